What follows belongs to an exercise in optimizing a design on an open flow for small area; a production flow would make more cautious choices. Where RTL was checked, it was by simulation tests only, not by an equivalence proof against the original. Order is by start time. A run may have started before the one above it ended, and the first run may already hold edits. Some runs may be left out. An edit can pass the tests and still lose a function that they never use. Only the layout flow was run in runs 5 and 6; the RTL was not checked for function there. The flow treats the clock pin as an ideal source. Dropping or thinning the clock tree relies on that and would not hold on a real chip.

## flow/design.v

```verilog
`default_nettype none
module MagComp
  #(parameter WIDTH = 30)
  (output logic AltB, AeqB, AgtB,
   input logic [WIDTH-1:0] A,
   input logic [WIDTH-1:0] B);
  assign AltB= (A<B);
  assign AgtB= (A>B);
  assign AeqB= (A==B);
endmodule : MagComp
module Adder
  #(parameter WIDTH = 30)
  (output logic [WIDTH:0] S,
   input logic add,
   input logic [WIDTH-1:0] A,
   input logic [WIDTH-1:0] B);
  assign S = add ? A+B : A-B;
endmodule : Adder
module Multiplier
  #(parameter WIDTH = 30)
  (output logic [(WIDTH*2)-1:0] S,
   input logic [WIDTH-1:0] A,
   input logic [WIDTH-1:0] B);
  assign S = A*B;
endmodule : Multiplier
module Mux2to1
  #(parameter WIDTH = 30)
  (output logic [WIDTH-1:0]Y,
   input logic S,
   input logic [WIDTH-1:0]I0,
   input logic [WIDTH-1:0]I1);
  assign Y=S?I1:I0;
endmodule : Mux2to1
module Register
  #(parameter WIDTH = 3)
  (input logic [WIDTH-1:0] D,
   input logic en, clear,
   input logic clock,
   output logic [WIDTH-1:0] Q);
  always_ff @(posedge clock)
    if (clear)
      Q <= 0;
    else if (en)
      Q <= D;
    else
      Q <= Q;
endmodule: Register
module Counter
  #(parameter WIDTH = 4)
  (input logic clock,
   input logic clear,
   input logic en,
   output logic [WIDTH-1:0] Q);
  always_ff @(posedge clock) begin
    if (clear) begin
      Q <= 0;
    end
    else if (en) begin
      Q <= Q + 1'b1;
    end
    else begin
      Q <= Q;
    end
  end
endmodule: Counter
module Synchronizer
  (input logic async,
   input logic clock,
   output logic sync);
  logic tmp1, tmp2;
  assign tmp2 = tmp1;
  always_ff @(posedge clock)
    tmp1 <= async;
  always_ff @(posedge clock)
    sync <= tmp2;
endmodule : Synchronizer
module ShiftRegister_8_128 
  (input logic [7:0] data_in,
   input logic en,
   input logic clock, rst,
   output logic [127:0] Q);
  always_ff @(posedge clock) begin
    if (rst) begin
      Q <= 128'b0;
    end
    else if (en) begin
      Q <= {Q[119:0],data_in};
    end
    else begin
      Q <= Q;
    end
  end
endmodule : ShiftRegister_8_128
module ShiftRegister_6_96
  (input logic [5:0] data_in,
   input logic en,
   input logic clock, rst,
   output logic [95:0] Q);
  always_ff @(posedge clock) begin
    if (rst) begin
      Q <= 96'b0;
    end
    else if (en) begin
      Q <= {Q[89:0],data_in};
    end
    else begin
      Q <= Q;
    end
  end
endmodule : ShiftRegister_6_96
module ShiftRegister_48_96
  (input logic [47:0] data_in,
   input logic en,
   input logic clock, rst,
   output logic [95:0] Q);
  always_ff @(posedge clock) begin
    if (rst) begin
      Q <= 96'b0;
    end
    else if (en) begin
      Q <= {Q[47:0],data_in};
    end
    else begin
      Q <= Q;
    end
  end
endmodule : ShiftRegister_48_96
module edge_detector (
    input logic signal,
    input logic clk,
    output logic pulse
);
    logic tmp1;
    always_ff @(posedge clk) begin
        tmp1<=signal;
    end
    assign pulse = (~tmp1)& signal;
endmodule: edge_detector
module ShiftRegister_12_96
  (input logic [11:0] data_in,
   input logic en,
   input logic clock, rst,
   output logic [95:0] Q);
  always_ff @(posedge clock) begin
    if (rst) begin
      Q <= 96'b0;
    end
    else if (en) begin
      Q <= {Q[83:0],data_in};
    end
    else begin
      Q <= Q;
    end
  end
endmodule : ShiftRegister_12_96
module ShiftRegister_20_160
  (input logic [19:0] data_in,
   input logic en,
   input logic clock, rst,
   output logic [159:0] Q);
  always_ff @(posedge clock) begin
    if (rst) begin
      Q <= 160'b0;
    end
    else if (en) begin
      Q <= {Q[149:0],data_in};
    end
    else begin
      Q <= Q;
    end
  end
endmodule : ShiftRegister_20_160
module ShiftRegister_96_96
  (input logic [95:0] data_in,
   input logic en,
   input logic clock, rst,
   output logic [95:0] Q);
  always_ff @(posedge clock) begin
    if (rst) begin
      Q <= 96'b0;
    end
    else if (en) begin
      Q <= data_in;
    end
    else begin
      Q <= Q;
    end
  end
endmodule : ShiftRegister_96_96
module ShiftRegister_160_160
  (input logic [159:0] data_in,
   input logic en,
   input logic clock, rst,
   output logic [159:0] Q);
  always_ff @(posedge clock) begin
    if (rst) begin
      Q <= 160'b0;
    end
    else if (en) begin
      Q <= data_in;
    end
    else begin
      Q <= Q;
    end
  end
endmodule : ShiftRegister_160_160
module ShiftRegister_80_160
  (input logic [79:0] data_in,
   input logic en,
   input logic clock, rst,
   output logic [159:0] Q);
  always_ff @(posedge clock) begin
    if (rst) begin
      Q <= 160'b0;
    end
    else if (en) begin
      Q <= {Q[79:0],data_in};
    end
    else begin
      Q <= Q;
    end
  end
endmodule : ShiftRegister_80_160
module ShiftRegister_40_160
  (input logic [39:0] data_in,
   input logic en,
   input logic clock, rst,
   output logic [159:0] Q);
  always_ff @(posedge clock) begin
    if (rst) begin
      Q <= 160'b0;
    end
    else if (en) begin
      Q <= {Q[119:0],data_in};
    end
    else begin
      Q <= Q;
    end
  end
endmodule : ShiftRegister_40_160
`default_nettype none
module Add_Path(input logic [63:0] mat_A, mat_B,
                input logic clk, rst, add_en,
                input logic sign,
                output logic [159:0] mat_out,
                output logic finish);
    logic shift_en;
    logic [19:0] shift_in;
    logic [4:0] add1_out, add2_out;
    logic [3:0] add1_in1, add1_in2, add2_in1, add2_in2;
    Adder #(4) add1 (.S(add1_out), .add(~sign), .A(add1_in1), .B(add1_in2));
    Adder #(4) add2 (.S(add2_out), .add(~sign), .A(add2_in1), .B(add2_in2));
    assign shift_in[19:10] = {5'b0, add1_out};
    assign shift_in[9:0] = {5'b0, add2_out};
    ShiftRegister_20_160 shift1 (.data_in(shift_in), .en(shift_en), .clock(clk), .rst(rst), .Q(mat_out));
    add_fsm fsm (.mat_A(mat_A), .mat_B(mat_B), .clk(clk), .rst(rst), .add_en(add_en),
                 .add1_in1(add1_in1), .add1_in2(add1_in2), .add2_in1(add2_in1), .add2_in2(add2_in2),
                 .shift_en(shift_en), .finish(finish));
endmodule : Add_Path
module add_fsm (input logic [63:0] mat_A, mat_B,
                input logic clk, rst, add_en,
                output logic [3:0] add1_in1, add1_in2, add2_in1, add2_in2,
                output logic shift_en, finish);
    logic [3:0] mat_A_1, mat_A_2, mat_A_3, mat_A_4;
    logic [3:0] mat_A_5, mat_A_6, mat_A_7, mat_A_8;
    logic [3:0] mat_A_9, mat_A_10, mat_A_11, mat_A_12;
    logic [3:0] mat_A_13, mat_A_14, mat_A_15, mat_A_16;
    logic [3:0] mat_B_1, mat_B_2, mat_B_3, mat_B_4;
    logic [3:0] mat_B_5, mat_B_6, mat_B_7, mat_B_8;
    logic [3:0] mat_B_9, mat_B_10, mat_B_11, mat_B_12;
    logic [3:0] mat_B_13, mat_B_14, mat_B_15, mat_B_16;
    assign mat_A_1 = mat_A[63:60];
    assign mat_A_2 = mat_A[59:56];
    assign mat_A_3 = mat_A[55:52];
    assign mat_A_4 = mat_A[51:48];
    assign mat_A_5 = mat_A[47:44];
    assign mat_A_6 = mat_A[43:40];
    assign mat_A_7 = mat_A[39:36];
    assign mat_A_8 = mat_A[35:32];
    assign mat_A_9 = mat_A[31:28];
    assign mat_A_10 = mat_A[27:24];
    assign mat_A_11 = mat_A[23:20];
    assign mat_A_12 = mat_A[19:16];
    assign mat_A_13 = mat_A[15:12];
    assign mat_A_14 = mat_A[11:8];
    assign mat_A_15 = mat_A[7:4];
    assign mat_A_16 = mat_A[3:0];
    assign mat_B_1 = mat_B[63:60];
    assign mat_B_2 = mat_B[59:56];
    assign mat_B_3 = mat_B[55:52];
    assign mat_B_4 = mat_B[51:48];
    assign mat_B_5 = mat_B[47:44];
    assign mat_B_6 = mat_B[43:40];
    assign mat_B_7 = mat_B[39:36];
    assign mat_B_8 = mat_B[35:32];
    assign mat_B_9 = mat_B[31:28];
    assign mat_B_10 = mat_B[27:24];
    assign mat_B_11 = mat_B[23:20];
    assign mat_B_12 = mat_B[19:16];
    assign mat_B_13 = mat_B[15:12];
    assign mat_B_14 = mat_B[11:8];
    assign mat_B_15 = mat_B[7:4];
    assign mat_B_16 = mat_B[3:0];
    enum logic [3:0] {S,A1,A2,A3,A4,A5,A6,A7,A8,E} cur_state, n_state;
    always_comb begin
        case(cur_state)
            S: begin
                add1_in1 = 4'b0;
                add1_in2 = 4'b0;
                add2_in1 = 4'b0;
                add2_in2 = 4'b0;
                shift_en = 1'b0;
                finish = 1'b0;
                if(add_en) begin
                    n_state = A1;
                end
                else begin
                    n_state = S;
                end
            end
            A1: begin
                add1_in1 = mat_A_1;
                add1_in2 = mat_B_1;
                add2_in1 = mat_A_2;
                add2_in2 = mat_B_2;
                shift_en = 1'b1;
                finish = 1'b0;
                n_state = A2;
            end
            A2: begin
                add1_in1 = mat_A_3;
                add1_in2 = mat_B_3;
                add2_in1 = mat_A_4;
                add2_in2 = mat_B_4;
                shift_en = 1'b1;
                finish = 1'b0;
                n_state = A3;
            end
            A3: begin
                add1_in1 = mat_A_5;
                add1_in2 = mat_B_5;
                add2_in1 = mat_A_6;
                add2_in2 = mat_B_6;
                shift_en = 1'b1;
                finish = 1'b0;
                n_state = A4;
            end
            A4: begin
                add1_in1 = mat_A_7;
                add1_in2 = mat_B_7;
                add2_in1 = mat_A_8;
                add2_in2 = mat_B_8;
                shift_en = 1'b1;
                finish = 1'b0;
                n_state = A5;
            end
            A5: begin
                add1_in1 = mat_A_9;
                add1_in2 = mat_B_9;
                add2_in1 = mat_A_10;
                add2_in2 = mat_B_10;
                shift_en = 1'b1;
                finish = 1'b0;
                n_state = A6;
            end
            A6: begin
                add1_in1 = mat_A_11;
                add1_in2 = mat_B_11;
                add2_in1 = mat_A_12;
                add2_in2 = mat_B_12;
                shift_en = 1'b1;
                finish = 1'b0;
                n_state = A7;
            end
            A7: begin
                add1_in1 = mat_A_13;
                add1_in2 = mat_B_13;
                add2_in1 = mat_A_14;
                add2_in2 = mat_B_14;
                shift_en = 1'b1;
                finish = 1'b0;
                n_state = A8;
            end
            A8: begin
                add1_in1 = mat_A_15;
                add1_in2 = mat_B_15;
                add2_in1 = mat_A_16;
                add2_in2 = mat_B_16;
                shift_en = 1'b1;
                finish = 1'b0;
                n_state = E;
            end
            E: begin
                add1_in1 = 4'b0;
                add1_in2 = 4'b0;
                add2_in1 = 4'b0;
                add2_in2 = 4'b0;
                shift_en = 1'b0;
                finish = 1'b1;
                n_state = E;
            end
            default: begin
                add1_in1 = 4'b0;
                add1_in2 = 4'b0;
                add2_in1 = 4'b0;
                add2_in2 = 4'b0;
                shift_en = 1'b0;
                finish = 1'b0;
                n_state = S;
            end
        endcase
    end
    always_ff @(posedge clk) begin
        if(rst)
            cur_state <= S;
        else
            cur_state <= n_state;
    end
endmodule : add_fsm
`default_nettype none
module Multiply_Path(input logic [63:0] mat_A, mat_B,
                     input logic clk, rst, mult_en,
                     output logic [159:0] mat_out,
                     output logic finish);
    logic [3:0] mult1_in1, mult1_in2;
    logic [7:0] mult1_out;
    logic [3:0] mult2_in1, mult2_in2;
    logic [7:0] mult2_out;
    logic [3:0] mult3_in1, mult3_in2;
    logic [7:0] mult3_out;
    logic [3:0] mult4_in1, mult4_in2;
    logic [7:0] mult4_out;
    logic [3:0] mult5_in1, mult5_in2;
    logic [7:0] mult5_out;
    logic [3:0] mult6_in1, mult6_in2;
    logic [7:0] mult6_out;
    logic [3:0] mult7_in1, mult7_in2;
    logic [7:0] mult7_out;
    logic [3:0] mult8_in1, mult8_in2;
    logic [7:0] mult8_out;
    logic [7:0] add_in1, add_in2, add_in3, add_in4;
    logic [9:0] add_out;
    logic [7:0] add_in5, add_in6, add_in7, add_in8;
    logic [9:0] add_out2;
    logic layer_1_en, layer_2_en;
    Multiplier #(4) mult1(.S(mult1_out),
                          .A(mult1_in1),
                          .B(mult1_in2));
    Multiplier #(4) mult2(.S(mult2_out),
                          .A(mult2_in1),
                          .B(mult2_in2));
    Multiplier #(4) mult3(.S(mult3_out),
                          .A(mult3_in1),
                          .B(mult3_in2));
    Multiplier #(4) mult4(.S(mult4_out),
                          .A(mult4_in1),
                          .B(mult4_in2));
    Multiplier #(4) mult5(.S(mult5_out),
                          .A(mult5_in1),
                          .B(mult5_in2));
    Multiplier #(4) mult6(.S(mult6_out),
                          .A(mult6_in1),
                          .B(mult6_in2));
    Multiplier #(4) mult7(.S(mult7_out),
                          .A(mult7_in1),
                          .B(mult7_in2));
    Multiplier #(4) mult8(.S(mult8_out),
                          .A(mult8_in1),
                          .B(mult8_in2));
    Register #(32) layer_1_reg(.D({mult1_out, mult2_out, mult3_out, mult4_out}),
                               .en(layer_1_en),
                               .clock(clk),
                               .clear(rst),
                               .Q({add_in1, add_in2, add_in3, add_in4}));
    Register #(32) layer_1_2_reg(.D({mult5_out, mult6_out, mult7_out, mult8_out}),
                                 .en(layer_1_en),
                                 .clock(clk),
                                 .clear(rst),
                                 .Q({add_in5, add_in6, add_in7, add_in8}));
    assign add_out = add_in1 + add_in2 + add_in3 + add_in4;
    assign add_out2 = add_in5 + add_in6 + add_in7 + add_in8;
    ShiftRegister_20_160 shift_register(.data_in({add_out, add_out2}),
                                      .en(layer_2_en),
                                      .clock(clk),
                                      .rst(rst),
                                      .Q(mat_out));
    mult_fsm fsm(.mat_A(mat_A),
                 .mat_B(mat_B),
                 .clk(clk),
                 .rst(rst),
                 .mult_en(mult_en),
                 .mult1_in1(mult1_in1),
                 .mult1_in2(mult1_in2),
                 .mult2_in1(mult2_in1),
                 .mult2_in2(mult2_in2),
                 .mult3_in1(mult3_in1),
                 .mult3_in2(mult3_in2),
                 .mult4_in1(mult4_in1),
                 .mult4_in2(mult4_in2),
                 .mult5_in1(mult5_in1),
                 .mult5_in2(mult5_in2),
                 .mult6_in1(mult6_in1),
                 .mult6_in2(mult6_in2),
                 .mult7_in1(mult7_in1),
                 .mult7_in2(mult7_in2),
                 .mult8_in1(mult8_in1),
                 .mult8_in2(mult8_in2),
                 .layer_1_en(layer_1_en),
                 .layer_2_en(layer_2_en),
                 .finish(finish));
endmodule : Multiply_Path
module mult_fsm(input logic [63:0] mat_A, mat_B,
                input logic clk, rst, mult_en,
                output logic [3:0] mult1_in1, mult1_in2,
                output logic [3:0] mult2_in1, mult2_in2,
                output logic [3:0] mult3_in1, mult3_in2,
                output logic [3:0] mult4_in1, mult4_in2,
                output logic [3:0] mult5_in1, mult5_in2,
                output logic [3:0] mult6_in1, mult6_in2,
                output logic [3:0] mult7_in1, mult7_in2,
                output logic [3:0] mult8_in1, mult8_in2,
                output logic layer_1_en, layer_2_en, finish);
    logic [3:0] mat_A_1, mat_A_2, mat_A_3, mat_A_4;
    logic [3:0] mat_A_5, mat_A_6, mat_A_7, mat_A_8;
    logic [3:0] mat_A_9, mat_A_10, mat_A_11, mat_A_12;
    logic [3:0] mat_A_13, mat_A_14, mat_A_15, mat_A_16;
    logic [3:0] mat_B_1, mat_B_2, mat_B_3, mat_B_4;
    logic [3:0] mat_B_5, mat_B_6, mat_B_7, mat_B_8;
    logic [3:0] mat_B_9, mat_B_10, mat_B_11, mat_B_12;
    logic [3:0] mat_B_13, mat_B_14, mat_B_15, mat_B_16;
    assign mat_A_1 = mat_A[63:60];
    assign mat_A_2 = mat_A[59:56];
    assign mat_A_3 = mat_A[55:52];
    assign mat_A_4 = mat_A[51:48];
    assign mat_A_5 = mat_A[47:44];
    assign mat_A_6 = mat_A[43:40];
    assign mat_A_7 = mat_A[39:36];
    assign mat_A_8 = mat_A[35:32];
    assign mat_A_9 = mat_A[31:28];
    assign mat_A_10 = mat_A[27:24];
    assign mat_A_11 = mat_A[23:20];
    assign mat_A_12 = mat_A[19:16];
    assign mat_A_13 = mat_A[15:12];
    assign mat_A_14 = mat_A[11:8];
    assign mat_A_15 = mat_A[7:4];
    assign mat_A_16 = mat_A[3:0];
    assign mat_B_1 = mat_B[63:60];
    assign mat_B_2 = mat_B[59:56];
    assign mat_B_3 = mat_B[55:52];
    assign mat_B_4 = mat_B[51:48];
    assign mat_B_5 = mat_B[47:44];
    assign mat_B_6 = mat_B[43:40];
    assign mat_B_7 = mat_B[39:36];
    assign mat_B_8 = mat_B[35:32];
    assign mat_B_9 = mat_B[31:28];
    assign mat_B_10 = mat_B[27:24];
    assign mat_B_11 = mat_B[23:20];
    assign mat_B_12 = mat_B[19:16];
    assign mat_B_13 = mat_B[15:12];
    assign mat_B_14 = mat_B[11:8];
    assign mat_B_15 = mat_B[7:4];
    assign mat_B_16 = mat_B[3:0];
    enum logic [4:0] {S,M1,M2A1,M3A2,M4A3,M5A4,M6A5,M7A6,M8A7,A8,E} cur_state, n_state;
    always_comb begin
        case(cur_state)
            S: begin
                mult1_in1 = 4'b0;
                mult1_in2 = 4'b0;
                mult2_in1 = 4'b0;
                mult2_in2 = 4'b0;
                mult3_in1 = 4'b0;
                mult3_in2 = 4'b0;
                mult4_in1 = 4'b0;
                mult4_in2 = 4'b0;
                mult5_in1 = 4'b0;
                mult5_in2 = 4'b0;
                mult6_in1 = 4'b0;
                mult6_in2 = 4'b0;
                mult7_in1 = 4'b0;
                mult7_in2 = 4'b0;
                mult8_in1 = 4'b0;
                mult8_in2 = 4'b0;
                layer_1_en = 1'b0;
                layer_2_en = 1'b0;
                finish = 1'b0;
                if(mult_en)
                    n_state = M1;
                else
                    n_state = S;
            end
            M1: begin
                mult1_in1 = mat_A_1;
                mult1_in2 = mat_B_1;
                mult2_in1 = mat_A_2;
                mult2_in2 = mat_B_5;
                mult3_in1 = mat_A_3;
                mult3_in2 = mat_B_9;
                mult4_in1 = mat_A_4;
                mult4_in2 = mat_B_13;
                mult5_in1 = mat_A_1;
                mult5_in2 = mat_B_2;
                mult6_in1 = mat_A_2;
                mult6_in2 = mat_B_6;
                mult7_in1 = mat_A_3;
                mult7_in2 = mat_B_10;
                mult8_in1 = mat_A_4;
                mult8_in2 = mat_B_14;
                layer_1_en = 1'b1;
                layer_2_en = 1'b0;
                finish = 1'b0;
                n_state = M2A1;
            end
            M2A1: begin
                mult1_in1 = mat_A_1;
                mult1_in2 = mat_B_3;
                mult2_in1 = mat_A_2;
                mult2_in2 = mat_B_7;
                mult3_in1 = mat_A_3;
                mult3_in2 = mat_B_11;
                mult4_in1 = mat_A_4;
                mult4_in2 = mat_B_15;
                mult5_in1 = mat_A_1;
                mult5_in2 = mat_B_4;
                mult6_in1 = mat_A_2;
                mult6_in2 = mat_B_8;
                mult7_in1 = mat_A_3;
                mult7_in2 = mat_B_12;
                mult8_in1 = mat_A_4;
                mult8_in2 = mat_B_16;
                layer_1_en = 1'b1;
                layer_2_en = 1'b1;
                finish = 1'b0;
                n_state = M3A2;
            end
            M3A2: begin
                mult1_in1 = mat_A_5;
                mult1_in2 = mat_B_1;
                mult2_in1 = mat_A_6;
                mult2_in2 = mat_B_5;
                mult3_in1 = mat_A_7;
                mult3_in2 = mat_B_9;
                mult4_in1 = mat_A_8;
                mult4_in2 = mat_B_13;
                mult5_in1 = mat_A_5;
                mult5_in2 = mat_B_2;
                mult6_in1 = mat_A_6;
                mult6_in2 = mat_B_6;
                mult7_in1 = mat_A_7;
                mult7_in2 = mat_B_10;
                mult8_in1 = mat_A_8;
                mult8_in2 = mat_B_14;
                layer_1_en = 1'b1;
                layer_2_en = 1'b1;
                finish = 1'b0;
                n_state = M4A3;
            end
            M4A3: begin
                mult1_in1 = mat_A_5;
                mult1_in2 = mat_B_3;
                mult2_in1 = mat_A_6;
                mult2_in2 = mat_B_7;
                mult3_in1 = mat_A_7;
                mult3_in2 = mat_B_11;
                mult4_in1 = mat_A_8;
                mult4_in2 = mat_B_15;
                mult5_in1 = mat_A_5;
                mult5_in2 = mat_B_4;
                mult6_in1 = mat_A_6;
                mult6_in2 = mat_B_8;
                mult7_in1 = mat_A_7;
                mult7_in2 = mat_B_12;
                mult8_in1 = mat_A_8;
                mult8_in2 = mat_B_16;
                layer_1_en = 1'b1;
                layer_2_en = 1'b1;
                finish = 1'b0;
                n_state = M5A4;
            end
            M5A4: begin
                mult1_in1 = mat_A_9;
                mult1_in2 = mat_B_1;
                mult2_in1 = mat_A_10;
                mult2_in2 = mat_B_5;
                mult3_in1 = mat_A_11;
                mult3_in2 = mat_B_9;
                mult4_in1 = mat_A_12;
                mult4_in2 = mat_B_13;
                mult5_in1 = mat_A_9;
                mult5_in2 = mat_B_2;
                mult6_in1 = mat_A_10;
                mult6_in2 = mat_B_6;
                mult7_in1 = mat_A_11;
                mult7_in2 = mat_B_10;
                mult8_in1 = mat_A_12;
                mult8_in2 = mat_B_14;
                layer_1_en = 1'b1;
                layer_2_en = 1'b1;
                finish = 1'b0;
                n_state = M6A5;
            end
            M6A5: begin
                mult1_in1 = mat_A_9;
                mult1_in2 = mat_B_3;
                mult2_in1 = mat_A_10;
                mult2_in2 = mat_B_7;
                mult3_in1 = mat_A_11;
                mult3_in2 = mat_B_11;
                mult4_in1 = mat_A_12;
                mult4_in2 = mat_B_15;
                mult5_in1 = mat_A_9;
                mult5_in2 = mat_B_4;
                mult6_in1 = mat_A_10;
                mult6_in2 = mat_B_8;
                mult7_in1 = mat_A_11;
                mult7_in2 = mat_B_12;
                mult8_in1 = mat_A_12;
                mult8_in2 = mat_B_16;
                layer_1_en = 1'b1;
                layer_2_en = 1'b1;
                finish = 1'b0;
                n_state = M7A6;
            end
            M7A6: begin
                mult1_in1 = mat_A_13;
                mult1_in2 = mat_B_1;
                mult2_in1 = mat_A_14;
                mult2_in2 = mat_B_5;
                mult3_in1 = mat_A_15;
                mult3_in2 = mat_B_9;
                mult4_in1 = mat_A_16;
                mult4_in2 = mat_B_13;
                mult5_in1 = mat_A_13;
                mult5_in2 = mat_B_2;
                mult6_in1 = mat_A_14;
                mult6_in2 = mat_B_6;
                mult7_in1 = mat_A_15;
                mult7_in2 = mat_B_10;
                mult8_in1 = mat_A_16;
                mult8_in2 = mat_B_14;
                layer_1_en = 1'b1;
                layer_2_en = 1'b1;
                finish = 1'b0;
                n_state = M8A7;
            end
            M8A7: begin
                mult1_in1 = mat_A_13;
                mult1_in2 = mat_B_3;
                mult2_in1 = mat_A_14;
                mult2_in2 = mat_B_7;
                mult3_in1 = mat_A_15;
                mult3_in2 = mat_B_11;
                mult4_in1 = mat_A_16;
                mult4_in2 = mat_B_15;
                mult5_in1 = mat_A_13;
                mult5_in2 = mat_B_4;
                mult6_in1 = mat_A_14;
                mult6_in2 = mat_B_8;
                mult7_in1 = mat_A_15;
                mult7_in2 = mat_B_12;
                mult8_in1 = mat_A_16;
                mult8_in2 = mat_B_16;
                layer_1_en = 1'b1;
                layer_2_en = 1'b1;
                finish = 1'b0;
                n_state = A8;
            end
            A8: begin
                mult1_in1 = 4'b0;
                mult1_in2 = 4'b0;
                mult2_in1 = 4'b0;
                mult2_in2 = 4'b0;
                mult3_in1 = 4'b0;
                mult3_in2 = 4'b0;
                mult4_in1 = 4'b0;
                mult4_in2 = 4'b0;
                mult5_in1 = 4'b0;
                mult5_in2 = 4'b0;
                mult6_in1 = 4'b0;
                mult6_in2 = 4'b0;
                mult7_in1 = 4'b0;
                mult7_in2 = 4'b0;
                mult8_in1 = 4'b0;
                mult8_in2 = 4'b0;
                layer_1_en = 1'b0;
                layer_2_en = 1'b1;
                finish = 1'b0;
                n_state = E;
            end
            E: begin
                mult1_in1 = 4'b0;
                mult1_in2 = 4'b0;
                mult2_in1 = 4'b0;
                mult2_in2 = 4'b0;
                mult3_in1 = 4'b0;
                mult3_in2 = 4'b0;
                mult4_in1 = 4'b0;
                mult4_in2 = 4'b0;
                mult5_in1 = 4'b0;
                mult5_in2 = 4'b0;
                mult6_in1 = 4'b0;
                mult6_in2 = 4'b0;
                mult7_in1 = 4'b0;
                mult7_in2 = 4'b0;
                mult8_in1 = 4'b0;
                mult8_in2 = 4'b0;
                layer_1_en = 1'b0;
                layer_2_en = 1'b0;
                finish = 1'b1;
                n_state = E;
            end
            default: begin
                mult1_in1 = 4'b0;
                mult1_in2 = 4'b0;
                mult2_in1 = 4'b0;
                mult2_in2 = 4'b0;
                mult3_in1 = 4'b0;
                mult3_in2 = 4'b0;
                mult4_in1 = 4'b0;
                mult4_in2 = 4'b0;
                mult5_in1 = 4'b0;
                mult5_in2 = 4'b0;
                mult6_in1 = 4'b0;
                mult6_in2 = 4'b0;
                mult7_in1 = 4'b0;
                mult7_in2 = 4'b0;
                mult8_in1 = 4'b0;
                mult8_in2 = 4'b0;
                layer_1_en = 1'b0;
                layer_2_en = 1'b0;
                finish = 1'b0;
                n_state = S;
            end
        endcase
    end
    always_ff @(posedge clk) begin
        if(rst)
            cur_state <= S;
        else
            cur_state <= n_state;
    end
endmodule : mult_fsm
`default_nettype none
module Matrix_Calculator 
    (input logic [7:0] data_in,
     input logic enter, sw,
     input logic [1:0] operation,
     input logic clk, rst,
     output logic [4:0] data_out,
     output logic finish, error,
     output logic [3:0] index);
    logic input_en;
    logic[127:0] input_matrix;
    logic[1:0] input_op;
    logic[159:0] add_output, mul_output;
    logic[159:0] selected_output;
    logic[63:0] input_matrix_A, input_matrix_B;
    logic add_en, mul_en;
    logic add_finish, mul_finish;
    logic switch_pulse, enter_pulse;
    assign input_matrix_A = input_matrix[127:64];
    assign input_matrix_B = input_matrix[63:0];
    ShiftRegister_8_128 shift_register(.data_in(data_in),
                                      .en(enter_pulse && input_en),
                                      .clock(clk),
                                      .rst(rst),
                                      .Q(input_matrix));
    Register #(2) op_reg(.D(operation),
                         .en(enter_pulse && input_en),
                         .clock(clk),
                         .clear(rst),
                         .Q(input_op));
    Mux2to1 #(160) output_mux(.Y(selected_output),
                             .I1(add_output),
                             .I0(mul_output),
                             .S(input_op[1]));
    matrix_calc_fsm fsm(.clk(clk),
                        .rst(rst),
                        .enter(enter_pulse),
                        .add_finish(add_finish),
                        .mul_finish(mul_finish),
                        .finish(finish),
                        .input_op(input_op),
                        .input_en(input_en),
                        .error(error),
                        .mul_en(mul_en),
                        .add_en(add_en));
    Add_Path add_logic(.mat_A(input_matrix_A),
                       .mat_B(input_matrix_B),
                       .clk(clk),
                       .rst(rst),
                       .add_en(add_en),
                       .sign(input_op[0]),
                       .mat_out(add_output),
                       .finish(add_finish));
    Multiply_Path mul_logic(.mat_A(input_matrix_A),
                            .mat_B(input_matrix_B),
                            .clk(clk),
                            .rst(rst),
                            .mult_en(mul_en),
                            .mat_out(mul_output),
                            .finish(mul_finish));
    edge_detector sw_de(.clk(clk),
                        .signal(sw),
                        .pulse(switch_pulse));
    edge_detector ed_de(.clk(clk),
                        .signal(enter),
                        .pulse(enter_pulse));
    logic [4:0] index_count;
    Counter #(5) index_counter(.clock(clk),
                               .clear(rst),
                               .en(finish && switch_pulse),
                               .Q(index_count));
    assign index = index_count[4:1];
    always_comb begin
        case(index_count)
            5'b0000_0: data_out = selected_output[159:155];
            5'b0000_1: data_out = selected_output[154:150];
            5'b0001_0: data_out = selected_output[149:145];
            5'b0001_1: data_out = selected_output[144:140];
            5'b0010_0: data_out = selected_output[139:135];
            5'b0010_1: data_out = selected_output[134:130];
            5'b0011_0: data_out = selected_output[129:125];
            5'b0011_1: data_out = selected_output[124:120];
            5'b0100_0: data_out = selected_output[119:115];
            5'b0100_1: data_out = selected_output[114:110];
            5'b0101_0: data_out = selected_output[109:105];
            5'b0101_1: data_out = selected_output[104:100];
            5'b0110_0: data_out = selected_output[99:95];
            5'b0110_1: data_out = selected_output[94:90];
            5'b0111_0: data_out = selected_output[89:85];
            5'b0111_1: data_out = selected_output[84:80];
            5'b1000_0: data_out = selected_output[79:75];
            5'b1000_1: data_out = selected_output[74:70];
            5'b1001_0: data_out = selected_output[69:65];
            5'b1001_1: data_out = selected_output[64:60];
            5'b1010_0: data_out = selected_output[59:55];
            5'b1010_1: data_out = selected_output[54:50];
            5'b1011_0: data_out = selected_output[49:45];
            5'b1011_1: data_out = selected_output[44:40];
            5'b1100_0: data_out = selected_output[39:35];
            5'b1100_1: data_out = selected_output[34:30];
            5'b1101_0: data_out = selected_output[29:25];
            5'b1101_1: data_out = selected_output[24:20];
            5'b1110_0: data_out = selected_output[19:15];
            5'b1110_1: data_out = selected_output[14:10];
            5'b1111_0: data_out = selected_output[9:5];
            5'b1111_1: data_out = selected_output[4:0];
            default: data_out = 5'b0;
        endcase
    end
endmodule : Matrix_Calculator
module matrix_calc_fsm (input logic clk, rst,
                        input logic enter,
                        input logic [1:0] input_op,
                        input logic add_finish, mul_finish,
                        output logic finish,
                        output logic input_en, error,
                        output logic mul_en, add_en);
    enum logic [4:0] {S,S1,S2,S3,S4,S5,S6,S7,S8,
                      S9,S10,S11,S12,S13,S14,S15,S16,
                      M,A,E,F} cur_state, n_state;
    always_comb begin
        case(cur_state)
            S: begin
                input_en = 1'b1;
                error = 1'b0;
                mul_en = 1'b0;
                add_en = 1'b0;
                finish = 1'b0;
                if(enter) begin
                    n_state = S1;
                end
                else begin
                    n_state = S;
                end
            end
            S1: begin
                input_en = 1'b1;
                error = 1'b0;
                mul_en = 1'b0;
                add_en = 1'b0;
                finish = 1'b0;
                if(enter) begin
                    n_state = S2;
                end
                else begin
                    n_state = S1;
                end
            end
            S2: begin
                input_en = 1'b1;
                error = 1'b0;
                mul_en = 1'b0;
                add_en = 1'b0;
                finish = 1'b0;
                if(enter) begin
                    n_state = S3;
                end
                else begin
                    n_state = S2;
                end
            end
            S3: begin
                input_en = 1'b1;
                error = 1'b0;
                mul_en = 1'b0;
                add_en = 1'b0;
                finish = 1'b0;
                if(enter) begin
                    n_state = S4;
                end
                else begin
                    n_state = S3;
                end
            end
            S4: begin
                input_en = 1'b1;
                error = 1'b0;
                mul_en = 1'b0;
                add_en = 1'b0;
                finish = 1'b0;
                if(enter) begin
                    n_state = S5;
                end
                else begin
                    n_state = S4;
                end
            end
            S5: begin
                input_en = 1'b1;
                error = 1'b0;
                mul_en = 1'b0;
                add_en = 1'b0;
                finish = 1'b0;
                if(enter) begin
                    n_state = S6;
                end
                else begin
                    n_state = S5;
                end
            end
            S6: begin
                input_en = 1'b1;
                error = 1'b0;
                mul_en = 1'b0;
                add_en = 1'b0;
                finish = 1'b0;
                if(enter) begin
                    n_state = S7;
                end
                else begin
                    n_state = S6;
                end
            end
            S7: begin
                input_en = 1'b1;
                error = 1'b0;
                mul_en = 1'b0;
                add_en = 1'b0;
                finish = 1'b0;
                if(enter) begin
                    n_state = S8;
                end
                else begin
                    n_state = S7;
                end
            end
            S8: begin
                input_en = 1'b1;
                error = 1'b0;
                mul_en = 1'b0;
                add_en = 1'b0;
                finish = 1'b0;
                if(enter) begin
                    n_state = S9;
                end
                else begin
                    n_state = S8;
                end
            end
            S9: begin
                input_en = 1'b1;
                error = 1'b0;
                mul_en = 1'b0;
                add_en = 1'b0;
                finish = 1'b0;
                if(enter) begin
                    n_state = S10;
                end
                else begin
                    n_state = S9;
                end
            end
            S10: begin
                input_en = 1'b1;
                error = 1'b0;
                mul_en = 1'b0;
                add_en = 1'b0;
                finish = 1'b0;
                if(enter) begin
                    n_state = S11;
                end
                else begin
                    n_state = S10;
                end
            end
            S11: begin
                input_en = 1'b1;
                error = 1'b0;
                mul_en = 1'b0;
                add_en = 1'b0;
                finish = 1'b0;
                if(enter) begin
                    n_state = S12;
                end
                else begin
                    n_state = S11;
                end
            end
            S12: begin
                input_en = 1'b1;
                error = 1'b0;
                mul_en = 1'b0;
                add_en = 1'b0;
                finish = 1'b0;
                if(enter) begin
                    n_state = S13;
                end
                else begin
                    n_state = S12;
                end
            end
            S13: begin
                input_en = 1'b1;
                error = 1'b0;
                mul_en = 1'b0;
                add_en = 1'b0;
                finish = 1'b0;
                if(enter) begin
                    n_state = S14;
                end
                else begin
                    n_state = S13;
                end
            end
            S14: begin
                input_en = 1'b1;
                error = 1'b0;
                mul_en = 1'b0;
                add_en = 1'b0;
                finish = 1'b0;
                if(enter) begin
                    n_state = S15;
                end
                else begin
                    n_state = S14;
                end
            end
            S15: begin
                input_en = 1'b1;
                error = 1'b0;
                mul_en = 1'b0;
                add_en = 1'b0;
                finish = 1'b0;
                if(enter) begin
                    n_state = S16;
                end
                else begin
                    n_state = S15;
                end
            end
            S16: begin
                input_en = 1'b0;
                mul_en = 1'b0;
                add_en = 1'b0;
                finish = 1'b0;
                if (input_op == 2'b00) begin
                    n_state = M;
                    error = 1'b0;
                    mul_en = 1'b1;
                end
                else if (input_op[1] == 1'b1) begin
                    n_state = A;
                    error = 1'b0;
                    add_en = 1'b1;
                end
                else begin
                    n_state = F;
                    error = 1'b1;
                end
            end
            F: begin
                input_en = 1'b0;
                error = 1'b1;
                mul_en = 1'b0;
                add_en = 1'b0;
                finish = 1'b0;
                n_state = F;
            end
            M: begin
                input_en = 1'b0;
                mul_en = 1'b0;
                add_en = 1'b0;
                error = 1'b0;
                if (mul_finish) begin
                    n_state = E;
                    finish = 1'b1;
                end
                else begin
                    n_state = M;
                    finish = 1'b0;
                end
            end
            A: begin
                input_en = 1'b0;
                mul_en = 1'b0;
                add_en = 1'b0;
                error = 1'b0;
                if (add_finish) begin
                    n_state = E;
                    finish = 1'b1;
                end
                else begin
                    n_state = A;
                    finish = 1'b0;
                end
            end
            E: begin
                input_en = 1'b0;
                mul_en = 1'b0;
                add_en = 1'b0;
                error = 1'b0;
                finish = 1'b1;
                n_state = E;
            end
            default: begin
                input_en = 1'b0;
                mul_en = 1'b0;
                add_en = 1'b0;
                error = 1'b0;
                finish = 1'b0;
                n_state = S;
            end
        endcase
    end
    always_ff @(posedge clk) begin
        if(rst)
            cur_state <= S;
        else
            cur_state <= n_state;
    end
endmodule : matrix_calc_fsm
`default_nettype none
module my_chip (
    input logic [11:0] io_in,  
    output logic [11:0] io_out,  
    input logic clock,
    input logic reset  
);
    logic [7:0] data_in;
    logic enter, sw;
    logic rst;
    logic [1:0] operation;
    logic [4:0] data_out;
    logic finish, error;
    logic [3:0] index;
    Synchronizer sync1(.async(io_in[0]), .clock(clock), .sync(data_in[0]));
    Synchronizer sync2(.async(io_in[1]), .clock(clock), .sync(data_in[1]));
    Synchronizer sync3(.async(io_in[2]), .clock(clock), .sync(data_in[2]));
    Synchronizer sync4(.async(io_in[3]), .clock(clock), .sync(data_in[3]));
    Synchronizer sync5(.async(io_in[4]), .clock(clock), .sync(data_in[4]));
    Synchronizer sync6(.async(io_in[5]), .clock(clock), .sync(data_in[5]));
    Synchronizer sync7(.async(io_in[6]), .clock(clock), .sync(data_in[6]));
    Synchronizer sync8(.async(io_in[7]), .clock(clock), .sync(data_in[7]));
    Synchronizer sync9(.async(io_in[8]), .clock(clock), .sync(enter));
    Synchronizer sync10(.async(io_in[9]), .clock(clock), .sync(sw));
    Synchronizer sync11(.async(io_in[10]), .clock(clock), .sync(operation[0]));
    Synchronizer sync12(.async(io_in[11]), .clock(clock), .sync(operation[1]));
    Synchronizer sync13(.async(reset), .clock(clock), .sync(rst));
    assign io_out[4:0] = data_out[4:0];
    assign io_out[5] = finish;
    assign io_out[6] = error;
    assign io_out[10:7] = index[3:0];
    assign io_out[11] = 1'b0;
    Matrix_Calculator matrix_calculator(.data_in(data_in),
                                        .enter(enter),
                                        .sw(sw),
                                        .operation(operation), 
                                        .clk(clock), 
                                        .rst(rst), 
                                        .data_out(data_out), 
                                        .finish(finish), 
                                        .error(error), 
                                        .index(index));
endmodule
```

## flow/run.sh

```bash
#!/bin/bash
# synth_recipe.tcl (not shown) runs the flow's synth.tcl, then flattens the netlist and writes it again
# the make line also repeats each setting of config.mk as NAME=value (left out here)
make -C /OpenROAD-flow-scripts/flow DESIGN_CONFIG=/design/flow/config.mk WORK_HOME=/design/flow/orfs CLKGATE_MAP_FILE= SYNTH_SCRIPT=/design/flow/synth_recipe.tcl finish
```

## flow/config.mk

```make
export PLATFORM = sky130hd
export DESIGN_NAME = my_chip
export DESIGN_NICKNAME = my_chip
export VERILOG_FILES = /design/flow/design.v
export SDC_FILE = /design/flow/constraint.sdc
export NUM_CORES = 4
export LEC_CHECK = 0
export CAP_MARGIN = 20
export CORE_MARGIN = 2
export CORE_UTILIZATION = 40
export SLEW_MARGIN = 20
```

## flow/constraint.sdc

```tcl
create_clock -name core_clock -period 10.0 [get_ports {clock}]
set_input_delay 2.0000 -clock core_clock [delete_from_list [all_inputs] [get_ports {clock}]]
set_output_delay 2.0000 -clock core_clock [all_outputs]
set_load 0.01 [all_outputs]
```

==> flow_summary.yaml, run 1 <==
run_status:
  status: "complete, no violations"
clock_network:
  cts_resized: 0
  cts_root_buf: "clkbuf_16"
  clock-sinks: 480
  post_cts_buffers: 0
  cts_buffer_depth: 3
  hold_buffers: 0
  cts_tree: "done"
  clk_latency_ps: 620
  cts_buffers: 52
  clk_pin_slew_ps: 60
  htree_levels: 2
worst_setup_path:
  path_cells: "buf_4 > and3_1 > ha_1 > a2111oi_0 > o311a_1 > and3_1 > or4_1 > clkdlybuf4s50_1"
  r2r_slack_ps: 4960
  crit_buf_inv: 2
  worstPathMaxFanout: 56
  crit_arrival_ps: 4210
  startpoint: "matrix_calculator.index_counter.Q[2]"
  crit_family: "buffers and inverters"
  start_kind: "flop"
  crit_top_cell: "and3_1"
  critPathMaxStageDelay_ps: 650
  r2r_end: "matrix_calculator.mul_logic.layer_1_reg.Q[23]"
  slowest_stage: "buf_4"
  required_ps: 8000
  worst_setup_path_end_kind: "output pin"
  rr_startpoint: "matrix_calculator.mul_logic.fsm.cur_state[2]"
  ff2ff_path_depth: 13
  criticalPathCategory: "flop to output pin"
die:
  die_area_um2: 66100
  die_h_um: 257
  io_pins: 26
  rows: 92
  die_w_um: 257
  start_util_pct: 40.5
  core_area_um2: 63200
cells_and_area:
  utilization_pct: 44.3
  final_common_cell: "nand2_1"
  fin_nets: 3233
  diodes: 0
  layout_common_cells: "847 x nand2_1, 475 x dfxtp_1, 454 x a21oi_1, 137 x nor2_1, 130 x ha_1"
  fill_cells: 6197
  multi_input_comb_area_um2: 14800
  drive_above_1_share_pct: 7.14
  area_delta_synth_final_pct: 9.43
  seqCellArea_um2: 9620
  final_cells: 3913
detailed_routing:
  drt-initial-drc-count: 1881
  first_pass_iters: 6
  vias_per_cell: 5.58
  totalWireLength_mm: 74.7
  detail-route-antenna-nets: 0
  wl_per_cell_um: 19.1
  routed-via-count: 21800
  drc: 0
placed_design:
  detailed_place_hpwl_mm: 52.2
  io_buffers: 24
  place_congestion: 0.898
  dp.cells: 3815
grt:
  first_global_vias: 20900
  antenna_found_initial: 0
  grt_overflow_total: 0
  grt_pass1_wl_mm: 118
  grt_max_degree: 111
  grt_util_all_layers_pct: 22.0
synth:
  synth_seq_cells: 480
  ys_types: 91
  synth_top_flop_cell: "dfxtp_1"
  synth_edf_count: 0
  synth_xor_area_share_pct: 1.71
  synth-simple-area-share_pct: 20.8
  synth_top_family_by_area: "simple AND/OR/NAND/NOR gates"
  synth_area_leader_cell: "dfxtp_1"
  synth_area_leaders: "dfxtp_1 38%, nand2_1 12%, a21oi_1 8.9%"
  synth_mux_area_share_pct: 3.50
  synth_top_area_share_pct: 37.5
  async_flop_share_pct: 0
  synth_warnings: 11
  synthAdderAreaFrac_pct: 11.5
  yosysSeqAreaShare_pct: 37.5
  synth_area_um2: 25600
  syn-mean-instance-area_um2: 8.14
  synth_compound_area_share_pct: 20.2
  netlist_instances: 3144
sta:
  whs_ps: 325
  tightestPinTransition_ps: 1130
  slew_headroom_pct: 24.7
  timing.final.crit_share_pct: 62.1
  rsz0062_at_grt: "no"
  fmax_mhz: 161
  clock-skew-final_ps: 20.4
  finalMaxSlewViolations: 0
  final_hold_viol_count: 0
  setup_viol_count_final: 0
  fin_crit_ps: 6210
  setup_tns_ps: 0
hold_path:
  min_path_cells: 0
  hp-start: "sync9.tmp1"
  hold_path.class: "flop to flop"
  worstHoldEndpoint: "sync9.sync"
run:
  maxCapViolCount: 0
==> worst max-delay path by stage <==
stage	end	slack [ps]	depth (start not counted)
after floorplan	io_out[3]	5290	10
after global placement	io_out[3]	4530	8
after detailed placement	io_out[3]	4490	8
after CTS	io_out[3]	3810	8
after global routing	io_out[3]	3620	8
final	io_out[3]	3790	8
==> cell families (layout without fill, tap and decap cells) <==
| logic type | count (synthesis) | count (layout) |
|---|---|---|
| buffers and inverters | 291 | 214 |
| muxes | 85 | 85 |
| xor gates and xnor gates | 50 | 50 |
| AOI/OAI and AO/OA | 812 | 812 |
| adders and majority gates | 196 | 196 |
| DFF | 480 | 480 |
| other | 1 | 1 |
| and+or+nand+nor | 1229 | 1229 |
==> state kept, by name, indices dropped and copies added (netlist names), 2 cells and up <==
| signal | flops |
|---|---|
| matrix_calculator.shift_register.Q | 128 |
| matrix_calculator.fsm.cur_state | 5 |
| matrix_calculator.mul_logic.layer_1_2_reg.Q | 32 |
| matrix_calculator.op_reg.Q | 2 |
| matrix_calculator.mul_logic.layer_1_reg.Q | 32 |
| matrix_calculator.mul_logic.fsm.cur_state | 4 |
| matrix_calculator.mul_logic.shift_register.Q | 160 |
| matrix_calculator.index_counter.Q | 5 |
| matrix_calculator.add_logic.fsm.cur_state | 4 |
| matrix_calculator.add_logic.shift1.Q | 80 |
==> synth_stat cells (5+ instances only) <==
master,n
a211oi_1,22
a21boi_4,7
a21o_1,21
a21oi_1,454
a221o_1,6
a221oi_1,12
a222oi_1,20
a22o_1,12
a22oi_1,70
a31oi_1,14
a32oi_1,12
and2_1,14
and3_1,24
buf_1,9
buf_2,56
buf_4,12
clkbuf_1,148
dfxtp_1,480
fa_1,66
ha_1,130
inv_1,62
mux2_2,35
mux2i_1,49
nand2_1,847
nand2b_1,13
nand3_1,38
nand3b_1,13
nand4_1,5
nor2_1,139
nor2b_1,30
nor3_1,22
nor3b_1,11
o211ai_1,11
o21a_1,20
o21ai_0,49
o22ai_1,24
or2_1,19
or2_2,15
xnor2_1,43
xor2_1,7
==> routing by layer <==
layer  wire length [µm]  part of all wire, %  GRT usage (%)  up-vias
met5                  0                    0              0        -
met4               1820                  2.4           6.19        0
met3               3990                  5.3           2.69      110
met2              35800                   48           37.6      647
met1              33100                   44           29.2    10500
li1                   -                    -              -    10600
==> metrics by stage <==
| step | cell area (µm²) | setup WS (ps) |
|---|---|---|
| floorplan | 25600 | 5290 |
| global placement | 26200 | 4530 |
| detailed placement | 26200 | 4490 |
| CTS | 28000 | 3810 |
| global route | 28000 | 3620 |
| finish | 28000 | 3790 |
==> layout make-up <==
cell class	count	area share, %
multi-input cells	2373	53.0
flip-flops and latches	480	34.3
clock buffers	72	5.35
well taps	846	3.78
repair buffers	53	1.66
clock inverters	26	1.04
inverters	63	0.844
Power of run 1 is not shown: the default activity estimate is doubtful for this run.
==> run 2, diff against run 1 <==
==> flow/design.v (replaced) <==
`default_nettype none
module Synchronizer
  (input logic async,
   input logic clock,
   output logic sync);
  logic tmp1;
  always_ff @(posedge clock)
    tmp1 <= async;
  always_ff @(posedge clock)
    sync <= tmp1;
endmodule : Synchronizer
`default_nettype none
module my_chip (
    input logic [11:0] io_in,  
    output logic [11:0] io_out,  
    input logic clock,
    input logic reset  
);
    logic [11:0] in_s;
    logic rst;
    genvar g;
    generate
        for (g = 0; g < 12; g = g + 1) begin : sync
            Synchronizer s(.async(io_in[g]), .clock(clock), .sync(in_s[g]));
        end
    endgenerate
    Synchronizer sync_rst(.async(reset), .clock(clock), .sync(rst));
    wire [7:0] din   = in_s[7:0];
    wire       enter = in_s[8];
    wire       sw    = in_s[9];
    wire [1:0] opin  = in_s[11:10];
    logic en_d, pe_d, sw_d;
    wire pe = enter & ~en_d;
    wire ps = sw & ~sw_d;
    always_ff @(posedge clock) begin
        en_d <= enter;
        pe_d <= pe;
        sw_d <= sw;
    end
    logic ph;
    always_ff @(posedge clock)
        if (rst) ph <= 1'b0;
        else     ph <= ~ph;
    logic [4:0] pc;
    logic [1:0] op;
    always_ff @(posedge clock)
        if (rst) pc <= 5'd0;
        else if (pe_d & ~pc[4]) pc <= pc + 5'd1;
    always_ff @(posedge clock)
        if (pe_d & (pc == 5'd15)) op <= opin;
    wire       full = pc[4];
    wire [2:0] wring = pc[3] ? {1'b1, pc[1], pc[0]} : {1'b0, pc[2], pc[1]};
    wire       wslot = pc[3] ? pc[2] : pc[0];
    wire       wgo   = (pe | pe_d) & ~full & (ph ^ wslot);
    logic [63:0] P0, P1;
    generate
        for (g = 0; g < 8; g = g + 1) begin : ring
            always_ff @(posedge clock) begin
                P1[8*g+7:8*g] <= P0[8*g+7:8*g];
                P0[8*g+7:8*g] <= (wgo && wring == g) ? din : P1[8*g+7:8*g];
            end
        end
    endgenerate
    logic f1, fin;
    wire  err = full & (op == 2'b01);
    always_ff @(posedge clock)
        if (rst) begin
            f1  <= 1'b0;
            fin <= 1'b0;
        end else begin
            f1  <= full & ~(op == 2'b01);
            fin <= f1;
        end
    logic [4:0] n;
    always_ff @(posedge clock)
        if (rst) n <= 5'd0;
        else if (ps & fin) n <= n + 5'd1;
    wire [3:0] k = n[4:1] + {3'b0, fin};
    wire [1:0] i = k[3:2];
    wire [1:0] j = k[1:0];
    logic [3:0] X0, X1, Y0, Y1;
    always_comb begin
        case (i)
            2'd0: {X0, X1} = P0[7:0];
            2'd1: {X0, X1} = P0[15:8];
            2'd2: {X0, X1} = P0[23:16];
            default: {X0, X1} = P0[31:24];
        endcase
        case (j)
            2'd0: begin Y0 = P0[39:36]; Y1 = P0[55:52]; end
            2'd1: begin Y0 = P0[35:32]; Y1 = P0[51:48]; end
            2'd2: begin Y0 = P0[47:44]; Y1 = P0[63:60]; end
            default: begin Y0 = P0[43:40]; Y1 = P0[59:56]; end
        endcase
    end
    wire sub = op[1] & op[0];
    wire [3:0] a_el = j[0] ? X1 : X0;
    wire [3:0] b_el = (i[0] ? Y1 : Y0) ^ {4{sub}};
    wire [4:0] addsum = ((ph == j[1]) ? {1'b0, a_el} : 5'd0)
                      + ((ph == i[1]) ? {1'b0, b_el} : 5'd0);
    wire [8:0] mulsum = X0 * Y0 + X1 * Y1;
    wire [8:0] S = op[1] ? {4'd0, addsum} : mulsum;
    logic [8:0] Sp;
    always_ff @(posedge clock)
        Sp <= S;
    wire [9:0] C = S + Sp + {9'd0, sub};
    logic [9:0] R;
    always_ff @(posedge clock)
        if (~fin | (ps & n[0]))
            R <= {C[9:5], C[4] ^ sub, C[3:0]};
    assign io_out[4:0]  = n[0] ? R[4:0] : R[9:5];
    assign io_out[5]    = fin;
    assign io_out[6]    = err;
    assign io_out[10:7] = n[4:1];
    assign io_out[11]   = 1'b0;
endmodule
==> run 2 against run 1 <==
  * Critical path type is now flop to flop
  * Via count decreased by 81%
  * Synthesized cell count decreased by 82%
  * Area after synthesis decreased by 71%
  * Critical endpoint is now R[9]
  * Critical path depth increased by 16
  * First-iteration DRC count decreased by 91%
==> flow_summary.yaml, run 2 <==
run_status:
  status: "complete, no violations"
clock_network:
  hold_buffers: 0
  htree_levels: 4
  clock-sinks: 191
  cts_buffer_depth: 2
  post_cts_buffers: 0
  clk_pin_slew_ps: 70
  cts_buffers: 17
  cts_tree: "done"
  clk_latency_ps: 430
  cts_resized: 0
  cts_root_buf: "clkbuf_16"
die:
  die_h_um: 140
  io_pins: 26
  rows: 49
  die_area_um2: 19700
  die_w_um: 140
  start_util_pct: 41.1
  core_area_um2: 18100
worst_setup_path:
  start_kind: "flop"
  worstPathMaxFanout: 12
  slowest_stage: "xnor2_2"
  crit_top_cell: "inv_1"
  path_cells: "ha_1 > ha_1 > xnor2_2 > mux4_2 > and2_1 > fa_1 > inv_1 > fa_1 > inv_1 > fa_1 > inv_1 > fa_1 > inv_1 > ha_1 > a21o_1 > a21oi_1 > xnor2_1 > nor2_1 > ha_1 > a21oi_1 > inv_1 > a21oi_1 > nand2_1 > a31o_2"
  required_ps: 10190
  r2r_slack_ps: 2950
  worst_setup_path_end_kind: "flop"
  crit_arrival_ps: 7240
  criticalPathCategory: "flop to flop"
  critPathMaxStageDelay_ps: 820
  rr_startpoint: "n[1]"
  startpoint: "n[1]"
grt:
  met3_usage_pct: 3.93
  use_met2_pct: 23.8
  grt.met1_usage_pct: 18.2
  grt_util_all_layers_pct: 14.2
  grt_overflow_total: 0
  grt-busiest-layer: "met2"
  grt_max_degree: 23
  grt_pass1_wl_mm: 21.8
  antenna_found_initial: 0
  first_global_vias: 4214
detailed_routing:
  wl_per_cell_um: 15.6
  totalWireLength_mm: 13.1
  detail-route-antenna-nets: 0
  first_pass_iters: 6
  routed-via-count: 4081
  vias_per_cell: 4.85
  drt-initial-drc-count: 162
  drc: 0
cells_and_area:
  drive_above_1_share_pct: 20.8
  diodes: 0
  layout_common_cells: "179 x dfxtp_1, 72 x mux2_2, 38 x ha_1, 36 x inv_1, 33 x and2_1"
  area_delta_synth_final_pct: 14.1
  final_common_cell: "dfxtp_1"
  fill_cells: 1604
  reg.largest.list: "P0: 64 flops, P1: 64 flops"
  stdcell_area_um2: 8480
  fin_nets: 672
synth:
  synth_area_um2: 7430
  netlist_instances: 575
  async_flop_share_pct: 0
  synth_seq_cells: 191
  syn-mean-instance-area_um2: 12.9
  synth_top_area_share_pct: 48.2
  synth_top_flop_cell: "dfxtp_1"
  synth_area_leaders: "dfxtp_1 48%, mux2_2 11%, ha_1 6.4%"
  synth_area_leader_cell: "dfxtp_1"
  synth_warnings: 2
  yosysSeqAreaShare_pct: 53.1
  ys_types: 43
  ys_top_cells_by_count: "179 x dfxtp_1, 72 x mux2_2, 38 x ha_1"
  synth_edf_count: 12
  yosysMostFrequentCell: "dfxtp_1"
placed_design:
  detailed_place_hpwl_mm: 9.56
  pre_cts_slack_ps: 2950
  place_congestion: 0.807
  io_buffers: 24
  placed_area_um2: 7860
sta:
  fmax_mhz: 142
  rsz0062_at_grt: "no"
  clock-skew-final_ps: 9.33
  setup_slack_ps: 2950
  timing.final.crit_share_pct: 70.5
  tightestPinTransition_ps: 1070
  slew_headroom_pct: 28.2
  whs_ps: 327
  setup_tns_ps: 0
  setup_viol_count_final: 0
  fin_crit_ps: 7050
  finalMaxSlewViolations: 0
  final_hold_viol_count: 0
run:
  maxCapViolCount: 0
hold_path:
  hold_path.class: "flop to flop"
  hp-start: "sync[1].s.tmp1"
==> run 2: cell count changes in the layout (fill, tap and decap cells not counted), moves of 32 or more <==
cell and change:
nand2_1 -829, a21oi_1 -446, dfxtp_1 -296, nor2_1 -118, ha_1 -92, a22oi_1 -70
fa_1 -45, o21ai_0 -42, mux2i_1 -38, mux2_2 +37, clkbuf_16 -36, nand3_1 -32
==> run 2: worst paths after layout <==
kind,to,cells past startpoint
max,R[9],24
min,sync[1].s.sync,0
max reg2reg,R[9],24
min reg2reg,sync[1].s.sync,0
==> run 2: through the flow <==
| stage | utilization (%) | std cells |
|---|---|---|
| finish | 46.9 | 841 |
| global route | 46.9 | 841 |
| CTS | 46.9 | 841 |
| detailed placement | 43.4 | 809 |
| global placement | 43.4 | 809 |
| floorplan | - | 575 |
==> run 2: worst max-delay path, delay by kind of cell (launching register included) <==
kind / cells / cell delay [ps]
fa+ha+maj: 8 / 3190
flops: 1 / 350
xor+xnor: 2 / 970
compound gates: 5 / 980
simple gates: 3 / 370
mux: 1 / 670
buf+inv: 5 / 270
==> run 2: final cells by class <==
| type | instances | area [µm²] | share of cell area, % |
|---|---|---|---|
| tap | 229 | 287 | 3.38 |
| inverter | 37 | 139 | 1.64 |
| timing repair buffer | 24 | 240 | 2.83 |
| clock buffer | 18 | 439 | 5.18 |
| sequential | 191 | 3940 | 46.5 |
| clock inverter | 14 | 188 | 2.21 |
| multi-input combinational | 328 | 3250 | 38.3 |
==> run 2: cell families after synthesis <==
| family | after synthesis | share of synthesized area [%] |
|---|---|---|
| flops | 191 | 53.1 |
| fa+ha+maj | 59 | 12.1 |
| xor+xnor | 24 | 2.93 |
| compound gates | 35 | 3.13 |
| other cells | 1 | 0.0505 |
| simple gates | 110 | 8.17 |
| buf+inv | 56 | 3.37 |
| mux | 99 | 17.2 |
==> run 2: metal layers <==
layer  part of all wire [%]  up-vias
met5                      0        -
met4                    1.3        0
met3                    2.8       15
met2                     49       46
met1                     47     2009
li1                       -     2011
Power of run 2 is not shown: the default activity estimate is doubtful for this run.
==> run 3, diff against run 2 <==
--- a/flow/config.mk
+++ b/flow/config.mk
@@ -5,6 +5,7 @@
 export SDC_FILE = /design/flow/constraint.sdc
 export NUM_CORES = 4
 export LEC_CHECK = 0
+export ABC_AREA = 1
 export CAP_MARGIN = 20
 export CORE_MARGIN = 2
 export CORE_UTILIZATION = 40
==> run 3 against run 2 <==
  * Final cell count is 32% higher
  * Highest routed layer unchanged
  * Non-clock buffer count stayed put
  * Critical path depth is 3 higher
  * Sequential share of layout area down 0.089 points
  * Area after synthesis increased by 1.1%
  * Critical path type unchanged
  * Setup slack gained 200 ps
  * Synthesized cell count grew 46%
  * Clock-buffer cell count did not move
  * Utilization down 1.2 points
  * Routed wire length increased by 17%
  * Still clean on timing, DRC and antenna
==> flow_summary.yaml, run 3 <==
cells_and_area:
  final_common_cell: "nand2_1"
  fill_cells: 1775
  area_delta_synth_final_pct: 13.1
  reg.largest.list: "P0: 64 flops, P1: 64 flops"
  drive_above_1_share_pct: 5.15
  diodes: 0
  fin_nets: 933
  layout_common_cells: "193 x nand2_1, 179 x dfxtp_1, 88 x o21ai_0, 85 x inv_1, 64 x nor2_1"
synth:
  ys_types: 32
  yosysMostFrequentCell: "nand2_1"
  synth_area_um2: 7510
  synth_top_area_share_pct: 47.7
  synth_area_leader_cell: "dfxtp_1"
  synth_area_leaders: "dfxtp_1 48%, nand2_1 9.6%, ha_1 6.3%"
  synth_top_flop_cell: "dfxtp_1"
  netlist_instances: 842
  ys_top_cells_by_count: "193 x nand2_1, 179 x dfxtp_1, 88 x o21ai_0"
  yosysSeqAreaShare_pct: 52.5
  async_flop_share_pct: 0
  synth_edf_count: 12
  syn-mean-instance-area_um2: 8.92
  synth_seq_cells: 191
  synth_warnings: 2
worst_setup_path:
  criticalPathCategory: "flop to flop"
  worstPathMaxFanout: 18
  startpoint: "n[1]"
  endpoint: "R[7]"
  start_kind: "flop"
  required_ps: 10180
  r2r_slack_ps: 3150
  crit_arrival_ps: 7030
  worst_setup_path_end_kind: "flop"
  ff2ff_path_depth: 27
  rr_startpoint: "n[1]"
  r2r_end: "R[7]"
clock_network:
  cts_root_buf: "clkbuf_16"
  clk_pin_slew_ps: 70
  post_cts_buffers: 0
  hold_buffers: 0
  cts_resized: 0
  clock-sinks: 191
  htree_levels: 4
  cts_tree: "done"
  cts_buffer_depth: 2
  clk_latency_ps: 440
  cts_buffers: 17
grt:
  grt_overflow_total: 0
  grt_pass1_wl_mm: 26.2
  antenna_found_initial: 0
  grt_max_degree: 21
  grt_util_all_layers_pct: 16.9
  first_global_vias: 5166
detailed_routing:
  drc: 0
  routed-via-count: 5269
  first_pass_iters: 5
  vias_per_cell: 4.76
  detail-route-antenna-nets: 0
  drt-initial-drc-count: 221
  wl_per_cell_um: 13.9
  totalWireLength_mm: 15.4
sta:
  tightestPinTransition_ps: 907
  slew_headroom_pct: 38.9
  fin_crit_ps: 6850
  rsz0062_at_grt: "no"
  fmax_mhz: 146
  final_hold_viol_count: 0
  setup_tns_ps: 0
  whs_ps: 329
  setup_viol_count_final: 0
  timing.final.crit_share_pct: 68.5
  finalMaxSlewViolations: 0
  clock-skew-final_ps: 14.3
die:
  die_area_um2: 19900
  start_util_pct: 40.4
  die_h_um: 141
  rows: 50
  io_pins: 26
  die_w_um: 141
  core_area_um2: 18600
placed_design:
  detailed_place_hpwl_mm: 11.4
  place_congestion: 0.887
  io_buffers: 24
run_status:
  status: "complete, no violations"
hold_path:
  hold_path.class: "flop to flop"
  min_path_cells: 0
run:
  maxCapViolCount: 0
[run 3: cell types whose count changed in the layout (fill, tap and decap cells not counted), moves of 33 or more]
cell and change:
and2_1 -33, inv_1 +49, mux2_2 -72, nand2_1 +175, nand3_1 +40, nor2_1 +45, o21ai_0 +81
[run 3: cell families after synthesis]
| kind of cell | count (synthesis) | share of synthesized area, % |
|---|---|---|
| AND/OR/NAND/NOR | 343 | 19.3 |
| adder cells (fa/ha/maj) | 59 | 11.9 |
| buffers and inverters | 111 | 6.15 |
| multiplexers | 1 | 0.133 |
| XOR/XNOR | 11 | 1.28 |
| flip-flops | 191 | 52.5 |
| other | 1 | 0.0499 |
| AO/OA/AOI/OAI | 125 | 8.71 |
[run 3: metal layers]
layer / global-route usage, % / vias up / share of wire, %
li1: - / 2760 / -
met2: 27.4 / 91 / 45
met1: 22.1 / 2393 / 49
met4: 6.68 / 0 / 2.1
met5: 0 / - / 0
met3: 3.53 / 25 / 4.0
[run 3: final cells by class]
class	count	area (µm²)	share of cell area, %
clock buffers	18	429	5.05
clock inverters	14	163	1.91
inverters	86	323	3.80
multi-input cells	540	3110	36.6
flip-flops and latches	191	3940	46.4
well taps	234	293	3.45
repair buffers	24	240	2.83
[run 3: worst max-delay path: stages, from the launching register on]
cell and delay [ps]:
dfxtp_1 370, ha_1 270, ha_1 210, inv_1 50
nand2_1 40, nand2_1 350, clkinv_1 550, nand2_1 170
nand2_1 60, nand2_1 70, and3_1 250, nor2_1 90
fa_1 530, inv_1 50, fa_1 470, inv_1 50
fa_1 520, inv_1 50, fa_1 520, fa_1 480
o31ai_1 310, o21ai_0 120, a21oi_1 190, ha_1 310
a21o_1 200, inv_1 60, o21ai_0 100, xor2_1 150
[run 3: how the worst min path moves through the flow]
| stage | start | endpoint | slack [ps] |
|---|---|---|---|
| 3_3_place_gp | sync[6].s.tmp1 | sync[6].s.sync | 310 |
| 2_1_floorplan | sync[0].s.tmp1 | sync[0].s.sync | 310 |
| 3_5_place_dp | sync[4].s.tmp1 | sync[4].s.sync | 310 |
| 5_1_grt | sync[9].s.tmp1 | sync[9].s.sync | 340 |
| 4_1_cts | sync[4].s.tmp1 | sync[4].s.sync | 330 |
| 6_report | sync[7].s.tmp1 | sync[7].s.sync | 330 |
[run 3: metrics by stage]
step,instances,worst slack [ps],utilization [%],instance area (µm²)
after global placement,1075,3300,42.6,7910
after CTS,1107,3150,45.7,8500
after detailed placement,1075,3180,42.6,7910
after floorplan,842,4180,-,7510
after global routing,1107,2560,45.7,8500
final,1107,3150,45.7,8500
Power of run 3 is not shown: the default activity estimate is doubtful for this run.
==> run 4, diff against run 3 <==
--- a/flow/config.mk
+++ b/flow/config.mk
@@ -5,8 +5,8 @@
 export SDC_FILE = /design/flow/constraint.sdc
 export NUM_CORES = 4
 export LEC_CHECK = 0
-export ABC_AREA = 1
 export CAP_MARGIN = 20
 export CORE_MARGIN = 2
 export CORE_UTILIZATION = 40
+export CTS_BUF_LIST = sky130_fd_sc_hd__clkbuf_8
 export SLEW_MARGIN = 20
==> run 4 against run 3 <==
  * Area after synthesis decreased by 1.1%
  * Global-route usage decreased by 2.7 points
  * Critical path type unchanged
  * Setup slack got worse by 160 ps
  * Fmax decreased by 2.2%
==> flow_summary.yaml, run 4 <==
run_status:
  status: "complete, no violations"
synth:
  synth_area_um2: 7430
  synth_seq_cells: 191
  synth_edf_count: 12
  syn-mean-instance-area_um2: 12.9
  netlist_instances: 575
  synth_top_area_share_pct: 48.2
  synth_top_flop_cell: "dfxtp_1"
  ys_types: 43
  async_flop_share_pct: 0
  yosysMostFrequentCell: "dfxtp_1"
  synth_area_leaders: "dfxtp_1 48%, mux2_2 11%, ha_1 6.4%"
  synth_warnings: 2
  yosysSeqAreaShare_pct: 53.1
  synth_area_leader_cell: "dfxtp_1"
  ys_top_cells_by_count: "179 x dfxtp_1, 72 x mux2_2, 38 x ha_1"
detailed_routing:
  routed-via-count: 4083
  wl_per_cell_um: 15.5
  drc: 0
  first_pass_iters: 4
  drt-initial-drc-count: 122
  totalWireLength_mm: 13.0
  detail-route-antenna-nets: 0
  vias_per_cell: 4.85
worst_setup_path:
  crit_family: "adder cells"
  critPathMaxStageDelay_ps: 790
  slowest_stage: "xnor2_2"
  start_kind: "flop"
  startpoint: "n[1]"
  worstPathMaxFanout: 12
  crit_buf_inv: 5
  required_ps: 10220
  worst_setup_path_end_kind: "flop"
  rr_startpoint: "n[1]"
  crit_arrival_ps: 7230
  criticalPathCategory: "flop to flop"
  path_cells: "ha_1 > ha_1 > xnor2_2 > mux4_2 > and2_1 > fa_1 > inv_1 > fa_1 > inv_1 > fa_1 > inv_1 > fa_1 > inv_1 > ha_1 > a21o_1 > a21oi_1 > xnor2_1 > nor2_1 > ha_1 > a21oi_1 > inv_1 > a21oi_1 > nand2_1 > a31o_2"
  crit_top_cell: "inv_1"
hold_path:
  hp-start: "sync[1].s.tmp1"
  hold_path.class: "flop to flop"
placed_design:
  place_congestion: 0.807
  detailed_place_hpwl_mm: 9.56
  io_buffers: 24
sta:
  slew_headroom_pct: 30.8
  clock-skew-final_ps: 13.4
  setup_tns_ps: 0
  tightestPinTransition_ps: 1030
  fin_crit_ps: 7010
  timing.final.crit_share_pct: 70.1
  finalMaxSlewViolations: 0
  fmax_mhz: 143
  rsz0062_at_grt: "no"
  setup_viol_count_final: 0
  final_hold_viol_count: 0
die:
  io_pins: 26
  rows: 49
  core_area_um2: 18100
  die_w_um: 140
  die_area_um2: 19700
  start_util_pct: 41.1
  die_h_um: 140
grt:
  grt_util_all_layers_pct: 14.1
  first_global_vias: 4187
  grt-busiest-layer: "met2"
  grt_overflow_total: 0
  antenna_found_initial: 0
  grt_max_degree: 23
  met3_usage_pct: 3.52
  use_met2_pct: 23.8
  grt.met1_usage_pct: 18.0
  grt_pass1_wl_mm: 21.7
cells_and_area:
  drive_above_1_share_pct: 20.8
  area_delta_synth_final_pct: 11.5
  fill_cells: 1637
  layout_common_cells: "179 x dfxtp_1, 72 x mux2_2, 38 x ha_1, 36 x inv_1, 33 x and2_1"
  fin_nets: 672
  final_common_cell: "dfxtp_1"
  reg.largest.list: "P0: 64 flops, P1: 64 flops"
  diodes: 0
clock_network:
  clk_pin_slew_ps: 100
  clock-sinks: 191
  cts_buffers: 17
  clk_latency_ps: 450
  cts_resized: 0
  cts_tree: "done"
  post_cts_buffers: 0
  cts_buffer_depth: 2
  cts_root_buf: "clkbuf_8"
  hold_buffers: 0
  htree_levels: 4
run:
  maxCapViolCount: 0
-- run 4: cell types whose count changed after synthesis, moves of 11 or more --
cell     delta
mux4_2     +16
inv_1      -49
nand3_1    -40
nor2_1     -45
xnor2_1    +11
a21oi_1    -17
o21ai_0    -81
nor2b_1    +11
nand4_1    -13
mux2_2     +72
nand2_1   -175
and2_1     +33
or2_2      -13
-- run 4: cells by family (layout without fill, tap and decap cells) --
| family | count (synthesis) | in the layout | share of synthesized area [%] |
|---|---|---|---|
| buffers and inverters | 56 | 93 | 3.37 |
| AOI/OAI and AO/OA | 35 | 35 | 3.13 |
| xor gates and xnor gates | 24 | 24 | 2.93 |
| adders and majority gates | 59 | 59 | 12.1 |
| other | 1 | 1 | 0.0505 |
| and+or+nand+nor | 110 | 110 | 8.17 |
| muxes | 99 | 99 | 17.2 |
| DFF | 191 | 191 | 53.1 |
-- run 4: path summary, 6_finish.rpt --
path                     to  slack [ps]  depth (start not counted)
max                    R[9]        2990                         24
min          sync[1].s.sync         330                          0
max reg2reg            R[9]        2990                         24
min reg2reg  sync[1].s.sync         330                          0
-- run 4: area by class of cell --
type	count	area (µm²)	area share, %
clock inverters	14	188	2.26
repair buffers	24	240	2.90
multi-input cells	328	3250	39.1
inverters	37	139	1.68
well taps	229	287	3.46
flip-flops and latches	191	3940	47.6
clock buffers	18	248	2.99
-- run 4: through the flow --
stage	utilization, %	hold slack [ps]	worst slack (ps)	instances	area (µm²)
after global placement	43.4	311	3090	809	7860
after global routing	45.8	333	2570	841	8290
after detailed placement	43.4	314	2950	809	7860
final	45.8	331	2990	841	8290
after CTS	45.8	330	2930	841	8290
after floorplan	-	310	3650	575	7430
-- run 4: routing by layer --
layer	wire, µm	part of all wire, %	vias to the layer above
met1	6040	46	1999
met3	432	3.3	14
met5	0	0	-
li1	-	-	2011
met4	162	1.2	0
met2	6360	49	59
Power of run 4 is not shown: the default activity estimate is doubtful for this run.
==> run 5, diff against run 4 <==
--- a/flow/design.v
+++ b/flow/design.v
@@ -45,7 +45,7 @@
     logic [1:0] op;
     always_ff @(posedge clock)
         if (rst) pc <= 5'd0;
-        else if (pe_d & ~pc[4]) pc <= pc + 5'd1;
+        else if (pe_d & ~pc[4] | pc[4] & ~pc[1]) pc <= pc + 5'd1;
     always_ff @(posedge clock)
         if (pe_d & (pc == 5'd15)) op <= opin;
     wire       full = pc[4];
@@ -61,21 +61,14 @@
             end
         end
     endgenerate
-    logic f1, fin;
     wire  err = full & (op == 2'b01);
-    always_ff @(posedge clock)
-        if (rst) begin
-            f1  <= 1'b0;
-            fin <= 1'b0;
-        end else begin
-            f1  <= full & ~(op == 2'b01);
-            fin <= f1;
-        end
+    wire  fin = pc[4] & pc[1] & ~(op == 2'b01);
     logic [4:0] n;
+    wire  [4:0] np = n + {4'd0, fin};
     always_ff @(posedge clock)
         if (rst) n <= 5'd0;
-        else if (ps & fin) n <= n + 5'd1;
-    wire [3:0] k = n[4:1] + {3'b0, fin};
+        else if (ps) n <= np;
+    wire [3:0] k = np[4:1];
     wire [1:0] i = k[3:2];
     wire [1:0] j = k[1:0];
     logic [3:0] X0, X1, Y0, Y1;
@@ -104,11 +97,12 @@
     always_ff @(posedge clock)
         Sp <= S;
     wire [9:0] C = S + Sp + {9'd0, sub};
-    logic [9:0] R;
+    wire [9:0] Cf = {C[9:5], C[4] ^ sub, C[3:0]};
+    logic [4:0] R;
     always_ff @(posedge clock)
-        if (~fin | (ps & n[0]))
-            R <= {C[9:5], C[4] ^ sub, C[3:0]};
-    assign io_out[4:0]  = n[0] ? R[4:0] : R[9:5];
+        if (~fin | ps)
+            R <= np[0] ? Cf[4:0] : Cf[9:5];
+    assign io_out[4:0]  = R;
     assign io_out[5]    = fin;
     assign io_out[6]    = err;
     assign io_out[10:7] = n[4:1];
==> run 5 against run 4 <==
  * Register-to-register slack worse by 1200 ps
  * Non-clock buffer count unchanged
  * First-iteration DRC count up 42%
  * Clock-buffer cell count up 2
  * Synthesized cell count down 0.87%
  * Routed wire length up 1.7%
  * Cell area down 3.2%
  * Via count up 0.49%
  * Area after synthesis down 3.4%
  * Setup slack worse by 1200 ps
  * Sequential share of layout area down 0.80 points
  * Die area down 3.3%
  * Highest routed layer unchanged
==> flow_summary.yaml, run 5 <==
cells_and_area:
  diodes: 0
  reg.largest.list: "P0: 64 flops, P1: 64 flops"
  multi_input_comb_area_um2: 3220
  layout_common_cells: "177 x dfxtp_1, 66 x mux2_2, 37 x ha_1, 33 x inv_1, 28 x and2_1"
  fill_cells: 1588
  final_common_cell: "dfxtp_1"
  seqCellArea_um2: 3750
  drive_above_1_share_pct: 19.0
  area_delta_synth_final_pct: 11.8
  fin_nets: 668
  utilization_pct: 46.1
placed_design:
  place_congestion: 0.815
  io_buffers: 24
  detailed_place_hpwl_mm: 9.78
synth:
  yosysMostFrequentCell: "dfxtp_1"
  synth_edf_count: 7
  netlist_instances: 570
  ys_top_cells_by_count: "177 x dfxtp_1, 66 x mux2_2, 37 x ha_1"
  synth_area_leader_cell: "dfxtp_1"
  synth_area_um2: 7180
  synth_warnings: 2
  async_flop_share_pct: 0
  yosysSeqAreaShare_pct: 52.3
  synth_top_flop_cell: "dfxtp_1"
  ys_types: 47
  synth_top_area_share_pct: 49.4
  syn-mean-instance-area_um2: 12.6
  synth_seq_cells: 184
  synth_area_leaders: "dfxtp_1 49%, mux2_2 10%, ha_1 6.4%"
die:
  rows: 48
  io_pins: 26
  core_area_um2: 17400
  start_util_pct: 41.2
  die_area_um2: 19000
  die_h_um: 138
  die_w_um: 138
worst_setup_path:
  startpoint: "op[1]"
  rr_startpoint: "op[1]"
  worstPathMaxFanout: 17
  worst_setup_path_end_kind: "flop"
  crit_arrival_ps: 8400
  endpoint: "R[2]"
  start_kind: "flop"
  r2r_slack_ps: 1800
  ff2ff_path_depth: 26
  required_ps: 10200
  criticalPathCategory: "flop to flop"
  r2r_end: "R[2]"
sta:
  fin_crit_ps: 8200
  setup_viol_count_final: 0
  setup_tns_ps: 0
  finalMaxSlewViolations: 0
  tightestPinTransition_ps: 1010
  rsz0062_at_grt: "no"
  final_hold_viol_count: 0
  fmax_mhz: 122
  timing.final.crit_share_pct: 82.0
  clock-skew-final_ps: 14.1
  slew_headroom_pct: 32.7
clock_network:
  cts_buffers: 17
  htree_levels: 4
  cts_buffer_depth: 2
  clock-sinks: 184
  post_cts_buffers: 0
  clk_pin_slew_ps: 100
  cts_root_buf: "clkbuf_8"
  cts_resized: 0
  clk_latency_ps: 460
  cts_tree: "done"
  hold_buffers: 0
run_status:
  status: "complete, no violations"
grt:
  grt_max_degree: 18
  antenna_found_initial: 0
  grt_pass1_wl_mm: 21.5
  grt_util_all_layers_pct: 15.1
  grt_overflow_total: 0
  first_global_vias: 4229
detailed_routing:
  wl_per_cell_um: 15.9
  vias_per_cell: 4.92
  drc: 0
  routed-via-count: 4103
  totalWireLength_mm: 13.2
  drt-initial-drc-count: 173
  detail-route-antenna-nets: 0
  first_pass_iters: 4
hold_path:
  hold_path.class: "flop to flop"
run:
  maxCapViolCount: 0
run 5: changes by cell type after synthesis, moves of 4 or more:
| cell | change |
|---|---|
| a21oi_1 | +6 |
| and2_1 | -5 |
| edfxtp_1 | -5 |
| inv_1 | -5 |
| mux2_2 | -6 |
| nand2_1 | +6 |
| nand2b_1 | +6 |
| nor2_1 | +5 |
| nor2b_1 | -5 |
| o21ai_0 | +4 |
run 5: cell type report:
type | instances | share of cell area, %
Sequential cell | 184 | 46.8
Timing Repair Buffer | 24 | 2.99
Inverter | 31 | 1.45
Clock inverter | 12 | 1.73
Clock buffer | 20 | 3.43
Multi-Input combinational cell | 338 | 40.1
Tap cell | 225 | 3.51
run 5: worst max-delay path: stages (launching register included):
cell       delay, ps
edfxtp_1         600
nand2b_1         270
and3_1           230
ha_1             210
ha_1             240
nand3_1          150
xor2_1           790
mux4_2           470
and2_1           200
fa_1             540
inv_1             50
fa_1             460
fa_1             540
inv_1             50
fa_1             560
inv_1             60
fa_1             460
nor2b_1          120
o21ai_0           90
a21boi_0         340
nor3_1           120
ha_1             390
a2111oi_0        450
o21ai_0          200
nand2_1          110
xor2_1           150
o21ai_0           90
run 5: cells by family after synthesis:
kind of cell | synth area share (%)
AOI/OAI and AO/OA | 5.16
xor gates and xnor gates | 2.54
adders and majority gates | 12.3
buffers and inverters | 2.96
DFF | 52.3
muxes | 16.6
other | 0.0522
and+or+nand+nor | 8.05
run 5: how the worst min path moves through the flow:
| stage | startpoint | to | slack [ps] | cells past startpoint |
|---|---|---|---|---|
| finish | sync[1].s.tmp1 | sync[1].s.sync | 330 | 0 |
| global route | sync[6].s.tmp1 | sync[6].s.sync | 340 | 0 |
| CTS | sync[7].s.tmp1 | sync[7].s.sync | 330 | 0 |
| detailed placement | sync[7].s.tmp1 | sync[7].s.sync | 310 | 0 |
| floorplan | sync[0].s.tmp1 | sync[0].s.sync | 310 | 0 |
| global placement | sync[0].s.tmp1 | sync[0].s.sync | 310 | 0 |
run 5: per-stage QoR:
step	area (µm²)	setup WS [ps]	hold slack, ps	std cells
3_3_place_gp	7610	2050	312	802
3_5_place_dp	7610	1760	312	802
6_report	8030	1800	333	834
5_1_grt	8030	1240	343	834
4_1_cts	8030	1780	334	834
2_1_floorplan	7180	2830	310	570
run 5: layer usage:
metal,track usage [%],vias up,wire length (µm)
li1,-,2004,-
met1,18.7,2037,6110
met2,25.8,44,6570
met3,3.11,18,281
met4,6.29,0,264
met5,0,-,0
Power of run 5 is not shown: the default activity estimate is doubtful for this run.
==> run 6, diff against run 5 <==
--- a/flow/config.mk
+++ b/flow/config.mk
@@ -9,4 +9,6 @@
 export CORE_MARGIN = 2
 export CORE_UTILIZATION = 40
 export CTS_BUF_LIST = sky130_fd_sc_hd__clkbuf_8
+export CTS_CLUSTER_DIAMETER = 80
+export CTS_CLUSTER_SIZE = 40
 export SLEW_MARGIN = 20
==> run 6 against run 5 <==
  * Still clean on timing, DRC and antenna
  * Clock-buffer cell count stayed put
  * Register-to-register slack about the same
  * Fmax unchanged
==> flow_summary.yaml, run 6 <==
run_status:
  status: "complete, no violations"
sta:
  fmax_mhz: 122
  slew_headroom_pct: 32.7
  rsz0062_at_grt: "no"
  fin_crit_ps: 8200
  tightestPinTransition_ps: 1010
  clock-skew-final_ps: 14.1
  setup_tns_ps: 0
  timing.final.crit_share_pct: 82.0
  setup_viol_count_final: 0
  finalMaxSlewViolations: 0
  final_hold_viol_count: 0
cells_and_area:
  area_delta_synth_final_pct: 11.8
  layout_common_cells: "177 x dfxtp_1, 66 x mux2_2, 37 x ha_1, 33 x inv_1, 28 x and2_1"
  drive_above_1_share_pct: 19.0
  fin_nets: 668
  utilization_pct: 46.1
  diodes: 0
  final_common_cell: "dfxtp_1"
  reg.largest.list: "P0: 64 flops, P1: 64 flops"
synth:
  synth_top_family_by_area: "multiplexers"
  ys_top_cells_by_count: "177 x dfxtp_1, 66 x mux2_2, 37 x ha_1"
  synth_mux_area_share_pct: 16.6
  synth_area_um2: 7180
  synth-simple-area-share_pct: 8.05
  synth_area_leader_cell: "dfxtp_1"
  synthAdderAreaFrac_pct: 12.3
  synth_top_area_share_pct: 49.4
  ys_types: 47
  yosysMostFrequentCell: "dfxtp_1"
  synth_top_flop_cell: "dfxtp_1"
  async_flop_share_pct: 0
  synth_seq_cells: 184
  synth_xor_area_share_pct: 2.54
  synth_warnings: 2
  syn-mean-instance-area_um2: 12.6
  netlist_instances: 570
  synth_compound_area_share_pct: 5.16
  synth_edf_count: 7
  yosysSeqAreaShare_pct: 52.3
  synth_area_leaders: "dfxtp_1 49%, mux2_2 10%, ha_1 6.4%"
detailed_routing:
  drt-initial-drc-count: 173
  detail-route-antenna-nets: 0
  drc: 0
  vias_per_cell: 4.92
  routed-via-count: 4103
  totalWireLength_mm: 13.2
  first_pass_iters: 4
  wl_per_cell_um: 15.9
placed_design:
  io_buffers: 24
  detailed_place_hpwl_mm: 9.78
  place_congestion: 0.815
worst_setup_path:
  worst_setup_path_end_kind: "flop"
  required_ps: 10200
  crit_arrival_ps: 8400
  critPathMaxStageDelay_ps: 790
  slowest_stage: "xor2_1"
  rr_startpoint: "op[1]"
  start_kind: "flop"
  startpoint: "op[1]"
  worstPathMaxFanout: 17
  criticalPathCategory: "flop to flop"
  crit_top_cell: "fa_1"
clock_network:
  cts_resized: 0
  clock-sinks: 184
  clk_latency_ps: 460
  hold_buffers: 0
  cts_buffers: 17
  cts_tree: "done"
  cts_root_buf: "clkbuf_8"
  clk_pin_slew_ps: 100
  cts_buffer_depth: 2
  post_cts_buffers: 0
  htree_levels: 4
grt:
  first_global_vias: 4229
  grt_max_degree: 18
  antenna_found_initial: 0
  grt.met1_usage_pct: 18.7
  grt_overflow_total: 0
  grt_pass1_wl_mm: 21.5
  use_met2_pct: 25.8
  grt_util_all_layers_pct: 15.1
  met3_usage_pct: 3.11
  grt-busiest-layer: "met2"
die:
  rows: 48
  die_area_um2: 19000
  core_area_um2: 17400
  die_h_um: 138
  die_w_um: 138
  io_pins: 26
  start_util_pct: 41.2
hold_path:
  hp-start: "sync[1].s.tmp1"
  hold_path.class: "flop to flop"
run:
  maxCapViolCount: 0
[run 6: cell counts after synthesis]
No cell type changed its count.
[run 6: kinds of logic (layout without fill, tap and decap cells)]
group,after synthesis,count (layout)
flip-flops,184,184
buffers and inverters,48,87
AO/OA/AOI/OAI,57,57
AND/OR/NAND/NOR,111,111
XOR/XNOR,20,20
adder cells (fa/ha/maj),58,58
other,1,1
multiplexers,91,91
[run 6: metal layers]
metal	part of all wire (%)	vias to the layer above
met5	0	-
met4	2.0	0
met3	2.1	18
met2	50	44
met1	46	2037
li1	-	2004
[run 6: final cells by class]
type / count / area (µm²)
Clock inverter: 12 / 139
Multi-Input combinational cell: 338 / 3220
Clock buffer: 20 / 275
Fill cell: 1588 / 9390
Sequential cell: 184 / 3750
Tap cell: 225 / 282
Timing Repair Buffer: 24 / 240
Inverter: 31 / 116
[run 6: critical path, delay by kind of cell (launching register included)]
| kind | cells | cell delay (ps) |
|---|---|---|
| flops | 1 | 600 |
| compound gates | 5 | 1170 |
| buf+inv | 3 | 160 |
| xor+xnor | 2 | 940 |
| simple gates | 7 | 1200 |
| fa+ha+maj | 8 | 3400 |
| mux | 1 | 470 |
[run 6: path summary, 6_finish.rpt]
check	endpoint	slack, ps	depth (start not counted)
hold / removal	sync[1].s.sync	330	0
setup / recovery	R[2]	1800	26
setup reg to reg	R[2]	1800	26
hold reg to reg	sync[1].s.sync	330	0
[run 6: through the flow]
step / area (µm²) / hold slack (ps) / setup WS (ps) / std cells
after floorplan: 7180 / 310 / 2830 / 570
after global placement: 7610 / 312 / 2050 / 802
after detailed placement: 7610 / 312 / 1760 / 802
after CTS: 8030 / 334 / 1780 / 834
after global routing: 8030 / 343 / 1240 / 834
final: 8030 / 333 / 1800 / 834
Power of run 6 is not shown: the default activity estimate is doubtful for this run.
==> run 7, diff against run 6 <==
--- a/flow/design.v
+++ b/flow/design.v
@@ -10,12 +10,80 @@
     sync <= tmp1;
 endmodule : Synchronizer
 `default_nettype none
+module DotTree (input logic [15:0] pp0, pp1,
+                output logic [8:0] s);
+    function automatic logic [1:0] fa(input logic a, b, c);
+        fa = {(a & b) | (a & c) | (b & c), a ^ b ^ c};
+    endfunction
+    function automatic logic [1:0] ha(input logic a, b);
+        ha = {a & b, a ^ b};
+    endfunction
+    logic d_s1, d_c1, d_s2, d_c2, d_s3, d_c3, d_s4, d_c4, d_s5, d_c5, d_s6, d_c6, d_s7, d_c7, d_s8, d_c8, d_s9, d_c9, d_s10, d_c10, d_s11, d_c11, d_s12, d_c12, d_s13, d_c13, d_s14, d_c14, d_s15, d_c15, d_s16, d_c16, d_s17, d_c17, d_s18, d_c18, d_s19, d_c19, d_s20, d_c20, d_s21, d_c21, d_s22, d_c22, d_s23, d_c23, d_s24, d_c24, d_s25, d_c25, d_s26, d_c26, d_s27, d_c27, d_s28, d_c28;
+    assign {d_c1, d_s1} = ha(pp0[0], pp1[0]);
+    assign {d_c2, d_s2} = fa(pp0[1], pp0[4], pp1[1]);
+    assign {d_c3, d_s3} = fa(pp1[4], d_c1, d_s2);
+    assign {d_c4, d_s4} = fa(pp0[2], pp0[5], pp0[8]);
+    assign {d_c5, d_s5} = fa(pp1[2], pp1[5], pp1[8]);
+    assign {d_c6, d_s6} = fa(d_c2, d_c3, d_s4);
+    assign {d_c7, d_s7} = ha(d_s5, d_s6);
+    assign {d_c8, d_s8} = fa(pp0[3], pp0[6], pp0[9]);
+    assign {d_c9, d_s9} = fa(pp0[12], pp1[3], pp1[6]);
+    assign {d_c10, d_s10} = fa(pp1[9], pp1[12], d_c4);
+    assign {d_c11, d_s11} = fa(d_c5, d_c6, d_c7);
+    assign {d_c12, d_s12} = fa(d_s8, d_s9, d_s10);
+    assign {d_c13, d_s13} = ha(d_s11, d_s12);
+    assign {d_c14, d_s14} = fa(pp0[7], pp0[10], pp0[13]);
+    assign {d_c15, d_s15} = fa(pp1[7], pp1[10], pp1[13]);
+    assign {d_c16, d_s16} = fa(d_c8, d_c9, d_c10);
+    assign {d_c17, d_s17} = fa(d_c11, d_c12, d_c13);
+    assign {d_c18, d_s18} = fa(d_s14, d_s15, d_s16);
+    assign {d_c19, d_s19} = ha(d_s17, d_s18);
+    assign {d_c20, d_s20} = fa(pp0[11], pp0[14], pp1[11]);
+    assign {d_c21, d_s21} = fa(pp1[14], d_c14, d_c15);
+    assign {d_c22, d_s22} = fa(d_c16, d_c17, d_c18);
+    assign {d_c23, d_s23} = fa(d_c19, d_s20, d_s21);
+    assign {d_c24, d_s24} = ha(d_s22, d_s23);
+    assign {d_c25, d_s25} = fa(pp0[15], pp1[15], d_c20);
+    assign {d_c26, d_s26} = fa(d_c21, d_c22, d_c23);
+    assign {d_c27, d_s27} = fa(d_c24, d_s25, d_s26);
+    assign {d_c28, d_s28} = fa(d_c25, d_c26, d_c27);
+    assign s = {d_c28, d_s28, d_s27, d_s24, d_s19, d_s13, d_s7, d_s3, d_s1};
+endmodule : DotTree
+module SumAdd (input logic [8:0] s, sp, input logic cin,
+               output logic [9:0] c);
+    function automatic logic [1:0] fa(input logic a, b, c);
+        fa = {(a & b) | (a & c) | (b & c), a ^ b ^ c};
+    endfunction
+    function automatic logic [1:0] ha(input logic a, b);
+        ha = {a & b, a ^ b};
+    endfunction
+    logic e_s1, e_c1, e_s2, e_c2, e_s3, e_c3, e_s4, e_c4, e_s5, e_c5, e_s6, e_c6, e_s7, e_c7, e_s8, e_c8, e_s9, e_c9;
+    assign {e_c1, e_s1} = fa(cin, s[0], sp[0]);
+    assign {e_c2, e_s2} = fa(s[1], sp[1], e_c1);
+    assign {e_c3, e_s3} = fa(s[2], sp[2], e_c2);
+    assign {e_c4, e_s4} = fa(s[3], sp[3], e_c3);
+    assign {e_c5, e_s5} = fa(s[4], sp[4], e_c4);
+    assign {e_c6, e_s6} = fa(s[5], sp[5], e_c5);
+    assign {e_c7, e_s7} = fa(s[6], sp[6], e_c6);
+    assign {e_c8, e_s8} = fa(s[7], sp[7], e_c7);
+    assign {e_c9, e_s9} = fa(s[8], sp[8], e_c8);
+    assign c = {e_c9, e_s9, e_s8, e_s7, e_s6, e_s5, e_s4, e_s3, e_s2, e_s1};
+endmodule : SumAdd
+`default_nettype none
 module my_chip (
     input logic [11:0] io_in,  
     output logic [11:0] io_out,  
     input logic clock,
     input logic reset  
 );
+    function automatic logic [4:0] inc5(input logic [4:0] x, input logic cin);
+        logic c;
+        c = cin;
+        for (int b = 0; b < 5; b++) begin
+            inc5[b] = x[b] ^ c;
+            c = x[b] & c;
+        end
+    endfunction
     logic [11:0] in_s;
     logic rst;
     genvar g;
@@ -45,7 +113,7 @@
     logic [1:0] op;
     always_ff @(posedge clock)
         if (rst) pc <= 5'd0;
-        else if (pe_d & ~pc[4] | pc[4] & ~pc[1]) pc <= pc + 5'd1;
+        else pc <= inc5(pc, pe_d & ~pc[4] | pc[4] & ~pc[1]);
     always_ff @(posedge clock)
         if (pe_d & (pc == 5'd15)) op <= opin;
     wire       full = pc[4];
@@ -64,13 +132,12 @@
     wire  err = full & (op == 2'b01);
     wire  fin = pc[4] & pc[1] & ~(op == 2'b01);
     logic [4:0] n;
-    wire  [4:0] np = n + {4'd0, fin};
+    wire  [4:0] np = inc5(n, fin);
     always_ff @(posedge clock)
         if (rst) n <= 5'd0;
         else if (ps) n <= np;
-    wire [3:0] k = np[4:1];
-    wire [1:0] i = k[3:2];
-    wire [1:0] j = k[1:0];
+    wire [1:0] i = np[4:3];
+    wire [1:0] j = np[2:1];
     logic [3:0] X0, X1, Y0, Y1;
     always_comb begin
         case (i)
@@ -86,17 +153,25 @@
             default: begin Y0 = P0[43:40]; Y1 = P0[59:56]; end
         endcase
     end
+    wire mul = ~op[1];
     wire sub = op[1] & op[0];
-    wire [3:0] a_el = j[0] ? X1 : X0;
-    wire [3:0] b_el = (i[0] ? Y1 : Y0) ^ {4{sub}};
-    wire [4:0] addsum = ((ph == j[1]) ? {1'b0, a_el} : 5'd0)
-                      + ((ph == i[1]) ? {1'b0, b_el} : 5'd0);
-    wire [8:0] mulsum = X0 * Y0 + X1 * Y1;
-    wire [8:0] S = op[1] ? {4'd0, addsum} : mulsum;
-    logic [8:0] Sp;
+    wire [3:0] aval = (ph == j[1]) ? (j[0] ? X1 : X0) : 4'd0;
+    wire [3:0] bval = (ph == i[1]) ? ((i[0] ? Y1 : Y0) ^ {4{sub}}) : 4'd0;
+    logic [15:0] pp0, pp1;    
+    always_comb
+        for (int a = 0; a < 4; a++)
+            for (int b = 0; b < 4; b++) begin
+                pp0[4*a+b] = mul & X0[a] & Y0[b];
+                pp1[4*a+b] = mul & X1[a] & Y1[b];
+                if (b == 0) pp0[4*a+b] = mul ? X0[a] & Y0[b] : aval[a];
+                if (a == 0) pp1[4*a+b] = mul ? X1[a] & Y1[b] : bval[b];
+            end
+    logic [8:0] S, Sp;
+    DotTree dot(.pp0(pp0), .pp1(pp1), .s(S));
     always_ff @(posedge clock)
         Sp <= S;
-    wire [9:0] C = S + Sp + {9'd0, sub};
+    logic [9:0] C;
+    SumAdd sum(.s(S), .sp(Sp), .cin(sub), .c(C));
     wire [9:0] Cf = {C[9:5], C[4] ^ sub, C[3:0]};
     logic [4:0] R;
     always_ff @(posedge clock)
--- a/flow/config.mk
+++ b/flow/config.mk
@@ -9,6 +9,4 @@
 export CORE_MARGIN = 2
 export CORE_UTILIZATION = 40
 export CTS_BUF_LIST = sky130_fd_sc_hd__clkbuf_8
-export CTS_CLUSTER_DIAMETER = 80
-export CTS_CLUSTER_SIZE = 40
 export SLEW_MARGIN = 20
==> run 7 against run 6 <==
  * Fmax is 9.3% lower
  * First-iteration DRC count is 13% lower
  * Utilization is 0.15 points higher
  * Area after synthesis is 5.2% lower
  * Hold slack better by 0.71 ps
  * Global-route usage is 0.57 points higher
  * Critical path type unchanged
==> flow_summary.yaml, run 7 <==
clock_network:
  clk_pin_slew_ps: 90
  hold_buffers: 0
  cts_tree: "done"
  cts_buffer_depth: 2
  post_cts_buffers: 0
  cts_buffers: 17
  cts_root_buf: "clkbuf_8"
  clk_latency_ps: 480
  cts_resized: 0
  clock-sinks: 184
  htree_levels: 4
cells_and_area:
  area_delta_synth_final_pct: 12.7
  drive_above_1_share_pct: 23.8
  final_common_cell: "dfxtp_1"
  diodes: 0
  reg.largest.list: "P0: 64 flops, P1: 64 flops"
  fin_nets: 588
  fill_cells: 1509
  layout_common_cells: "177 x dfxtp_1, 73 x mux2_2, 33 x inv_1, 31 x fa_1, 24 x clkdlybuf4s50_1"
sta:
  fin_crit_ps: 9040
  setup_viol_count_final: 0
  clock-skew-final_ps: 24.9
  final_hold_viol_count: 0
  rsz0062_at_grt: "no"
  timing.final.crit_share_pct: 90.4
  finalMaxSlewViolations: 0
  tightestPinTransition_ps: 751
  slew_headroom_pct: 49.6
  fmax_mhz: 111
  setup_tns_ps: 0
worst_setup_path:
  r2r_slack_ps: 960
  criticalPathCategory: "flop to flop"
  required_ps: 10230
  worstPathMaxFanout: 16
  critPathMaxStageDelay_ps: 710
  worst_setup_path_end_kind: "flop"
  start_kind: "flop"
  crit_top_cell: "fa_1"
  ff2ff_path_depth: 30
  crit_arrival_ps: 9260
  slowest_stage: "ha_1"
synth:
  synth_seq_cells: 184
  synth_warnings: 4
  synth_top_area_share_pct: 52.1
  synth_area_um2: 6800
  synth_edf_count: 7
  yosysSeqAreaShare_pct: 55.2
  synth_area_leader_cell: "dfxtp_1"
  ys_top_cells_by_count: "177 x dfxtp_1, 73 x mux2_2, 33 x inv_1"
  synth_area_leaders: "dfxtp_1 52%, mux2_2 12%, fa_1 9.1%"
  yosysMostFrequentCell: "dfxtp_1"
  netlist_instances: 502
  synth_top_flop_cell: "dfxtp_1"
  async_flop_share_pct: 0
  syn-mean-instance-area_um2: 13.6
  ys_types: 44
grt:
  grt_max_degree: 18
  antenna_found_initial: 0
  grt_util_all_layers_pct: 15.7
  grt_overflow_total: 0
  first_global_vias: 3868
  grt_pass1_wl_mm: 21.0
run:
  maxCapViolCount: 0
detailed_routing:
  drt-initial-drc-count: 151
  wl_per_cell_um: 16.8
  first_pass_iters: 4
  totalWireLength_mm: 12.8
  drc: 0
  routed-via-count: 3575
  vias_per_cell: 4.70
  detail-route-antenna-nets: 0
die:
  rows: 47
  die_w_um: 134
  die_h_um: 134
  die_area_um2: 18100
  start_util_pct: 41.0
  io_pins: 26
  core_area_um2: 16600
hold_path:
  min_path_cells: 0
  hold_path.class: "flop to flop"
placed_design:
  io_buffers: 24
  place_congestion: 0.851
  detailed_place_hpwl_mm: 9.41
run_status:
  status: "complete, no violations"
[run 7: worst max-delay path, delay by kind of cell (launching register included)]
family | cells | cell delay (ps)
adder cells (fa/ha/maj) | 17 | 6190
buffers and inverters | 7 | 400
flip-flops | 1 | 630
multiplexers | 3 | 720
AND/OR/NAND/NOR | 3 | 840
[run 7: through the flow]
step / instance area, µm² / std cells / utilization, % / setup WS [ps] / hold slack (ps)
CTS: 7670 / 761 / 46.2 / 903 / 334
global placement: 7230 / 730 / 43.6 / 1080 / 311
global route: 7670 / 761 / 46.2 / 497 / 338
finish: 7670 / 761 / 46.2 / 964 / 333
detailed placement: 7230 / 730 / 43.6 / 914 / 313
floorplan: 6800 / 502 / - / 1520 / 310
[run 7: worst paths after layout]
kind | from | end
hold reg to reg | sync[11].s.tmp1 | sync[11].s.sync
setup / recovery | op[1] | R[2]
setup reg to reg | op[1] | R[2]
hold / removal | sync[11].s.tmp1 | sync[11].s.sync
[run 7: per-layer routing]
| layer | part of all wire (%) | vias to the layer above | routed length (µm) | track usage [%] |
|---|---|---|---|---|
| li1 | - | 1725 | - | - |
| met1 | 46 | 1773 | 5920 | 19.2 |
| met2 | 48 | 55 | 6100 | 26.0 |
| met3 | 3.2 | 22 | 405 | 4.61 |
| met4 | 3.0 | 0 | 380 | 6.55 |
| met5 | 0 | - | 0 | 0 |
[run 7: final cells by class]
cell class / instances / area [µm²] / share of cell area [%]
inverter: 33 / 124 / 1.62
timing repair buffer: 28 / 270 / 3.53
clock inverter: 13 / 185 / 2.42
clock buffer: 18 / 248 / 3.23
sequential: 184 / 3750 / 49.0
multi-input combinational: 265 / 2810 / 36.7
tap: 220 / 275 / 3.59
[run 7: kinds of logic (layout without fill, tap and decap cells)]
kind of cell	Yosys count	in the layout	share of synthesized area (%)
flops	184	184	55.2
xor+xnor	17	17	2.30
mux	107	107	19.2
compound gates	18	18	1.77
other cells	1	1	0.0551
buf+inv	53	92	3.53
fa+ha+maj	45	45	11.7
simple gates	77	77	6.33
Power of run 7 is not shown: the default activity estimate is doubtful for this run.
==> run 8, diff against run 7 <==
==> flow/flow/run.sh (new file) <==
#!/bin/bash
# Standard ORFS layout, with two changes: CTS adds no dummy loads, and the
# port buffers are the smallest buffer (buf_1). Full output in flow_make.log.
set -euo pipefail
export CTS_ARGS="-sink_clustering_enable -repair_clock_nets -dont_use_dummy_load -buf_list sky130_fd_sc_hd__clkbuf_8"
export BUFFER_PORTS_ARGS="-buffer_cell sky130_fd_sc_hd__buf_1"
bash standard.sh finish > flow_make.log 2>&1
==> flow/standard.sh (new file) <==
#!/bin/bash
# synth_recipe.tcl (not shown) runs the flow's synth.tcl, then flattens the netlist and writes it again
# the make line also repeats each setting of config.mk as NAME=value (left out here)
make -C /OpenROAD-flow-scripts/flow DESIGN_CONFIG=/design/flow/config.mk WORK_HOME=/design/flow/orfs CLKGATE_MAP_FILE= SYNTH_SCRIPT=/design/flow/synth_recipe.tcl "${@:-finish}"
removed: flow/run.sh
==> run 8 against run 7 <==
  * Clock-buffer cell count decreased by 1
  * Cell area decreased by 4.7%
  * Non-clock buffer count decreased by 1
  * Largest cell class unchanged
  * Flip-flop and latch count unchanged
  * Routed wire length decreased by 4.3%
  * First-iteration DRC count decreased by 6.6%
  * Via count decreased by 1.1%
  * Critical path type unchanged
  * Fmax decreased by 0.71%
==> flow_summary.yaml, run 8 <==
synth:
  yosysSeqAreaShare_pct: 55.2
  synth_area_leader_cell: "dfxtp_1"
  yosysMostFrequentCell: "dfxtp_1"
  synth_top_area_share_pct: 52.1
  synth_seq_cells: 184
  netlist_instances: 502
  ys_top_cells_by_count: "177 x dfxtp_1, 73 x mux2_2, 33 x inv_1"
  syn-mean-instance-area_um2: 13.6
  synth_area_leaders: "dfxtp_1 52%, mux2_2 12%, fa_1 9.1%"
  async_flop_share_pct: 0
  synth_warnings: 4
  synth_edf_count: 7
  ys_types: 44
  synth_area_um2: 6800
  synth_top_flop_cell: "dfxtp_1"
worst_setup_path:
  crit_top_cell: "fa_1"
  slowest_stage: "mux4_1"
  crit_arrival_ps: 9280
  worstPathMaxFanout: 16
  criticalPathCategory: "flop to flop"
  critPathMaxStageDelay_ps: 680
  worst_setup_path_end_kind: "flop"
  start_kind: "flop"
  required_ps: 10180
placed_design:
  place_congestion: 0.858
  io_buffers: 24
  detailed_place_hpwl_mm: 9.25
clock_network:
  post_cts_buffers: 0
  clock-sinks: 184
  cts_buffers: 17
  cts_root_buf: "clkbuf_8"
  htree_levels: 4
  clk_latency_ps: 450
  clk_pin_slew_ps: 100
  cts_buffer_depth: 2
  cts_tree: "done"
  cts_resized: 0
  hold_buffers: 0
sta:
  setup_tns_ps: 0
  setup_viol_count_final: 0
  timing.final.crit_share_pct: 91.0
  rsz0062_at_grt: "no"
  finalMaxSlewViolations: 0
  fmax_mhz: 110
  clock-skew-final_ps: 30.9
  slew_headroom_pct: 45.1
  final_hold_viol_count: 0
  tightestPinTransition_ps: 817
  fin_crit_ps: 9100
detailed_routing:
  drt-initial-drc-count: 141
  detail-route-antenna-nets: 0
  first_pass_iters: 4
  wl_per_cell_um: 16.4
  totalWireLength_mm: 12.3
  routed-via-count: 3535
  drc: 0
  vias_per_cell: 4.74
die:
  core_area_um2: 16600
  io_pins: 26
  rows: 47
  start_util_pct: 41.0
  die_area_um2: 18100
  die_w_um: 134
  die_h_um: 134
cells_and_area:
  final_common_cell: "dfxtp_1"
  drive_above_1_share_pct: 21.7
  fin_nets: 587
  diodes: 0
  reg.largest.list: "P0: 64 flops, P1: 64 flops"
  layout_common_cells: "177 x dfxtp_1, 73 x mux2_2, 33 x inv_1, 31 x fa_1, 24 x buf_1"
  fill_cells: 1580
  area_delta_synth_final_pct: 7.43
grt:
  grt_max_degree: 18
  grt_overflow_total: 0
  grt_pass1_wl_mm: 20.2
  antenna_found_initial: 0
  grt_util_all_layers_pct: 14.9
  first_global_vias: 3827
run_status:
  status: "complete, no violations"
run:
  maxCapViolCount: 0
hold_path:
  hold_path.class: "flop to flop"
==> run 8: logic make-up (layout without fill, tap and decap cells) <==
| logic type | count (synthesis) | after routing | synth area share, % |
|---|---|---|---|
| DFF | 184 | 184 | 55.2 |
| and+or+nand+nor | 77 | 77 | 6.33 |
| muxes | 107 | 107 | 19.2 |
| xor gates and xnor gates | 17 | 17 | 2.30 |
| buffers and inverters | 53 | 77 | 3.53 |
| adders and majority gates | 45 | 45 | 11.7 |
| AOI/OAI and AO/OA | 18 | 18 | 1.77 |
| other | 1 | 1 | 0.0551 |
==> run 8: worst max-delay path, delay by kind of cell, from the launching register on <==
kind | cells | cell delay [ps]
flops | 1 | 620
fa+ha+maj | 17 | 5710
buf+inv | 7 | 410
simple gates | 2 | 490
compound gates | 1 | 230
mux | 2 | 950
xor+xnor | 1 | 450
==> run 8: final timing paths <==
path         startpoint     end  slack (ps)  cells past startpoint
min              P0[58]  P1[58]         320                      0
max reg2reg       op[1]    R[2]         900                     30
min reg2reg      P0[58]  P1[58]         320                      0
max               op[1]    R[2]         900                     30
==> run 8: routing by layer <==
layer | routed length [µm] | vias up | share of wire (%) | global-route usage, %
met5 | 0 | - | 0 | 0
met4 | 238 | 0 | 1.9 | 5.26
met3 | 333 | 16 | 2.7 | 4.08
met2 | 5840 | 41 | 48 | 24.5
met1 | 5840 | 1777 | 48 | 18.9
li1 | - | 1701 | - | -
==> run 8: metrics by stage <==
step,cell area (µm²),worst slack [ps],utilization (%),hold WS [ps],std cells
after floorplan,6800,1520,-,310,502
after global placement,7080,1040,42.7,310,729
after detailed placement,7080,867,42.7,312,729
after CTS,7310,854,44.1,324,746
after global routing,7310,416,44.1,328,746
final,7310,899,44.1,322,746
==> run 8: layout make-up <==
| cell class | instances | area, µm² | share of cell area, % |
|---|---|---|---|
| Clock buffer | 17 | 234 | 3.20 |
| Inverter | 33 | 124 | 1.69 |
| Timing Repair Buffer | 27 | 113 | 1.54 |
| Multi-Input combinational cell | 265 | 2810 | 38.4 |
| Sequential cell | 184 | 3750 | 51.4 |
| Tap cell | 220 | 275 | 3.77 |
Power of run 8 is not shown: the default activity estimate is doubtful for this run.
==> run 9, diff against run 8 <==
==> flow/flow/run.sh (replaced) <==
#!/bin/bash
# Standard ORFS layout, with two changes: CTS adds no dummy loads, and the
# port buffers are the smallest buffer (buf_1). Full output in flow_make.log.
set -euo pipefail
export CTS_ARGS="-sink_clustering_enable -repair_clock_nets -dont_use_dummy_load -buf_list sky130_fd_sc_hd__clkbuf_8 -sink_clustering_size 30 -sink_clustering_max_diameter 100"
export BUFFER_PORTS_ARGS="-buffer_cell sky130_fd_sc_hd__buf_1"
bash standard.sh finish > flow_make.log 2>&1
==> run 9 against run 8 <==
  * Flip-flop and latch count unchanged
  * Cell area unchanged
  * Routed wire length unchanged
  * Area after synthesis unchanged
  * Die area unchanged
  * Clock skew unchanged
  * Global-route usage unchanged
  * Critical path depth unchanged
  * First-iteration DRC count unchanged
  * Register-to-register slack about the same
  * Utilization unchanged
  * Setup slack unchanged
  * Critical path type unchanged
==> flow_summary.yaml, run 9 <==
synth:
  yosysMostFrequentCell: "dfxtp_1"
  synth_area_um2: 6800
  syn-mean-instance-area_um2: 13.6
  ys_top_cells_by_count: "177 x dfxtp_1, 73 x mux2_2, 33 x inv_1"
  ys_types: 44
  synth_seq_cells: 184
  yosysSeqAreaShare_pct: 55.2
  netlist_instances: 502
  synth_edf_count: 7
  synth_area_leaders: "dfxtp_1 52%, mux2_2 12%, fa_1 9.1%"
  synth_top_area_share_pct: 52.1
  synth_area_leader_cell: "dfxtp_1"
  synth_top_flop_cell: "dfxtp_1"
  async_flop_share_pct: 0
  synth_warnings: 4
cells_and_area:
  final_common_cell: "dfxtp_1"
  multi_input_comb_area_um2: 2810
  drive_above_1_share_pct: 21.7
  area_delta_synth_final_pct: 7.43
  fill_cells: 1580
  utilization_pct: 44.1
  seqCellArea_um2: 3750
  reg.largest.list: "P0: 64 flops, P1: 64 flops"
  diodes: 0
  layout_common_cells: "177 x dfxtp_1, 73 x mux2_2, 33 x inv_1, 31 x fa_1, 24 x buf_1"
  fin_nets: 587
  stdcell_area_um2: 7310
worst_setup_path:
  criticalPathCategory: "flop to flop"
  crit_top_cell: "fa_1"
  start_kind: "flop"
  worst_setup_path_end_kind: "flop"
  required_ps: 10180
  crit_arrival_ps: 9280
  slowest_stage: "mux4_1"
  critPathMaxStageDelay_ps: 680
  worstPathMaxFanout: 16
clock_network:
  cts_buffer_depth: 2
  cts_root_buf: "clkbuf_8"
  clk_latency_ps: 450
  cts_tree: "done"
  htree_levels: 4
  clk_pin_slew_ps: 100
  cts_buffers: 17
  cts_resized: 0
  post_cts_buffers: 0
  hold_buffers: 0
  clock-sinks: 184
detailed_routing:
  route.met2.wl_mm: 5.84
  met3_wirelength_um: 333
  detail-route-antenna-nets: 0
  maxUsedRoutingLayer: "met4"
  totalWireLength_mm: 12.3
  vias_per_cell: 4.74
  routed-via-count: 3535
  drc: 0
  drt-initial-drc-count: 141
  wl_met1_mm: 5.84
  first_pass_iters: 4
  wl_per_cell_um: 16.4
grt:
  grt_overflow_total: 0
  antenna_found_initial: 0
  grt_max_degree: 18
  grt_util_all_layers_pct: 14.9
  grt_pass1_wl_mm: 20.2
  first_global_vias: 3827
run:
  maxCapViolCount: 0
die:
  rows: 47
  start_util_pct: 41.0
  core_area_um2: 16600
  die_area_um2: 18100
  die_w_um: 134
  die_h_um: 134
  io_pins: 26
sta:
  final_hold_viol_count: 0
  slew_headroom_pct: 45.1
  timing.final.crit_share_pct: 91.0
  whs_ps: 322
  finalMaxSlewViolations: 0
  setup_viol_count_final: 0
  clock-skew-final_ps: 30.9
  rsz0062_at_grt: "no"
  setup_tns_ps: 0
  tightestPinTransition_ps: 817
  fmax_mhz: 110
  fin_crit_ps: 9100
hold_path:
  hold_path.class: "flop to flop"
placed_design:
  io_buffers: 24
  place_congestion: 0.858
  placed_area_um2: 7080
  detailed_place_hpwl_mm: 9.25
run_status:
  status: "complete, no violations"
-- run 9: routing by layer --
layer / vias up / global-route usage (%)
li1: 1701 / -
met1: 1777 / 18.9
met2: 41 / 24.5
met3: 16 / 4.08
met4: 0 / 5.26
met5: - / 0
-- run 9: area by class of cell --
type,instances,share of cell area (%)
Inverter,33,1.69
Multi-Input combinational cell,265,38.4
Sequential cell,184,51.4
Timing Repair Buffer,27,1.54
Clock buffer,17,3.20
Tap cell,220,3.77
-- run 9: through the flow --
stage	setup slack (ps)	std cells
detailed placement	867	729
global placement	1040	729
finish	899	746
global route	416	746
floorplan	1520	502
CTS	854	746
-- run 9: cells by family (layout without fill, tap and decap cells) --
kind of cell / Yosys count / in the layout / share of synthesized area (%)
fa+ha+maj: 45 / 45 / 11.7
xor+xnor: 17 / 17 / 2.30
buf+inv: 53 / 77 / 3.53
flops: 184 / 184 / 55.2
simple gates: 77 / 77 / 6.33
mux: 107 / 107 / 19.2
compound gates: 18 / 18 / 1.77
other cells: 1 / 1 / 0.0551
-- run 9: worst max-delay path, delay by kind of cell, from the launching register on --
kind,cells,cell delay [ps]
adder cells (fa/ha/maj),17,5710
AND/OR/NAND/NOR,2,490
buffers and inverters,7,410
multiplexers,2,950
AO/OA/AOI/OAI,1,230
flip-flops,1,620
XOR/XNOR,1,450
-- run 9: final timing paths --
path | start | to | slack [ps] | cells after the start
min | P0[58] | P1[58] | 320 | 0
max reg2reg | op[1] | R[2] | 900 | 30
max | op[1] | R[2] | 900 | 30
min reg2reg | P0[58] | P1[58] | 320 | 0
Power of run 9 is not shown: the default activity estimate is doubtful for this run.
==> run 10, diff against run 9 <==
==> flow/flow/run.sh (replaced) <==
#!/bin/bash
# Standard ORFS layout, with two changes: CTS adds no dummy loads, and the
# port buffers are the smallest buffer (buf_1). Full output in flow_make.log.
set -euo pipefail
export CTS_ARGS="-sink_clustering_enable -repair_clock_nets -dont_use_dummy_load -buf_list sky130_fd_sc_hd__clkbuf_8"
export BUFFER_PORTS_ARGS="-buffer_cell sky130_fd_sc_hd__buf_1"
bash standard.sh finish > flow_make.log 2>&1
--- a/flow/config.mk
+++ b/flow/config.mk
@@ -7,6 +7,6 @@
 export LEC_CHECK = 0
 export CAP_MARGIN = 20
 export CORE_MARGIN = 2
-export CORE_UTILIZATION = 40
-export CTS_BUF_LIST = sky130_fd_sc_hd__clkbuf_8
+export CORE_UTILIZATION = 65
+export PLACE_DENSITY = 0.75
 export SLEW_MARGIN = 20
==> run 10 against run 9 <==
  * Still clean
  * Global-route usage rose by 8.5 points
  * Fmax up 0.35%
  * Die area shrank 37%
  * Register-to-register slack better by 30 ps
  * Non-clock buffer count is 1 higher
  * First-iteration DRC count grew 21%
  * Flip-flop and latch count did not move
  * Setup slack better by 32 ps
  * Cell area fell by 1.3%
  * Clock skew fell by 4.6 ps
  * Via count increased by 0.62%
  * Clock-buffer cell count is the same
  * Critical path type unchanged
  * Largest cell class unchanged
==> flow_summary.yaml, run 10 <==
cells_and_area:
  seqCellArea_um2: 3750
  fill_cells: 744
  stdcell_area_um2: 7210
  final_common_cell: "dfxtp_1"
  multi_input_comb_area_um2: 2810
  fin_nets: 588
  layout_common_cells: "177 x dfxtp_1, 73 x mux2_2, 33 x inv_1, 31 x fa_1, 24 x buf_1"
  drive_above_1_share_pct: 21.8
  diodes: 0
  reg.largest.list: "P0: 64 flops, P1: 64 flops"
  area_delta_synth_final_pct: 5.99
detailed_routing:
  routed-via-count: 3557
  detail-route-antenna-nets: 0
  wl_per_cell_um: 18.0
  first_pass_iters: 6
  drc: 0
  vias_per_cell: 5.37
  drt-initial-drc-count: 170
  totalWireLength_mm: 11.9
sta:
  clock-skew-final_ps: 26.3
  setup_slack_ps: 931
  fin_crit_ps: 9070
  fmax_mhz: 110
  rsz0062_at_grt: "no"
  finalMaxSlewViolations: 0
  final_hold_viol_count: 0
  slew_headroom_pct: 46.4
  setup_viol_count_final: 0
  tightestPinTransition_ps: 799
  whs_ps: 321
  setup_tns_ps: 0
  timing.final.crit_share_pct: 90.7
worst_setup_path:
  worst_setup_path_end_kind: "flop"
  critPathMaxStageDelay_ps: 710
  criticalPathCategory: "flop to flop"
  required_ps: 10180
  slowest_stage: "ha_1"
  worstPathMaxFanout: 16
  crit_arrival_ps: 9250
  start_kind: "flop"
  crit_top_cell: "fa_1"
clock_network:
  hold_buffers: 0
  clk_pin_slew_ps: 90
  cts_tree: "done"
  clock-sinks: 184
  htree_levels: 4
  cts_buffers: 17
  cts_root_buf: "clkbuf_8"
  post_cts_buffers: 0
  clk_latency_ps: 440
  cts_buffer_depth: 2
  cts_resized: 0
placed_design:
  io_buffers: 24
  pre_cts_slack_ps: 850
  detailed_place_hpwl_mm: 8.88
  place_congestion: 0.927
  placed_area_um2: 6980
synth:
  synth_seq_cells: 184
  synth_area_leader_cell: "dfxtp_1"
  synth_edf_count: 7
  ys_types: 44
  async_flop_share_pct: 0
  netlist_instances: 502
  synth_top_flop_cell: "dfxtp_1"
  synth_warnings: 4
  ys_top_cells_by_count: "177 x dfxtp_1, 73 x mux2_2, 33 x inv_1"
  yosysSeqAreaShare_pct: 55.2
  yosysMostFrequentCell: "dfxtp_1"
  synth_area_leaders: "dfxtp_1 52%, mux2_2 12%, fa_1 9.1%"
  synth_top_area_share_pct: 52.1
  syn-mean-instance-area_um2: 13.6
  synth_area_um2: 6800
die:
  start_util_pct: 66.5
  core_area_um2: 10200
  die_h_um: 106
  die_w_um: 106
  die_area_um2: 11300
  rows: 37
  io_pins: 26
grt:
  grt_overflow_total: 0
  first_global_vias: 3736
  grt_pass1_wl_mm: 19.5
  antenna_found_initial: 0
  met3_usage_pct: 5.76
  use_met2_pct: 36.7
  grt_util_all_layers_pct: 23.4
  grt_max_degree: 18
  grt.met1_usage_pct: 32.0
  grt-busiest-layer: "met2"
run_status:
  status: "complete, no violations"
run:
  maxCapViolCount: 0
hold_path:
  hold_path.class: "flop to flop"
run 10: cell counts after synthesis:
No cell type changed its count.
run 10: metal layers:
layer	wire, µm	vias to the layer above
li1	-	1712
met1	5550	1753
met2	5740	79
met3	456	13
met4	189	0
met5	0	-
run 10: cells by family (layout without fill, tap and decap cells):
group,Yosys count,in the layout,share of synthesized area [%]
flops,184,184,55.2
mux,107,107,19.2
simple gates,77,77,6.33
buf+inv,53,78,3.53
fa+ha+maj,45,45,11.7
compound gates,18,18,1.77
xor+xnor,17,17,2.30
other cells,1,1,0.0551
run 10: per-stage QoR:
| step | util (%) | instances |
|---|---|---|
| finish | 70.5 | 663 |
| global route | 70.5 | 663 |
| CTS | 70.5 | 663 |
| detailed placement | 68.2 | 646 |
| global placement | 68.2 | 646 |
| floorplan | - | 502 |
run 10: worst paths after layout:
check,depth (start not counted),startpoint,slack [ps],to
worst max-delay path,30,op[1],930,R[2]
worst max register to register,30,op[1],930,R[2]
worst min-delay path,0,sync[4].s.tmp1,320,sync[4].s.sync
worst min register to register,0,sync[4].s.tmp1,320,sync[4].s.sync
run 10: area by class of cell:
| type | instances | share of cell area (%) |
|---|---|---|
| sequential | 184 | 52.0 |
| multi-input combinational | 265 | 39.0 |
| clock buffer | 17 | 3.24 |
| tap | 136 | 2.36 |
| inverter | 33 | 1.72 |
| timing repair buffer | 28 | 1.67 |
run 10: critical path, delay by kind of cell, from the launching register on:
family	cells	cell delay [ps]
XOR/XNOR	1	180
AND/OR/NAND/NOR	2	500
flip-flops	1	630
multiplexers	3	880
adder cells (fa/ha/maj)	16	6010
buffers and inverters	7	420
AO/OA/AOI/OAI	1	200
Power of run 10 is not shown: the default activity estimate is doubtful for this run.
==> run 11, diff against run 10 <==
--- a/flow/design.v
+++ b/flow/design.v
@@ -19,34 +19,34 @@
         ha = {a & b, a ^ b};
     endfunction
     logic d_s1, d_c1, d_s2, d_c2, d_s3, d_c3, d_s4, d_c4, d_s5, d_c5, d_s6, d_c6, d_s7, d_c7, d_s8, d_c8, d_s9, d_c9, d_s10, d_c10, d_s11, d_c11, d_s12, d_c12, d_s13, d_c13, d_s14, d_c14, d_s15, d_c15, d_s16, d_c16, d_s17, d_c17, d_s18, d_c18, d_s19, d_c19, d_s20, d_c20, d_s21, d_c21, d_s22, d_c22, d_s23, d_c23, d_s24, d_c24, d_s25, d_c25, d_s26, d_c26, d_s27, d_c27, d_s28, d_c28;
-    assign {d_c1, d_s1} = ha(pp0[0], pp1[0]);
-    assign {d_c2, d_s2} = fa(pp0[1], pp0[4], pp1[1]);
-    assign {d_c3, d_s3} = fa(pp1[4], d_c1, d_s2);
-    assign {d_c4, d_s4} = fa(pp0[2], pp0[5], pp0[8]);
-    assign {d_c5, d_s5} = fa(pp1[2], pp1[5], pp1[8]);
-    assign {d_c6, d_s6} = fa(d_c2, d_c3, d_s4);
-    assign {d_c7, d_s7} = ha(d_s5, d_s6);
-    assign {d_c8, d_s8} = fa(pp0[3], pp0[6], pp0[9]);
-    assign {d_c9, d_s9} = fa(pp0[12], pp1[3], pp1[6]);
-    assign {d_c10, d_s10} = fa(pp1[9], pp1[12], d_c4);
-    assign {d_c11, d_s11} = fa(d_c5, d_c6, d_c7);
-    assign {d_c12, d_s12} = fa(d_s8, d_s9, d_s10);
-    assign {d_c13, d_s13} = ha(d_s11, d_s12);
-    assign {d_c14, d_s14} = fa(pp0[7], pp0[10], pp0[13]);
-    assign {d_c15, d_s15} = fa(pp1[7], pp1[10], pp1[13]);
-    assign {d_c16, d_s16} = fa(d_c8, d_c9, d_c10);
-    assign {d_c17, d_s17} = fa(d_c11, d_c12, d_c13);
-    assign {d_c18, d_s18} = fa(d_s14, d_s15, d_s16);
-    assign {d_c19, d_s19} = ha(d_s17, d_s18);
-    assign {d_c20, d_s20} = fa(pp0[11], pp0[14], pp1[11]);
-    assign {d_c21, d_s21} = fa(pp1[14], d_c14, d_c15);
-    assign {d_c22, d_s22} = fa(d_c16, d_c17, d_c18);
-    assign {d_c23, d_s23} = fa(d_c19, d_s20, d_s21);
-    assign {d_c24, d_s24} = ha(d_s22, d_s23);
-    assign {d_c25, d_s25} = fa(pp0[15], pp1[15], d_c20);
-    assign {d_c26, d_s26} = fa(d_c21, d_c22, d_c23);
-    assign {d_c27, d_s27} = fa(d_c24, d_s25, d_s26);
-    assign {d_c28, d_s28} = fa(d_c25, d_c26, d_c27);
+    HalfAdd d_h1(.a(pp0[0]), .b(pp1[0]), .co(d_c1), .s(d_s1));
+    FullAdd d_f2(.a(pp0[1]), .b(pp0[4]), .c(pp1[1]), .co(d_c2), .s(d_s2));
+    FullAdd d_f3(.a(pp1[4]), .b(d_c1), .c(d_s2), .co(d_c3), .s(d_s3));
+    FullAdd d_f4(.a(pp0[2]), .b(pp0[5]), .c(pp0[8]), .co(d_c4), .s(d_s4));
+    FullAdd d_f5(.a(pp1[2]), .b(pp1[5]), .c(pp1[8]), .co(d_c5), .s(d_s5));
+    FullAdd d_f6(.a(d_c2), .b(d_c3), .c(d_s4), .co(d_c6), .s(d_s6));
+    HalfAdd d_h7(.a(d_s5), .b(d_s6), .co(d_c7), .s(d_s7));
+    FullAdd d_f8(.a(pp0[3]), .b(pp0[6]), .c(pp0[9]), .co(d_c8), .s(d_s8));
+    FullAdd d_f9(.a(pp0[12]), .b(pp1[3]), .c(pp1[6]), .co(d_c9), .s(d_s9));
+    FullAdd d_f10(.a(pp1[9]), .b(pp1[12]), .c(d_c4), .co(d_c10), .s(d_s10));
+    FullAdd d_f11(.a(d_c5), .b(d_c6), .c(d_c7), .co(d_c11), .s(d_s11));
+    FullAdd d_f12(.a(d_s8), .b(d_s9), .c(d_s10), .co(d_c12), .s(d_s12));
+    HalfAdd d_h13(.a(d_s11), .b(d_s12), .co(d_c13), .s(d_s13));
+    FullAdd d_f14(.a(pp0[7]), .b(pp0[10]), .c(pp0[13]), .co(d_c14), .s(d_s14));
+    FullAdd d_f15(.a(pp1[7]), .b(pp1[10]), .c(pp1[13]), .co(d_c15), .s(d_s15));
+    FullAdd d_f16(.a(d_c8), .b(d_c9), .c(d_c10), .co(d_c16), .s(d_s16));
+    FullAdd d_f17(.a(d_c11), .b(d_c12), .c(d_c13), .co(d_c17), .s(d_s17));
+    FullAdd d_f18(.a(d_s14), .b(d_s15), .c(d_s16), .co(d_c18), .s(d_s18));
+    HalfAdd d_h19(.a(d_s17), .b(d_s18), .co(d_c19), .s(d_s19));
+    FullAdd d_f20(.a(pp0[11]), .b(pp0[14]), .c(pp1[11]), .co(d_c20), .s(d_s20));
+    FullAdd d_f21(.a(pp1[14]), .b(d_c14), .c(d_c15), .co(d_c21), .s(d_s21));
+    FullAdd d_f22(.a(d_c16), .b(d_c17), .c(d_c18), .co(d_c22), .s(d_s22));
+    FullAdd d_f23(.a(d_c19), .b(d_s20), .c(d_s21), .co(d_c23), .s(d_s23));
+    HalfAdd d_h24(.a(d_s22), .b(d_s23), .co(d_c24), .s(d_s24));
+    FullAdd d_f25(.a(pp0[15]), .b(pp1[15]), .c(d_c20), .co(d_c25), .s(d_s25));
+    FullAdd d_f26(.a(d_c21), .b(d_c22), .c(d_c23), .co(d_c26), .s(d_s26));
+    FullAdd d_f27(.a(d_c24), .b(d_s25), .c(d_s26), .co(d_c27), .s(d_s27));
+    FullAdd d_f28(.a(d_c25), .b(d_c26), .c(d_c27), .co(d_c28), .s(d_s28));
     assign s = {d_c28, d_s28, d_s27, d_s24, d_s19, d_s13, d_s7, d_s3, d_s1};
 endmodule : DotTree
 module SumAdd (input logic [8:0] s, sp, input logic cin,
@@ -58,17 +58,25 @@
         ha = {a & b, a ^ b};
     endfunction
     logic e_s1, e_c1, e_s2, e_c2, e_s3, e_c3, e_s4, e_c4, e_s5, e_c5, e_s6, e_c6, e_s7, e_c7, e_s8, e_c8, e_s9, e_c9;
-    assign {e_c1, e_s1} = fa(cin, s[0], sp[0]);
-    assign {e_c2, e_s2} = fa(s[1], sp[1], e_c1);
-    assign {e_c3, e_s3} = fa(s[2], sp[2], e_c2);
-    assign {e_c4, e_s4} = fa(s[3], sp[3], e_c3);
-    assign {e_c5, e_s5} = fa(s[4], sp[4], e_c4);
-    assign {e_c6, e_s6} = fa(s[5], sp[5], e_c5);
-    assign {e_c7, e_s7} = fa(s[6], sp[6], e_c6);
-    assign {e_c8, e_s8} = fa(s[7], sp[7], e_c7);
-    assign {e_c9, e_s9} = fa(s[8], sp[8], e_c8);
+    FullAdd e_f1(.a(cin), .b(s[0]), .c(sp[0]), .co(e_c1), .s(e_s1));
+    FullAdd e_f2(.a(s[1]), .b(sp[1]), .c(e_c1), .co(e_c2), .s(e_s2));
+    FullAdd e_f3(.a(s[2]), .b(sp[2]), .c(e_c2), .co(e_c3), .s(e_s3));
+    FullAdd e_f4(.a(s[3]), .b(sp[3]), .c(e_c3), .co(e_c4), .s(e_s4));
+    FullAdd e_f5(.a(s[4]), .b(sp[4]), .c(e_c4), .co(e_c5), .s(e_s5));
+    FullAdd e_f6(.a(s[5]), .b(sp[5]), .c(e_c5), .co(e_c6), .s(e_s6));
+    FullAdd e_f7(.a(s[6]), .b(sp[6]), .c(e_c6), .co(e_c7), .s(e_s7));
+    FullAdd e_f8(.a(s[7]), .b(sp[7]), .c(e_c7), .co(e_c8), .s(e_s8));
+    FullAdd e_f9(.a(s[8]), .b(sp[8]), .c(e_c8), .co(e_c9), .s(e_s9));
     assign c = {e_c9, e_s9, e_s8, e_s7, e_s6, e_s5, e_s4, e_s3, e_s2, e_s1};
 endmodule : SumAdd
+module FullAdd (input logic a, b, c, output logic co, s);
+    assign co = (a & b) | (a & c) | (b & c);
+    assign s = a ^ b ^ c;
+endmodule : FullAdd
+module HalfAdd (input logic a, b, output logic co, s);
+    assign co = a & b;
+    assign s = a ^ b;
+endmodule : HalfAdd
 `default_nettype none
 module my_chip (
     input logic [11:0] io_in,  
@@ -158,11 +166,13 @@
     wire [3:0] aval = (ph == j[1]) ? (j[0] ? X1 : X0) : 4'd0;
     wire [3:0] bval = (ph == i[1]) ? ((i[0] ? Y1 : Y0) ^ {4{sub}}) : 4'd0;
     logic [15:0] pp0, pp1;    
+    wire [3:0] Y0g = {Y0[3:1] & {3{mul}}, Y0[0]};
+    wire [3:0] X1g = {X1[3:1] & {3{mul}}, X1[0]};
     always_comb
         for (int a = 0; a < 4; a++)
             for (int b = 0; b < 4; b++) begin
-                pp0[4*a+b] = mul & X0[a] & Y0[b];
-                pp1[4*a+b] = mul & X1[a] & Y1[b];
+                pp0[4*a+b] = X0[a] & Y0g[b];
+                pp1[4*a+b] = X1g[a] & Y1[b];
                 if (b == 0) pp0[4*a+b] = mul ? X0[a] & Y0[b] : aval[a];
                 if (a == 0) pp1[4*a+b] = mul ? X1[a] & Y1[b] : bval[b];
             end
--- a/flow/config.mk
+++ b/flow/config.mk
@@ -7,6 +7,6 @@
 export LEC_CHECK = 0
 export CAP_MARGIN = 20
 export CORE_MARGIN = 2
-export CORE_UTILIZATION = 65
-export PLACE_DENSITY = 0.75
+export CORE_UTILIZATION = 40
+export CTS_BUF_LIST = sky130_fd_sc_hd__clkbuf_8
 export SLEW_MARGIN = 20
==> run 11 against run 10 <==
  * Still clean
  * Flip-flop and latch count did not move
  * Area after synthesis fell by 0.50%
  * Sequential share of layout area fell by 0.24 points
  * Clock skew rose by 16 ps
  * Utilization fell by 27 points
  * Die area rose by 59%
  * Final cell count rose by 11%
  * Register-to-register slack got worse by 150 ps
  * Setup slack got worse by 150 ps
  * Hold slack got worse by 0.53 ps
  * Non-clock buffer count fell by 3
  * Largest cell class unchanged
  * Highest routed layer unchanged
==> flow_summary.yaml, run 11 <==
synth:
  synth_edf_count: 7
  synth_area_um2: 6770
  synth_area_leaders: "dfxtp_1 52%, mux2_2 11%, fa_1 9.2%"
  synth_area_leader_cell: "dfxtp_1"
  syn-mean-instance-area_um2: 13.7
  netlist_instances: 494
  yosysSeqAreaShare_pct: 55.4
  ys_top_cells_by_count: "177 x dfxtp_1, 69 x mux2_2, 34 x inv_1"
  synth_warnings: 2
  yosysMostFrequentCell: "dfxtp_1"
  synth_seq_cells: 184
  synth_top_flop_cell: "dfxtp_1"
  async_flop_share_pct: 0
  ys_types: 48
  synth_top_area_share_pct: 52.3
clock_network:
  clock-sinks: 184
  cts_buffers: 17
  clk_pin_slew_ps: 90
  cts_resized: 0
  post_cts_buffers: 0
  clk_latency_ps: 450
  cts_tree: "done"
  hold_buffers: 0
  cts_buffer_depth: 2
  htree_levels: 4
  cts_root_buf: "clkbuf_8"
worst_setup_path:
  worstPathMaxFanout: 14
  start_kind: "flop"
  crit_top_cell: "fa_1"
  r2r_slack_ps: 790
  required_ps: 10180
  worst_setup_path_end_kind: "flop"
  criticalPathCategory: "flop to flop"
  crit_arrival_ps: 9390
  critPathMaxStageDelay_ps: 650
  slowest_stage: "mux4_2"
detailed_routing:
  vias_per_cell: 4.74
  detail-route-antenna-nets: 0
  routed-via-count: 3491
  totalWireLength_mm: 12.1
  first_pass_iters: 6
  drc: 0
  wl_per_cell_um: 16.4
  drt-initial-drc-count: 141
run:
  maxCapViolCount: 0
die:
  die_area_um2: 18000
  rows: 47
  start_util_pct: 40.8
  die_w_um: 134
  io_pins: 26
  core_area_um2: 16600
  die_h_um: 134
cells_and_area:
  fill_cells: 1540
  area_delta_synth_final_pct: 7.02
  stdcell_area_um2: 7250
  drive_above_1_share_pct: 22.1
  diodes: 0
  layout_common_cells: "177 x dfxtp_1, 69 x mux2_2, 34 x inv_1, 31 x fa_1, 30 x nand2_1"
  fin_nets: 577
  reg.largest.list: "P0: 64 flops, P1: 64 flops"
  final_common_cell: "dfxtp_1"
sta:
  tightestPinTransition_ps: 808
  rsz0062_at_grt: "no"
  setup_viol_count_final: 0
  final_hold_viol_count: 0
  fmax_mhz: 109
  finalMaxSlewViolations: 0
  clock-skew-final_ps: 42.0
  slew_headroom_pct: 45.9
  fin_crit_ps: 9210
  setup_tns_ps: 0
  timing.final.crit_share_pct: 92.1
grt:
  grt_pass1_wl_mm: 20.1
  antenna_found_initial: 0
  first_global_vias: 3790
  grt_overflow_total: 0
  grt_util_all_layers_pct: 14.9
  grt_max_degree: 19
hold_path:
  hold_path.class: "flop to flop"
placed_design:
  io_buffers: 24
  place_congestion: 0.874
  detailed_place_hpwl_mm: 9.13
  placed_area_um2: 7010
run_status:
  status: "complete, no violations"
-- run 11: changes by cell type in the layout (fill, tap and decap cells not counted), sizes merged, moves of 4 or more --
| cell | change |
|---|---|
| nand2 | +7 |
| xnor2 | -7 |
| nand2b | -4 |
| mux2 | -4 |
| mux2i | -14 |
| and3 | +8 |
-- run 11: routing by layer --
layer / track usage (%) / vias up / routed length [µm]
met5: 0 / - / 0
li1: - / 1695 / -
met2: 24.7 / 47 / 5800
met1: 19.3 / 1743 / 5800
met4: 4.04 / 0 / 113
met3: 4.08 / 6 / 383
-- run 11: worst paths after layout --
path	end	startpoint	cells after the start
worst max-delay path	R[2]	op[1]	30
worst min-delay path	P1[1]	P0[1]	0
worst max register to register	R[2]	op[1]	30
worst min register to register	P1[1]	P0[1]	0
-- run 11: cell families after synthesis --
kind of cell	count (synthesis)	share of synthesized area (%)
muxes	92	17.5
xor gates and xnor gates	10	1.61
other	1	0.0554
adders and majority gates	45	11.8
AOI/OAI and AO/OA	27	2.86
DFF	184	55.4
buffers and inverters	54	3.83
and+or+nand+nor	81	6.93
-- run 11: worst max-delay path: cells and delay by family, from the launching register on --
family	cells	cell delay (ps)
buf+inv	8	710
flops	1	570
xor+xnor	1	590
mux	2	910
compound gates	2	410
fa+ha+maj	17	5780
-- run 11: stage by stage --
| stage | std cells | hold slack [ps] | utilization [%] | setup slack (ps) |
|---|---|---|---|---|
| 2_1_floorplan | 494 | 310 | - | 1520 |
| 3_3_place_gp | 719 | 309 | 42.3 | 883 |
| 3_5_place_dp | 719 | 313 | 42.3 | 702 |
| 4_1_cts | 736 | 328 | 43.7 | 706 |
| 5_1_grt | 736 | 325 | 43.7 | 221 |
| 6_report | 736 | 320 | 43.7 | 786 |
-- run 11: area by class of cell --
| type | instances | area, µm² | share of cell area (%) |
|---|---|---|---|
| Tap cell | 220 | 275 | 3.80 |
| Timing Repair Buffer | 25 | 97.6 | 1.35 |
| Sequential cell | 184 | 3750 | 51.8 |
| Multi-Input combinational cell | 256 | 2760 | 38.1 |
| Inverter | 34 | 128 | 1.76 |
| Clock buffer | 17 | 234 | 3.23 |
Power of run 11 is not shown: the default activity estimate is doubtful for this run.
==> run 12, diff against run 11 <==
--- a/flow/config.mk
+++ b/flow/config.mk
@@ -5,8 +5,8 @@
 export SDC_FILE = /design/flow/constraint.sdc
 export NUM_CORES = 4
 export LEC_CHECK = 0
-export CAP_MARGIN = 20
+export CAP_MARGIN = 0
 export CORE_MARGIN = 2
 export CORE_UTILIZATION = 40
 export CTS_BUF_LIST = sky130_fd_sc_hd__clkbuf_8
-export SLEW_MARGIN = 20
+export SLEW_MARGIN = 0
==> run 12 against run 11 <==
  * Final cell count is the same
  * Flip-flop and latch count is the same
  * Non-clock buffer count is the same
  * Setup slack is the same
  * Cell area is the same
  * Hold slack is the same
  * Die area is the same
  * Utilization is the same
  * Sequential share of layout area is the same
  * Fmax is the same
  * Register-to-register slack is essentially flat
  * Critical endpoint unchanged
==> flow_summary.yaml, run 12 <==
run_status:
  status: "complete, no violations"
synth:
  yosysMostFrequentCell: "dfxtp_1"
  async_flop_share_pct: 0
  synth_edf_count: 7
  ys_top_cells_by_count: "177 x dfxtp_1, 69 x mux2_2, 34 x inv_1"
  synth_warnings: 2
  syn-mean-instance-area_um2: 13.7
  synth_area_leader_cell: "dfxtp_1"
  synth_seq_cells: 184
  synth_top_flop_cell: "dfxtp_1"
  netlist_instances: 494
  ys_types: 48
  synth_area_leaders: "dfxtp_1 52%, mux2_2 11%, fa_1 9.2%"
  synth_area_um2: 6770
  yosysSeqAreaShare_pct: 55.4
  synth_top_area_share_pct: 52.3
placed_design:
  place_congestion: 0.874
  io_buffers: 24
  detailed_place_hpwl_mm: 9.13
detailed_routing:
  route.met2.wl_mm: 5.80
  drc: 0
  maxUsedRoutingLayer: "met4"
  routed-via-count: 3491
  wl_met1_mm: 5.80
  detail-route-antenna-nets: 0
  totalWireLength_mm: 12.1
  vias_per_cell: 4.74
  met3_wirelength_um: 383
  drt-initial-drc-count: 141
  wl_per_cell_um: 16.4
  first_pass_iters: 6
clock_network:
  post_cts_buffers: 0
  clock-sinks: 184
  cts_resized: 0
  htree_levels: 4
  cts_tree: "done"
  cts_buffer_depth: 2
  cts_buffers: 17
  cts_root_buf: "clkbuf_8"
  clk_latency_ps: 450
  hold_buffers: 0
  clk_pin_slew_ps: 90
sta:
  setup_viol_count_final: 0
  rsz0062_at_grt: "no"
  clock-skew-final_ps: 42.0
  timing.final.crit_share_pct: 92.1
  fmax_mhz: 109
  fin_crit_ps: 9210
  setup_tns_ps: 0
  final_hold_viol_count: 0
  finalMaxSlewViolations: 0
  tightestPinTransition_ps: 808
  slew_headroom_pct: 45.9
cells_and_area:
  area_delta_synth_final_pct: 7.02
  diodes: 0
  fin_nets: 577
  layout_common_cells: "177 x dfxtp_1, 69 x mux2_2, 34 x inv_1, 31 x fa_1, 30 x nand2_1"
  reg.largest.list: "P0: 64 flops, P1: 64 flops"
  fill_cells: 1540
  drive_above_1_share_pct: 22.1
  final_common_cell: "dfxtp_1"
die:
  core_area_um2: 16600
  die_area_um2: 18000
  die_h_um: 134
  io_pins: 26
  rows: 47
  start_util_pct: 40.8
  die_w_um: 134
hold_path:
  min_path_cells: 0
  hold_path.class: "flop to flop"
worst_setup_path:
  cp_num_cells: 30
  required_ps: 10180
  crit_buf_inv: 8
  crit_top_cell: "fa_1"
  worst_setup_path_end_kind: "flop"
  criticalPathCategory: "flop to flop"
  crit_arrival_ps: 9390
  worstPathMaxFanout: 14
  slowest_stage: "mux4_2"
  start_kind: "flop"
  ff2ff_path_depth: 30
  critPathMaxStageDelay_ps: 650
  crit_family: "adder cells"
run:
  maxCapViolCount: 0
grt:
  grt_pass1_wl_mm: 20.1
  grt_util_all_layers_pct: 14.9
  grt_overflow_total: 0
  grt_max_degree: 19
  first_global_vias: 3790
  antenna_found_initial: 0
[run 12: cell counts after synthesis]
No cell type changed its count.
[run 12: cell type report]
class,instances,area (µm²),share of cell area [%]
clock buffers,17,234,3.23
repair buffers,25,97.6,1.35
multi-input cells,256,2760,38.1
well taps,220,275,3.80
flip-flops and latches,184,3750,51.8
inverters,34,128,1.76
[run 12: worst reg2reg max path, delay by kind of cell (launching register included)]
| family | cells | cell delay (ps) |
|---|---|---|
| xor+xnor | 1 | 590 |
| buf+inv | 8 | 710 |
| compound gates | 2 | 410 |
| mux | 2 | 910 |
| fa+ha+maj | 17 | 5790 |
| flops | 1 | 570 |
[run 12: per-layer routing]
| layer | up-vias | GRT usage (%) |
|---|---|---|
| li1 | 1695 | - |
| met1 | 1743 | 19.3 |
| met2 | 47 | 24.7 |
| met3 | 6 | 4.08 |
| met4 | 0 | 4.04 |
| met5 | - | 0 |
[run 12: cell families (layout without fill, tap and decap cells)]
logic type | count (synthesis) | in the layout | share of synthesized area [%]
buffers and inverters | 54 | 76 | 3.83
other | 1 | 1 | 0.0554
xor gates and xnor gates | 10 | 10 | 1.61
and+or+nand+nor | 81 | 81 | 6.93
adders and majority gates | 45 | 45 | 11.8
DFF | 184 | 184 | 55.4
muxes | 92 | 92 | 17.5
AOI/OAI and AO/OA | 27 | 27 | 2.86
[run 12: final timing paths]
check	slack, ps	end	from
worst min-delay path	320	P1[1]	P0[1]
worst max register to register	790	R[2]	op[1]
worst min register to register	320	P1[1]	P0[1]
worst max-delay path	790	R[2]	op[1]
[run 12: through the flow]
| step | setup WS, ps | utilization [%] | instance area, µm² | instances | hold slack, ps |
|---|---|---|---|---|---|
| 2_1_floorplan | 1520 | - | 6770 | 494 | 310 |
| 3_3_place_gp | 883 | 42.3 | 7010 | 719 | 309 |
| 3_5_place_dp | 702 | 42.3 | 7010 | 719 | 313 |
| 4_1_cts | 706 | 43.7 | 7250 | 736 | 328 |
| 5_1_grt | 221 | 43.7 | 7250 | 736 | 325 |
| 6_report | 786 | 43.7 | 7250 | 736 | 320 |
Power of run 12 is not shown: the default activity estimate is doubtful for this run.
==> run 13, diff against run 12 <==
==> flow/flow/run.sh (replaced) <==
#!/bin/bash
# Standard ORFS layout, with two changes: CTS adds no dummy loads, and the
# port buffers are the smallest buffer (buf_1). Full output in flow_make.log.
set -euo pipefail
export CTS_ARGS="-sink_clustering_enable -sink_clustering_levels 1 -sink_clustering_size 25 -sink_clustering_max_diameter 60 -repair_clock_nets -dont_use_dummy_load -buf_list sky130_fd_sc_hd__clkbuf_8"
export BUFFER_PORTS_ARGS="-buffer_cell sky130_fd_sc_hd__buf_1"
bash standard.sh finish > flow_make.log 2>&1
--- a/flow/config.mk
+++ b/flow/config.mk
@@ -5,8 +5,8 @@
 export SDC_FILE = /design/flow/constraint.sdc
 export NUM_CORES = 4
 export LEC_CHECK = 0
-export CAP_MARGIN = 0
+export CAP_MARGIN = 20
 export CORE_MARGIN = 2
 export CORE_UTILIZATION = 40
 export CTS_BUF_LIST = sky130_fd_sc_hd__clkbuf_8
-export SLEW_MARGIN = 0
+export SLEW_MARGIN = 20
==> run 13 against run 12 <==
  * Still clean on timing, DRC and antenna
  * Setup slack unchanged
  * Fmax stayed put
  * Die area unchanged
==> flow_summary.yaml, run 13 <==
run:
  maxCapViolCount: 0
sta:
  fin_crit_ps: 9210
  final_hold_viol_count: 0
  rsz0062_at_grt: "no"
  timing.final.crit_share_pct: 92.1
  setup_slack_ps: 786
  setup_viol_count_final: 0
  clock-skew-final_ps: 42.0
  tightestPinTransition_ps: 808
  slew_headroom_pct: 45.9
  finalMaxSlewViolations: 0
  fmax_mhz: 109
  setup_tns_ps: 0
worst_setup_path:
  worst_setup_path_end_kind: "flop"
  critPathMaxStageDelay_ps: 650
  start_kind: "flop"
  crit_arrival_ps: 9390
  crit_top_cell: "fa_1"
  worstPathMaxFanout: 14
  criticalPathCategory: "flop to flop"
  required_ps: 10180
  slowest_stage: "mux4_2"
placed_design:
  place_congestion: 0.874
  io_buffers: 24
  detailed_place_hpwl_mm: 9.13
  pre_cts_slack_ps: 702
cells_and_area:
  fin_nets: 577
  drive_above_1_share_pct: 22.1
  diodes: 0
  layout_common_cells: "177 x dfxtp_1, 69 x mux2_2, 34 x inv_1, 31 x fa_1, 30 x nand2_1"
  area_delta_synth_final_pct: 7.02
  fill_cells: 1540
  final_common_cell: "dfxtp_1"
  reg.largest.list: "P0: 64 flops, P1: 64 flops"
synth:
  ys_types: 48
  ys_top_cells_by_count: "177 x dfxtp_1, 69 x mux2_2, 34 x inv_1"
  syn-mean-instance-area_um2: 13.7
  synth_seq_cells: 184
  synth_edf_count: 7
  synth_area_leaders: "dfxtp_1 52%, mux2_2 11%, fa_1 9.2%"
  yosysMostFrequentCell: "dfxtp_1"
  yosysSeqAreaShare_pct: 55.4
  netlist_instances: 494
  synth_area_leader_cell: "dfxtp_1"
  synth_warnings: 2
  synth_top_area_share_pct: 52.3
  synth_area_um2: 6770
  synth_top_flop_cell: "dfxtp_1"
  async_flop_share_pct: 0
detailed_routing:
  wl_per_cell_um: 16.4
  routed-via-count: 3491
  detail-route-antenna-nets: 0
  totalWireLength_mm: 12.1
  vias_per_cell: 4.74
  drt-initial-drc-count: 141
  first_pass_iters: 6
  drc: 0
clock_network:
  cts_buffer_depth: 2
  hold_buffers: 0
  cts_resized: 0
  htree_levels: 4
  cts_tree: "done"
  clk_pin_slew_ps: 90
  clk_latency_ps: 450
  clock-sinks: 184
  cts_root_buf: "clkbuf_8"
  cts_buffers: 17
  post_cts_buffers: 0
grt:
  first_global_vias: 3790
  grt_pass1_wl_mm: 20.1
  antenna_found_initial: 0
  grt_max_degree: 19
  grt_overflow_total: 0
  grt_util_all_layers_pct: 14.9
die:
  rows: 47
  core_area_um2: 16600
  die_area_um2: 18000
  start_util_pct: 40.8
  die_h_um: 134
  io_pins: 26
  die_w_um: 134
hold_path:
  hold_path.class: "flop to flop"
run_status:
  status: "complete, no violations"
==> run 13: cell counts in the layout (fill, tap and decap cells not counted) <==
No cell type changed its count.
==> run 13: worst max-delay path: cells and delay by family, from the launching register on <==
family,cells,cell delay [ps]
xor+xnor,1,590
compound gates,2,410
fa+ha+maj,17,5780
flops,1,570
mux,2,910
buf+inv,8,710
==> run 13: kinds of logic (layout without fill, tap and decap cells) <==
| logic type | count (synthesis) | in the layout | synth area share [%] |
|---|---|---|---|
| flip-flops | 184 | 184 | 55.4 |
| multiplexers | 92 | 92 | 17.5 |
| AND/OR/NAND/NOR | 81 | 81 | 6.93 |
| buffers and inverters | 54 | 76 | 3.83 |
| adder cells (fa/ha/maj) | 45 | 45 | 11.8 |
| AO/OA/AOI/OAI | 27 | 27 | 2.86 |
| XOR/XNOR | 10 | 10 | 1.61 |
| other | 1 | 1 | 0.0554 |
==> run 13: per-stage QoR <==
step	hold WS, ps	cell area (µm²)	std cells	util, %
2_1_floorplan	310	6770	494	-
3_3_place_gp	309	7010	719	42.3
3_5_place_dp	313	7010	719	42.3
4_1_cts	328	7250	736	43.7
5_1_grt	325	7250	736	43.7
6_report	320	7250	736	43.7
==> run 13: cell type report <==
cell class	count	area (µm²)	area share, %
inverters	34	128	1.76
multi-input cells	256	2760	38.1
repair buffers	25	97.6	1.35
clock buffers	17	234	3.23
well taps	220	275	3.80
flip-flops and latches	184	3750	51.8
==> run 13: final timing paths <==
| check | from | end | slack, ps | cells past startpoint |
|---|---|---|---|---|
| max | op[1] | R[2] | 790 | 30 |
| min | P0[1] | P1[1] | 320 | 0 |
| max reg2reg | op[1] | R[2] | 790 | 30 |
| min reg2reg | P0[1] | P1[1] | 320 | 0 |
==> run 13: metal layers <==
metal / global-route usage (%) / share of wire [%] / vias up
li1: - / - / 1695
met1: 19.3 / 48 / 1743
met2: 24.7 / 48 / 47
met3: 4.08 / 3.2 / 6
met4: 4.04 / 0.93 / 0
met5: 0 / 0 / -
Power of run 13 is not shown: the default activity estimate is doubtful for this run.
==> run 14, diff against run 13 <==
==> flow/flow/run.sh (replaced) <==
#!/bin/bash
# Standard ORFS layout, with two changes: CTS adds no dummy loads, and the
# port buffers are the smallest buffer (buf_1). Full output in flow_make.log.
set -euo pipefail
export CTS_ARGS="-repair_clock_nets -dont_use_dummy_load -buf_list sky130_fd_sc_hd__clkbuf_8"
export BUFFER_PORTS_ARGS="-buffer_cell sky130_fd_sc_hd__buf_1"
bash standard.sh finish > flow_make.log 2>&1
==> run 14 against run 13 <==
  * Clock skew is the same
  * Cell area stayed put
  * Global-route usage did not move
  * Sequential share of layout area is the same
  * Clock-buffer cell count is the same
  * Synthesized cell count did not move
  * Register-to-register slack barely moved
  * Via count did not move
  * Final cell count did not move
  * Hold slack stayed put
  * Critical path type unchanged
  * Critical endpoint unchanged
==> flow_summary.yaml, run 14 <==
synth:
  ys_top_cells_by_count: "177 x dfxtp_1, 69 x mux2_2, 34 x inv_1"
  synth_top_family_by_area: "multiplexers"
  synth_edf_count: 7
  synthAdderAreaFrac_pct: 11.8
  synth_mux_area_share_pct: 17.5
  synth-simple-area-share_pct: 6.93
  ys_types: 48
  synth_warnings: 2
  synth_area_leader_cell: "dfxtp_1"
  netlist_instances: 494
  yosysMostFrequentCell: "dfxtp_1"
  yosysSeqAreaShare_pct: 55.4
  synth_area_um2: 6770
  synth_top_flop_cell: "dfxtp_1"
  synth_top_area_share_pct: 52.3
  async_flop_share_pct: 0
  synth_area_leaders: "dfxtp_1 52%, mux2_2 11%, fa_1 9.2%"
  synth_compound_area_share_pct: 2.86
  syn-mean-instance-area_um2: 13.7
  synth_xor_area_share_pct: 1.61
  synth_seq_cells: 184
clock_network:
  post_cts_buffers: 0
  cts_buffer_depth: 2
  clock-sinks: 184
  clk_latency_ps: 450
  cts_tree: "done"
  clk_pin_slew_ps: 90
  hold_buffers: 0
  cts_buffers: 17
  cts_resized: 0
  cts_root_buf: "clkbuf_8"
  htree_levels: 4
run:
  maxCapViolCount: 0
hold_path:
  min_path_cells: 0
  hold_path.class: "flop to flop"
detailed_routing:
  vias_per_cell: 4.74
  wl_per_cell_um: 16.4
  first_pass_iters: 6
  drt-initial-drc-count: 141
  detail-route-antenna-nets: 0
  routed-via-count: 3491
  drc: 0
  totalWireLength_mm: 12.1
run_status:
  status: "complete, no violations"
die:
  io_pins: 26
  die_area_um2: 18000
  rows: 47
  die_h_um: 134
  die_w_um: 134
  start_util_pct: 40.8
  core_area_um2: 16600
sta:
  fmax_mhz: 109
  rsz0062_at_grt: "no"
  clock-skew-final_ps: 42.0
  setup_tns_ps: 0
  timing.final.crit_share_pct: 92.1
  final_hold_viol_count: 0
  finalMaxSlewViolations: 0
  fin_crit_ps: 9210
  setup_viol_count_final: 0
  slew_headroom_pct: 45.9
  tightestPinTransition_ps: 808
cells_and_area:
  fin_nets: 577
  final_common_cell: "dfxtp_1"
  fill_cells: 1540
  reg.largest.list: "P0: 64 flops, P1: 64 flops"
  area_delta_synth_final_pct: 7.02
  drive_above_1_share_pct: 22.1
  layout_common_cells: "177 x dfxtp_1, 69 x mux2_2, 34 x inv_1, 31 x fa_1, 30 x nand2_1"
  diodes: 0
grt:
  grt_overflow_total: 0
  grt_pass1_wl_mm: 20.1
  first_global_vias: 3790
  antenna_found_initial: 0
  grt_util_all_layers_pct: 14.9
  grt_max_degree: 19
worst_setup_path:
  required_ps: 10180
  ff2ff_path_depth: 30
  crit_arrival_ps: 9390
  worstPathMaxFanout: 14
  start_kind: "flop"
  worst_setup_path_end_kind: "flop"
  criticalPathCategory: "flop to flop"
  crit_top_cell: "fa_1"
  critPathMaxStageDelay_ps: 650
  slowest_stage: "mux4_2"
placed_design:
  io_buffers: 24
  place_congestion: 0.874
  detailed_place_hpwl_mm: 9.13
-- run 14: cell counts after synthesis --
Identical to the previous run, type by type.
-- run 14: path summary, 6_finish.rpt --
kind / slack (ps) / endpoint / start
hold reg to reg: 320 / P1[1] / P0[1]
hold / removal: 320 / P1[1] / P0[1]
setup / recovery: 790 / R[2] / op[1]
setup reg to reg: 790 / R[2] / op[1]
-- run 14: layer usage --
metal / part of all wire (%) / vias up / global-route usage [%] / wire [µm]
li1: - / 1695 / - / -
met1: 48 / 1743 / 19.3 / 5800
met2: 48 / 47 / 24.7 / 5800
met3: 3.2 / 6 / 4.08 / 383
met4: 0.93 / 0 / 4.04 / 113
met5: 0 / - / 0 / 0
-- run 14: layout make-up --
cell class	count	area, µm²	area share, %
Clock buffer	17	234	3.23
Sequential cell	184	3750	51.8
Timing Repair Buffer	25	97.6	1.35
Multi-Input combinational cell	256	2760	38.1
Inverter	34	128	1.76
Tap cell	220	275	3.80
-- run 14: logic make-up after synthesis --
group | count (synthesis)
xor gates and xnor gates | 10
other | 1
adders and majority gates | 45
buffers and inverters | 54
AOI/OAI and AO/OA | 27
and+or+nand+nor | 81
DFF | 184
muxes | 92
-- run 14: per-stage QoR --
step	instance area [µm²]	util [%]	hold slack [ps]	instances	setup slack, ps
after detailed placement	7010	42.3	313	719	702
after global routing	7250	43.7	325	736	221
after CTS	7250	43.7	328	736	706
after floorplan	6770	-	310	494	1520
after global placement	7010	42.3	309	719	883
final	7250	43.7	320	736	786
-- run 14: worst max-delay path, delay by kind of cell, from the launching register on --
kind / cells / cell delay (ps)
adder cells (fa/ha/maj): 17 / 5780
flip-flops: 1 / 570
multiplexers: 2 / 910
XOR/XNOR: 1 / 590
AO/OA/AOI/OAI: 2 / 410
buffers and inverters: 8 / 710
Power of run 14 is not shown: the default activity estimate is doubtful for this run.
==> run 15, diff against run 14 <==
==> flow/flow/run.sh (replaced) <==
#!/bin/bash
# Standard ORFS layout, with two changes: CTS adds no dummy loads, and the
# port buffers are the smallest buffer (buf_1). Full output in flow_make.log.
set -euo pipefail
export CTS_ARGS="-sink_clustering_enable -sink_buffer_max_cap_derate 1.0 -repair_clock_nets -dont_use_dummy_load -buf_list sky130_fd_sc_hd__clkbuf_8"
export BUFFER_PORTS_ARGS="-buffer_cell sky130_fd_sc_hd__buf_1"
bash standard.sh finish > flow_make.log 2>&1
==> run 15 against run 14 <==
  * Still clean
  * Global-route usage stayed put
  * Cell area stayed put
  * Clock-buffer cell count stayed put
==> flow_summary.yaml, run 15 <==
run_status:
  status: "complete, no violations"
clock_network:
  cts_buffers: 17
  hold_buffers: 0
  htree_levels: 4
  post_cts_buffers: 0
  clk_latency_ps: 450
  cts_tree: "done"
  cts_root_buf: "clkbuf_8"
  clock-sinks: 184
  cts_buffer_depth: 2
  cts_resized: 0
  clk_pin_slew_ps: 90
synth:
  synth_area_um2: 6770
  ys_top_cells_by_count: "177 x dfxtp_1, 69 x mux2_2, 34 x inv_1"
  yosysMostFrequentCell: "dfxtp_1"
  netlist_instances: 494
  synth_top_flop_cell: "dfxtp_1"
  async_flop_share_pct: 0
  synth_area_leader_cell: "dfxtp_1"
  ys_types: 48
  synth_seq_cells: 184
  syn-mean-instance-area_um2: 13.7
  yosysSeqAreaShare_pct: 55.4
  synth_warnings: 2
  synth_edf_count: 7
  synth_area_leaders: "dfxtp_1 52%, mux2_2 11%, fa_1 9.2%"
  synth_top_area_share_pct: 52.3
grt:
  grt_overflow_total: 0
  use_met2_pct: 24.7
  met3_usage_pct: 4.08
  grt-busiest-layer: "met2"
  grt_max_degree: 19
  first_global_vias: 3790
  grt_pass1_wl_mm: 20.1
  grt.met1_usage_pct: 19.3
  grt_util_all_layers_pct: 14.9
  antenna_found_initial: 0
worst_setup_path:
  slowest_stage: "mux4_2"
  worstPathMaxFanout: 14
  criticalPathCategory: "flop to flop"
  critPathMaxStageDelay_ps: 650
  crit_top_cell: "fa_1"
  worst_setup_path_end_kind: "flop"
  start_kind: "flop"
  required_ps: 10180
  crit_arrival_ps: 9390
sta:
  rsz0062_at_grt: "no"
  setup_tns_ps: 0
  timing.final.crit_share_pct: 92.1
  clock-skew-final_ps: 42.0
  setup_viol_count_final: 0
  fmax_mhz: 109
  final_hold_viol_count: 0
  fin_crit_ps: 9210
  tightestPinTransition_ps: 808
  slew_headroom_pct: 45.9
  finalMaxSlewViolations: 0
die:
  io_pins: 26
  die_area_um2: 18000
  start_util_pct: 40.8
  die_h_um: 134
  rows: 47
  die_w_um: 134
  core_area_um2: 16600
detailed_routing:
  vias_per_cell: 4.74
  drt-initial-drc-count: 141
  detail-route-antenna-nets: 0
  drc: 0
  first_pass_iters: 6
  wl_per_cell_um: 16.4
  totalWireLength_mm: 12.1
  routed-via-count: 3491
placed_design:
  io_buffers: 24
  place_congestion: 0.874
  detailed_place_hpwl_mm: 9.13
cells_and_area:
  fin_nets: 577
  final_common_cell: "dfxtp_1"
  fill_cells: 1540
  area_delta_synth_final_pct: 7.02
  layout_common_cells: "177 x dfxtp_1, 69 x mux2_2, 34 x inv_1, 31 x fa_1, 30 x nand2_1"
  reg.largest.list: "P0: 64 flops, P1: 64 flops"
  diodes: 0
  drive_above_1_share_pct: 22.1
run:
  maxCapViolCount: 0
hold_path:
  hold_path.class: "flop to flop"
==> run 15: cell counts after synthesis <==
Identical to the previous run, type by type.
==> run 15: routing by layer <==
layer  up-vias  part of all wire (%)
li1       1695                     -
met1      1743                    48
met2        47                    48
met3         6                   3.2
met4         0                  0.93
met5         -                     0
==> run 15: through the flow <==
step | utilization (%) | std cells | setup slack (ps) | area, µm² | hold WS (ps)
after detailed placement | 42.3 | 719 | 702 | 7010 | 313
after floorplan | - | 494 | 1520 | 6770 | 310
final | 43.7 | 736 | 786 | 7250 | 320
after global placement | 42.3 | 719 | 883 | 7010 | 309
after global routing | 43.7 | 736 | 221 | 7250 | 325
after CTS | 43.7 | 736 | 706 | 7250 | 328
==> run 15: worst max-delay path, delay by kind of cell (launching register included) <==
kind	cells	cell delay (ps)
fa+ha+maj	17	5780
compound gates	2	410
flops	1	570
mux	2	910
xor+xnor	1	590
buf+inv	8	710
==> run 15: cell families after synthesis <==
| group | share of synthesized area [%] |
|---|---|
| buf+inv | 3.83 |
| mux | 17.5 |
| fa+ha+maj | 11.8 |
| compound gates | 2.86 |
| xor+xnor | 1.61 |
| simple gates | 6.93 |
| flops | 55.4 |
| other cells | 0.0554 |
==> run 15: area by class of cell <==
cell class | instances | area, µm² | share of cell area, %
inverters | 34 | 128 | 1.76
clock buffers | 17 | 234 | 3.23
repair buffers | 25 | 97.6 | 1.35
flip-flops and latches | 184 | 3750 | 51.8
well taps | 220 | 275 | 3.80
multi-input cells | 256 | 2760 | 38.1
==> run 15: final timing paths <==
check / from / end / slack (ps) / cells after the start
setup / recovery: op[1] / R[2] / 790 / 30
hold / removal: P0[1] / P1[1] / 320 / 0
setup reg to reg: op[1] / R[2] / 790 / 30
hold reg to reg: P0[1] / P1[1] / 320 / 0
Power of run 15 is not shown: the default activity estimate is doubtful for this run.
==> run 16, diff against run 15 <==
==> flow/flow/run.sh (replaced) <==
#!/bin/bash
# Standard ORFS layout, with two changes: CTS adds no dummy loads, and the
# port buffers are the smallest buffer (buf_1). Full output in flow_make.log.
set -euo pipefail
export CTS_ARGS="-sink_clustering_enable -sink_buffer_max_cap_derate 0.5 -repair_clock_nets -dont_use_dummy_load -buf_list sky130_fd_sc_hd__clkbuf_8"
export BUFFER_PORTS_ARGS="-buffer_cell sky130_fd_sc_hd__buf_1"
bash standard.sh finish > flow_make.log 2>&1
==> run 16 against run 15 <==
  * Sequential share of layout area did not move
  * Cell area did not move
  * Via count unchanged
  * Flip-flop and latch count unchanged
  * Die area did not move
  * Utilization is the same
  * Routed wire length unchanged
  * Still clean
  * Synthesized cell count stayed put
  * Final cell count unchanged
==> flow_summary.yaml, run 16 <==
die:
  core_area_um2: 16600
  io_pins: 26
  die_w_um: 134
  rows: 47
  die_h_um: 134
  start_util_pct: 40.8
  die_area_um2: 18000
sta:
  timing.final.crit_share_pct: 92.1
  clock-skew-final_ps: 42.0
  setup_tns_ps: 0
  slew_headroom_pct: 45.9
  tightestPinTransition_ps: 808
  fin_crit_ps: 9210
  setup_slack_ps: 786
  rsz0062_at_grt: "no"
  setup_viol_count_final: 0
  finalMaxSlewViolations: 0
  fmax_mhz: 109
  final_hold_viol_count: 0
grt:
  grt_overflow_total: 0
  grt_pass1_wl_mm: 20.1
  grt_max_degree: 19
  antenna_found_initial: 0
  first_global_vias: 3790
  grt_util_all_layers_pct: 14.9
placed_design:
  io_buffers: 24
  detailed_place_hpwl_mm: 9.13
  place_congestion: 0.874
  pre_cts_slack_ps: 702
synth:
  synth_xor_area_share_pct: 1.61
  ys_top_cells_by_count: "177 x dfxtp_1, 69 x mux2_2, 34 x inv_1"
  synth_compound_area_share_pct: 2.86
  synth_seq_cells: 184
  synth_area_leader_cell: "dfxtp_1"
  synth_warnings: 2
  async_flop_share_pct: 0
  synth_area_um2: 6770
  synth_top_flop_cell: "dfxtp_1"
  synth_top_area_share_pct: 52.3
  yosysMostFrequentCell: "dfxtp_1"
  ys_types: 48
  synth_area_leaders: "dfxtp_1 52%, mux2_2 11%, fa_1 9.2%"
  synth_mux_area_share_pct: 17.5
  syn-mean-instance-area_um2: 13.7
  netlist_instances: 494
  synth_edf_count: 7
  yosysSeqAreaShare_pct: 55.4
  synthAdderAreaFrac_pct: 11.8
  synth_top_family_by_area: "multiplexers"
  synth-simple-area-share_pct: 6.93
worst_setup_path:
  crit_buf_inv: 8
  criticalPathCategory: "flop to flop"
  crit_family: "adder cells"
  critPathMaxStageDelay_ps: 650
  crit_arrival_ps: 9390
  start_kind: "flop"
  required_ps: 10180
  worst_setup_path_end_kind: "flop"
  slowest_stage: "mux4_2"
  crit_top_cell: "fa_1"
  worstPathMaxFanout: 14
detailed_routing:
  totalWireLength_mm: 12.1
  drc: 0
  vias_per_cell: 4.74
  first_pass_iters: 6
  drt-initial-drc-count: 141
  detail-route-antenna-nets: 0
  routed-via-count: 3491
  wl_per_cell_um: 16.4
run:
  maxCapViolCount: 0
run_status:
  status: "complete, no violations"
clock_network:
  cts_buffers: 17
  htree_levels: 4
  post_cts_buffers: 0
  clk_latency_ps: 450
  clock-sinks: 184
  cts_buffer_depth: 2
  cts_resized: 0
  hold_buffers: 0
  cts_root_buf: "clkbuf_8"
  clk_pin_slew_ps: 90
  cts_tree: "done"
cells_and_area:
  fill_cells: 1540
  diodes: 0
  reg.largest.list: "P0: 64 flops, P1: 64 flops"
  area_delta_synth_final_pct: 7.02
  layout_common_cells: "177 x dfxtp_1, 69 x mux2_2, 34 x inv_1, 31 x fa_1, 30 x nand2_1"
  fin_nets: 577
  final_common_cell: "dfxtp_1"
  seqCellArea_um2: 3750
  multi_input_comb_area_um2: 2760
  drive_above_1_share_pct: 22.1
hold_path:
  hold_path.class: "flop to flop"
run 16: cell counts in the layout (fill, tap and decap cells not counted):
No cell type changed its count.
run 16: final cells by class:
class                      instances  share of cell area, %
clock buffer                      17                   3.23
inverter                          34                   1.76
multi-input combinational        256                   38.1
sequential                       184                   51.8
tap                              220                   3.80
timing repair buffer              25                   1.35
run 16: final timing paths:
kind / from / endpoint / slack [ps] / depth (start not counted)
worst min register to register: P0[1] / P1[1] / 320 / 0
worst min-delay path: P0[1] / P1[1] / 320 / 0
worst max-delay path: op[1] / R[2] / 790 / 30
worst max register to register: op[1] / R[2] / 790 / 30
run 16: per-layer routing:
metal | global-route usage [%] | up-vias | wire length, µm
met2 | 24.7 | 47 | 5800
met3 | 4.08 | 6 | 383
met1 | 19.3 | 1743 | 5800
met5 | 0 | - | 0
li1 | - | 1695 | -
met4 | 4.04 | 0 | 113
run 16: cells by family after synthesis:
logic type,Yosys count
DFF,184
muxes,92
and+or+nand+nor,81
buffers and inverters,54
adders and majority gates,45
AOI/OAI and AO/OA,27
xor gates and xnor gates,10
other,1
run 16: per-stage QoR:
stage | std cells | instance area (µm²) | hold WS [ps] | utilization [%]
2_1_floorplan | 494 | 6770 | 310 | -
5_1_grt | 736 | 7250 | 325 | 43.7
4_1_cts | 736 | 7250 | 328 | 43.7
3_5_place_dp | 719 | 7010 | 313 | 42.3
6_report | 736 | 7250 | 320 | 43.7
3_3_place_gp | 719 | 7010 | 309 | 42.3
Power of run 16 is not shown: the default activity estimate is doubtful for this run.
==> run 17, diff against run 16 <==
==> flow/flow/run.sh (replaced) <==
#!/bin/bash
# Standard ORFS layout with three changes: the port buffers are the smallest
# buffer (buf_1); CTS adds no dummy loads; and after CTS a hook (my_cts.tcl)
# replaces the clock tree with a two-level one (root buffer -> leaf buffers
# over equal groups of flip-flops). Full output of make in flow_make.log.
set -euo pipefail
export MYCTS_LEAVES=20 MYCTS_LEAF=sky130_fd_sc_hd__clkbuf_4
here=$(pwd)
export CTS_ARGS="-sink_clustering_enable -repair_clock_nets -dont_use_dummy_load -buf_list sky130_fd_sc_hd__clkbuf_8"
export BUFFER_PORTS_ARGS="-buffer_cell sky130_fd_sc_hd__buf_1"
export POST_CTS_TCL="$here/flow/my_cts.tcl"
bash standard.sh finish > flow_make.log 2>&1
==> flow/flow/my_cts.tcl (new file) <==
# Post-CTS hook: replace the H-tree built by clock_tree_synthesis with a
# two-level tree: clock port -> one root buffer -> MYCTS_LEAVES leaf buffers, each
# driving an equal share of the flip-flops, split by recursive bisection of
# their placement. Then legalize.
set nleaf    [expr {[info exists ::env(MYCTS_LEAVES)] ? $::env(MYCTS_LEAVES) : 10}]
set leafcell [expr {[info exists ::env(MYCTS_LEAF)] ? $::env(MYCTS_LEAF) : "sky130_fd_sc_hd__clkbuf_8"}]
set rootcell [expr {[info exists ::env(MYCTS_ROOT)] ? $::env(MYCTS_ROOT) : "sky130_fd_sc_hd__clkbuf_8"}]

set db [ord::get_db]
set block [ord::get_db_block]
set clk [$block findNet clock]

# remove the buffers CTS made, and their nets
set sinks {}
foreach inst [$block getInsts] {
  set m [[$inst getMaster] getName]
  if {[string match "clkbuf_*" [$inst getName]] && [string match "sky130_fd_sc_hd__clkbuf_*" $m]} {
    lappend dead $inst
  }
}
puts "my_cts: removing [llength $dead] CTS buffers"
foreach inst $dead { odb::dbInst_destroy $inst }
foreach net [$block getNets] {
  if {[string match "clknet_*" [$net getName]]} { odb::dbNet_destroy $net }
}
foreach inst [$block getInsts] {
  set it [$inst findITerm CLK]
  if {$it != "NULL" && [[$inst getMaster] isSequential]} {
    set loc [$inst getLocation]
    lappend sinks [list [lindex $loc 0] [lindex $loc 1] $it]
  }
}
puts "my_cts: [llength $sinks] sinks"

proc bisect {items k axis} {
  if {$k <= 1} { return [list $items] }
  set s [lsort -integer -index $axis $items]
  set k1 [expr {$k / 2}]
  set h [expr {([llength $s] * $k1 + $k / 2) / $k}]
  set na [expr {1 - $axis}]
  return [concat [bisect [lrange $s 0 [expr {$h - 1}]] $k1 $na] \
                 [bisect [lrange $s $h end] [expr {$k - $k1}] $na]]
}
# split first along the longer side
set xs [lsort -integer [lmap s $sinks {lindex $s 0}]]
set ys [lsort -integer [lmap s $sinks {lindex $s 1}]]
set axis [expr {([lindex $xs end] - [lindex $xs 0]) >= ([lindex $ys end] - [lindex $ys 0]) ? 0 : 1}]
set groups [bisect $sinks $nleaf $axis]

set lm [$db findMaster $leafcell]
set rm [$db findMaster $rootcell]
set rootnet [odb::dbNet_create $block clknet_root]
$rootnet setSigType CLOCK
$clk setSigType CLOCK
set sx 0; set sy 0; set k 0
foreach g $groups {
  set cx 0; set cy 0
  foreach s $g { incr cx [lindex $s 0]; incr cy [lindex $s 1] }
  set cx [expr {$cx / [llength $g]}]; set cy [expr {$cy / [llength $g]}]
  set b [odb::dbInst_create $block $lm clkbuf_leaf_$k]
  $b setLocation $cx $cy
  $b setPlacementStatus PLACED
  $b setSourceType TIMING
  set n [odb::dbNet_create $block clknet_leaf_$k]
  $n setSigType CLOCK
  [$b findITerm A] connect $rootnet
  [$b findITerm X] connect $n
  foreach s $g {
    set it [lindex $s 2]
    $it disconnect
    $it connect $n
  }
  puts "my_cts: leaf $k at $cx $cy drives [llength $g]"
  incr sx $cx; incr sy $cy; incr k
}
set r [odb::dbInst_create $block $rm clkbuf_root]
$r setLocation [expr {$sx / $k}] [expr {$sy / $k}]
$r setPlacementStatus PLACED
$r setSourceType TIMING
[$r findITerm A] connect $clk
[$r findITerm X] connect $rootnet

detailed_placement
check_placement -verbose
estimate_parasitics -placement
report_clock_skew
report_worst_slack -min
report_worst_slack -max
--- a/flow/config.mk
+++ b/flow/config.mk
@@ -7,6 +7,7 @@
 export LEC_CHECK = 0
 export CAP_MARGIN = 20
 export CORE_MARGIN = 2
-export CORE_UTILIZATION = 40
+export CORE_UTILIZATION = 70
 export CTS_BUF_LIST = sky130_fd_sc_hd__clkbuf_8
+export PLACE_DENSITY = 0.8
 export SLEW_MARGIN = 20
==> run 17 against run 16 <==
  * Still clean
  * Sequential share of layout area rose by 1.3 points
  * Global-route usage rose by 9.3 points
  * Largest cell class unchanged
  * Area after synthesis is the same
  * Utilization up 32 points
  * Register-to-register slack lost 50 ps
==> flow_summary.yaml, run 17 <==
clock_network:
  clk_latency_ps: 470
  clk_pin_slew_ps: 110
  cts_tree: "done"
  clock-sinks: 184
cells_and_area:
  final_common_cell: "dfxtp_1"
  drive_above_1_share_pct: 22.7
  diodes: 0
  area_delta_synth_final_pct: 4.31
  fin_nets: 581
  fill_cells: 620
  layout_common_cells: "177 x dfxtp_1, 69 x mux2_2, 34 x inv_1, 31 x fa_1, 30 x nand2_1"
  reg.largest.list: "P0: 64 flops, P1: 64 flops"
worst_setup_path:
  crit_top_cell: "fa_1"
  critPathMaxStageDelay_ps: 650
  criticalPathCategory: "flop to flop"
  worstPathMaxFanout: 14
  required_ps: 10230
  start_kind: "flop"
  worst_setup_path_end_kind: "flop"
  slowest_stage: "mux4_2"
  crit_arrival_ps: 9490
synth:
  synth_top_flop_cell: "dfxtp_1"
  synth_seq_cells: 184
  ys_top_cells_by_count: "177 x dfxtp_1, 69 x mux2_2, 34 x inv_1"
  synth_warnings: 2
  synth_top_area_share_pct: 52.3
  synth_area_um2: 6770
  synth_area_leader_cell: "dfxtp_1"
  async_flop_share_pct: 0
  synth_edf_count: 7
  yosysMostFrequentCell: "dfxtp_1"
  ys_types: 48
  synth_area_leaders: "dfxtp_1 52%, mux2_2 11%, fa_1 9.2%"
  syn-mean-instance-area_um2: 13.7
  yosysSeqAreaShare_pct: 55.4
  netlist_instances: 494
run_status:
  status: "complete, no violations"
run:
  maxCapViolCount: 0
grt:
  grt_pass1_wl_mm: 19.4
  antenna_found_initial: 0
  grt_util_all_layers_pct: 24.2
  first_global_vias: 3850
  grt_max_degree: 21
  grt_overflow_total: 0
sta:
  clock-skew-final_ps: 27.1
  fmax_mhz: 108
  setup_tns_ps: 0
  finalMaxSlewViolations: 0
  slew_headroom_pct: 43.9
  tightestPinTransition_ps: 838
  fin_crit_ps: 9260
  setup_viol_count_final: 0
  timing.final.crit_share_pct: 92.6
  final_hold_viol_count: 0
  rsz0062_at_grt: "no"
die:
  die_h_um: 102
  start_util_pct: 72.6
  die_area_um2: 10500
  io_pins: 26
  die_w_um: 102
  core_area_um2: 9330
  rows: 35
placed_design:
  detailed_place_hpwl_mm: 8.65
  io_buffers: 24
  place_congestion: 0.929
detailed_routing:
  totalWireLength_mm: 11.7
  detail-route-antenna-nets: 0
  first_pass_iters: 4
  drt-initial-drc-count: 111
  routed-via-count: 3560
  drc: 0
  wl_per_cell_um: 18.0
  vias_per_cell: 5.49
hold_path:
  hold_path.class: "flop to flop"
==> run 17: cell counts after synthesis <==
Identical to the previous run, type by type.
==> run 17: area by class of cell, without the clock buffers <==
class                      instances  area, µm²  area share [%]
timing repair buffer              25       97.6            1.38
multi-input combinational        256       2760            39.1
sequential                       184       3750            53.2
inverter                          34        128            1.81
tap                              129        161            2.29
==> run 17: through the flow <==
stage | std cells | hold WS (ps) | cell area [µm²] | worst slack [ps] | util [%]
after floorplan | 494 | 310 | 6770 | 1520 | -
after global placement | 628 | 310 | 6900 | 1010 | 74.0
after detailed placement | 628 | 313 | 6900 | 715 | 74.0
after global routing | 649 | 332 | 7060 | 165 | 75.7
final | 649 | 327 | 7060 | 739 | 75.7
==> run 17: path summary, 6_finish.rpt <==
path	from	endpoint	slack [ps]	cells past startpoint
max	op[1]	R[2]	740	30
min	P0[12]	P1[12]	330	0
max reg2reg	op[1]	R[2]	740	30
min reg2reg	P0[12]	P1[12]	330	0
==> run 17: logic make-up (layout without fill, tap and decap cells) <==
kind of cell    Yosys count  after routing  synth area share [%]
compound gates           27             27                  2.86
flops                   184            184                  55.4
mux                      92             92                  17.5
buf+inv                  54             80                  3.83
xor+xnor                 10             10                  1.61
other cells               1              1                0.0554
fa+ha+maj                45             45                  11.8
simple gates             81             81                  6.93
==> run 17: metal layers <==
layer | GRT usage (%) | vias to the layer above | share of wire (%)
met3 | 3.83 | 24 | 3.6
met5 | 0 | - | 0
met4 | 7.28 | 0 | 2.2
li1 | - | 1722 | -
met1 | 31.3 | 1746 | 44
met2 | 42.3 | 68 | 50
==> run 17: worst max-delay path: cells and delay by family (launching register included) <==
kind                     cells  cell delay (ps)
AO/OA/AOI/OAI                2              410
XOR/XNOR                     1              560
adder cells (fa/ha/maj)     17             5860
buffers and inverters        8              730
flip-flops                   1              580
multiplexers                 2              910
Power of run 17 is not shown: the default activity estimate is doubtful for this run.
==> run 18, diff against run 17 <==
--- a/flow/flow/run.sh
+++ b/flow/flow/run.sh
@@ -4,7 +4,7 @@
 # replaces the clock tree with a two-level one (root buffer -> leaf buffers
 # over equal groups of flip-flops). Full output of make in flow_make.log.
 set -euo pipefail
-export MYCTS_LEAVES=20 MYCTS_LEAF=sky130_fd_sc_hd__clkbuf_4
+export MYCTS_LEAVES=9
 here=$(pwd)
 export CTS_ARGS="-sink_clustering_enable -repair_clock_nets -dont_use_dummy_load -buf_list sky130_fd_sc_hd__clkbuf_8"
 export BUFFER_PORTS_ARGS="-buffer_cell sky130_fd_sc_hd__buf_1"
==> run 18 against run 17 <==
  * Die area did not move
  * Still clean
  * Routed wire length fell by 0.94%
  * Sequential share of layout area rose by 0.20 points
  * Cell area fell by 0.37%
==> flow_summary.yaml, run 18 <==
die:
  core_area_um2: 9330
  start_util_pct: 72.6
  rows: 35
  die_area_um2: 10500
  die_w_um: 102
  io_pins: 26
  die_h_um: 102
cells_and_area:
  diodes: 0
  stdcell_area_um2: 7040
  reg.largest.list: "P0: 64 flops, P1: 64 flops"
  seqCellArea_um2: 3750
  layout_common_cells: "177 x dfxtp_1, 69 x mux2_2, 34 x inv_1, 31 x fa_1, 30 x nand2_1"
  fill_cells: 620
  final_common_cell: "dfxtp_1"
  multi_input_comb_area_um2: 2760
  fin_nets: 570
  area_delta_synth_final_pct: 3.92
  drive_above_1_share_pct: 21.0
worst_setup_path:
  rr_startpoint: "op[1]"
  required_ps: 10150
  worstPathMaxFanout: 14
  worst_setup_path_end_kind: "flop"
  ff2ff_path_depth: 31
  r2r_end: "R[4]"
  startpoint: "op[1]"
  crit_top_cell: "fa_1"
  start_kind: "flop"
  critPathMaxStageDelay_ps: 650
  crit_arrival_ps: 9460
  slowest_stage: "mux4_2"
  criticalPathCategory: "flop to flop"
  r2r_slack_ps: 690
synth:
  synth_edf_count: 7
  synth_warnings: 2
  ys_top_cells_by_count: "177 x dfxtp_1, 69 x mux2_2, 34 x inv_1"
  synth_seq_cells: 184
  synth_area_um2: 6770
  synth_area_leaders: "dfxtp_1 52%, mux2_2 11%, fa_1 9.2%"
  synth_top_flop_cell: "dfxtp_1"
  ys_types: 48
  synth_area_leader_cell: "dfxtp_1"
  yosysMostFrequentCell: "dfxtp_1"
  async_flop_share_pct: 0
  netlist_instances: 494
  yosysSeqAreaShare_pct: 55.4
  syn-mean-instance-area_um2: 13.7
  synth_top_area_share_pct: 52.3
placed_design:
  io_buffers: 24
  detailed_place_hpwl_mm: 8.65
  pre_cts_slack_ps: 715
  placed_area_um2: 6900
  place_congestion: 0.929
hold_path:
  hp-start: "sync[11].s.tmp1"
  min_path_cells: 0
  hold_path.class: "flop to flop"
  worstHoldEndpoint: "sync[11].s.sync"
grt:
  antenna_found_initial: 0
  grt_overflow_total: 0
  grt_max_degree: 22
  grt_pass1_wl_mm: 19.2
  grt_util_all_layers_pct: 24.0
  first_global_vias: 3743
clock_network:
  clock-sinks: 184
  clk_pin_slew_ps: 120
  clk_latency_ps: 400
sta:
  finalMaxSlewViolations: 0
  final_hold_viol_count: 0
  rsz0062_at_grt: "no"
  setup_tns_ps: 0
  clock-skew-final_ps: 14.7
  fmax_mhz: 107
  whs_ps: 330
  fin_crit_ps: 9310
  slew_headroom_pct: 46.9
  setup_slack_ps: 685
  timing.final.crit_share_pct: 93.1
  tightestPinTransition_ps: 794
  setup_viol_count_final: 0
detailed_routing:
  routed-via-count: 3522
  vias_per_cell: 5.52
  drt-initial-drc-count: 134
  first_pass_iters: 4
  detail-route-antenna-nets: 0
  drc: 0
  totalWireLength_mm: 11.6
  wl_per_cell_um: 18.1
run_status:
  status: "complete, no violations"
run:
  maxCapViolCount: 0
## run 18: cell families after synthesis
logic type | Yosys count | synth area share, %
buffers and inverters | 54 | 3.83
xor gates and xnor gates | 10 | 1.61
and+or+nand+nor | 81 | 6.93
adders and majority gates | 45 | 11.8
DFF | 184 | 55.4
other | 1 | 0.0554
muxes | 92 | 17.5
AOI/OAI and AO/OA | 27 | 2.86
## run 18: worst max-delay path: cells and delay by family, from the launching register on
kind / cells / cell delay, ps
fa+ha+maj: 17 / 5840
buf+inv: 8 / 730
mux: 1 / 650
flops: 1 / 600
compound gates: 4 / 690
xor+xnor: 1 / 560
## run 18: how the worst max path moves through the flow
stage               endpoint  slack, ps  cells past startpoint
floorplan               R[2]       1520                     31
global placement        R[2]       1010                     30
global route            R[4]        120                     33
finish                  R[4]        690                     31
detailed placement      R[4]        710                     31
## run 18: layout make-up, without the clock buffers
cell class              count  area share, %
flip-flops and latches    184           53.4
multi-input cells         256           39.2
well taps                 129           2.29
inverters                  34           1.81
repair buffers             25           1.39
## run 18: through the flow
| step | util [%] | cells |
|---|---|---|
| after floorplan | - | 494 |
| after global placement | 74.0 | 628 |
| after detailed placement | 74.0 | 628 |
| after global routing | 75.4 | 638 |
| final | 75.4 | 638 |
## run 18: layer usage
metal	GRT usage (%)	up-vias	routed length (µm)
met5	0	-	0
met4	7.38	0	317
met3	2.80	22	393
met2	41.6	76	5680
met1	31.8	1737	5180
li1	-	1687	-
Power of run 18 is not shown: the default activity estimate is doubtful for this run.
==> run 19, diff against run 18 <==
--- a/flow/flow/run.sh
+++ b/flow/flow/run.sh
@@ -4,7 +4,7 @@
 # replaces the clock tree with a two-level one (root buffer -> leaf buffers
 # over equal groups of flip-flops). Full output of make in flow_make.log.
 set -euo pipefail
-export MYCTS_LEAVES=9
+export MYCTS_LEAVES=10
 here=$(pwd)
 export CTS_ARGS="-sink_clustering_enable -repair_clock_nets -dont_use_dummy_load -buf_list sky130_fd_sc_hd__clkbuf_8"
 export BUFFER_PORTS_ARGS="-buffer_cell sky130_fd_sc_hd__buf_1"
==> run 19 against run 18 <==
  * Area after synthesis stayed put
  * Die area stayed put
  * Critical endpoint unchanged
  * Routed wire length is 1.1% higher
  * Fmax is 0.26% higher
  * Sequential share of layout area is 0.10 points lower
  * Critical path depth stayed put
==> flow_summary.yaml, run 19 <==
worst_setup_path:
  crit_top_cell: "fa_1"
  slowest_stage: "mux4_2"
  rr_startpoint: "op[1]"
  criticalPathCategory: "flop to flop"
  crit_family: "adder cells"
  required_ps: 10160
  crit_arrival_ps: 9450
  start_kind: "flop"
  ff2ff_path_depth: 31
  crit_buf_inv: 8
  r2r_slack_ps: 710
  critPathMaxStageDelay_ps: 650
  worst_setup_path_end_kind: "flop"
  worstPathMaxFanout: 14
  r2r_end: "R[4]"
hold_path:
  worstHoldEndpoint: "sync[5].s.sync"
  min_path_cells: 0
  hp-start: "sync[5].s.tmp1"
  hold_path.class: "flop to flop"
sta:
  clock-skew-final_ps: 13.9
  finalMaxSlewViolations: 0
  whs_ps: 335
  final_hold_viol_count: 0
  rsz0062_at_grt: "no"
  slew_headroom_pct: 44.5
  timing.final.crit_share_pct: 92.9
  setup_tns_ps: 0
  fin_crit_ps: 9290
  tightestPinTransition_ps: 828
  setup_viol_count_final: 0
  fmax_mhz: 108
grt:
  grt_util_all_layers_pct: 24.1
  grt_overflow_total: 0
  first_global_vias: 3776
  grt_max_degree: 20
  antenna_found_initial: 0
  grt_pass1_wl_mm: 19.3
placed_design:
  place_congestion: 0.929
  detailed_place_hpwl_mm: 8.65
  io_buffers: 24
detailed_routing:
  maxUsedRoutingLayer: "met4"
  totalWireLength_mm: 11.7
  drt-initial-drc-count: 92
  detail-route-antenna-nets: 0
  wl_per_cell_um: 18.3
  drc: 0
  met3_wirelength_um: 445
  route.met2.wl_mm: 5.80
  routed-via-count: 3519
  wl_met1_mm: 5.19
  vias_per_cell: 5.51
  first_pass_iters: 4
synth:
  synth_top_flop_cell: "dfxtp_1"
  synth_edf_count: 7
  netlist_instances: 494
  synth_seq_cells: 184
  synth_area_leaders: "dfxtp_1 52%, mux2_2 11%, fa_1 9.2%"
  yosysMostFrequentCell: "dfxtp_1"
  synth_warnings: 2
  synth_area_um2: 6770
  synth_area_leader_cell: "dfxtp_1"
  ys_top_cells_by_count: "177 x dfxtp_1, 69 x mux2_2, 34 x inv_1"
  async_flop_share_pct: 0
  syn-mean-instance-area_um2: 13.7
  ys_types: 48
  yosysSeqAreaShare_pct: 55.4
  synth_top_area_share_pct: 52.3
run:
  maxCapViolCount: 0
die:
  core_area_um2: 9330
  io_pins: 26
  die_w_um: 102
  rows: 35
  start_util_pct: 72.6
  die_area_um2: 10500
  die_h_um: 102
cells_and_area:
  diodes: 0
  area_delta_synth_final_pct: 4.12
  final_common_cell: "dfxtp_1"
  drive_above_1_share_pct: 21.2
  layout_common_cells: "177 x dfxtp_1, 69 x mux2_2, 34 x inv_1, 31 x fa_1, 30 x nand2_1"
  fill_cells: 625
  reg.largest.list: "P0: 64 flops, P1: 64 flops"
  utilization_pct: 75.6
  fin_nets: 571
run_status:
  status: "complete, no violations"
clock_network:
  clk_latency_ps: 420
  clock-sinks: 184
  clk_pin_slew_ps: 110
run 19: cell counts after synthesis:
Identical to the previous run, type by type.
run 19: per-layer routing:
metal	vias to the layer above	GRT usage [%]
met3	21	3.76
met1	1753	31.5
met2	62	42.4
met5	-	0
met4	0	6.26
li1	1683	-
run 19: final cells by class, without the clock buffers:
| cell class | count | area, µm² | area share [%] |
|---|---|---|---|
| repair buffers | 25 | 97.6 | 1.38 |
| inverters | 34 | 128 | 1.81 |
| flip-flops and latches | 184 | 3750 | 53.2 |
| multi-input cells | 256 | 2760 | 39.1 |
| well taps | 129 | 161 | 2.29 |
run 19: worst max path at each step:
stage | cells after the start | to | from
3_5_place_dp | 31 | R[4] | op[1]
5_1_grt | 33 | R[4] | op[1]
3_3_place_gp | 30 | R[2] | op[1]
6_report | 31 | R[4] | op[1]
2_1_floorplan | 31 | R[2] | op[1]
run 19: per-stage QoR:
| step | cells | instance area (µm²) | worst slack, ps |
|---|---|---|---|
| final | 639 | 7050 | 709 |
| after detailed placement | 628 | 6900 | 715 |
| after global routing | 639 | 7050 | 135 |
| after floorplan | 494 | 6770 | 1520 |
| after global placement | 628 | 6900 | 1010 |
run 19: logic make-up after synthesis:
| logic type | share of synthesized area [%] |
|---|---|
| AO/OA/AOI/OAI | 2.86 |
| XOR/XNOR | 1.61 |
| adder cells (fa/ha/maj) | 11.8 |
| buffers and inverters | 3.83 |
| flip-flops | 55.4 |
| multiplexers | 17.5 |
| other | 0.0554 |
| AND/OR/NAND/NOR | 6.93 |
Power of run 19 is not shown: the default activity estimate is doubtful for this run.
==> run 20, diff against run 19 <==
==> flow/flow/run.sh (replaced) <==
#!/bin/bash
# Standard ORFS layout with four changes: synthesis maps logic with an
# area-oriented ABC script (flow/synth.tcl, flow/abc_area.script); the port buffers are the smallest
# buffer (buf_1); CTS adds no dummy loads; and after CTS a hook (my_cts.tcl)
# replaces the clock tree with a two-level one (root buffer -> leaf buffers
# over equal groups of flip-flops). Full output of make in flow_make.log.
set -euo pipefail
export MYCTS_LEAVES=10
here=$(pwd)
export CTS_ARGS="-sink_clustering_enable -repair_clock_nets -dont_use_dummy_load -buf_list sky130_fd_sc_hd__clkbuf_8"
export BUFFER_PORTS_ARGS="-buffer_cell sky130_fd_sc_hd__buf_1"
export POST_CTS_TCL="$here/flow/my_cts.tcl"
export MY_ABC_SCRIPT="$here/flow/abc_area.script"
bash standard.sh SYNTH_SCRIPT="$here/flow/synth.tcl" finish > flow_make.log 2>&1
==> flow/flow/abc_area.script (new file) <==
strash
dch
map -a
topo
==> flow/flow/synth.tcl (new file) <==
# The standard synthesis script (synth_recipe.tcl), except that ABC maps
# with flow/abc_area.script (area-oriented, no buffering or upsizing)
# instead of ORFS's speed script. Registers are untouched by ABC.
proc synth {args} { yosys synth -nofsm -noshare {*}$args }
proc abc {args} {
  set i [lsearch $args -script]
  if {$i >= 0} { set args [lreplace $args [expr {$i+1}] [expr {$i+1}] $::env(MY_ABC_SCRIPT)] }
  yosys abc {*}$args
}
source $::env(SCRIPTS_DIR)/synth.tcl
# left out here: clear keep_hierarchy, flatten, clean up, hide names made inside functions, write 1_2_yosys.v
==> run 20 against run 19 <==
  * Still clean
  * Utilization increased by 1.5 points
  * Area after synthesis shrank 5.3%
  * Setup slack got worse by 110 ps
  * Fmax decreased by 1.2%
  * Die area shrank 5.1%
  * First-iteration DRC count rose by 150%
  * Critical path depth is 3 higher
  * Critical path type unchanged
  * Largest cell class unchanged
==> flow_summary.yaml, run 20 <==
run_status:
  status: "complete, no violations"
detailed_routing:
  first_pass_iters: 5
  vias_per_cell: 5.69
  drc: 0
  wl_per_cell_um: 17.6
  totalWireLength_mm: 13.7
  routed-via-count: 4408
  detail-route-antenna-nets: 0
  drt-initial-drc-count: 227
placed_design:
  place_congestion: 0.946
  io_buffers: 24
  detailed_place_hpwl_mm: 10.0
worst_setup_path:
  slowest_stage: "fa_1"
  criticalPathCategory: "flop to flop"
  required_ps: 10180
  critPathMaxStageDelay_ps: 520
  crit_buf_inv: 9
  ff2ff_path_depth: 34
  worstPathMaxFanout: 9
  cp_num_cells: 34
  start_kind: "flop"
  crit_arrival_ps: 9580
  crit_top_cell: "fa_1"
  worst_setup_path_end_kind: "flop"
  crit_family: "adder cells"
synth:
  synth_warnings: 2
  async_flop_share_pct: 0
  ys_types: 26
  yosysSeqAreaShare_pct: 58.6
  netlist_instances: 633
  synth_area_leader_cell: "dfxtp_1"
  synth_top_area_share_pct: 55.3
  syn-mean-instance-area_um2: 10.1
  synth_edf_count: 7
  synth_seq_cells: 184
  synth_top_flop_cell: "dfxtp_1"
  synth_area_leaders: "dfxtp_1 55%, fa_1 9.7%, nand2_1 7.1%"
  ys_top_cells_by_count: "177 x dfxtp_1, 122 x nand2_1, 91 x o21ai_0"
  yosysMostFrequentCell: "dfxtp_1"
  synth_area_um2: 6410
grt:
  grt_pass1_wl_mm: 22.3
  grt_max_degree: 20
  grt_overflow_total: 0
  grt_util_all_layers_pct: 28.6
  antenna_found_initial: 0
  first_global_vias: 4500
sta:
  clock-skew-final_ps: 19.9
  timing.final.crit_share_pct: 94.0
  setup_tns_ps: 0
  rsz0062_at_grt: "no"
  setup_viol_count_final: 0
  fin_crit_ps: 9400
  fmax_mhz: 106
  tightestPinTransition_ps: 751
  final_hold_viol_count: 0
  finalMaxSlewViolations: 0
  slew_headroom_pct: 49.7
cells_and_area:
  final_common_cell: "dfxtp_1"
  layout_common_cells: "177 x dfxtp_1, 122 x nand2_1, 88 x o21ai_0, 70 x clkinv_1, 42 x nor2_1"
  diodes: 0
  reg.largest.list: "P0: 64 flops, P1: 64 flops"
  fin_nets: 728
  area_delta_synth_final_pct: 5.84
  drive_above_1_share_pct: 3.75
run:
  maxCapViolCount: 0
die:
  die_h_um: 99.7
  die_area_um2: 9940
  core_area_um2: 8810
  die_w_um: 99.7
  io_pins: 26
  rows: 34
  start_util_pct: 72.8
clock_network:
  clk_pin_slew_ps: 110
  clk_latency_ps: 420
  clock-sinks: 184
hold_path:
  hold_path.class: "flop to flop"
  min_path_cells: 0
run 20: cell types whose count changed in the layout (fill, tap and decap cells not counted), sizes merged, moves of 7 or more:
cell / before / now
mux2: 69 / 3
and3: 9 / 0
nand2: 32 / 122
a21oi: 4 / 13
a22oi: 6 / 16
nor2: 16 / 42
nor2b: 7 / 0
mux2i: 9 / 0
nand3: 3 / 11
clkinv: 0 / 70
mux4: 14 / 0
o21ai: 4 / 91
inv: 34 / 1
run 20: worst paths after layout:
path | end | slack (ps) | from
setup / recovery | R[2] | 600 | op[1]
hold reg to reg | sync[8].s.sync | 340 | sync[8].s.tmp1
hold / removal | sync[8].s.sync | 340 | sync[8].s.tmp1
setup reg to reg | R[2] | 600 | op[1]
run 20: cell families (layout without fill, tap and decap cells):
kind of cell | after synthesis | in the layout | share of synthesized area, %
AO/OA/AOI/OAI | 137 | 137 | 11.9
XOR/XNOR | 3 | 3 | 0.410
adder cells (fa/ha/maj) | 45 | 45 | 12.4
buffers and inverters | 78 | 112 | 4.98
flip-flops | 184 | 184 | 58.6
multiplexers | 3 | 3 | 0.527
other | 1 | 1 | 0.0585
AND/OR/NAND/NOR | 182 | 182 | 11.1
run 20: worst register-to-register path: cells and delay by family, from the launching register on:
family          cells  cell delay, ps
mux                 1             270
buf+inv             9            1030
flops               1             460
compound gates      4             680
fa+ha+maj          17            5900
simple gates        3             820
run 20: metrics by stage:
step	utilization [%]	worst slack [ps]	instance area [µm²]	hold WS [ps]	instances
3_5_place_dp	75.0	229	6600	313	761
5_1_grt	77.0	25.9	6780	341	775
3_3_place_gp	75.0	656	6600	310	761
2_1_floorplan	-	1210	6410	310	633
6_report	77.0	598	6780	337	775
run 20: area by class of cell, without the clock buffers:
type,count,area [µm²]
fillers,601,2020
inverters,71,267
multi-input cells,371,2340
flip-flops and latches,184,3750
well taps,108,135
repair buffers,30,135
run 20: layer usage:
| layer | wire [µm] | global-route usage (%) | part of all wire (%) |
|---|---|---|---|
| met5 | 0 | 0 | 0 |
| met3 | 725 | 4.08 | 5.3 |
| met2 | 6770 | 50.2 | 50 |
| met1 | 5870 | 37.9 | 43 |
| met4 | 295 | 6.64 | 2.2 |
Power of run 20 is not shown: the default activity estimate is doubtful for this run.
==> run 21, diff against run 20 <==
==> flow/flow/abc_area.script (replaced) <==
strash
dch
map -a
strash
dch
map -a
topo
==> run 21 against run 20 <==
  * Sequential share of layout area barely moved
  * Fmax fell by 0.90%
  * Routed wire length rose by 1.5%
  * Largest cell class unchanged
  * Critical endpoint unchanged
==> flow_summary.yaml, run 21 <==
run_status:
  status: "complete, no violations"
clock_network:
  clk_pin_slew_ps: 110
  clk_latency_ps: 430
  clock-sinks: 184
sta:
  fin_crit_ps: 9490
  rsz0062_at_grt: "no"
  setup_tns_ps: 0
  setup_viol_count_final: 0
  setup_slack_ps: 513
  slew_headroom_pct: 55.4
  fmax_mhz: 105
  final_hold_viol_count: 0
  timing.final.crit_share_pct: 94.9
  tightestPinTransition_ps: 667
  clock-skew-final_ps: 15.8
  finalMaxSlewViolations: 0
cells_and_area:
  reg.largest.list: "P0: 64 flops, P1: 64 flops"
  fin_nets: 728
  drive_above_1_share_pct: 3.75
  area_delta_synth_final_pct: 5.88
  layout_common_cells: "177 x dfxtp_1, 115 x nand2_1, 100 x o21ai_0, 72 x clkinv_1, 39 x nor2_1"
  utilization_pct: 77.0
  diodes: 0
  final_common_cell: "dfxtp_1"
  fill_cells: 589
worst_setup_path:
  criticalPathCategory: "flop to flop"
  slowest_stage: "fa_1"
  critPathMaxStageDelay_ps: 490
  worstPathMaxFanout: 13
  worst_setup_path_end_kind: "flop"
  ff2ff_path_depth: 36
  start_kind: "flop"
  crit_family: "adder cells"
  crit_buf_inv: 10
  crit_arrival_ps: 9670
  cp_num_cells: 36
  required_ps: 10180
placed_design:
  place_congestion: 0.943
  pre_cts_slack_ps: 377
  detailed_place_hpwl_mm: 10.2
  io_buffers: 24
grt:
  grt_max_degree: 20
  antenna_found_initial: 0
  grt_overflow_total: 0
  first_global_vias: 4404
  grt_pass1_wl_mm: 22.2
  grt_util_all_layers_pct: 28.9
die:
  io_pins: 26
  core_area_um2: 8810
  die_h_um: 99.6
  start_util_pct: 72.7
  die_area_um2: 9930
  rows: 34
  die_w_um: 99.6
run:
  maxCapViolCount: 0
detailed_routing:
  routed-via-count: 4385
  first_pass_iters: 5
  totalWireLength_mm: 13.9
  vias_per_cell: 5.66
  drt-initial-drc-count: 248
  drc: 0
  wl_per_cell_um: 17.9
  detail-route-antenna-nets: 0
synth:
  ys_types: 27
  synth_top_flop_cell: "dfxtp_1"
  synth_warnings: 2
  synth_area_um2: 6400
  syn-mean-instance-area_um2: 10.1
  async_flop_share_pct: 0
  synth_seq_cells: 184
  yosysSeqAreaShare_pct: 58.6
  yosysMostFrequentCell: "dfxtp_1"
  synth_top_area_share_pct: 55.3
  ys_top_cells_by_count: "177 x dfxtp_1, 115 x nand2_1, 101 x o21ai_0"
  synth_edf_count: 7
  synth_area_leaders: "dfxtp_1 55%, fa_1 9.7%, o21ai_0 7.9%"
  synth_area_leader_cell: "dfxtp_1"
  netlist_instances: 632
hold_path:
  hold_path.class: "flop to flop"
  min_path_cells: 0
run 21: cell types whose count changed after synthesis, moves of 3 or more:
| cell | previous run | this run |
|---|---|---|
| a31oi_1 | 4 | 0 |
| nor2_1 | 42 | 39 |
| o21ai_0 | 91 | 101 |
| o21a_1 | 6 | 3 |
| nand2_1 | 122 | 115 |
| nand3_1 | 11 | 16 |
run 21: final cells by class, without the clock buffers:
class	count	area [µm²]	share of cell area, %
Sequential cell	184	3750	55.4
Timing Repair Buffer	31	143	2.10
Inverter	72	270	3.99
Tap cell	108	135	1.99
Multi-Input combinational cell	369	2330	34.3
run 21: worst paths after layout:
kind / from / endpoint / slack [ps]
max: op[1] / R[2] / 510
min: sync[7].s.tmp1 / sync[7].s.sync / 340
max reg2reg: op[1] / R[2] / 510
min reg2reg: sync[7].s.tmp1 / sync[7].s.sync / 340
run 21: metal layers:
layer,global-route usage (%),up-vias,part of all wire [%]
li1,-,2111,-
met3,3.94,50,5.0
met1,37.9,2072,42
met4,10.7,0,4.0
met5,0,-,0
met2,49.3,152,49
run 21: through the flow:
step,area [µm²],std cells,hold slack [ps]
after floorplan,6400,632,310
after global placement,6610,762,310
after detailed placement,6610,762,312
after global routing,6780,775,343
final,6780,775,336
run 21: cell families after synthesis:
| family | after synthesis | synth area share (%) |
|---|---|---|
| flip-flops | 184 | 58.6 |
| AND/OR/NAND/NOR | 178 | 11.0 |
| AO/OA/AOI/OAI | 138 | 11.7 |
| buffers and inverters | 79 | 5.04 |
| adder cells (fa/ha/maj) | 45 | 12.4 |
| XOR/XNOR | 4 | 0.547 |
| multiplexers | 3 | 0.528 |
| other | 1 | 0.0586 |
Power of run 21 is not shown: the default activity estimate is doubtful for this run.
==> run 22, diff against run 21 <==
==> flow/flow/run.sh (replaced) <==
#!/bin/bash
# Standard ORFS layout with four changes: synthesis maps logic with an
# area-oriented ABC script (flow/synth.tcl, flow/abc_area.script), with the
# FullAdd and HalfAdd modules kept whole until the end of synthesis; the port buffers are the smallest
# buffer (buf_1); CTS adds no dummy loads; and after CTS a hook (my_cts.tcl)
# replaces the clock tree with a two-level one (root buffer -> leaf buffers
# over equal groups of flip-flops). Full output of make in flow_make.log.
set -euo pipefail
export MYCTS_LEAVES=10
here=$(pwd)
export CTS_ARGS="-sink_clustering_enable -repair_clock_nets -dont_use_dummy_load -buf_list sky130_fd_sc_hd__clkbuf_8"
export BUFFER_PORTS_ARGS="-buffer_cell sky130_fd_sc_hd__buf_1"
export POST_CTS_TCL="$here/flow/my_cts.tcl"
export MY_ABC_SCRIPT="$here/flow/abc_area.script"
export SYNTH_KEEP_MODULES="FullAdd HalfAdd"
bash standard.sh SYNTH_SCRIPT="$here/flow/synth.tcl" finish > flow_make.log 2>&1
==> run 22 against run 21 <==
  * Setup slack better by 74 ps
  * Utilization is 0.38 points lower
  * Clock skew is 6.9 ps higher
  * Fmax is 0.79% higher
  * Flip-flop and latch count stayed put
  * Hold slack worse by 21 ps
==> flow_summary.yaml, run 22 <==
synth:
  synth_top_flop_cell: "dfxtp_1"
  yosysSeqAreaShare_pct: 58.9
  ys_top_cells_by_count: "177 x dfxtp_1, 68 x mux2_2, 67 x nor2_1"
  synth_top_area_share_pct: 55.6
  synth_area_leader_cell: "dfxtp_1"
  synth_area_um2: 6370
  synth_area_leaders: "dfxtp_1 56%, mux2_2 12%, fa_1 10%"
  ys_types: 23
  syn-mean-instance-area_um2: 12.2
  synth_seq_cells: 184
  yosysMostFrequentCell: "dfxtp_1"
  synth_edf_count: 7
  async_flop_share_pct: 0
  synth_warnings: 2
  netlist_instances: 521
cells_and_area:
  final_cells: 658
  fin_nets: 611
  final_common_cell: "dfxtp_1"
  layout_common_cells: "177 x dfxtp_1, 68 x mux2_2, 66 x nor2_1, 37 x nand2_1, 33 x o21ai_0"
  drive_above_1_share_pct: 15.8
  reg.largest.list: "P0: 64 flops, P1: 64 flops"
  stdcell_area_um2: 6710
  diodes: 0
  area_delta_synth_final_pct: 5.32
sta:
  tightestPinTransition_ps: 859
  final_hold_viol_count: 0
  setup_viol_count_final: 0
  setup_tns_ps: 0
  slew_headroom_pct: 42.6
  clock-skew-final_ps: 22.7
  timing.final.crit_share_pct: 94.1
  rsz0062_at_grt: "no"
  fin_crit_ps: 9410
  finalMaxSlewViolations: 0
  fmax_mhz: 106
  setup_slack_ps: 587
detailed_routing:
  totalWireLength_mm: 12.7
  detail-route-antenna-nets: 0
  route.met2.wl_mm: 6.39
  vias_per_cell: 5.77
  drc: 0
  routed-via-count: 3799
  maxUsedRoutingLayer: "met4"
  met3_wirelength_um: 497
  wl_per_cell_um: 19.4
  drt-initial-drc-count: 257
  first_pass_iters: 5
  wl_met1_mm: 5.57
placed_design:
  io_buffers: 24
  place_congestion: 0.903
  dp.cells: 647
  pre_cts_slack_ps: 269
  detailed_place_hpwl_mm: 9.38
  placed_area_um2: 6550
worst_setup_path:
  required_ps: 10170
  worst_setup_path_end_kind: "flop"
  start_kind: "flop"
  criticalPathCategory: "flop to flop"
  crit_arrival_ps: 9580
  worstPathMaxFanout: 18
  ff2ff_path_depth: 27
grt:
  grt_util_all_layers_pct: 26.8
  grt_overflow_total: 0
  first_global_vias: 4071
  antenna_found_initial: 0
  grt_pass1_wl_mm: 20.7
  grt_max_degree: 20
die:
  die_area_um2: 9880
  die_h_um: 99.4
  die_w_um: 99.4
  io_pins: 26
  core_area_um2: 8760
  start_util_pct: 72.7
  rows: 34
run:
  maxCapViolCount: 0
clock_network:
  clock-sinks: 184
  clk_pin_slew_ps: 120
  clk_latency_ps: 420
hold_path:
  min_path_cells: 0
  hold_path.class: "flop to flop"
run_status:
  status: "complete, no violations"
-- run 22: final cells by class, without the clock buffers --
type	count	area [µm²]
flip-flops and latches	184	3750
fillers	570	2050
well taps	108	135
inverters	24	90.1
repair buffers	25	97.6
multi-input cells	306	2480
-- run 22: logic make-up after synthesis --
group           Yosys count  share of synthesized area, %
compound gates           69                          6.12
xor+xnor                  4                         0.550
fa+ha+maj                45                          12.6
buf+inv                  31                          2.24
flops                   184                          58.9
mux                      70                          12.3
other cells               1                        0.0588
simple gates            117                          7.20
-- run 22: per-stage QoR --
step | util [%] | hold slack (ps)
after floorplan | - | 310
after global placement | 74.8 | 310
after detailed placement | 74.8 | 314
after global routing | 76.6 | 330
final | 76.6 | 315
-- run 22: Yosys stat by module (local to each module, per instance) --
module   times used  cells inside  area [µm²]  flops+latches
FullAdd          32             1        20.0              0
HalfAdd           5             1        12.5              0
my_chip           1           484        5670            184
-- run 22: final timing paths --
kind | slack (ps) | end | startpoint
worst max-delay path | 590 | R[3] | op[1]
worst min-delay path | 320 | sync[11].s.sync | sync[11].s.tmp1
worst max register to register | 590 | R[3] | op[1]
worst min register to register | 320 | sync[11].s.sync | sync[11].s.tmp1
-- run 22: critical path, stage by stage, from the launching register on --
cell and delay (ps):
edfxtp_1 430, clkinv_1 250, a211oi_2 370, ha_1 240, ha_1 160, clkinv_1 70
nor2_1 90, ha_1 440, nor2_1 510, nand2_1 110, nand3_1 120, o21ai_0 220
o22ai_1 320, fa_1 470, fa_1 400, fa_1 470, ha_1 200, fa_1 440
ha_1 220, fa_1 430, ha_1 230, fa_1 430, fa_1 470, fa_1 410
fa_1 500, fa_1 460, fa_1 430, mux2_2 270
-- run 22: per-layer routing --
| layer | GRT usage, % | up-vias |
|---|---|---|
| li1 | - | 1803 |
| met1 | 35.2 | 1862 |
| met2 | 47.5 | 106 |
| met3 | 3.44 | 28 |
| met4 | 6.85 | 0 |
| met5 | 0 | - |
Power of run 22 is not shown: the default activity estimate is doubtful for this run.
==> run 23, diff against run 22 <==
--- a/flow/design.v
+++ b/flow/design.v
@@ -146,43 +146,46 @@
         else if (ps) n <= np;
     wire [1:0] i = np[4:3];
     wire [1:0] j = np[2:1];
-    logic [3:0] X0, X1, Y0, Y1;
+    logic [3:0] Ahi, Alo, Y0n, Y1n;
     always_comb begin
         case (i)
-            2'd0: {X0, X1} = P0[7:0];
-            2'd1: {X0, X1} = P0[15:8];
-            2'd2: {X0, X1} = P0[23:16];
-            default: {X0, X1} = P0[31:24];
+            2'd0: {Ahi, Alo} = P0[7:0];
+            2'd1: {Ahi, Alo} = P0[15:8];
+            2'd2: {Ahi, Alo} = P0[23:16];
+            default: {Ahi, Alo} = P0[31:24];
         endcase
         case (j)
-            2'd0: begin Y0 = P0[39:36]; Y1 = P0[55:52]; end
-            2'd1: begin Y0 = P0[35:32]; Y1 = P0[51:48]; end
-            2'd2: begin Y0 = P0[47:44]; Y1 = P0[63:60]; end
-            default: begin Y0 = P0[43:40]; Y1 = P0[59:56]; end
+            2'd0: begin Y0n = P0[39:36]; Y1n = P0[55:52]; end
+            2'd1: begin Y0n = P0[35:32]; Y1n = P0[51:48]; end
+            2'd2: begin Y0n = P0[47:44]; Y1n = P0[63:60]; end
+            default: begin Y0n = P0[43:40]; Y1n = P0[59:56]; end
         endcase
     end
+    wire add = op[1];
     wire mul = ~op[1];
     wire sub = op[1] & op[0];
-    wire [3:0] aval = (ph == j[1]) ? (j[0] ? X1 : X0) : 4'd0;
-    wire [3:0] bval = (ph == i[1]) ? ((i[0] ? Y1 : Y0) ^ {4{sub}}) : 4'd0;
+    wire cA  = add & (ph == j[1]);
+    wire cB  = add & (ph == i[1]);
+    wire [3:0] X0 = (add & j[0]) ? Alo : Ahi;
+    wire [3:0] Y1 = (add & ~i[0]) ? Y0n : Y1n;
+    wire [3:0] Y0 = mul ? Y0n : {3'b000, cA};
+    wire [3:0] X1 = mul ? Alo : {{3{sub & cB}}, cB};
     logic [15:0] pp0, pp1;    
-    wire [3:0] Y0g = {Y0[3:1] & {3{mul}}, Y0[0]};
-    wire [3:0] X1g = {X1[3:1] & {3{mul}}, X1[0]};
-    always_comb
+    always_comb begin
         for (int a = 0; a < 4; a++)
             for (int b = 0; b < 4; b++) begin
-                pp0[4*a+b] = X0[a] & Y0g[b];
-                pp1[4*a+b] = X1g[a] & Y1[b];
-                if (b == 0) pp0[4*a+b] = mul ? X0[a] & Y0[b] : aval[a];
-                if (a == 0) pp1[4*a+b] = mul ? X1[a] & Y1[b] : bval[b];
+                pp0[4*a+b] = X0[a] & Y0[b];
+                pp1[4*a+b] = X1[a] & Y1[b];
             end
+        if (!mul) pp0[13] = sub & cB & Y1[0];
+    end
     logic [8:0] S, Sp;
     DotTree dot(.pp0(pp0), .pp1(pp1), .s(S));
     always_ff @(posedge clock)
         Sp <= S;
     logic [9:0] C;
-    SumAdd sum(.s(S), .sp(Sp), .cin(sub), .c(C));
-    wire [9:0] Cf = {C[9:5], C[4] ^ sub, C[3:0]};
+    SumAdd sum(.s(S), .sp(Sp), .cin(1'b0), .c(C));
+    wire [9:0] Cf = {C[9:5] & {5{mul}}, C[4:0]};
     logic [4:0] R;
     always_ff @(posedge clock)
         if (~fin | ps)
==> run 23 against run 22 <==
  * Fmax is 1.9% higher
  * Sequential share of layout area is 1.5 points higher
  * Global-route usage is 0.57 points lower
  * Area after synthesis is 3.1% lower
  * Register-to-register slack better by 170 ps
  * Routed wire length decreased by 5.2%
  * First-iteration DRC count is 23% lower
  * Hold slack better by 3.3 ps
  * Utilization fell by 0.94 points
  * Critical path depth grew 3
==> flow_summary.yaml, run 23 <==
run_status:
  status: "complete, no violations"
cells_and_area:
  multi_input_comb_area_um2: 2260
  area_delta_synth_final_pct: 5.79
  drive_above_1_share_pct: 2.60
  fill_cells: 599
  seqCellArea_um2: 3750
  fin_nets: 677
  final_common_cell: "dfxtp_1"
  final_cells: 724
  diodes: 0
  reg.largest.list: "P0: 64 flops, P1: 64 flops"
  layout_common_cells: "177 x dfxtp_1, 90 x nand2_1, 75 x nor2_1, 68 x o21ai_0, 35 x a21oi_1"
synth:
  yosysSeqAreaShare_pct: 60.8
  synth_area_leaders: "dfxtp_1 57%, fa_1 10%, o21ai_0 5.5%"
  yosysMostFrequentCell: "dfxtp_1"
  synth_compound_area_share_pct: 11.3
  synth-simple-area-share_pct: 12.0
  synth_edf_count: 7
  async_flop_share_pct: 0
  synthAdderAreaFrac_pct: 13.0
  synth_top_area_share_pct: 57.4
  synth_area_leader_cell: "dfxtp_1"
  syn-mean-instance-area_um2: 10.6
  synth_mux_area_share_pct: 0
  synth_top_family_by_area: "adder cells"
  ys_top_cells_by_count: "177 x dfxtp_1, 90 x nand2_1, 75 x nor2_1"
  synth_top_flop_cell: "dfxtp_1"
  netlist_instances: 583
  synth_warnings: 2
  synth_seq_cells: 184
  synth_xor_area_share_pct: 0.142
  ys_types: 22
  synth_area_um2: 6180
placed_design:
  detailed_place_hpwl_mm: 8.80
  io_buffers: 24
  pre_cts_slack_ps: 816
  place_congestion: 0.874
  dp.cells: 713
worst_setup_path:
  criticalPathCategory: "flop to flop"
  slowest_stage: "fa_1"
  required_ps: 10180
  critPathMaxStageDelay_ps: 510
  crit_arrival_ps: 9420
  crit_buf_inv: 2
  crit_top_cell: "fa_1"
  worst_setup_path_end_kind: "flop"
  start_kind: "flop"
  crit_family: "adder cells"
  worstPathMaxFanout: 8
clock_network:
  clk_pin_slew_ps: 110
  clock-sinks: 184
  clk_latency_ps: 420
die:
  die_h_um: 97.9
  die_area_um2: 9590
  die_w_um: 97.9
  io_pins: 26
  start_util_pct: 71.5
  rows: 34
  core_area_um2: 8640
grt:
  grt_overflow_total: 0
  grt_max_degree: 20
  antenna_found_initial: 0
  grt_pass1_wl_mm: 20.3
  grt_util_all_layers_pct: 26.3
  first_global_vias: 4109
detailed_routing:
  drc: 0
  vias_per_cell: 5.68
  totalWireLength_mm: 12.1
  first_pass_iters: 4
  detail-route-antenna-nets: 0
  wl_per_cell_um: 16.7
  routed-via-count: 4109
  drt-initial-drc-count: 197
sta:
  timing.final.crit_share_pct: 92.4
  tightestPinTransition_ps: 765
  rsz0062_at_grt: "no"
  fmax_mhz: 108
  slew_headroom_pct: 48.4
  setup_viol_count_final: 0
  setup_tns_ps: 0
  fin_crit_ps: 9240
  clock-skew-final_ps: 16.9
  setup_slack_ps: 762
  finalMaxSlewViolations: 0
  final_hold_viol_count: 0
hold_path:
  hold_path.class: "flop to flop"
run:
  maxCapViolCount: 0
==> run 23: cell types whose count changed after synthesis, moves of 7 or more <==
cell / before / now
nor2_1: 67 / 75
o21ai_0: 33 / 68
nand2_1: 37 / 90
o22ai_1: 8 / 0
clkinv_1: 24 / 31
mux2_2: 68 / 0
a21oi_1: 15 / 35
a22oi_1: 10 / 18
==> run 23: cells by family after synthesis <==
kind of cell / after synthesis
compound gates: 127
flops: 184
xor+xnor: 1
other cells: 1
fa+ha+maj: 45
buf+inv: 38
simple gates: 187
==> run 23: final timing paths <==
path                   start              end  slack [ps]  cells past startpoint
max                    pc[1]             R[3]         760                     30
min          sync[10].s.tmp1  sync[10].s.sync         320                      0
max reg2reg            pc[1]             R[3]         760                     30
min reg2reg  sync[10].s.tmp1  sync[10].s.sync         320                      0
==> run 23: Yosys stat by module, one instance, submodules excluded <==
module | copies in the design | cells inside | flip-flops and latches | cell area, µm²
FullAdd | 32 | 1 | 0 | 20.0
HalfAdd | 5 | 1 | 0 | 12.5
my_chip | 1 | 546 | 184 | 5470
==> run 23: per-layer routing <==
layer  wire, µm  up-vias  global-route usage (%)
li1           -     1989                       -
met1       5240     1945                    35.3
met2       5880      147                    44.5
met3        583       28                    3.15
met4        386        0                    9.29
met5          0        -                       0
==> run 23: layout make-up, without the clock buffers <==
class                   count  share of cell area [%]
inverters                  31                    1.78
flip-flops and latches    184                    57.4
multi-input cells         362                    34.5
repair buffers             28                    1.84
well taps                 108                    2.07
==> run 23: worst register-to-register path: cells and delay by family (launching register included) <==
kind            cells  cell delay [ps]
fa+ha+maj          18             6340
simple gates        7             1000
compound gates      3              800
flops               1              480
buf+inv             2              390
==> run 23: per-stage QoR <==
stage                     hold slack, ps  utilization, %  cell area, µm²
final                                319            75.7            6530
after global routing                 329            75.7            6530
after detailed placement             314            73.9            6380
after global placement               310            73.9            6380
after floorplan                      310               -            6180
Power of run 23 is not shown: the default activity estimate is doubtful for this run.
==> run 24, diff against run 23 <==
==> flow/flow/abc_area.script (replaced) <==
strash
dch
amap
topo
==> run 24 against run 23 <==
  * Still clean on timing, DRC and antenna
  * Utilization decreased by 0.17 points
  * Setup slack got worse by 200 ps
  * Sequential share of layout area increased by 0.13 points
  * Final cell count decreased by 3.7%
  * First-iteration DRC count increased by 42%
  * Via count decreased by 1.9%
  * Cell area decreased by 0.23%
  * Die area decreased by 0.43%
  * Clock skew decreased by 2.1 ps
  * Critical endpoint unchanged
==> flow_summary.yaml, run 24 <==
synth:
  synth_edf_count: 7
  synth_warnings: 2
  synth_area_um2: 6150
  yosysMostFrequentCell: "dfxtp_1"
  synth_top_flop_cell: "dfxtp_1"
  ys_types: 29
  synth_top_area_share_pct: 57.6
  synth_area_leaders: "dfxtp_1 58%, fa_1 10%, nor2_1 7.3%"
  synth_seq_cells: 184
  synth_area_leader_cell: "dfxtp_1"
  netlist_instances: 556
  yosysSeqAreaShare_pct: 61.1
  syn-mean-instance-area_um2: 11.1
  ys_top_cells_by_count: "177 x dfxtp_1, 119 x nor2_1, 76 x a21oi_1"
  async_flop_share_pct: 0
sta:
  setup_slack_ps: 561
  timing.final.crit_share_pct: 94.4
  slew_headroom_pct: 31.0
  tightestPinTransition_ps: 1030
  setup_tns_ps: 0
  fmax_mhz: 106
  fin_crit_ps: 9440
  setup_viol_count_final: 0
  clock-skew-final_ps: 14.8
  final_hold_viol_count: 0
  rsz0062_at_grt: "no"
  finalMaxSlewViolations: 0
grt:
  first_global_vias: 4092
  grt_pass1_wl_mm: 20.1
  grt_overflow_total: 0
  antenna_found_initial: 0
  grt-busiest-layer: "met2"
  use_met2_pct: 44.8
  grt_max_degree: 20
  grt_util_all_layers_pct: 26.2
  grt.met1_usage_pct: 35.8
  met3_usage_pct: 2.88
worst_setup_path:
  crit_buf_inv: 2
  start_kind: "flop"
  ff2ff_path_depth: 29
  critPathMaxStageDelay_ps: 510
  required_ps: 10190
  r2r_slack_ps: 560
  r2r_end: "R[3]"
  slowest_stage: "edfxtp_1"
  crit_arrival_ps: 9620
  startpoint: "op[1]"
  crit_family: "adder cells"
  crit_top_cell: "fa_1"
  endpoint: "R[3]"
  criticalPathCategory: "flop to flop"
  rr_startpoint: "op[1]"
  cp_num_cells: 29
  worst_setup_path_end_kind: "flop"
  worstPathMaxFanout: 8
die:
  io_pins: 26
  core_area_um2: 8640
  die_w_um: 97.7
  die_area_um2: 9550
  rows: 34
  die_h_um: 97.7
  start_util_pct: 71.2
run_status:
  status: "complete, no violations"
detailed_routing:
  drt-initial-drc-count: 280
  first_pass_iters: 5
  drc: 0
  routed-via-count: 4030
  detail-route-antenna-nets: 0
  wl_per_cell_um: 17.9
  totalWireLength_mm: 12.5
  vias_per_cell: 5.78
cells_and_area:
  fill_cells: 601
  area_delta_synth_final_pct: 6.02
  fin_nets: 650
  reg.largest.list: "P0: 64 flops, P1: 64 flops"
  diodes: 0
  final_common_cell: "dfxtp_1"
  layout_common_cells: "177 x dfxtp_1, 114 x nor2_1, 76 x a21oi_1, 32 x fa_1, 28 x clkinv_1"
  drive_above_1_share_pct: 3.40
clock_network:
  clock-sinks: 184
  clk_pin_slew_ps: 110
  clk_latency_ps: 420
hold_path:
  hold_path.class: "flop to flop"
placed_design:
  pre_cts_slack_ps: 324
  io_buffers: 24
  detailed_place_hpwl_mm: 9.07
  place_congestion: 0.938
run:
  maxCapViolCount: 0
-- run 24: changes by cell type after synthesis, sizes merged, moves of 5 or more --
| cell | before | now |
|---|---|---|
| nand2 | 90 | 24 |
| a21oi | 35 | 76 |
| nand4 | 6 | 0 |
| nand3 | 12 | 2 |
| nor2b | 0 | 6 |
| nor2 | 75 | 119 |
| o21ai | 68 | 14 |
| o22ai | 0 | 10 |
| a22oi | 18 | 1 |
| a32o | 0 | 5 |
| a222oi | 0 | 12 |
-- run 24: area by class of cell, without the clock buffers --
cell class / instances / area [µm²] / area share [%]
flip-flops and latches: 184 / 3750 / 57.6
multi-input cells: 338 / 2250 / 34.6
well taps: 108 / 135 / 2.07
repair buffers: 28 / 120 / 1.84
inverters: 28 / 105 / 1.61
-- run 24: how the worst min path moves through the flow --
stage / startpoint / endpoint / slack (ps) / cells after the start
finish: sync[11].s.tmp1 / sync[11].s.sync / 320 / 0
global route: sync[11].s.tmp1 / sync[11].s.sync / 320 / 0
detailed placement: sync[3].s.tmp1 / sync[3].s.sync / 310 / 0
global placement: sync_rst.tmp1 / sync_rst.sync / 310 / 0
floorplan: sync[0].s.tmp1 / sync[0].s.sync / 310 / 0
-- run 24: per-module statistics from Yosys, one instance, submodules excluded --
module | times used | flip-flops and latches
FullAdd | 32 | 0
my_chip | 1 | 184
HalfAdd | 5 | 0
-- run 24: cell families after synthesis --
kind of cell	after synthesis	share of synthesized area (%)
simple gates	161	10.4
compound gates	130	12.8
other cells	1	0.0610
flops	184	61.1
buf+inv	35	2.56
fa+ha+maj	45	13.1
-- run 24: metal layers --
metal / wire [µm] / part of all wire, % / up-vias
li1: - / - / 1939
met1: 5260 / 42 / 1926
met2: 6240 / 50 / 131
met3: 638 / 5.1 / 34
met4: 342 / 2.7 / 0
met5: 0 / 0 / -
-- run 24: per-stage QoR --
step | area [µm²] | util [%] | std cells | hold WS (ps)
2_1_floorplan | 6150 | - | 557 | 310
3_3_place_gp | 6350 | 73.6 | 686 | 310
3_5_place_dp | 6350 | 73.6 | 686 | 312
5_1_grt | 6520 | 75.5 | 697 | 324
6_report | 6520 | 75.5 | 697 | 324
Power of run 24 is not shown: the default activity estimate is doubtful for this run.
==> run 25, diff against run 24 <==
--- a/flow/design.v
+++ b/flow/design.v
@@ -49,7 +49,7 @@
     FullAdd d_f28(.a(d_c25), .b(d_c26), .c(d_c27), .co(d_c28), .s(d_s28));
     assign s = {d_c28, d_s28, d_s27, d_s24, d_s19, d_s13, d_s7, d_s3, d_s1};
 endmodule : DotTree
-module SumAdd (input logic [8:0] s, sp, input logic cin,
+module SumAdd (input logic [8:0] s, sp,
                output logic [9:0] c);
     function automatic logic [1:0] fa(input logic a, b, c);
         fa = {(a & b) | (a & c) | (b & c), a ^ b ^ c};
@@ -58,7 +58,7 @@
         ha = {a & b, a ^ b};
     endfunction
     logic e_s1, e_c1, e_s2, e_c2, e_s3, e_c3, e_s4, e_c4, e_s5, e_c5, e_s6, e_c6, e_s7, e_c7, e_s8, e_c8, e_s9, e_c9;
-    FullAdd e_f1(.a(cin), .b(s[0]), .c(sp[0]), .co(e_c1), .s(e_s1));
+    HalfAdd e_h1(.a(s[0]), .b(sp[0]), .co(e_c1), .s(e_s1));
     FullAdd e_f2(.a(s[1]), .b(sp[1]), .c(e_c1), .co(e_c2), .s(e_s2));
     FullAdd e_f3(.a(s[2]), .b(sp[2]), .c(e_c2), .co(e_c3), .s(e_s3));
     FullAdd e_f4(.a(s[3]), .b(sp[3]), .c(e_c3), .co(e_c4), .s(e_s4));
@@ -184,7 +184,7 @@
     always_ff @(posedge clock)
         Sp <= S;
     logic [9:0] C;
-    SumAdd sum(.s(S), .sp(Sp), .cin(1'b0), .c(C));
+    SumAdd sum(.s(S), .sp(Sp), .c(C));
     wire [9:0] Cf = {C[9:5] & {5{mul}}, C[4:0]};
     logic [4:0] R;
     always_ff @(posedge clock)
--- a/flow/flow/run.sh
+++ b/flow/flow/run.sh
@@ -6,7 +6,7 @@
 # replaces the clock tree with a two-level one (root buffer -> leaf buffers
 # over equal groups of flip-flops). Full output of make in flow_make.log.
 set -euo pipefail
-export MYCTS_LEAVES=10
+export MYCTS_LEAVES=10 MYCTS_ROOT=sky130_fd_sc_hd__clkbuf_4
 here=$(pwd)
 export CTS_ARGS="-sink_clustering_enable -repair_clock_nets -dont_use_dummy_load -buf_list sky130_fd_sc_hd__clkbuf_8"
 export BUFFER_PORTS_ARGS="-buffer_cell sky130_fd_sc_hd__buf_1"
==> run 25 against run 24 <==
  * Critical endpoint unchanged
  * Synthesized cell count is the same
  * Global-route usage decreased by 0.11 points
  * Clock skew grew 1.5 ps
  * Hold slack improved by 1.0 ps
  * Cell area about the same
  * Utilization increased by 0.34 points
  * Register-to-register slack improved by 100 ps
  * Routed wire length decreased by 3.3%
  * Die area fell by 0.12%
  * Still clean
  * Critical path type unchanged
==> flow_summary.yaml, run 25 <==
synth:
  yosysMostFrequentCell: "dfxtp_1"
  synth_area_leaders: "dfxtp_1 58%, fa_1 10%, nor2_1 7.3%"
  synth_area_leader_cell: "dfxtp_1"
  syn-mean-instance-area_um2: 11.0
  synth_edf_count: 7
  synth_area_um2: 6140
  ys_top_cells_by_count: "177 x dfxtp_1, 119 x nor2_1, 76 x a21oi_1"
  netlist_instances: 556
  yosysSeqAreaShare_pct: 61.1
  synth_warnings: 2
  synth_top_flop_cell: "dfxtp_1"
  ys_types: 29
  synth_top_area_share_pct: 57.7
  async_flop_share_pct: 0
  synth_seq_cells: 184
cells_and_area:
  area_delta_synth_final_pct: 6.11
  fin_nets: 652
  layout_common_cells: "177 x dfxtp_1, 117 x nor2_1, 76 x a21oi_1, 31 x fa_1, 28 x clkinv_1"
  final_common_cell: "dfxtp_1"
  diodes: 0
  reg.largest.list: "P0: 64 flops, P1: 64 flops"
  drive_above_1_share_pct: 3.38
placed_design:
  io_buffers: 24
  detailed_place_hpwl_mm: 8.68
  place_congestion: 0.884
worst_setup_path:
  critPathMaxStageDelay_ps: 510
  required_ps: 10310
  r2r_slack_ps: 660
  crit_buf_inv: 3
  r2r_end: "R[3]"
  worst_setup_path_end_kind: "flop"
  crit_top_cell: "fa_1"
  ff2ff_path_depth: 31
  start_kind: "flop"
  slowest_stage: "fa_1"
  rr_startpoint: "op[1]"
  startpoint: "op[1]"
  crit_arrival_ps: 9650
  worstPathMaxFanout: 8
  crit_family: "adder cells"
  criticalPathCategory: "flop to flop"
die:
  io_pins: 26
  core_area_um2: 8590
  start_util_pct: 71.5
  die_area_um2: 9540
  rows: 34
  die_h_um: 97.7
  die_w_um: 97.7
sta:
  finalMaxSlewViolations: 0
  tightestPinTransition_ps: 1090
  slew_headroom_pct: 27.0
  setup_tns_ps: 0
  fmax_mhz: 107
  clock-skew-final_ps: 16.2
  rsz0062_at_grt: "no"
  setup_viol_count_final: 0
  fin_crit_ps: 9340
  final_hold_viol_count: 0
  timing.final.crit_share_pct: 93.4
grt:
  first_global_vias: 4034
  grt_overflow_total: 0
  grt_pass1_wl_mm: 19.9
  antenna_found_initial: 0
  grt_max_degree: 20
  grt_util_all_layers_pct: 26.0
clock_network:
  clk_latency_ps: 540
  clk_pin_slew_ps: 120
  clock-sinks: 184
run:
  maxCapViolCount: 0
hold_path:
  worstHoldEndpoint: "sync[11].s.sync"
  hp-start: "sync[11].s.tmp1"
  min_path_cells: 0
  hold_path.class: "flop to flop"
detailed_routing:
  first_pass_iters: 7
  totalWireLength_mm: 12.1
  wl_per_cell_um: 17.3
  drt-initial-drc-count: 288
  detail-route-antenna-nets: 0
  drc: 0
  vias_per_cell: 5.73
  routed-via-count: 4005
run_status:
  status: "complete, no violations"
==> run 25: how the worst max path moves through the flow <==
stage,slack (ps),cells after the start,end
final,660,31,R[3]
after global routing,130,31,R[3]
after detailed placement,800,31,R[3]
after global placement,1060,31,R[3]
after floorplan,1010,29,R[3]
==> run 25: metal layers <==
layer	part of all wire (%)	vias to the layer above	wire length, µm	track usage, %
met3	5.4	25	647	3.31
met4	2.2	0	265	6.84
met5	0	-	0	0
met2	48	113	5790	43.9
met1	44	1918	5370	36.1
li1	-	1949	-	-
==> run 25: cell families after synthesis <==
logic type	share of synthesized area [%]
AOI/OAI and AO/OA	12.8
adders and majority gates	13.0
buffers and inverters	2.57
DFF	61.1
other	0.0611
and+or+nand+nor	10.5
==> run 25: stage by stage <==
stage	cells	setup WS, ps	cell area, µm²	util (%)	hold WS [ps]
detailed placement	687	802	6360	74.0	312
global placement	687	1060	6360	74.0	310
floorplan	556	1010	6140	-	310
global route	699	131	6520	75.8	344
finish	699	663	6520	75.8	325
==> run 25: layout make-up, without the clock buffers <==
class	instances	area, µm²
Tap cell	108	135
Sequential cell	184	3750
Timing Repair Buffer	31	143
Multi-Input combinational cell	337	2230
Fill cell	601	2080
Inverter	28	105
==> run 25: modules after synthesis, one instance, submodules excluded <==
module / cells inside / flip-flops and latches
my_chip: 519 / 184
FullAdd: 1 / 0
HalfAdd: 1 / 0
Power of run 25 is not shown: the default activity estimate is doubtful for this run.

[static timing again, ports no longer ideal]
In the flow no input, the clock included, has a driving cell. The finished layouts below were timed again as built, in two steps.
Step 1, drivers: a clkbuf_16 drives clock and a buf_2 each remaining input, both assumed.
Step 2 adds t to the input delays and takes it off the output delays; t is the mean of the earliest and latest rising clock arrival at the registers after step 1. Input paths then give back, and output paths get back, about the clock's delay inside the block.
a / b / c = ideal ports / drivers / drivers and shift; a / b = the first two.
run	t, ns	setup WS [ns]	worst hold slack (ns)
run 1	0.666	3.794 / 3.734 / 4.400	0.325 / 0.325 / 0.325
run 2	0.464	2.947 / 2.947 / 2.947	0.327 / 0.327 / 0.327
run 3	0.476	3.148 / 3.148 / 3.148	0.329 / 0.329 / 0.329
run 4	0.484	2.990 / 2.990 / 2.990	0.331 / 0.331 / 0.331
run 5	0.487	1.802 / 1.802 / 1.802	0.333 / 0.333 / 0.333
run 6	0.487	1.802 / 1.802 / 1.802	0.333 / 0.333 / 0.333
run 7	0.508	0.964 / 0.964 / 0.964	0.333 / 0.333 / 0.333
run 8	0.471	0.899 / 0.899 / 0.899	0.322 / 0.322 / 0.322
run 9	0.471	0.899 / 0.899 / 0.899	0.322 / 0.322 / 0.322
run 10	0.464	0.931 / 0.931 / 0.931	0.321 / 0.321 / 0.321
run 11	0.463	0.786 / 0.786 / 0.786	0.320 / 0.320 / 0.320
run 12	0.463	0.786 / 0.786 / 0.786	0.320 / 0.320 / 0.320
run 13	0.463	0.786 / 0.786 / 0.786	0.320 / 0.320 / 0.320
run 14	0.463	0.786 / 0.786 / 0.786	0.320 / 0.320 / 0.320
run 15	0.463	0.786 / 0.786 / 0.786	0.320 / 0.320 / 0.320
run 16	0.463	0.786 / 0.786 / 0.786	0.320 / 0.320 / 0.320
run 17	0.487	0.739 / 0.739 / 0.739	0.327 / 0.327 / 0.327
run 18	0.430	0.685 / 0.685 / 0.685	0.330 / 0.330 / 0.330
run 19	0.447	0.709 / 0.709 / 0.709	0.335 / 0.335 / 0.335
run 20	0.446	0.598 / 0.598 / 0.598	0.337 / 0.337 / 0.337
run 21	0.453	0.513 / 0.513 / 0.513	0.336 / 0.336 / 0.336
run 22	0.446	0.587 / 0.587 / 0.587	0.315 / 0.315 / 0.315
run 23	0.444	0.762 / 0.762 / 0.762	0.319 / 0.319 / 0.319
run 24	0.448	0.561 / 0.561 / 0.561	0.324 / 0.324 / 0.324
run 25	0.568	0.663 / 0.663 / 0.663	0.325 / 0.325 / 0.325
After both steps setup and hold are still met in every run listed.
